Background: an optimization exercise with open tools, aiming at small area. Do not read the settings as production practice.
Function was checked by simulation only, so behaviour that the tests miss may differ from the original.
Runs are listed by start time; runs that overlapped did not see each other's results, and the first one shown may already differ from the original design.
The series may have gaps, and a smaller design here may also do less where the tests do not look.
Power is estimated from default activity; no workload was simulated.

**design/flow/run.sh**
```bash
#!/bin/bash
# synth_recipe.tcl (not shown) runs the flow's synth.tcl, then flattens the netlist and writes it again
# the make line also repeats each setting of config.mk as NAME=value (left out here)
make -C /OpenROAD-flow-scripts/flow DESIGN_CONFIG=/design/flow/config.mk WORK_HOME=/design/flow/orfs CLKGATE_MAP_FILE= SYNTH_SCRIPT=/design/flow/synth_recipe.tcl finish
```
**design/flow/config.mk**
```make
export PLATFORM = sky130hd
export DESIGN_NAME = P_HV_image
export DESIGN_NICKNAME = P_HV_image
export VERILOG_FILES = /design/flow/design.v
export SDC_FILE = /design/flow/constraint.sdc
export NUM_CORES = 4
export LEC_CHECK = 0
export CAP_MARGIN = 20
export CORE_AREA = 5 5 555 555
export DIE_AREA = 0 0 560 560
export SLEW_MARGIN = 20
```
**design/flow/constraint.sdc**
```tcl
create_clock -name core_clock -period 6.0 [get_ports {clk}]
set_input_delay 1.2000 -clock core_clock [delete_from_list [all_inputs] [get_ports {clk}]]
set_output_delay 1.2000 -clock core_clock [all_outputs]
set_load 0.01 [all_outputs]
```
**design/flow/design.v**
```verilog
module vdc10bit(clk, reset, scalar, bs);
input clk,reset;
input [9:0] scalar;
output bs;
reg [9:0] outcount;
wire [9:0] vdcout;
always@(posedge clk)
begin
    if(reset)
        outcount <= 0;
    else
        outcount <= outcount + 1;
end
assign vdcout [9:0] = {outcount[0],outcount[1],outcount[2],outcount[3],outcount[4],outcount[5],outcount[6],outcount[7],outcount[8],outcount[9]};
assign bs = (scalar > vdcout) ? 1'b1:1'b0;
endmodule
module jk_ff ( input j, input k, input clk, input reset, output reg q);  
   always @ (posedge clk) begin  
      if (reset)
         q <= 1'b0;
      else
      case ({j,k})  
         2'b00 :  q <= q;  
         2'b01 :  q <= 0;  
         2'b10 :  q <= 1;  
         2'b11 :  q <= ~q;  
      endcase 
	end	  
endmodule
module P_HV_image (clk, reset, scalar, out_p);
input clk, reset;
input [1439:0] scalar;
output [143:0] out_p;
wire bs_vdc [0:143], Q_T [0:143];
genvar i;
generate
for (i=0; i<144; i = i+1)begin
	vdc10bit vdc(clk, reset, scalar[10*i+9:10*i],bs_vdc[i]);
	jk_ff TFF(bs_vdc[i], bs_vdc[i], clk, reset, Q_T[i]);
	assign out_p[i] = bs_vdc[i] ^ Q_T[i];
end
endgenerate
endmodule
```
==> results.json, run 1 <==
{
  "hpwlAfterDp_um": 259400,
  "post-place-ws_ns": 0.5729,
  "final_antenna_net_count": 0,
  "synth-seq-cells": 1584,
  "cts_buffers": 195,
  "whs_ns": 0.4410,
  "seq_area_frac_synth_pct": 31.10,
  "worst_ep_required_time_ns": 4.80,
  "io_pins": 1586,
  "start_kind": "primary input",
  "netlist-cell-type-count": 33,
  "cp-end-kind": "primary output",
  "worst-endpoint-arrival_ns": 4.09,
  "critical_path.max_fanout": 4,
  "largest_vdd_supply_drop_mv": 0.2190,
  "layout.cells.most_common": "sky130_fd_sc_hd__inv_1",
  "cts_setup_buffers": 0,
  "grt_start_max_net_pins": 151,
  "drt_pre_antenna_iters": 5,
  "instances_no_fill": 17780,
  "cell_area_after_placement_um2": 122400,
  "yosysWarnings": 3,
  "worstPathBufferInverterCount": 3,
  "grtUsageTotal_pct": 19.12,
  "max_clock_skew_ns": 0.04809,
  "synth_cells": 11880,
  "route.detailed.wl_per_inst_um": 17.58,
  "clkTransAtPathRegs_ns": 0.05,
  "clock_tree.root_cell": "sky130_fd_sc_hd__clkbuf_16",
  "holdBufCountCts": 0,
  "number_of_setup_violations_in_the_final_report": 0,
  "drive_above_1_share_pct": 5.536,
  "full_die_area_um2": 313600,
  "fin_crit_sh_pct": 88.12,
  "drc_errors": 0,
  "floorplan.die.width_um": 560,
  "tightest_slew_margin_relative_to_the_limit_pct": 41.07,
  "avg_vias_per_cell": 4.696,
  "setup.worst_path.class": "in2out",
  "post-route-cell-area_um2": 129200,
  "final_core_util_pct": 42.78,
  "placed_cells": 17290,
  "netlist.top_cell.by_area": "sky130_fd_sc_hd__dfxtp_1",
  "worstHoldPathType": "reg2reg",
  "htreeDepth": 4,
  "postSynthNetCount": 15050,
  "rsz0062_at_grt": "false",
  "floorplan.initialDensity_pct": 33.76,
  "setup_tns_ns": 0,
  "layout.nets": 16680,
  "setup_slack_of_the_critical_path_after_layout_ns": 0.7129,
  "fmaxAchievable_mhz": 189.1,
  "critical_path.slowest_cell": "sky130_fd_sc_hd__a221oi_2",
  "postSynthAreaPerCell_um2": 8.581,
  "antenna_found_initial": 257,
  "status": "finished clean",
  "globalplace.congestion": 0.9081,
  "vias_in_the_first_global_route": 82210,
  "worst-slew-pin-transition_ns": 0.8840,
  "final.fill_count": 29970,
  "synth_top_area_share_pct": 31.10,
  "post_synth_main_area_contributors": "sky130_fd_sc_hd__dfxtp_1 (31%), sky130_fd_sc_hd__ha_1 (21%), sky130_fd_sc_hd__xnor2_1 (9.6%), sky130_fd_sc_hd__inv_1 (6.9%), sky130_fd_sc_hd__nor2_1 (4.9%)",
  "final_period_minus_worst_setup_slack_ns": 5.287,
  "total_power_mw": 29.33,
  "die_height_um": 560,
  "power_density_nw_per_um2": 227.1,
  "vias": 83510,
  "critical_path.top_delay_family": "buffers and inverters",
  "critical_path_cell_sequence": "clkdlybuf4s50_1, ha_1, nand4_2, nor2_2, a211oi_2, a221oi_2, ha_1, inv_1, clkdlybuf4s50_1",
  "timing.critical_path.slowest_cell_delay_ns": 0.72,
  "portBuffers": 1585,
  "synthesis.area_um2": 102000,
  "coreArea_um2": 302000,
  "grt_overflow_total": 0,
  "drt-total-wl_um": 312600,
  "global_route_wire_length_before_repair_um": 471600,
  "clock_latency_reported_for_the_late_side_of_the_worst_skew_pair_ns": 0.87,
  "hold_viol_final": 0,
  "clock_sink_count": 1584,
  "ctsLongestPathBuffers": 4,
  "std_cell_rows": 202,
  "finalMaxSlewViolations": 0,
  "leakagePower_nw": 51.56,
  "detail_route.iter0.violations": 3906,
  "tritoncts_clock_tree": "built",
  "syn_to_final_growth_pct": 26.71,
  "most_frequent_cells_in_the_layout": "sky130_fd_sc_hd__inv_1 (1872), sky130_fd_sc_hd__ha_1 (1728), sky130_fd_sc_hd__dfxtp_1 (1584)",
  "cap_violations": 0,
  "cts-resized-gates": 0
}
-- cell usage after synthesis, drive strengths merged --
library cell	instances
inv	1872
ha	1728
dfxtp	1584
nor2	1362
xnor2	1118
nand3	685
and3	533
a21oi	424
a211oi	288
nand2b	288
nor2b	288
nand2	287
o21ai	280
nor3	259
nand4	187
a21o	144
mux2i	144
buf	134
a41oi	110
clkbuf	58
a211o	34
a221oi	34
or3	26
nor4	8
xor2	8
-- final timing paths --
| check | start | to | slack [ns] | cells past startpoint |
|---|---|---|---|---|
| max | scalar[959] | out_p[95] | 0.71 | 9 |
| min | genblk1[85].vdc.outcount[0] | genblk1[85].vdc.outcount[0] | 0.44 | 1 |
| min reg2reg | genblk1[85].vdc.outcount[0] | genblk1[85].vdc.outcount[0] | 0.44 | 1 |
| max reg2reg | genblk1[95].vdc.outcount[2] | genblk1[95].TFF.q | 3.45 | 9 |
-- cells by family (layout without fill, tap and decap cells) --
| family | after synthesis | in the layout | synth area share, % |
|---|---|---|---|
| XOR/XNOR | 1126 | 1126 | 9.672 |
| buffers and inverters | 2064 | 3837 | 7.757 |
| adder cells (fa/ha/maj) | 1728 | 1728 | 21.20 |
| AO/OA/AOI/OAI | 1314 | 1314 | 9.086 |
| multiplexers | 144 | 144 | 1.414 |
| AND/OR/NAND/NOR | 3923 | 3923 | 19.77 |
| other | 0 | 149 | 0 |
| flip-flops | 1584 | 1584 | 31.10 |
-- cell type report --
class                      count  area (µm²)  area share (%)
inverter                    1872        7027           5.439
multi-input combinational   8235       62340           48.26
tap                         3978        4977           3.853
sequential                  1584       31710           24.54
clock buffer                 279        5699           4.411
antenna                      149       372.9          0.2886
timing repair buffer        1621       16330           12.64
clock inverter                65       739.5          0.5724
-- worst reg2reg max path: cells and delay by family (launching register included) --
family          cells  cell delay [ns]
flops               1             0.41
simple gates        3             0.37
mux                 1             0.16
compound gates      2             0.80
fa+ha+maj           2             0.60
buf+inv             1             0.12
-- where the power goes --
part	internal, mW	leakage [nW]	switching (mW)
clock network	7.06	3.18	4.86
registers	10.9	12.9	0.300
logic	3.14	35.5	3.04
-- layer usage --
layer / vias up / wire [µm] / GRT usage (%)
met5: - / 1077 / 0
met4: 170 / 16280 / 9.705
met3: 692 / 24820 / 6.382
met2: 1841 / 147800 / 33.00
met1: 37600 / 122700 / 20.88
li1: 43220 / - / -
-- sequential cells by signal (all words and copies together), names as in the netlist --
register	cells
genblk1.vdc.outcount	1440
genblk1.TFF.q	144
==> run 2: changes to the inputs <==
==> design/flow/design.v (replaced) <==
module vdc_cmp (a, nv, gt);
input  [9:0] a;
input  [9:0] nv;
output gt;
wire [9:0] c;
assign c[0] = a[0] & nv[0];
genvar b;
generate
for (b = 1; b < 10; b = b + 1) begin : st
    vdc_maj m (.a(a[b]), .b(nv[b]), .c(c[b-1]), .y(c[b]));
end
endgenerate
assign gt = c[9];
endmodule
module vdc_maj (a, b, c, y);
input a, b, c;
output y;
assign y = (a & b) | (a & c) | (b & c);
endmodule
module P_HV_image (clk, reset, scalar, out_p);
input clk, reset;
input [1439:0] scalar;
output [143:0] out_p;
reg [9:0] n;
always @(posedge clk)
    if (reset) n <= 10'd0;
    else       n <= n + 10'd1;
wire [9:0] nv = ~{n[0],n[1],n[2],n[3],n[4],n[5],n[6],n[7],n[8],n[9]};
reg  [143:0] q;
wire [143:0] bs;
genvar i;
generate
for (i = 0; i < 144; i = i + 1) begin : ch
    vdc_cmp cmp (.a(scalar[10*i+9:10*i]), .nv(nv), .gt(bs[i]));
end
endgenerate
assign out_p = bs ^ q;
always @(posedge clk)
    if (reset) q <= 144'd0;
    else       q <= out_p;
endmodule
--- a/design/flow/config.mk
+++ b/design/flow/config.mk
@@ -8,4 +8,6 @@
 export CAP_MARGIN = 20
-export CORE_AREA = 5 5 555 555
-export DIE_AREA = 0 0 560 560
+export CORE_AREA = 5 5 295 295
+export DIE_AREA = 0 0 300 300
 export SLEW_MARGIN = 20
+export SYNTH_HIERARCHICAL = 1
+export SYNTH_MINIMUM_KEEP_SIZE = 0
==> results.json, run 2 <==
{
  "status": "stopped before the end",
  "stopped_at": "I/O pin placement",
  "first-error": "[ERROR PPL-0024] Number of IO pins (1586) exceeds maximum number of available positions (1082). Increase the die perimeter from 1200.00um to 2156.96um.",
  "share_of_synthesized_registers_carrying_an_async_set_or_reset_pct": 0,
  "synth_edf_count": 0,
  "netlist-cell-type-count": 22,
  "synth_top_area_share_pct": 69.33,
  "netlist.top_cell.by_area": "sky130_fd_sc_hd__maj3_2",
  "synthMostInstantiatedCell": "sky130_fd_sc_hd__maj3_2",
  "yosysWarnings": 7,
  "leading_register_cell_type_out_of_synthesis": "sky130_fd_sc_hd__dfxtp_1",
  "synth-seq-cells": 154,
  "floorplan.initialDensity_pct": 25.19,
  "postSynthAreaPerCell_um2": 10.85,
  "die_height_um": 300,
  "std_cell_rows": 106,
  "floorplan.die.width_um": 300,
  "postSynthNetCount": 3383,
  "post_synth_main_area_contributors": "sky130_fd_sc_hd__maj3_2 (69%), sky130_fd_sc_hd__dfxtp_1 (15%), sky130_fd_sc_hd__xor2_1 (6.0%), sky130_fd_sc_hd__nor2b_1 (4.3%), sky130_fd_sc_hd__and2_1 (4.3%)",
  "yosys-top-cells-count": "sky130_fd_sc_hd__maj3_2 (1296), sky130_fd_sc_hd__dfxtp_1 (154), sky130_fd_sc_hd__nor2b_1 (145)",
  "synth_cells": 1940,
  "seq_area_frac_synth_pct": 14.65,
  "synthesis.area_um2": 21050
}
[run 2: cell families after synthesis]
group | count (synthesis) | synth area share, %
compound gates | 10 | 0.2615
xor+xnor | 147 | 6.117
fa+ha+maj | 1297 | 69.39
buf+inv | 27 | 0.5587
flops | 154 | 14.65
simple gates | 305 | 9.023
[run 2: modules after synthesis, one instance, submodules excluded]
module      times used  flip-flops and latches
vdc_maj           1296                       0
vdc_cmp            144                       0
P_HV_image           1                     154
==> run 3: changes to the inputs <==
==> design/flow/flow/run.sh (new file) <==
#!/bin/bash
# Standard synthesis, then the standard layout with three changes:
# combinational cells start at their smallest drive strength (downsize.tcl,
# after floorplan), the port buffers are buf_1 cells, and repair_timing's power
# recovery downsizes cells on paths with positive slack after global routing.
set -euo pipefail
W=$(pwd)
bash standard.sh synth > "$W/synth.log" 2>&1
bash standard.sh \
  "POST_FLOORPLAN_TCL=$W/flow/downsize.tcl" \
  "BUFFER_PORTS_ARGS=-buffer_cell sky130_fd_sc_hd__buf_1" \
  "RECOVER_POWER=100" \
  finish > "$W/layout.log" 2>&1
==> design/flow/flow/downsize.tcl (new file) <==
# Swap every combinational cell that synthesis gave a drive strength above
# the smallest to the smallest cell of the same function; later repair steps
# size up again wherever timing, slew or capacitance needs it.
set n 0
foreach inst [get_cells *] {
  set m [get_property $inst ref_name]
  if {![regexp {^(sky130_fd_sc_hd__[a-z0-9]+)_([0-9]+)$} $m -> base drv]} { continue }
  if {[regexp {df|dl|sdf|edf|conb|tap|fill|decap} $base]} { continue }
  set cur [get_lib_cells */$m]
  set best ""
  set best_area [get_property $cur area]
  foreach d {0 1 2} {
    if {$d >= $drv} { break }
    set cand [get_lib_cells -quiet */${base}_$d]
    if {$cand eq ""} { continue }
    if {[get_property $cand dont_use]} { continue }
    set a [get_property $cand area]
    if {$a < $best_area} { set best $cand; set best_area $a }
  }
  if {$best ne ""} {
    replace_cell $inst $best
    incr n
  }
}
puts "downsize: swapped $n cells to a smaller drive strength"
==> design/flow/standard.sh (new file) <==
#!/bin/bash
# synth_recipe.tcl (not shown) runs the flow's synth.tcl, then flattens the netlist and writes it again
# the make line also repeats each setting of config.mk as NAME=value (left out here)
make -C /OpenROAD-flow-scripts/flow DESIGN_CONFIG=/design/flow/config.mk WORK_HOME=/design/flow/orfs CLKGATE_MAP_FILE= SYNTH_SCRIPT=/design/flow/synth_recipe.tcl "${@:-finish}"
removed: design/flow/run.sh
==> results.json, run 3 <==
{
  "synthMuxAreaShare_pct": 0,
  "synthesis.area_um2": 21050,
  "floorplan.initialDensity_pct": 25.19,
  "seq_area_frac_synth_pct": 14.65,
  "status": "stopped before the end",
  "synth_cells": 1940,
  "first-error": "[ERROR PPL-0024] Number of IO pins (1586) exceeds maximum number of available positions (1082). Increase the die perimeter from 1200.00um to 2156.96um.",
  "postSynthAreaPerCell_um2": 10.85,
  "stopped_at": "I/O pin placement",
  "largest_family_of_logic_cells_by_synthesized_area": "adder cells",
  "synth_edf_count": 0,
  "netlist.top_cell.by_area": "sky130_fd_sc_hd__maj3_2",
  "post_synth_xor_area_fraction_pct": 6.117,
  "die_height_um": 300,
  "yosys-top-cells-count": "sky130_fd_sc_hd__maj3_2 (1296), sky130_fd_sc_hd__dfxtp_1 (154), sky130_fd_sc_hd__nor2b_1 (145)",
  "synth-simple-area-share_pct": 9.023,
  "post_synth_main_area_contributors": "sky130_fd_sc_hd__maj3_2 (69%), sky130_fd_sc_hd__dfxtp_1 (15%), sky130_fd_sc_hd__xor2_1 (6.0%), sky130_fd_sc_hd__nor2b_1 (4.3%), sky130_fd_sc_hd__and2_1 (4.3%)",
  "yosysWarnings": 7,
  "synth-seq-cells": 154,
  "synth-adder-area-share_pct": 69.39,
  "leading_register_cell_type_out_of_synthesis": "sky130_fd_sc_hd__dfxtp_1",
  "floorplan.die.width_um": 300,
  "share_of_synthesized_registers_carrying_an_async_set_or_reset_pct": 0,
  "std_cell_rows": 106,
  "postSynthNetCount": 3383,
  "synth_compound_gate_area_share_pct": 0.2615,
  "synthMostInstantiatedCell": "sky130_fd_sc_hd__maj3_2",
  "netlist-cell-type-count": 22,
  "synth_top_area_share_pct": 69.33
}
## run 3: cell families after synthesis
logic type	Yosys count
xor gates and xnor gates	147
DFF	154
adders and majority gates	1297
AOI/OAI and AO/OA	10
and+or+nand+nor	305
buffers and inverters	27
## run 3: per-module statistics from Yosys (local to each module, per instance)
module      copies in the design  cell area (µm²)  flops+latches  cells inside
vdc_maj                     1296            11.26              0             1
P_HV_image                     1             5554            154           500
vdc_cmp                      144            6.256              0             1
==> run 4: changes to the inputs <==
==> design/flow/design.v (replaced) <==
module vdc_cmp (a, nv, gt);
input  [9:0] a;
input  [9:0] nv;
output gt;
wire [9:0] c;    
vdc_nand2 s0 (.a(a[0]), .b(nv[0]), .y(c[0]));    
vdc_stb  s1 (.a(a[1]), .b(nv[1]), .cn(c[0]), .y(c[1]));    
vdc_maj  s2 (.a(a[2]), .b(nv[2]), .c(c[1]), .y(c[2]));    
vdc_maj  s3 (.a(a[3]), .b(nv[3]), .c(c[2]), .y(c[3]));    
vdc_maj  s4 (.a(a[4]), .b(nv[4]), .c(c[3]), .y(c[4]));    
vdc_maj  s5 (.a(a[5]), .b(nv[5]), .c(c[4]), .y(c[5]));    
vdc_maj  s6 (.a(a[6]), .b(nv[6]), .c(c[5]), .y(c[6]));    
vdc_maj  s7 (.a(a[7]), .b(nv[7]), .c(c[6]), .y(c[7]));    
vdc_sta  s8 (.a(a[8]), .b(nv[8]), .c(c[7]), .y(c[8]));    
vdc_stb  s9 (.a(a[9]), .b(nv[9]), .cn(c[8]), .y(c[9]));    
assign gt = c[9];
endmodule
module vdc_stb (a, b, cn, y);
input a, b, cn;
output y;
wire np, ng;
vdc_nor2  u0 (.a(a), .b(b), .y(np));
vdc_nand2 u1 (.a(a), .b(b), .y(ng));
vdc_oai21 u2 (.a1(np), .a2(cn), .b1(ng), .y(y));
endmodule
module vdc_sta (a, b, c, y);
input a, b, c;
output y;
wire g, p;
vdc_and2  u0 (.a(a), .b(b), .y(g));
vdc_or2   u1 (.a(a), .b(b), .y(p));
vdc_oai21 u2 (.a1(c), .a2(g), .b1(p), .y(y));
endmodule
module vdc_and2 (a, b, y);
input a, b;
output y;
assign y = a & b;
endmodule
module vdc_or2 (a, b, y);
input a, b;
output y;
assign y = a | b;
endmodule
module vdc_maj (a, b, c, y);
input a, b, c;
output y;
assign y = (a & b) | (a & c) | (b & c);
endmodule
module vdc_nmaj (a, b, c, y);
input a, b, c;
output y;
vdc_aoi222 u0 (.a1(a), .a2(b), .b1(a), .b2(c), .c1(b), .c2(c), .y(y));
endmodule
module vdc_aoi222 (a1, a2, b1, b2, c1, c2, y);
input a1, a2, b1, b2, c1, c2;
output y;
assign y = ~((a1 & a2) | (b1 & b2) | (c1 & c2));
endmodule
module vdc_nand2 (a, b, y);
input a, b;
output y;
assign y = ~(a & b);
endmodule
module vdc_nor2 (a, b, y);
input a, b;
output y;
assign y = ~(a | b);
endmodule
module vdc_oai21 (a1, a2, b1, y);
input a1, a2, b1;
output y;
assign y = ~((a1 | a2) & b1);
endmodule
module P_HV_image (clk, reset, scalar, out_p);
input clk, reset;
input [1439:0] scalar;
output [143:0] out_p;
reg  [9:0] nv;
wire [9:0] n      = ~{nv[0],nv[1],nv[2],nv[3],nv[4],nv[5],nv[6],nv[7],nv[8],nv[9]};
wire [9:0] n_next = n + 10'd1;
always @(posedge clk)
    if (reset) nv <= 10'h3ff;
    else       nv <= ~{n_next[0],n_next[1],n_next[2],n_next[3],n_next[4],
                       n_next[5],n_next[6],n_next[7],n_next[8],n_next[9]};
reg  [143:0] q;
wire [143:0] bs;
genvar i;
generate
for (i = 0; i < 144; i = i + 1) begin : ch
    vdc_cmp cmp (.a(scalar[10*i+9:10*i]), .nv(nv), .gt(bs[i]));
end
endgenerate
assign out_p = bs ^ q;
always @(posedge clk)
    if (reset) q <= 144'd0;
    else       q <= out_p;
endmodule
--- a/design/flow/flow/run.sh
+++ b/design/flow/flow/run.sh
@@ -12,2 +12,3 @@
   "RECOVER_POWER=100" \
+  "PLACE_PINS_ARGS=-min_distance 1 -min_distance_in_tracks" \
   finish > "$W/layout.log" 2>&1
--- a/design/flow/config.mk
+++ b/design/flow/config.mk
@@ -8,4 +8,8 @@
 export CAP_MARGIN = 20
-export CORE_AREA = 5 5 295 295
-export DIE_AREA = 0 0 300 300
+export CELL_PAD_IN_SITES_DETAIL_PLACEMENT = 1
+export CELL_PAD_IN_SITES_GLOBAL_PLACEMENT = 1
+export CORE_AREA = 5 5 315 315
+export CTS_BUF_LIST = sky130_fd_sc_hd__clkbuf_4 sky130_fd_sc_hd__clkbuf_8
+export DIE_AREA = 0 0 320 320
+export PLACE_DENSITY = 0.35
 export SLEW_MARGIN = 20
==> results.json, run 4 <==
{
  "synth_cells": 2797,
  "largest_vdd_supply_drop_mv": 0.1317,
  "worst-endpoint-arrival_ns": 4.64,
  "drc_errors": 0,
  "final.fill_count": 12580,
  "hpwlAfterDp_um": 123100,
  "final_antenna_net_count": 0,
  "clock_tree.root_cell": "sky130_fd_sc_hd__clkbuf_8",
  "ctsLongestPathBuffers": 2,
  "seq_area_frac_synth_pct": 14.07,
  "yosysWarnings": 7,
  "drt_pre_antenna_iters": 5,
  "tightest_slew_margin_relative_to_the_limit_pct": -72.81,
  "leading_registers_by_flop_count": "q (144), nv (10)",
  "max_clock_skew_ns": 0.02418,
  "whs_ns": 0.5840,
  "floorplan.initialDensity_pct": 23.03,
  "critical_path_cell_sequence": "buf_12, nor2_1, o21ai_1, maj3_1, maj3_1, maj3_1, maj3_1, maj3_1, maj3_1, o21ai_0, o21ai_1, xor2_1, clkbuf_1",
  "grt.busiest_layer": "met2",
  "holdBufCountCts": 0,
  "layout.cells.most_common": "sky130_fd_sc_hd__buf_1",
  "so_faults": "max-capacitance violations, max-slew violations",
  "full_die_area_um2": 102400,
  "vias": 28080,
  "start_kind": "register",
  "number_of_setup_violations_in_the_final_report": 0,
  "grt.met3_usage_pct": 12.80,
  "synth-seq-cells": 154,
  "postSynthNetCount": 4240,
  "groute.layer.met1.usage_pct": 26.51,
  "cap_violations": 1,
  "hold_viol_final": 0,
  "layout.nets": 5867,
  "die_height_um": 320,
  "vias_in_the_first_global_route": 28460,
  "global_route_wire_length_before_repair_um": 203100,
  "tritoncts_clock_tree": "built",
  "largest_register_ffs": 144,
  "cts_buffers": 17,
  "final_period_minus_worst_setup_slack_ns": 5.845,
  "worst_ep_required_time_ns": 4.80,
  "yosys-top-cells-count": "sky130_fd_sc_hd__maj3_2 (864), sky130_fd_sc_hd__nand2_1 (436), sky130_fd_sc_hd__o21ai_1 (432)",
  "synth_edf_count": 0,
  "clock_latency_reported_for_the_late_side_of_the_worst_skew_pair_ns": 0.54,
  "leakagePower_nw": 8.402,
  "synth_top_area_share_pct": 44.39,
  "post_synth_main_area_contributors": "sky130_fd_sc_hd__maj3_2 (44%), sky130_fd_sc_hd__dfxtp_1 (14%), sky130_fd_sc_hd__o21ai_1 (9.9%), sky130_fd_sc_hd__and2_1 (8.2%), sky130_fd_sc_hd__nand2_1 (7.5%)",
  "antenna_found_initial": 190,
  "coreArea_um2": 95150,
  "syn_to_final_growth_pct": 35.30,
  "power_density_nw_per_um2": 137.5,
  "fmaxAchievable_mhz": 171.1,
  "synthesis.area_um2": 21920,
  "avg_vias_per_cell": 4.786,
  "worst-slew-pin-transition_ns": 2.589,
  "floorplan.die.width_um": 320,
  "timing.critical_path.slowest_cell_delay_ns": 0.49,
  "netlist.top_cell.by_area": "sky130_fd_sc_hd__maj3_2",
  "cp-end-kind": "primary output",
  "fin_crit_sh_pct": 97.41,
  "clkTransAtPathRegs_ns": 0.10,
  "post-route-cell-area_um2": 29650,
  "regMostFlops": "q",
  "route.detailed.wl_per_inst_um": 25.30,
  "share_of_synthesized_registers_carrying_an_async_set_or_reset_pct": 0,
  "clock_sink_count": 154,
  "status": "complete, but fails checks",
  "cell_mode_on_critical_path": "sky130_fd_sc_hd__maj3_1",
  "io_pins": 1586,
  "portBuffers": 1585,
  "leading_register_cell_type_out_of_synthesis": "sky130_fd_sc_hd__dfxtp_1",
  "final_core_util_pct": 31.16,
  "drt-total-wl_um": 148400,
  "critical_path.slowest_cell": "sky130_fd_sc_hd__dfxtp_4",
  "globalplace.congestion": 0.9429,
  "htreeDepth": 4,
  "grt_start_max_net_pins": 151,
  "drive_above_1_share_pct": 2.096,
  "detail_route.iter0.violations": 1286,
  "synthMostInstantiatedCell": "sky130_fd_sc_hd__maj3_2",
  "finalMaxSlewViolations": 66,
  "netlist-cell-type-count": 25,
  "grtUsageTotal_pct": 27.22,
  "postSynthAreaPerCell_um2": 7.836,
  "setup_tns_ns": 0,
  "grt.met2_usage_pct": 41.31,
  "std_cell_rows": 113,
  "critical_path.max_fanout": 82,
  "grt_overflow_total": 0,
  "most_frequent_cells_in_the_layout": "sky130_fd_sc_hd__buf_1 (1528), sky130_fd_sc_hd__maj3_1 (864), sky130_fd_sc_hd__nand2_1 (436)",
  "cell_area_after_placement_um2": 28740,
  "worstHoldPathType": "reg2reg",
  "setup.worst_path.class": "reg2out"
}
run 4: cell types whose count changed after synthesis, sizes merged, moves of 3 or more:
cell	change
nand2	+434
maj3	-432
o21ai	+432
nor2	+285
or2	+145
and2	+144
nor2b	-144
inv	-7
a21oi	-5
buf	-3
run 4: final timing paths:
check,start,slack (ns),depth (start not counted),end
worst min register to register,q[55],0.58,2,q[55]
worst min-delay path,q[55],0.58,2,q[55]
worst max register to register,nv[1],1.95,13,q[11]
worst max-delay path,nv[1],0.16,13,out_p[133]
run 4: layer usage:
| metal | wire length (µm) | vias to the layer above | part of all wire (%) |
|---|---|---|---|
| met4 | 17060 | 54 | 11 |
| met2 | 64890 | 1452 | 44 |
| li1 | - | 13220 | - |
| met1 | 51320 | 12790 | 35 |
| met5 | 372 | - | 0.25 |
| met3 | 14770 | 568 | 9.9 |
run 4: logic make-up (layout without fill, tap and decap cells):
family | after synthesis | after routing | synth area share, %
buffers and inverters | 20 | 1659 | 0.3425
other | 0 | 166 | 0
flip-flops | 154 | 154 | 14.07
multiplexers | 1 | 1 | 0.04567
adder cells (fa/ha/maj) | 865 | 865 | 44.45
XOR/XNOR | 146 | 146 | 5.835
AND/OR/NAND/NOR | 1174 | 1174 | 25.26
AO/OA/AOI/OAI | 437 | 437 | 10.00
run 4: timing repair:
item / in CTS / in global routing
setup endpoints to repair: 4 / 38
cloned: 0 / 0
resized for setup: 0 / 13
buffers inserted: 2 / 1
run 4: critical path: cells and delay by family, from the launching register on:
| family | cells | cell delay, ns |
|---|---|---|
| xor+xnor | 1 | 0.16 |
| flops | 1 | 0.49 |
| compound gates | 3 | 0.37 |
| fa+ha+maj | 6 | 2.28 |
| simple gates | 1 | 0.15 |
| buf+inv | 2 | 0.61 |
run 4: Yosys stat by module, one instance, submodules excluded, a selection:
module      flops+latches  cells inside  times used  area (µm²)
P_HV_image            154           493           1        5520
vdc_maj                 0             1         864       11.26
vdc_and2                0             1         144       6.256
vdc_or2                 0             1         144       6.256
vdc_oai21               0             1         432       5.005
vdc_nand2               0             1         432       3.754
vdc_nor2                0             1         288       3.754
run 4: layout make-up:
| class | instances | area (µm²) | area share (%) |
|---|---|---|---|
| clock buffers | 20 | 269.0 | 0.9072 |
| inverters | 4 | 20.02 | 0.06751 |
| diodes | 166 | 415.4 | 1.401 |
| flip-flops and latches | 154 | 3117 | 10.51 |
| repair buffers | 1624 | 6432 | 21.69 |
| multi-input cells | 2623 | 17670 | 59.59 |
| clock inverters | 11 | 145.1 | 0.4895 |
| well taps | 1265 | 1583 | 5.338 |
run 4: where the power goes:
group          internal, mW  leakage (nW)  switching (mW)  total, mW
logic                 0.762          6.91            1.14       1.90
registers              1.18          1.29           0.101       1.28
clock network         0.434         0.202           0.459      0.893
total                  2.38          8.40            1.70       4.08
run 4: per-stage QoR:
step | power, mW | std cells | worst slack [ns]
5_1_grt | 4.386 | 5844 | -0.009094
3_5_place_dp | 3.219 | 5667 | 0.2677
4_1_cts | 4.166 | 5700 | 0.04605
3_3_place_gp | 3.201 | 5667 | 0.2591
6_report | 4.076 | 5867 | 0.1553
2_1_floorplan | 2.265 | 2797 | 0.08910
==> run 5: changes to the inputs <==
--- a/design/flow/design.v
+++ b/design/flow/design.v
@@ -13,4 +13,4 @@
 vdc_maj  s7 (.a(a[7]), .b(nv[7]), .c(c[6]), .y(c[7]));    
-vdc_sta  s8 (.a(a[8]), .b(nv[8]), .c(c[7]), .y(c[8]));    
-vdc_stb  s9 (.a(a[9]), .b(nv[9]), .cn(c[8]), .y(c[9]));    
+vdc_maj  s8 (.a(a[8]), .b(nv[8]), .c(c[7]), .y(c[8]));    
+vdc_maj  s9 (.a(a[9]), .b(nv[9]), .c(c[8]), .y(c[9]));    
 assign gt = c[9];
==> design/flow/flow/run.sh (replaced) <==
#!/bin/bash
# Standard synthesis, then the standard layout with two changes:
# combinational cells start at their smallest drive strength (downsize.tcl,
# after floorplan; later repair steps size up where timing, slew or
# capacitance need it), and the port buffers are buf_1 cells.
set -euo pipefail
W=$(pwd)
bash standard.sh synth > "$W/synth.log" 2>&1
bash standard.sh \
  "POST_FLOORPLAN_TCL=$W/flow/downsize.tcl" \
  "BUFFER_PORTS_ARGS=-buffer_cell sky130_fd_sc_hd__buf_1" \
  "PLACE_PINS_ARGS=-min_distance 1 -min_distance_in_tracks" \
  finish > "$W/layout.log" 2>&1
--- a/design/flow/config.mk
+++ b/design/flow/config.mk
@@ -14,2 +14,3 @@
 export PLACE_DENSITY = 0.35
+export SETUP_SLACK_MARGIN = -0.6
 export SLEW_MARGIN = 20
==> results.json, run 5 <==
{
  "detail_route.iter0.violations": 1327,
  "full_die_area_um2": 102400,
  "largest_vdd_supply_drop_mv": 0.09059,
  "layout.cells.most_common": "sky130_fd_sc_hd__buf_1",
  "pwr-share-comb_pct": 47.8,
  "cap_violations": 0,
  "number_of_setup_violations_in_the_final_report": 141,
  "max_clock_skew_ns": 0.01778,
  "post-place-ws_ns": -0.2472,
  "holdBufCountCts": 0,
  "multi_input_comb_area_um2": 16230,
  "synthesis.area_um2": 20830,
  "clock_tree.root_cell": "sky130_fd_sc_hd__clkbuf_8",
  "worst_ep_required_time_ns": 4.80,
  "floorplan.initialDensity_pct": 21.90,
  "reg2regPathDepth": 14,
  "power.share.clock_pct": 21.3,
  "drive_above_1_share_pct": 4.422,
  "global_route_wire_length_before_repair_um": 216400,
  "layout.nets": 5297,
  "htreeDepth": 4,
  "drt_pre_antenna_iters": 6,
  "leakagePower_nw": 7.518,
  "postSynthNetCount": 3664,
  "io_pins": 1586,
  "clkTransAtPathRegs_ns": 0.10,
  "coreArea_um2": 95150,
  "tightest_slew_margin_relative_to_the_limit_pct": 26.96,
  "vias": 26290,
  "timing.hold.worst.start": "q[55]",
  "synth_cells": 2221,
  "grt_start_max_net_pins": 108,
  "status": "complete, but fails checks",
  "clock_latency_reported_for_the_late_side_of_the_worst_skew_pair_ns": 0.54,
  "hold_depth": 2,
  "holdPathEnd": "q[55]",
  "drc_errors": 0,
  "tritoncts_clock_tree": "built",
  "critical_path.reg2reg.startpoint": "nv[1]",
  "die_height_um": 320,
  "avg_vias_per_cell": 4.904,
  "endpoint_of_the_worst_slack_reg_to_reg_timing_path": "q[11]",
  "hold_viol_final": 0,
  "seq_area_frac_synth_pct": 14.80,
  "floorplan.die.width_um": 320,
  "std_cell_rows": 113,
  "critical_path.max_fanout": 86,
  "netlist-cell-type-count": 24,
  "setup.worst_path.class": "reg2out",
  "final.fill_count": 12140,
  "cts-resized-gates": 0,
  "register_cell_area_after_layout_um2": 3120,
  "clock_sink_count": 154,
  "power.net_switching_mw": 1.708,
  "start_kind": "register",
  "globalplace.congestion": 0.9708,
  "route.detailed.wl_per_inst_um": 30.17,
  "antenna_found_initial": 260,
  "final_period_minus_worst_setup_slack_ns": 6.304,
  "post_synth_main_area_contributors": "sky130_fd_sc_hd__maj3_2 (62%), sky130_fd_sc_hd__dfxtp_1 (15%), sky130_fd_sc_hd__xor2_1 (6.1%), sky130_fd_sc_hd__nand2_1 (5.3%), sky130_fd_sc_hd__and2_1 (4.3%)",
  "cp-end-kind": "primary output",
  "regMostFlops": "q",
  "postSynthAreaPerCell_um2": 9.381,
  "cts_setup_buffers": 0,
  "ctsLongestPathBuffers": 2,
  "syn_to_final_growth_pct": 37.64,
  "netSwitchingFraction_pct": 41.18,
  "worst-slew-pin-transition_ns": 1.096,
  "grtUsageTotal_pct": 29.78,
  "hpwlAfterDp_um": 129100,
  "cts_buffers": 17,
  "most_frequent_cells_in_the_layout": "sky130_fd_sc_hd__buf_1 (1503), sky130_fd_sc_hd__maj3_1 (1152), sky130_fd_sc_hd__nand2_1 (292)",
  "yosysWarnings": 7,
  "cell_internal_pwr_mw": 2.439,
  "yosys-top-cells-count": "sky130_fd_sc_hd__maj3_2 (1152), sky130_fd_sc_hd__nand2_1 (292), sky130_fd_sc_hd__dfxtp_1 (154)",
  "so_faults": "negative setup slack",
  "worstHoldPathType": "reg2reg",
  "netlist.top_cell.by_area": "sky130_fd_sc_hd__maj3_2",
  "drt-total-wl_um": 161700,
  "vias_in_the_first_global_route": 27810,
  "largest_register_ffs": 144,
  "final_antenna_net_count": 0,
  "portBuffers": 1585,
  "setup_slack_of_the_critical_path_after_layout_ns": -0.3044,
  "synth_top_area_share_pct": 62.26,
  "fin_crit_sh_pct": 105.1,
  "setup_tns_ns": -18.66,
  "leading_register_cell_type_out_of_synthesis": "sky130_fd_sc_hd__dfxtp_1",
  "synth-seq-cells": 154,
  "fmaxAchievable_mhz": 158.6,
  "synth_edf_count": 0,
  "grt_overflow_total": 0,
  "power_frac_seq_pct": 30.9,
  "reg2reg_slack_ns": 1.34,
  "share_of_synthesized_registers_carrying_an_async_set_or_reset_pct": 0,
  "leading_registers_by_flop_count": "q (144), nv (10)",
  "finalMaxSlewViolations": 0,
  "synthMostInstantiatedCell": "sky130_fd_sc_hd__maj3_2",
  "power_density_nw_per_um2": 144.6,
  "worst-endpoint-arrival_ns": 5.10
}
==> run 5: per-stage QoR <==
step	power, mW	hold slack, ns	cells	util (%)	cell area [µm²]
floorplan	2.217	0.6129	2221	-	20840
global placement	3.213	0.5702	5099	29.10	27690
detailed placement	3.241	0.5755	5100	29.12	27710
CTS	4.176	0.5897	5132	29.53	28100
global route	4.402	0.6089	5322	30.03	28580
finish	4.147	0.5872	5361	30.14	28680
==> run 5: power by group through the flow <==
stage	Combinational, mW	Clock (mW)	Sequential (mW)
floorplan	0.895	0	1.32
global placement	1.91	0	1.30
detailed placement	1.93	0	1.31
CTS	1.95	0.947	1.28
global route	2.14	0.967	1.30
finish	1.98	0.885	1.28
==> run 5: routing by layer <==
| metal | track usage (%) | share of wire [%] |
|---|---|---|
| met2 | 44.01 | 45 |
| met1 | 27.05 | 33 |
| met3 | 14.71 | 9.4 |
| met5 | 1.574 | 0.38 |
| met4 | 36.66 | 13 |
==> run 5: how the worst max path moves through the flow <==
stage,startpoint,cells past startpoint,end
4_1_cts,nv[1],13,out_p[108]
5_1_grt,nv[1],13,out_p[11]
3_3_place_gp,scalar[821],13,out_p[82]
6_report,nv[1],13,out_p[9]
3_5_place_dp,scalar[1081],13,out_p[108]
2_1_floorplan,nv[5],6,out_p[0]
==> run 5: area by class of cell <==
class | count | share of cell area [%]
Clock buffer | 22 | 0.9686
Sequential cell | 154 | 10.88
Clock inverter | 10 | 0.4101
Timing Repair Buffer | 1630 | 23.57
Inverter | 4 | 0.06108
Multi-Input combinational cell | 2047 | 56.59
Tap cell | 1265 | 5.519
Antenna cell | 229 | 1.998
==> run 5: kinds of logic (layout without fill, tap and decap cells) <==
logic type               count (synthesis)  in the layout  synth area share, %
multiplexers                             1              1              0.04804
flip-flops                             154            154                14.80
AND/OR/NAND/NOR                        598            598                12.73
buffers and inverters                   20           1666               0.3603
adder cells (fa/ha/maj)               1153           1153                62.32
other                                    0            229                    0
AO/OA/AOI/OAI                          149            149                3.603
XOR/XNOR                               146            146                6.137
==> run 5: Yosys stat by module, one instance, submodules excluded, excerpt <==
module / flops+latches / times used / cells inside / area (µm²)
vdc_oai21: 0 / 144 / 1 / 5.005
vdc_maj: 0 / 1152 / 1 / 11.26
P_HV_image: 154 / 1 / 493 / 5520
vdc_nand2: 0 / 288 / 1 / 3.754
vdc_nor2: 0 / 144 / 1 / 3.754
==> run 5: worst max-delay path: stages, from the launching register on <==
cell and delay (ns):
sky130_fd_sc_hd__dfxtp_4 0.49, sky130_fd_sc_hd__buf_12 0.27, sky130_fd_sc_hd__nor2_1 0.16, sky130_fd_sc_hd__o21ai_1 0.07, sky130_fd_sc_hd__maj3_1 0.35, sky130_fd_sc_hd__maj3_1 0.44
sky130_fd_sc_hd__maj3_1 0.39, sky130_fd_sc_hd__maj3_1 0.38, sky130_fd_sc_hd__maj3_1 0.37, sky130_fd_sc_hd__maj3_1 0.36, sky130_fd_sc_hd__maj3_1 0.36, sky130_fd_sc_hd__maj3_1 0.40
sky130_fd_sc_hd__xor2_1 0.19, sky130_fd_sc_hd__buf_1 0.25
==> run 6: changes to the inputs <==
--- a/design/flow/design.v
+++ b/design/flow/design.v
@@ -13,4 +13,4 @@
 vdc_maj  s7 (.a(a[7]), .b(nv[7]), .c(c[6]), .y(c[7]));    
-vdc_maj  s8 (.a(a[8]), .b(nv[8]), .c(c[7]), .y(c[8]));    
-vdc_maj  s9 (.a(a[9]), .b(nv[9]), .c(c[8]), .y(c[9]));    
+vdc_sta  s8 (.a(a[8]), .b(nv[8]), .c(c[7]), .y(c[8]));    
+vdc_stb  s9 (.a(a[9]), .b(nv[9]), .cn(c[8]), .y(c[9]));    
 assign gt = c[9];
--- a/design/flow/config.mk
+++ b/design/flow/config.mk
@@ -14,3 +14,2 @@
 export PLACE_DENSITY = 0.35
-export SETUP_SLACK_MARGIN = -0.6
 export SLEW_MARGIN = 20
==> results.json, run 6 <==
{
  "worstPathBufferInverterCount": 2,
  "worst-path-stages": 13,
  "ctsLongestPathBuffers": 2,
  "final_core_util_pct": 31.18,
  "holdBufCountCts": 0,
  "synth_compound_gate_area_share_pct": 10.00,
  "setup.worst_path.class": "reg2out",
  "fmaxAchievable_mhz": 172.0,
  "worst_setup_path_endpoint": "out_p[133]",
  "cp-startpoint": "nv[1]",
  "netlist.top_cell.by_area": "sky130_fd_sc_hd__maj3_2",
  "post-place-ws_ns": 0.2677,
  "final_antenna_net_count": 0,
  "synth-simple-area-share_pct": 25.26,
  "full_die_area_um2": 102400,
  "rsz0062_at_grt": "false",
  "std_cell_rows": 113,
  "postSynthNetCount": 4240,
  "avg_vias_per_cell": 4.786,
  "largest_vdd_supply_drop_mv": 0.1328,
  "drc_errors": 0,
  "grt_overflow_total": 0,
  "share_of_synthesized_registers_carrying_an_async_set_or_reset_pct": 0,
  "portBuffers": 1585,
  "layout.cells.most_common": "sky130_fd_sc_hd__buf_1",
  "antenna_found_initial": 190,
  "grtUsageTotal_pct": 27.22,
  "synthesis.area_um2": 21920,
  "critical_path.max_fanout": 82,
  "die_height_um": 320,
  "critical_path.top_delay_family": "adder cells",
  "reg2regPathDepth": 13,
  "cp-end-kind": "primary output",
  "regMostFlops": "q",
  "max_clock_skew_ns": 0.02622,
  "post_synth_main_area_contributors": "sky130_fd_sc_hd__maj3_2 (44%), sky130_fd_sc_hd__dfxtp_1 (14%), sky130_fd_sc_hd__o21ai_1 (9.9%), sky130_fd_sc_hd__and2_1 (8.2%), sky130_fd_sc_hd__nand2_1 (7.5%)",
  "detail_route.iter0.violations": 1277,
  "global_route_wire_length_before_repair_um": 203100,
  "clock_tree.root_cell": "sky130_fd_sc_hd__clkbuf_8",
  "post_synth_xor_area_fraction_pct": 5.835,
  "synth_top_area_share_pct": 44.39,
  "tritoncts_clock_tree": "built",
  "synthMostInstantiatedCell": "sky130_fd_sc_hd__maj3_2",
  "whs_ns": 0.5853,
  "setup_slack_of_the_critical_path_after_layout_ns": 0.1863,
  "seq_area_frac_synth_pct": 14.07,
  "synthMuxAreaShare_pct": 0.04567,
  "endpoint_of_the_worst_slack_reg_to_reg_timing_path": "q[11]",
  "leakagePower_nw": 8.416,
  "finalMaxSlewViolations": 0,
  "number_of_setup_violations_in_the_final_report": 0,
  "grt_start_max_net_pins": 151,
  "cell_mode_on_critical_path": "sky130_fd_sc_hd__maj3_1",
  "floorplan.initialDensity_pct": 23.03,
  "hold_viol_final": 0,
  "largest_register_ffs": 144,
  "synth-seq-cells": 154,
  "htreeDepth": 4,
  "syn_to_final_growth_pct": 35.39,
  "status": "finished clean",
  "critical_path.reg2reg.startpoint": "nv[1]",
  "netlist-cell-type-count": 25,
  "worstHoldPathType": "reg2reg",
  "hpwlAfterDp_um": 123100,
  "total_power_mw": 4.096,
  "cts_buffers": 17,
  "tightest_slew_margin_relative_to_the_limit_pct": 45.28,
  "vias": 28100,
  "synth-adder-area-share_pct": 44.45,
  "reg2reg_slack_ns": 1.93,
  "clock_sink_count": 154,
  "globalplace.congestion": 0.9429,
  "yosysWarnings": 7,
  "start_kind": "register",
  "timing.hold.worst.start": "q[73]",
  "drive_above_1_share_pct": 2.142,
  "leading_register_cell_type_out_of_synthesis": "sky130_fd_sc_hd__dfxtp_1",
  "timing.critical_path.slowest_cell_delay_ns": 0.48,
  "clock_latency_reported_for_the_late_side_of_the_worst_skew_pair_ns": 0.55,
  "synth_cells": 2797,
  "most_frequent_cells_in_the_layout": "sky130_fd_sc_hd__buf_1 (1572), sky130_fd_sc_hd__maj3_1 (864), sky130_fd_sc_hd__nand2_1 (436)",
  "setup_tns_ns": 0,
  "worst-endpoint-arrival_ns": 4.61,
  "io_pins": 1586,
  "coreArea_um2": 95150,
  "vias_in_the_first_global_route": 28460,
  "critical_path_cell_sequence": "buf_12, nor2_1, o21ai_1, maj3_1, maj3_1, maj3_1, maj3_1, maj3_1, maj3_1, o21ai_1, o21ai_1, xor2_1, buf_1",
  "power_density_nw_per_um2": 138.0,
  "yosys-top-cells-count": "sky130_fd_sc_hd__maj3_2 (864), sky130_fd_sc_hd__nand2_1 (436), sky130_fd_sc_hd__o21ai_1 (432)",
  "fin_crit_sh_pct": 96.90,
  "clkTransAtPathRegs_ns": 0.10,
  "floorplan.die.width_um": 320,
  "worst-slew-pin-transition_ns": 0.8208,
  "critical_path.slowest_cell": "sky130_fd_sc_hd__dfxtp_4",
  "largest_family_of_logic_cells_by_synthesized_area": "adder cells",
  "postSynthAreaPerCell_um2": 7.836,
  "cap_violations": 0,
  "drt-total-wl_um": 148400,
  "synth_edf_count": 0,
  "final_period_minus_worst_setup_slack_ns": 5.814,
  "worst_ep_required_time_ns": 4.80,
  "layout.nets": 5867,
  "drt_pre_antenna_iters": 5,
  "route.detailed.wl_per_inst_um": 25.27,
  "leading_registers_by_flop_count": "q (144), nv (10)"
}
[run 6: cell types whose count changed after synthesis, sizes merged]
cell,previous run,this run
maj3,1152,864
o21ai,147,435
or2,1,145
nand2,292,436
and2,144,288
nor2,145,289
[run 6: routing by layer]
metal | track usage [%] | up-vias | part of all wire (%)
li1 | - | 13240 | -
met1 | 26.51 | 12830 | 35
met2 | 41.31 | 1432 | 44
met3 | 12.80 | 555 | 9.9
met4 | 28.10 | 52 | 11
met5 | 0 | - | 0.24
[run 6: layout make-up]
type                    instances  area, µm²
fillers                     12570      65480
flip-flops and latches        154       3120
clock inverters                11      145.1
multi-input cells            2623      17670
inverters                       4      20.02
diodes                        171      427.9
repair buffers               1624       6436
clock buffers                  20      269.0
well taps                    1265       1583
[run 6: per-module statistics from Yosys (local to each module, per instance), a selection]
module	times used	area [µm²]	flops+latches	cells
vdc_oai21	432	5.005	0	1
vdc_maj	864	11.26	0	1
P_HV_image	1	5520	154	493
vdc_and2	144	6.256	0	1
vdc_nor2	288	3.754	0	1
vdc_or2	144	6.256	0	1
vdc_nand2	432	3.754	0	1
[run 6: tightest hold or removal path, stage by stage (launching register included)]
cell and delay, ns:
sky130_fd_sc_hd__dfxtp_1 0.33, sky130_fd_sc_hd__xor2_1 0.07, sky130_fd_sc_hd__and2_1 0.15
[run 6: cell families after synthesis]
logic type | Yosys count
buffers and inverters | 20
adders and majority gates | 865
and+or+nand+nor | 1174
AOI/OAI and AO/OA | 437
muxes | 1
xor gates and xnor gates | 146
DFF | 154
[run 6: how the worst min path moves through the flow]
stage	end	slack, ns	cells after the start
6_report	q[73]	0.59	2
5_1_grt	q[13]	0.61	2
4_1_cts	q[67]	0.59	2
3_5_place_dp	q[55]	0.57	2
3_3_place_gp	q[122]	0.57	2
2_1_floorplan	q[0]	0.61	2
[run 6: what timing repair did]
action                                  4_1_cts  5_1_grt
cloned                                        0        0
endpoints found under the setup margin        4       38
resized for setup                             0       13
setup buffers                                 2        1
[run 6: power by group]
| group | switching (mW) | internal [mW] | total (mW) | leakage [nW] |
|---|---|---|---|---|
| sequential | 0.101 | 1.18 | 1.28 | 1.29 |
| combinational | 1.15 | 0.771 | 1.92 | 6.93 |
| clock | 0.461 | 0.434 | 0.895 | 0.202 |
[run 6: stage by stage]
step | instance area, µm² | cells
after floorplan | 21920 | 2797
after global placement | 28740 | 5667
after detailed placement | 28740 | 5667
after CTS | 29210 | 5700
after global routing | 29600 | 5844
final | 29670 | 5872
==> run 7: changes to the inputs <==
--- a/design/flow/design.v
+++ b/design/flow/design.v
@@ -1,5 +1,6 @@
-module vdc_cmp (a, nv, gt);
+module vdc_cmp (a, nv, q, y);
 input  [9:0] a;
 input  [9:0] nv;
-output gt;
+input  q;
+output y;
 wire [9:0] c;    
@@ -13,5 +14,5 @@
 vdc_maj  s7 (.a(a[7]), .b(nv[7]), .c(c[6]), .y(c[7]));    
-vdc_sta  s8 (.a(a[8]), .b(nv[8]), .c(c[7]), .y(c[8]));    
+vdc_stc  s8 (.a(a[8]), .b(nv[8]), .c(c[7]), .y(c[8]));    
 vdc_stb  s9 (.a(a[9]), .b(nv[9]), .cn(c[8]), .y(c[9]));    
-assign gt = c[9];
+assign y = c[9] ^ q;
 endmodule
@@ -42,2 +43,14 @@
 assign y = a | b;
+endmodule
+module vdc_stc (a, b, c, y);
+input a, b, c;
+output y;
+wire g;
+vdc_and2  u0 (.a(a), .b(b), .y(g));
+vdc_oai22 u1 (.a1(c), .a2(g), .b1(a), .b2(b), .y(y));
+endmodule
+module vdc_oai22 (a1, a2, b1, b2, y);
+input a1, a2, b1, b2;
+output y;
+assign y = ~((a1 | a2) & (b1 | b2));
 endmodule
@@ -85,3 +98,2 @@
 reg  [143:0] q;
-wire [143:0] bs;
 genvar i;
@@ -89,6 +101,5 @@
 for (i = 0; i < 144; i = i + 1) begin : ch
-    vdc_cmp cmp (.a(scalar[10*i+9:10*i]), .nv(nv), .gt(bs[i]));
+    vdc_cmp cmp (.a(scalar[10*i+9:10*i]), .nv(nv), .q(q[i]), .y(out_p[i]));
 end
 endgenerate
-assign out_p = bs ^ q;
 always @(posedge clk)
==> results.json, run 7 <==
{
  "clock_latency_reported_for_the_late_side_of_the_worst_skew_pair_ns": 0.54,
  "synth_top_area_share_pct": 45.93,
  "clkTransAtPathRegs_ns": 0.09,
  "worst_ep_required_time_ns": 4.80,
  "cell_internal_pwr_mw": 2.369,
  "cp-startpoint": "nv[1]",
  "drive_above_1_share_pct": 2.282,
  "drc_errors": 0,
  "die_height_um": 320,
  "fmaxAchievable_mhz": 171.8,
  "grt_overflow_total": 0,
  "tritoncts_clock_tree": "built",
  "largest_vdd_supply_drop_mv": 0.1561,
  "floorplan.die.width_um": 320,
  "postSynthNetCount": 4094,
  "worst-slew-pin-transition_ns": 1.001,
  "global_route_wire_length_before_repair_um": 202900,
  "netlist-cell-type-count": 23,
  "seq_area_frac_synth_pct": 14.55,
  "number_of_setup_violations_in_the_final_report": 0,
  "hpwlAfterDp_um": 122500,
  "floorplan.initialDensity_pct": 22.26,
  "globalplace.congestion": 0.9516,
  "netlist.top_cell.by_area": "sky130_fd_sc_hd__maj3_2",
  "io_pins": 1586,
  "worst-endpoint-arrival_ns": 4.62,
  "power_density_nw_per_um2": 141.4,
  "start_kind": "register",
  "cts_buffers": 17,
  "power_frac_seq_pct": 31.0,
  "std_cell_rows": 113,
  "leading_register_cell_type_out_of_synthesis": "sky130_fd_sc_hd__dfxtp_1",
  "coreArea_um2": 95150,
  "hold_viol_final": 0,
  "power.share.clock_pct": 21.3,
  "drt-total-wl_um": 149800,
  "critical_path.max_fanout": 74,
  "postSynthAreaPerCell_um2": 7.991,
  "post-place-ws_ns": 0.1634,
  "synthMostInstantiatedCell": "sky130_fd_sc_hd__maj3_2",
  "final_antenna_net_count": 0,
  "total_power_mw": 4.104,
  "cp-end-kind": "primary output",
  "setup.worst_path.class": "reg2out",
  "share_of_synthesized_registers_carrying_an_async_set_or_reset_pct": 0,
  "route.detailed.wl_per_inst_um": 26.09,
  "htreeDepth": 4,
  "synth_edf_count": 0,
  "detail_route.iter0.violations": 1262,
  "leading_registers_by_flop_count": "q (144), nv (10)",
  "finalMaxSlewViolations": 0,
  "max_clock_skew_ns": 0.02453,
  "clock_sink_count": 154,
  "yosysWarnings": 7,
  "timing.hold.worst.start": "q[39]",
  "pwr-share-comb_pct": 47.7,
  "clock_tree.root_cell": "sky130_fd_sc_hd__clkbuf_8",
  "portBuffers": 1585,
  "vias_in_the_first_global_route": 28020,
  "full_die_area_um2": 102400,
  "regMostFlops": "q",
  "synth-seq-cells": 154,
  "worstHoldPathType": "reg2reg",
  "synth_cells": 2651,
  "final_period_minus_worst_setup_slack_ns": 5.821,
  "grt_start_max_net_pins": 127,
  "status": "finished clean",
  "tightest_slew_margin_relative_to_the_limit_pct": 33.24,
  "syn_to_final_growth_pct": 36.99,
  "synthesis.area_um2": 21180,
  "largest_register_ffs": 144,
  "grtUsageTotal_pct": 27.35,
  "antenna_found_initial": 203,
  "netSwitchingFraction_pct": 42.29,
  "holdBufCountCts": 0,
  "post_synth_main_area_contributors": "sky130_fd_sc_hd__maj3_2 (46%), sky130_fd_sc_hd__dfxtp_1 (15%), sky130_fd_sc_hd__nand2_1 (7.7%), sky130_fd_sc_hd__o21ai_1 (6.8%), sky130_fd_sc_hd__xor2_1 (6.0%)",
  "cap_violations": 0,
  "final.fill_count": 12600,
  "fin_crit_sh_pct": 97.01,
  "setup_slack_of_the_critical_path_after_layout_ns": 0.1793,
  "leakagePower_nw": 8.184,
  "critical_path.reg2reg.startpoint": "nv[1]",
  "most_frequent_cells_in_the_layout": "sky130_fd_sc_hd__buf_1 (1572), sky130_fd_sc_hd__maj3_1 (864), sky130_fd_sc_hd__nand2_1 (435)",
  "vias": 27630,
  "layout.cells.most_common": "sky130_fd_sc_hd__buf_1",
  "ctsLongestPathBuffers": 2,
  "drt_pre_antenna_iters": 5,
  "avg_vias_per_cell": 4.811,
  "layout.nets": 5725,
  "yosys-top-cells-count": "sky130_fd_sc_hd__maj3_2 (864), sky130_fd_sc_hd__nand2_1 (435), sky130_fd_sc_hd__nor2_1 (289)",
  "power.net_switching_mw": 1.735
}
==> run 7: cell families (layout without fill, tap and decap cells) <==
| family | after synthesis | after routing | share of synthesized area, % |
|---|---|---|---|
| other | 0 | 182 | 0 |
| buffers and inverters | 20 | 1664 | 0.3544 |
| AO/OA/AOI/OAI | 438 | 438 | 11.23 |
| AND/OR/NAND/NOR | 1028 | 1028 | 21.83 |
| adder cells (fa/ha/maj) | 865 | 865 | 45.99 |
| multiplexers | 1 | 1 | 0.04726 |
| flip-flops | 154 | 154 | 14.55 |
| XOR/XNOR | 145 | 145 | 5.995 |
==> run 7: per-module statistics from Yosys (local to each module, per instance), a selection <==
module	flip-flops and latches	times used	cells inside	area, µm²
P_HV_image	154	1	347	4247
vdc_and2	0	144	1	6.256
vdc_cmp	0	144	1	8.758
vdc_maj	0	864	1	11.26
vdc_nand2	0	432	1	3.754
vdc_nor2	0	288	1	3.754
vdc_oai21	0	288	1	5.005
vdc_oai22	0	144	1	6.256
==> run 7: worst max-delay path: stages, from the launching register on <==
cell                      delay, ns
sky130_fd_sc_hd__dfxtp_4       0.48
sky130_fd_sc_hd__buf_12        0.24
sky130_fd_sc_hd__nor2_1        0.15
sky130_fd_sc_hd__o21ai_1       0.08
sky130_fd_sc_hd__maj3_1        0.36
sky130_fd_sc_hd__maj3_1        0.39
sky130_fd_sc_hd__maj3_1        0.37
sky130_fd_sc_hd__maj3_1        0.36
sky130_fd_sc_hd__maj3_1        0.37
sky130_fd_sc_hd__maj3_1        0.37
sky130_fd_sc_hd__o22ai_1       0.17
sky130_fd_sc_hd__o21ai_1       0.10
sky130_fd_sc_hd__xor2_1        0.17
sky130_fd_sc_hd__buf_1         0.39
==> run 7: power groups by stage <==
| stage | registers [mW] | logic, mW | clock network [mW] |
|---|---|---|---|
| 5_1_grt | 1.29 | 2.14 | 0.976 |
| 3_5_place_dp | 1.31 | 1.91 | 0 |
| 4_1_cts | 1.29 | 1.92 | 0.947 |
| 3_3_place_gp | 1.31 | 1.89 | 0 |
| 2_1_floorplan | 1.34 | 0.930 | 0 |
| 6_report | 1.27 | 1.96 | 0.875 |
==> run 7: area by class of cell <==
cell class | count | area [µm²] | area share, %
Clock buffer | 22 | 284.0 | 0.9788
Clock inverter | 10 | 115.1 | 0.3967
Timing Repair Buffer | 1628 | 6505 | 22.42
Tap cell | 1265 | 1583 | 5.454
Antenna cell | 182 | 455.4 | 1.570
Inverter | 4 | 15.01 | 0.05174
Multi-Input combinational cell | 2477 | 16940 | 58.38
Sequential cell | 154 | 3120 | 10.75
==> run 7: final timing paths <==
kind | end | slack [ns] | depth (start not counted)
worst max-delay path | out_p[101] | 0.18 | 13
worst min register to register | q[39] | 0.56 | 2
worst max register to register | q[10] | 2.01 | 13
worst min-delay path | q[39] | 0.56 | 2
==> run 7: repair_timing <==
item,CTS,global route
resized for setup,2,12
endpoints found under the setup margin,13,44
buffers inserted,1,2
==> run 7: metrics by stage <==
stage	TNS [ns]	hold slack [ns]	instances	cell area [µm²]	util, %
after floorplan	0	0.5872	2651	21200	-
after global placement	0	0.5449	5524	28070	29.50
after detailed placement	0	0.5471	5524	28070	29.50
after CTS	0	0.5656	5557	28490	29.95
after global routing	-0.06413	0.5782	5720	28960	30.44
final	0	0.5607	5742	29020	30.50
==> run 7: metal layers <==
| layer | wire length, µm | share of wire (%) | global-route usage [%] |
|---|---|---|---|
| met5 | 322 | 0.21 | 0 |
| met4 | 17940 | 12 | 30.45 |
| met3 | 13870 | 9.3 | 11.44 |
| met2 | 64540 | 43 | 40.54 |
| met1 | 53140 | 35 | 27.40 |
==> run 8: changes to the inputs <==
--- a/design/flow/design.v
+++ b/design/flow/design.v
@@ -13,6 +13,6 @@
 vdc_maj  s6 (.a(a[6]), .b(nv[6]), .c(c[5]), .y(c[6]));    
-vdc_maj  s7 (.a(a[7]), .b(nv[7]), .c(c[6]), .y(c[7]));    
-vdc_stc  s8 (.a(a[8]), .b(nv[8]), .c(c[7]), .y(c[8]));    
-vdc_stb  s9 (.a(a[9]), .b(nv[9]), .cn(c[8]), .y(c[9]));    
-assign y = c[9] ^ q;
+vdc_stc  s7 (.a(a[7]), .b(nv[7]), .c(c[6]), .y(c[7]));    
+vdc_stb  s8 (.a(a[8]), .b(nv[8]), .cn(c[7]), .y(c[8]));    
+vdc_stc  s9 (.a(a[9]), .b(nv[9]), .c(c[8]), .y(c[9]));    
+assign y = ~(c[9] ^ q);    
 endmodule
==> results.json, run 8 <==
{
  "layout.cells.most_common": "sky130_fd_sc_hd__buf_1",
  "final_period_minus_worst_setup_slack_ns": 5.733,
  "vias_in_the_first_global_route": 29110,
  "portBuffers": 1585,
  "globalplace.congestion": 0.9429,
  "grtUsageTotal_pct": 27.48,
  "cell_mode_on_critical_path": "sky130_fd_sc_hd__maj3_1",
  "synth_top_area_share_pct": 37.95,
  "hpwlAfterDp_um": 122600,
  "finalMaxSlewViolations": 0,
  "tritoncts_clock_tree": "built",
  "most_frequent_cells_in_the_layout": "sky130_fd_sc_hd__buf_1 (1578), sky130_fd_sc_hd__maj3_1 (720), sky130_fd_sc_hd__nand2_1 (435)",
  "regMostFlops": "q",
  "seq_area_frac_synth_pct": 14.43,
  "final_antenna_net_count": 0,
  "postSynthAreaPerCell_um2": 7.643,
  "worstPathBufferInverterCount": 2,
  "critical_path.max_fanout": 46,
  "layout.nets": 5862,
  "route.detailed.wl_per_inst_um": 25.66,
  "vias": 28890,
  "synth-simple-area-share_pct": 25.86,
  "std_cell_rows": 113,
  "worst-endpoint-arrival_ns": 4.53,
  "synth_cells": 2795,
  "post_synth_main_area_contributors": "sky130_fd_sc_hd__maj3_2 (38%), sky130_fd_sc_hd__dfxtp_1 (14%), sky130_fd_sc_hd__and2_1 (8.4%), sky130_fd_sc_hd__o22ai_1 (8.4%), sky130_fd_sc_hd__nand2_1 (7.6%)",
  "post-route-cell-area_um2": 29210,
  "detail_route.iter0.violations": 1292,
  "worst-slew-pin-transition_ns": 1.066,
  "timing.critical_path.slowest_cell_delay_ns": 0.50,
  "largest_family_of_logic_cells_by_synthesized_area": "adder cells",
  "avg_vias_per_cell": 4.920,
  "setup_slack_of_the_critical_path_after_layout_ns": 0.2672,
  "post_synth_xor_area_fraction_pct": 5.945,
  "die_height_um": 320,
  "leading_registers_by_flop_count": "q (144), nv (10)",
  "synthMostInstantiatedCell": "sky130_fd_sc_hd__maj3_2",
  "reg2reg_slack_ns": 2.07,
  "clock_tree.root_cell": "sky130_fd_sc_hd__clkbuf_8",
  "ctsLongestPathBuffers": 2,
  "post-place-ws_ns": 0.4362,
  "cts_buffers": 17,
  "cap_violations": 0,
  "io_pins": 1586,
  "htreeDepth": 4,
  "final_core_util_pct": 30.70,
  "drc_errors": 0,
  "netlist.top_cell.by_area": "sky130_fd_sc_hd__maj3_2",
  "yosysWarnings": 7,
  "fin_crit_sh_pct": 95.55,
  "synthesis.area_um2": 21360,
  "final.fill_count": 12630,
  "hold_viol_final": 0,
  "critical_path.slowest_cell": "sky130_fd_sc_hd__dfxtp_4",
  "clock_sink_count": 154,
  "largest_register_ffs": 144,
  "syn_to_final_growth_pct": 36.74,
  "global_route_wire_length_before_repair_um": 205400,
  "clock_latency_reported_for_the_late_side_of_the_worst_skew_pair_ns": 0.55,
  "power_density_nw_per_um2": 141.7,
  "status": "finished clean",
  "fmaxAchievable_mhz": 174.4,
  "grt_overflow_total": 0,
  "cell_area_after_placement_um2": 28360,
  "share_of_synthesized_registers_carrying_an_async_set_or_reset_pct": 0,
  "full_die_area_um2": 102400,
  "tightest_slew_margin_relative_to_the_limit_pct": 28.93,
  "drt_pre_antenna_iters": 5,
  "floorplan.initialDensity_pct": 22.45,
  "critical_path_cell_sequence": "buf_4, nor2_1, o21ai_1, maj3_1, maj3_1, maj3_1, maj3_1, maj3_1, o22ai_1, o21ai_1, o22ai_1, xnor2_1, buf_1",
  "max_clock_skew_ns": 0.02944,
  "synth-adder-area-share_pct": 38.01,
  "synth_compound_gate_area_share_pct": 15.36,
  "synthMuxAreaShare_pct": 0.04685,
  "floorplan.die.width_um": 320,
  "number_of_setup_violations_in_the_final_report": 0,
  "antenna_found_initial": 209,
  "worst_ep_required_time_ns": 4.80,
  "clkTransAtPathRegs_ns": 0.10,
  "leakagePower_nw": 8.219,
  "postSynthNetCount": 4238,
  "worstHoldPathType": "reg2reg",
  "drt-total-wl_um": 150700,
  "yosys-top-cells-count": "sky130_fd_sc_hd__maj3_2 (720), sky130_fd_sc_hd__nand2_1 (435), sky130_fd_sc_hd__nor2_1 (289)",
  "start_kind": "register",
  "grt_start_max_net_pins": 181,
  "leading_register_cell_type_out_of_synthesis": "sky130_fd_sc_hd__dfxtp_1",
  "coreArea_um2": 95150,
  "synth-seq-cells": 154,
  "netlist-cell-type-count": 22,
  "synth_edf_count": 0,
  "cp-end-kind": "primary output",
  "largest_vdd_supply_drop_mv": 0.1325,
  "drive_above_1_share_pct": 1.918,
  "setup.worst_path.class": "reg2out",
  "critical_path.top_delay_family": "adder cells"
}
==> run 8: cells by family (layout without fill, tap and decap cells) <==
| logic type | count (synthesis) | in the layout |
|---|---|---|
| AND/OR/NAND/NOR | 1172 | 1172 |
| adder cells (fa/ha/maj) | 721 | 721 |
| AO/OA/AOI/OAI | 582 | 582 |
| flip-flops | 154 | 154 |
| XOR/XNOR | 145 | 145 |
| buffers and inverters | 20 | 1657 |
| multiplexers | 1 | 1 |
| other | 0 | 175 |
==> run 8: modules after synthesis, one instance, submodules excluded, excerpt <==
module,times used,flops+latches,cell area (µm²)
vdc_and2,288,0,6.256
vdc_nand2,432,0,3.754
P_HV_image,1,154,4247
vdc_oai21,288,0,5.005
vdc_oai22,288,0,6.256
vdc_maj,720,0,11.26
vdc_cmp,144,0,8.758
vdc_nor2,288,0,3.754
==> run 8: area by class of cell <==
type                    instances  area, µm²  share of cell area [%]
multi-input cells            2621      17300                   59.22
repair buffers               1621       6372                   21.81
flip-flops and latches        154       3120                   10.68
well taps                    1265       1583                   5.418
diodes                        175      437.9                   1.499
clock buffers                  18      247.7                  0.8481
clock inverters                14      135.1                  0.4626
inverters                       4      15.01                 0.05140
==> run 8: what timing repair did <==
action	CTS	global route
endpoints found under the setup margin	4	26
hold buffers	0	0
pin swaps	0	0
buffers inserted	0	1
cloned	0	0
gates resized for setup	1	6
==> run 8: path summary, 6_finish.rpt <==
kind | startpoint | to | depth (start not counted)
max | nv[1] | out_p[35] | 13
min | q[55] | q[55] | 2
max reg2reg | nv[1] | q[111] | 14
min reg2reg | q[55] | q[55] | 2
==> run 8: tightest hold or removal path: cells and delay by family (launching register included) <==
family / cells / cell delay [ns]
simple gates: 1 / 0.12
xor+xnor: 1 / 0.08
flops: 1 / 0.33
==> run 8: routing by layer <==
layer | part of all wire [%] | wire, µm | track usage (%) | vias to the layer above
met2 | 43 | 65500 | 41.52 | 1464
met5 | 0.32 | 489 | 0.3704 | -
met1 | 35 | 52810 | 27.13 | 13190
met4 | 11 | 16770 | 28.09 | 72
li1 | - | - | - | 13560
met3 | 10 | 15080 | 12.68 | 608
==> run 8: where the power goes <==
part	total (mW)	switching (mW)	internal [mW]
combinational	2.01	1.16	0.843
clock	0.856	0.508	0.348
sequential	1.28	0.102	1.17
total	4.14	1.77	2.37
==> run 8: through the flow <==
step,hold slack [ns],power [mW],setup TNS [ns],std cells
2_1_floorplan,0.6099,2.339,0,2795
3_3_place_gp,0.5543,3.255,0,5664
3_5_place_dp,0.5561,3.277,0,5664
4_1_cts,0.5774,4.188,0,5696
5_1_grt,0.5877,4.444,-0.002147,5850
6_report,0.5696,4.139,0,5872
==> run 9: changes to the inputs <==
--- a/design/flow/design.v
+++ b/design/flow/design.v
@@ -1,5 +1,5 @@
-module vdc_cmp (a, nv, q, y);
+module vdc_cmp (a, nv, qn, y);
 input  [9:0] a;
 input  [9:0] nv;
-input  q;
+input  qn;
 output y;
@@ -13,6 +13,6 @@
 vdc_maj  s6 (.a(a[6]), .b(nv[6]), .c(c[5]), .y(c[6]));    
-vdc_stc  s7 (.a(a[7]), .b(nv[7]), .c(c[6]), .y(c[7]));    
-vdc_stb  s8 (.a(a[8]), .b(nv[8]), .cn(c[7]), .y(c[8]));    
-vdc_stc  s9 (.a(a[9]), .b(nv[9]), .c(c[8]), .y(c[9]));    
-assign y = ~(c[9] ^ q);    
+vdc_maj  s7 (.a(a[7]), .b(nv[7]), .c(c[6]), .y(c[7]));    
+vdc_stc  s8 (.a(a[8]), .b(nv[8]), .c(c[7]), .y(c[8]));    
+vdc_stb  s9 (.a(a[9]), .b(nv[9]), .cn(c[8]), .y(c[9]));    
+assign y = ~(c[9] ^ qn);
 endmodule
@@ -97,3 +97,3 @@
                        n_next[5],n_next[6],n_next[7],n_next[8],n_next[9]};
-reg  [143:0] q;
+reg  [143:0] qn;
 genvar i;
@@ -101,3 +101,3 @@
 for (i = 0; i < 144; i = i + 1) begin : ch
-    vdc_cmp cmp (.a(scalar[10*i+9:10*i]), .nv(nv), .q(q[i]), .y(out_p[i]));
+    vdc_cmp   cmp (.a(scalar[10*i+9:10*i]), .nv(nv), .qn(qn[i]), .y(out_p[i]));
 end
@@ -105,4 +105,3 @@
 always @(posedge clk)
-    if (reset) q <= 144'd0;
-    else       q <= out_p;
+    qn <= ~(out_p & {144{~reset}});
 endmodule
--- a/design/flow/flow/run.sh
+++ b/design/flow/flow/run.sh
@@ -4,3 +4,4 @@
 # after floorplan; later repair steps size up where timing, slew or
-# capacitance need it), and the port buffers are buf_1 cells.
+# capacitance need it), the port buffers are buf_1 cells, and each channel's
+# pins are kept together (io.tcl).
 set -euo pipefail
@@ -12,2 +13,3 @@
   "PLACE_PINS_ARGS=-min_distance 1 -min_distance_in_tracks" \
+  "PRE_IO_PLACEMENT_TCL=$W/flow/io.tcl" \
   finish > "$W/layout.log" 2>&1
==> design/flow/flow/io.tcl (new file) <==
# Keep each channel's pins together, in the order its logic uses them:
# scalar[10*i] .. scalar[10*i+9], then out_p[i].
for {set i 0} {$i < 144} {incr i} {
  set pins {}
  for {set b 0} {$b < 10} {incr b} {
    lappend pins "scalar\[[expr {10 * $i + $b}]\]"
  }
  lappend pins "out_p\[$i\]"
  set_io_pin_constraint -group -order -pin_names $pins
}
==> results.json, run 9 <==
{
  "netlist-cell-type-count": 24,
  "holdBufCountCts": 0,
  "most_frequent_cells_in_the_layout": "sky130_fd_sc_hd__buf_1 (1557), sky130_fd_sc_hd__maj3_1 (864), sky130_fd_sc_hd__nand2_1 (580)",
  "seq_area_frac_synth_pct": 14.80,
  "start_kind": "primary input",
  "drt_pre_antenna_iters": 5,
  "avg_vias_per_cell": 4.834,
  "hpwlAfterDp_um": 116100,
  "leading_register_cell_type_out_of_synthesis": "sky130_fd_sc_hd__dfxtp_1",
  "largest_register_ffs": 144,
  "synth_cells": 2653,
  "yosysWarnings": 7,
  "final_period_minus_worst_setup_slack_ns": 5.810,
  "regMostFlops": "qn",
  "largest_vdd_supply_drop_mv": 0.1568,
  "floorplan.initialDensity_pct": 21.90,
  "met3RoutedLength_um": 14100,
  "antenna_found_initial": 218,
  "clock_tree.root_cell": "sky130_fd_sc_hd__clkbuf_8",
  "final_antenna_net_count": 0,
  "cell_mode_on_critical_path": "sky130_fd_sc_hd__maj3_1",
  "synth_top_area_share_pct": 46.70,
  "instances_no_fill": 5748,
  "fin_crit_sh_pct": 96.83,
  "htreeDepth": 4,
  "grtUsageTotal_pct": 26.35,
  "maxUsedRoutingLayer": "met5",
  "coreArea_um2": 95150,
  "grt_overflow_total": 0,
  "number_of_setup_violations_in_the_final_report": 0,
  "postSynthAreaPerCell_um2": 7.853,
  "vias": 27790,
  "layout.nets": 5728,
  "vias_in_the_first_global_route": 28300,
  "reg2reg_slack_ns": 1.87,
  "final_core_util_pct": 30.14,
  "status": "finished clean",
  "worst-slew-pin-transition_ns": 1.009,
  "synthesis.area_um2": 20830,
  "portBuffers": 1585,
  "full_die_area_um2": 102400,
  "clkTransAtPathRegs_ns": 0.10,
  "netlist.top_cell.by_area": "sky130_fd_sc_hd__maj3_2",
  "met2RoutedLength_um": 61540,
  "detail_route.iter0.violations": 1197,
  "power_density_nw_per_um2": 142.5,
  "placed_cells": 5522,
  "clock_sink_count": 154,
  "final.fill_count": 12530,
  "leading_registers_by_flop_count": "qn (144), nv (10)",
  "synth_edf_count": 0,
  "multi_input_comb_area_um2": 16590,
  "leakagePower_nw": 8.117,
  "critical_path_cell_sequence": "buf_1, nor2_1, o21ai_1, maj3_1, maj3_1, maj3_1, maj3_1, maj3_1, maj3_1, o22ai_1, o21ai_1, xnor2_1, buf_1",
  "std_cell_rows": 113,
  "yosys-top-cells-count": "sky130_fd_sc_hd__maj3_2 (864), sky130_fd_sc_hd__nand2_1 (580), sky130_fd_sc_hd__nor2_1 (289)",
  "drt-total-wl_um": 144000,
  "io_pins": 1586,
  "setup.worst_path.class": "in2out",
  "ctsLongestPathBuffers": 2,
  "cts_buffers": 17,
  "worst_ep_required_time_ns": 4.80,
  "drc_errors": 0,
  "hold_viol_final": 0,
  "register_cell_area_after_layout_um2": 3120,
  "tightest_slew_margin_relative_to_the_limit_pct": 32.72,
  "finalMaxSlewViolations": 0,
  "syn_to_final_growth_pct": 37.64,
  "route.detailed.wl_per_inst_um": 25.04,
  "fmaxAchievable_mhz": 172.1,
  "worst-endpoint-arrival_ns": 4.61,
  "share_of_synthesized_registers_carrying_an_async_set_or_reset_pct": 0,
  "floorplan.die.width_um": 320,
  "tritoncts_clock_tree": "built",
  "clock_latency_reported_for_the_late_side_of_the_worst_skew_pair_ns": 0.55,
  "globalplace.congestion": 0.9340,
  "synth-seq-cells": 154,
  "drive_above_1_share_pct": 2.699,
  "cp-end-kind": "primary output",
  "critical_path.max_fanout": 2,
  "synthMostInstantiatedCell": "sky130_fd_sc_hd__maj3_2",
  "postSynthNetCount": 4096,
  "cap_violations": 0,
  "critical_path.slowest_cell": "sky130_fd_sc_hd__maj3_1",
  "grt_start_max_net_pins": 112,
  "post_synth_main_area_contributors": "sky130_fd_sc_hd__maj3_2 (47%), sky130_fd_sc_hd__dfxtp_1 (15%), sky130_fd_sc_hd__nand2_1 (10%), sky130_fd_sc_hd__o21ai_1 (6.9%), sky130_fd_sc_hd__xnor2_1 (6.1%)",
  "timing.critical_path.slowest_cell_delay_ns": 0.38,
  "global_route_wire_length_before_repair_um": 197900,
  "die_height_um": 320,
  "worstHoldPathType": "reg2reg",
  "layout.cells.most_common": "sky130_fd_sc_hd__buf_1",
  "wirelength_met1_um": 50020,
  "max_clock_skew_ns": 0.02293
}
## run 9: path summary, 6_finish.rpt
| kind | start | to | depth (start not counted) |
|---|---|---|---|
| worst max-delay path | scalar[751] | out_p[75] | 13 |
| worst min-delay path | qn[53] | qn[53] | 2 |
| worst max register to register | nv[1] | qn[6] | 15 |
| worst min register to register | qn[53] | qn[53] | 2 |
## run 9: cell families after synthesis
| family | synth area share, % |
|---|---|
| and+or+nand+nor | 20.51 |
| muxes | 0.04804 |
| AOI/OAI and AO/OA | 11.39 |
| xor gates and xnor gates | 6.137 |
| adders and majority gates | 46.76 |
| buffers and inverters | 0.3603 |
| DFF | 14.80 |
## run 9: worst max-delay path: cells and delay by family
family	cells	cell delay, ns
fa+ha+maj	6	2.18
buf+inv	2	0.47
compound gates	3	0.41
xor+xnor	1	0.26
simple gates	1	0.09
## run 9: metal layers
metal / up-vias / track usage, %
li1: 13000 / -
met1: 12590 / 25.96
met2: 1490 / 38.81
met3: 655 / 11.65
met4: 54 / 29.92
met5: - / 0.3241
## run 9: per-module statistics from Yosys, one instance, submodules excluded, a selection
module / flip-flops and latches / cells
P_HV_image: 154 / 349
vdc_oai21: 0 / 1
vdc_cmp: 0 / 1
vdc_and2: 0 / 1
vdc_nor2: 0 / 1
vdc_nand2: 0 / 1
vdc_oai22: 0 / 1
vdc_maj: 0 / 1
## run 9: report_power, final
part           internal, mW  switching (mW)
clock                 0.386           0.482
combinational         0.788            1.14
sequential             1.18           0.110
total                  2.35            1.73
## run 9: per-stage QoR
step                hold slack [ns]  setup slack (ns)  setup TNS (ns)  power (mW)  cell area (µm²)
detailed placement           0.4758            0.1369               0       3.198            27680
global placement             0.4743            0.1546               0       3.189            27680
CTS                          0.5051           0.01999               0       4.119            28100
floorplan                    0.5307           0.03411               0       2.286            20850
global route                 0.5189          -0.01129        -0.02871       4.399            28630
finish                       0.4964            0.1901               0       4.086            28680
## run 9: what timing repair did
item | 4_1_cts | 5_1_grt
pin swaps | 0 | 3
endpoints found under the setup margin | 31 | 64
resized for setup | 4 | 32
buffers inserted | 2 | 7
## run 9: layout make-up
| class | count | area share [%] |
|---|---|---|
| Multi-Input combinational cell | 2479 | 57.85 |
| Timing Repair Buffer | 1629 | 22.71 |
| Sequential cell | 154 | 10.88 |
| Tap cell | 1265 | 5.519 |
| Antenna cell | 185 | 1.614 |
| Clock buffer | 20 | 0.9163 |
| Clock inverter | 12 | 0.4320 |
| Inverter | 4 | 0.06981 |
==> run 10: changes to the inputs <==
--- a/design/flow/config.mk
+++ b/design/flow/config.mk
@@ -12,2 +12,4 @@
 export CTS_BUF_LIST = sky130_fd_sc_hd__clkbuf_4 sky130_fd_sc_hd__clkbuf_8
+export CTS_CLUSTER_DIAMETER = 120
+export CTS_CLUSTER_SIZE = 30
 export DIE_AREA = 0 0 320 320
==> results.json, run 10 <==
{
  "number_of_setup_violations_in_the_final_report": 0,
  "seq_area_frac_synth_pct": 14.80,
  "leading_register_cell_type_out_of_synthesis": "sky130_fd_sc_hd__dfxtp_1",
  "clock_sink_count": 154,
  "drt_pre_antenna_iters": 5,
  "hold_depth": 2,
  "critical_path.max_fanout": 2,
  "worst-endpoint-arrival_ns": 4.61,
  "final_period_minus_worst_setup_slack_ns": 5.810,
  "avg_vias_per_cell": 4.834,
  "route.detailed.wl_per_inst_um": 25.04,
  "finalMaxSlewViolations": 0,
  "post-place-ws_ns": 0.1369,
  "post_synth_main_area_contributors": "sky130_fd_sc_hd__maj3_2 (47%), sky130_fd_sc_hd__dfxtp_1 (15%), sky130_fd_sc_hd__nand2_1 (10%), sky130_fd_sc_hd__o21ai_1 (6.9%), sky130_fd_sc_hd__xnor2_1 (6.1%)",
  "drc_errors": 0,
  "final_antenna_net_count": 0,
  "std_cell_rows": 113,
  "synthMostInstantiatedCell": "sky130_fd_sc_hd__maj3_2",
  "full_die_area_um2": 102400,
  "fmaxAchievable_mhz": 172.1,
  "worst_ep_required_time_ns": 4.80,
  "hpwlAfterDp_um": 116100,
  "timing.hold.worst.start": "qn[53]",
  "clkTransAtPathRegs_ns": 0.10,
  "power_frac_seq_pct": 31.6,
  "setup_slack_of_the_critical_path_after_layout_ns": 0.1901,
  "start_kind": "primary input",
  "holdBufCountCts": 0,
  "reg2reg_slack_ns": 1.87,
  "portBuffers": 1585,
  "post-route-cell-area_um2": 28680,
  "total_power_mw": 4.086,
  "coreArea_um2": 95150,
  "cell_area_after_placement_um2": 27680,
  "endpoint_of_the_worst_slack_reg_to_reg_timing_path": "qn[6]",
  "max_clock_skew_ns": 0.02293,
  "status": "finished clean",
  "regMostFlops": "qn",
  "critical_path_cell_sequence": "buf_1, nor2_1, o21ai_1, maj3_1, maj3_1, maj3_1, maj3_1, maj3_1, maj3_1, o22ai_1, o21ai_1, xnor2_1, buf_1",
  "tightest_slew_margin_relative_to_the_limit_pct": 32.72,
  "cp-end-kind": "primary output",
  "holdPathEnd": "qn[53]",
  "syn_to_final_growth_pct": 37.64,
  "fin_crit_sh_pct": 96.83,
  "layout.cells.most_common": "sky130_fd_sc_hd__buf_1",
  "power.share.clock_pct": 21.3,
  "grt_start_max_net_pins": 112,
  "reg2regPathDepth": 15,
  "pwr-share-comb_pct": 47.2,
  "final_core_util_pct": 30.14,
  "largest_vdd_supply_drop_mv": 0.1568,
  "most_frequent_cells_in_the_layout": "sky130_fd_sc_hd__buf_1 (1557), sky130_fd_sc_hd__maj3_1 (864), sky130_fd_sc_hd__nand2_1 (580)",
  "whs_ns": 0.4964,
  "drive_above_1_share_pct": 2.699,
  "netlist.top_cell.by_area": "sky130_fd_sc_hd__maj3_2",
  "die_height_um": 320,
  "io_pins": 1586,
  "share_of_synthesized_registers_carrying_an_async_set_or_reset_pct": 0,
  "yosysWarnings": 7,
  "grt_overflow_total": 0,
  "synth_edf_count": 0,
  "antenna_found_initial": 218,
  "leakagePower_nw": 8.117,
  "synth-seq-cells": 154,
  "floorplan.initialDensity_pct": 21.90,
  "detail_route.iter0.violations": 1197,
  "drt-total-wl_um": 144000,
  "critical_path.reg2reg.startpoint": "nv[1]",
  "leading_registers_by_flop_count": "qn (144), nv (10)",
  "clock_latency_reported_for_the_late_side_of_the_worst_skew_pair_ns": 0.55,
  "netSwitchingFraction_pct": 42.40,
  "cell_internal_pwr_mw": 2.354,
  "yosys-top-cells-count": "sky130_fd_sc_hd__maj3_2 (864), sky130_fd_sc_hd__nand2_1 (580), sky130_fd_sc_hd__nor2_1 (289)",
  "globalplace.congestion": 0.9340,
  "postSynthAreaPerCell_um2": 7.853,
  "global_route_wire_length_before_repair_um": 197900,
  "worstHoldPathType": "reg2reg",
  "floorplan.die.width_um": 320,
  "placed_cells": 5522,
  "setup.worst_path.class": "in2out",
  "setup_tns_ns": 0,
  "cap_violations": 0,
  "instances_no_fill": 5748,
  "synthesis.area_um2": 20830,
  "ctsLongestPathBuffers": 2,
  "cts_buffers": 17,
  "layout.nets": 5728,
  "vias": 27790,
  "grtUsageTotal_pct": 26.35,
  "vias_in_the_first_global_route": 28300,
  "postSynthNetCount": 4096,
  "netlist-cell-type-count": 24,
  "timing.critical_path.slowest_cell_delay_ns": 0.38,
  "hold_viol_final": 0,
  "critical_path.slowest_cell": "sky130_fd_sc_hd__maj3_1",
  "synth_cells": 2653,
  "power.net_switching_mw": 1.732,
  "clock_tree.root_cell": "sky130_fd_sc_hd__clkbuf_8",
  "worst-slew-pin-transition_ns": 1.009,
  "htreeDepth": 4,
  "cell_mode_on_critical_path": "sky130_fd_sc_hd__maj3_1",
  "power_density_nw_per_um2": 142.5,
  "largest_register_ffs": 144,
  "tritoncts_clock_tree": "built",
  "synth_top_area_share_pct": 46.70
}
-- run 10: cell counts after synthesis --
Identical to the previous run, type by type.
-- run 10: kinds of logic after synthesis --
family / share of synthesized area [%]
DFF: 14.80
muxes: 0.04804
AOI/OAI and AO/OA: 11.39
xor gates and xnor gates: 6.137
adders and majority gates: 46.76
buffers and inverters: 0.3603
and+or+nand+nor: 20.51
-- run 10: power groups by stage --
stage                     clock network (mW)  logic (mW)  registers, mW
after floorplan                            0       0.948           1.34
after global placement                     0        1.87           1.32
after detailed placement                   0        1.88           1.32
after CTS                              0.930        1.89           1.29
after global routing                   0.961        2.13           1.31
final                                  0.869        1.93           1.29
-- run 10: worst max-delay path: cells and delay by family --
family | cells | cell delay [ns]
adder cells (fa/ha/maj) | 6 | 2.18
buffers and inverters | 2 | 0.47
AO/OA/AOI/OAI | 3 | 0.41
XOR/XNOR | 1 | 0.26
AND/OR/NAND/NOR | 1 | 0.09
-- run 10: per-layer routing --
metal	wire length (µm)	part of all wire, %	GRT usage, %	up-vias
met5	340	0.24	0.3241	-
met4	17950	12	29.92	54
met3	14100	9.8	11.65	655
met2	61540	43	38.81	1490
met1	50020	35	25.96	12590
li1	-	-	-	13000
-- run 10: layout make-up --
type                    count  area (µm²)
fillers                 12530       66480
clock inverters            12       123.9
repair buffers           1629        6514
diodes                    185       462.9
inverters                   4       20.02
multi-input cells        2479       16590
clock buffers              20       262.8
well taps                1265        1583
flip-flops and latches    154        3120
-- run 10: how the worst max path moves through the flow --
| stage | from | end | slack, ns | cells after the start |
|---|---|---|---|---|
| finish | scalar[751] | out_p[75] | 0.19 | 13 |
| global route | nv[0] | out_p[70] | -0.01 | 13 |
| CTS | nv[1] | out_p[68] | 0.02 | 14 |
| detailed placement | scalar[751] | out_p[75] | 0.14 | 13 |
| global placement | scalar[751] | out_p[75] | 0.15 | 13 |
| floorplan | nv[7] | out_p[0] | 0.03 | 4 |
-- run 10: what timing repair did --
action / 4_1_cts / 5_1_grt
buffers inserted: 2 / 7
gates cloned: 0 / 0
resized for setup: 4 / 32
endpoints found under the setup margin: 31 / 64
pin swaps: 0 / 3
-- run 10: modules after synthesis (local to each module, per instance), excerpt --
module | area, µm² | cells inside | copies in the design
P_HV_image | 3899 | 349 | 1
vdc_maj | 11.26 | 1 | 864
vdc_cmp | 8.758 | 1 | 144
vdc_and2 | 6.256 | 1 | 144
vdc_oai22 | 6.256 | 1 | 144
vdc_oai21 | 5.005 | 1 | 288
vdc_nand2 | 3.754 | 1 | 432
vdc_nor2 | 3.754 | 1 | 288
==> run 11: changes to the inputs <==
--- a/design/flow/flow/run.sh
+++ b/design/flow/flow/run.sh
@@ -4,4 +4,5 @@
 # after floorplan; later repair steps size up where timing, slew or
-# capacitance need it), the port buffers are buf_1 cells, and each channel's
-# pins are kept together (io.tcl).
+# capacitance need it), the port buffers are buf_1 cells, each channel's
+# pins are kept together (io.tcl), and clock tree synthesis adds no dummy
+# loads.
 set -euo pipefail
@@ -14,2 +15,3 @@
   "PRE_IO_PLACEMENT_TCL=$W/flow/io.tcl" \
+  "CTS_ARGS=-sink_clustering_enable -repair_clock_nets -dont_use_dummy_load -buf_list {sky130_fd_sc_hd__clkbuf_4 sky130_fd_sc_hd__clkbuf_8}" \
   finish > "$W/layout.log" 2>&1
--- a/design/flow/config.mk
+++ b/design/flow/config.mk
@@ -12,4 +12,2 @@
 export CTS_BUF_LIST = sky130_fd_sc_hd__clkbuf_4 sky130_fd_sc_hd__clkbuf_8
-export CTS_CLUSTER_DIAMETER = 120
-export CTS_CLUSTER_SIZE = 30
 export DIE_AREA = 0 0 320 320
==> results.json, run 11 <==
{
  "status": "finished clean",
  "seq_area_frac_synth_pct": 14.80,
  "avg_vias_per_cell": 4.824,
  "clkTransAtPathRegs_ns": 0.06,
  "share_of_synthesized_registers_carrying_an_async_set_or_reset_pct": 0,
  "worst_ep_required_time_ns": 4.80,
  "global_route_wire_length_before_repair_um": 198100,
  "std_cell_rows": 113,
  "yosysWarnings": 7,
  "cap_violations": 0,
  "route.detailed.wl_per_inst_um": 25.14,
  "fin_crit_sh_pct": 96.55,
  "largest_register_ffs": 144,
  "worst-path-stages": 13,
  "floorplan.die.width_um": 320,
  "hpwlAfterDp_um": 116100,
  "placed_cells": 5522,
  "layout.cells.most_common": "sky130_fd_sc_hd__buf_1",
  "cell_mode_on_critical_path": "sky130_fd_sc_hd__maj3_1",
  "htreeDepth": 4,
  "post_synth_main_area_contributors": "sky130_fd_sc_hd__maj3_2 (47%), sky130_fd_sc_hd__dfxtp_1 (15%), sky130_fd_sc_hd__nand2_1 (10%), sky130_fd_sc_hd__o21ai_1 (6.9%), sky130_fd_sc_hd__xnor2_1 (6.1%)",
  "worst-slew-pin-transition_ns": 1.021,
  "netlist-cell-type-count": 24,
  "synth_top_area_share_pct": 46.70,
  "drive_above_1_share_pct": 2.242,
  "final_antenna_net_count": 0,
  "critical_path_cell_sequence": "buf_1, nor2_1, o21ai_1, maj3_1, maj3_1, maj3_1, maj3_1, maj3_1, maj3_1, o22ai_1, o21ai_1, xnor2_1, buf_1",
  "vias": 27670,
  "critical_path.top_delay_family": "adder cells",
  "finalMaxSlewViolations": 0,
  "cts_buffers": 17,
  "critical_path.max_fanout": 2,
  "grt_start_max_net_pins": 112,
  "most_frequent_cells_in_the_layout": "sky130_fd_sc_hd__buf_1 (1560), sky130_fd_sc_hd__maj3_1 (864), sky130_fd_sc_hd__nand2_1 (580)",
  "worst-endpoint-arrival_ns": 4.59,
  "reg2regPathDepth": 15,
  "grt_overflow_total": 0,
  "postSynthAreaPerCell_um2": 7.853,
  "worst_setup_path_endpoint": "out_p[75]",
  "power_frac_seq_pct": 33.1,
  "postSynthNetCount": 4096,
  "full_die_area_um2": 102400,
  "cell_internal_pwr_mw": 2.214,
  "instances_no_fill": 5736,
  "leading_registers_by_flop_count": "qn (144), nv (10)",
  "antenna_found_initial": 216,
  "worstPathBufferInverterCount": 2,
  "hold_viol_final": 0,
  "final.fill_count": 12530,
  "number_of_setup_violations_in_the_final_report": 0,
  "rsz0062_at_grt": "true",
  "clock_latency_reported_for_the_late_side_of_the_worst_skew_pair_ns": 0.55,
  "floorplan.initialDensity_pct": 21.90,
  "clock_sink_count": 154,
  "synth-seq-cells": 154,
  "largest_vdd_supply_drop_mv": 0.1604,
  "grtUsageTotal_pct": 26.39,
  "portBuffers": 1585,
  "final_period_minus_worst_setup_slack_ns": 5.793,
  "tightest_slew_margin_relative_to_the_limit_pct": 31.91,
  "synth_edf_count": 0,
  "drt-total-wl_um": 144200,
  "power_density_nw_per_um2": 136.6,
  "cp-startpoint": "scalar[751]",
  "layout.nets": 5726,
  "netSwitchingFraction_pct": 43.16,
  "leakagePower_nw": 8.022,
  "critical_path.slowest_cell": "sky130_fd_sc_hd__maj3_1",
  "synthMostInstantiatedCell": "sky130_fd_sc_hd__maj3_2",
  "coreArea_um2": 95150,
  "fmaxAchievable_mhz": 172.6,
  "cp-end-kind": "primary output",
  "syn_to_final_growth_pct": 36.88,
  "start_kind": "primary input",
  "clock_tree.root_cell": "sky130_fd_sc_hd__clkbuf_8",
  "leading_register_cell_type_out_of_synthesis": "sky130_fd_sc_hd__dfxtp_1",
  "power.net_switching_mw": 1.681,
  "pwr-share-comb_pct": 49.5,
  "synth_cells": 2653,
  "critical_path.reg2reg.startpoint": "nv[1]",
  "worstHoldPathType": "reg2reg",
  "tritoncts_clock_tree": "built",
  "ctsLongestPathBuffers": 2,
  "drc_errors": 0,
  "regMostFlops": "qn",
  "netlist.top_cell.by_area": "sky130_fd_sc_hd__maj3_2",
  "synthesis.area_um2": 20830,
  "globalplace.congestion": 0.9340,
  "whs_ns": 0.4941,
  "die_height_um": 320,
  "yosys-top-cells-count": "sky130_fd_sc_hd__maj3_2 (864), sky130_fd_sc_hd__nand2_1 (580), sky130_fd_sc_hd__nor2_1 (289)",
  "endpoint_of_the_worst_slack_reg_to_reg_timing_path": "qn[48]",
  "vias_in_the_first_global_route": 28290,
  "power.share.clock_pct": 17.4,
  "setup.worst_path.class": "in2out",
  "max_clock_skew_ns": 0.02626,
  "drt_pre_antenna_iters": 5,
  "timing.critical_path.slowest_cell_delay_ns": 0.38,
  "detail_route.iter0.violations": 1304,
  "reg2reg_slack_ns": 1.90,
  "io_pins": 1586
}
[run 11: metal layers]
metal	wire length [µm]	GRT usage [%]	up-vias	part of all wire, %
met2	61490	39.02	1455	43
met4	18090	29.57	52	13
met5	356	0.3241	-	0.25
li1	-	-	12980	-
met3	13930	11.62	633	9.7
met1	50330	26.06	12550	35
[run 11: Yosys stat by module, one instance, submodules excluded, a selection]
module	cells	area, µm²	times used
vdc_and2	1	6.256	144
vdc_nor2	1	3.754	288
P_HV_image	349	3899	1
vdc_nand2	1	3.754	432
vdc_oai22	1	6.256	144
vdc_oai21	1	5.005	288
vdc_maj	1	11.26	864
vdc_cmp	1	8.758	144
[run 11: layout make-up]
cell class | instances | area, µm² | share of cell area, %
Clock buffer | 17 | 234.0 | 0.8204
Timing Repair Buffer | 1627 | 6497 | 22.78
Sequential cell | 154 | 3120 | 10.94
Antenna cell | 190 | 475.5 | 1.667
Inverter | 4 | 20.02 | 0.07019
Multi-Input combinational cell | 2479 | 16590 | 58.17
Tap cell | 1265 | 1583 | 5.550
[run 11: worst min path at each step]
stage | startpoint | end | slack (ns) | depth (start not counted)
CTS | qn[9] | qn[9] | 0.50 | 2
floorplan | qn[0] | qn[0] | 0.53 | 2
finish | qn[9] | qn[9] | 0.49 | 2
detailed placement | qn[53] | qn[53] | 0.48 | 2
global route | qn[91] | qn[91] | 0.52 | 2
global placement | qn[116] | qn[116] | 0.47 | 2
[run 11: repair_timing]
| action | in CTS | in global routing |
|---|---|---|
| buffers inserted | 2 | 5 |
| hold buffers | 0 | 0 |
| resized for setup | 3 | 33 |
| pin swaps | 0 | 1 |
| endpoints found under the setup margin | 27 | 61 |
[run 11: kinds of logic after synthesis]
group,synth area share (%)
AO/OA/AOI/OAI,11.39
XOR/XNOR,6.137
adder cells (fa/ha/maj),46.76
buffers and inverters,0.3603
flip-flops,14.80
multiplexers,0.04804
AND/OR/NAND/NOR,20.51
[run 11: power groups by stage]
stage,clock network [mW],logic [mW],registers [mW]
after CTS,0.739,1.89,1.29
after detailed placement,0,1.88,1.32
final,0.678,1.93,1.29
after global placement,0,1.87,1.32
after floorplan,0,0.948,1.34
after global routing,0.764,2.13,1.31
[run 11: worst min-delay path: stages (launching register included)]
cell                      delay [ns]
sky130_fd_sc_hd__dfxtp_1        0.32
sky130_fd_sc_hd__xnor2_1        0.08
sky130_fd_sc_hd__nand2_1        0.06
[run 11: per-stage QoR]
| step | TNS, ns | total power, mW | area (µm²) | setup slack [ns] | util (%) |
|---|---|---|---|---|---|
| final | 0 | 3.895 | 28520 | 0.2069 | 29.97 |
| after floorplan | 0 | 2.286 | 20850 | 0.03411 | - |
| after global routing | -0.05583 | 4.208 | 28460 | -0.03614 | 29.91 |
| after detailed placement | 0 | 3.198 | 27680 | 0.1369 | 29.09 |
| after CTS | 0 | 3.927 | 27950 | 0.01611 | 29.37 |
| after global placement | 0 | 3.189 | 27680 | 0.1546 | 29.09 |
==> run 12: changes to the inputs <==
--- a/design/flow/design.v
+++ b/design/flow/design.v
@@ -14,5 +14,5 @@
 vdc_maj  s7 (.a(a[7]), .b(nv[7]), .c(c[6]), .y(c[7]));    
-vdc_stc  s8 (.a(a[8]), .b(nv[8]), .c(c[7]), .y(c[8]));    
-vdc_stb  s9 (.a(a[9]), .b(nv[9]), .cn(c[8]), .y(c[9]));    
-assign y = ~(c[9] ^ qn);
+vdc_maj  s8 (.a(a[8]), .b(nv[8]), .c(c[7]), .y(c[8]));    
+vdc_stc  s9 (.a(a[9]), .b(nv[9]), .c(c[8]), .y(c[9]));    
+assign y = c[9] ^ qn;    
 endmodule
--- a/design/flow/flow/run.sh
+++ b/design/flow/flow/run.sh
@@ -4,3 +4,4 @@
 # after floorplan; later repair steps size up where timing, slew or
-# capacitance need it), the port buffers are buf_1 cells, each channel's
+# capacitance need it), the input port buffers are buf_1 cells and the output
+# ones buf_2 (outbuf.tcl), each channel's
 # pins are kept together (io.tcl), and clock tree synthesis adds no dummy
@@ -12,3 +13,4 @@
   "POST_FLOORPLAN_TCL=$W/flow/downsize.tcl" \
-  "BUFFER_PORTS_ARGS=-buffer_cell sky130_fd_sc_hd__buf_1" \
+  "PRE_GLOBAL_PLACE_TCL=$W/flow/outbuf.tcl" \
+  "BUFFER_PORTS_ARGS=-inputs -buffer_cell sky130_fd_sc_hd__buf_1" \
   "PLACE_PINS_ARGS=-min_distance 1 -min_distance_in_tracks" \
==> design/flow/flow/outbuf.tcl (new file) <==
# Buffer the outputs with buf_2 cells; the inputs get buf_1 cells from the
# standard buffer_ports call that follows (BUFFER_PORTS_ARGS -inputs).
buffer_ports -outputs -buffer_cell sky130_fd_sc_hd__buf_2
--- a/design/flow/config.mk
+++ b/design/flow/config.mk
@@ -13,3 +13,3 @@
 export DIE_AREA = 0 0 320 320
-export PLACE_DENSITY = 0.35
+export PLACE_DENSITY = 0.5
 export SLEW_MARGIN = 20
==> results.json, run 12 <==
{
  "final_core_util_pct": 31.39,
  "hold_depth": 2,
  "grtUsageTotal_pct": 23.29,
  "synth-seq-cells": 154,
  "postSynthNetCount": 3808,
  "syn_to_final_growth_pct": 44.58,
  "holdBufCountCts": 0,
  "avg_vias_per_cell": 4.904,
  "clock_latency_reported_for_the_late_side_of_the_worst_skew_pair_ns": 0.59,
  "post_synth_main_area_contributors": "sky130_fd_sc_hd__maj3_2 (55%), sky130_fd_sc_hd__dfxtp_1 (15%), sky130_fd_sc_hd__nand2_1 (7.9%), sky130_fd_sc_hd__xor2_1 (6.1%), sky130_fd_sc_hd__and2_1 (4.4%)",
  "global_route_wire_length_before_repair_um": 176700,
  "netlist.top_cell.by_area": "sky130_fd_sc_hd__maj3_2",
  "clkTransAtPathRegs_ns": 0.08,
  "clock_tree.root_cell": "sky130_fd_sc_hd__clkbuf_8",
  "worst-endpoint-arrival_ns": 4.66,
  "detail_route.iter0.violations": 1019,
  "timing.hold.worst.start": "qn[41]",
  "critical_path.reg2reg.startpoint": "nv[1]",
  "grt_start_max_net_pins": 148,
  "fmaxAchievable_mhz": 170.7,
  "vias": 26670,
  "globalplace.congestion": 0.9165,
  "final_period_minus_worst_setup_slack_ns": 5.860,
  "io_pins": 1586,
  "drt-total-wl_um": 134300,
  "power_frac_seq_pct": 32.3,
  "tritoncts_clock_tree": "built",
  "ctsLongestPathBuffers": 2,
  "holdPathEnd": "qn[41]",
  "largest_register_ffs": 144,
  "antenna_found_initial": 199,
  "grt_overflow_total": 0,
  "full_die_area_um2": 102400,
  "yosys-top-cells-count": "sky130_fd_sc_hd__maj3_2 (1008), sky130_fd_sc_hd__nand2_1 (436), sky130_fd_sc_hd__dfxtp_1 (154)",
  "max_clock_skew_ns": 0.02603,
  "reg2reg_slack_ns": 1.71,
  "regMostFlops": "qn",
  "synth_top_area_share_pct": 54.96,
  "cp-end-kind": "primary output",
  "synthMostInstantiatedCell": "sky130_fd_sc_hd__maj3_2",
  "synthesis.area_um2": 20650,
  "power.net_switching_mw": 1.630,
  "number_of_setup_violations_in_the_final_report": 0,
  "status": "finished clean",
  "rsz0062_at_grt": "true",
  "postSynthAreaPerCell_um2": 8.734,
  "worst_ep_required_time_ns": 4.80,
  "layout.cells.most_common": "sky130_fd_sc_hd__buf_1",
  "leading_register_cell_type_out_of_synthesis": "sky130_fd_sc_hd__dfxtp_1",
  "largest_vdd_supply_drop_mv": 0.1782,
  "vias_in_the_first_global_route": 26580,
  "drt_pre_antenna_iters": 5,
  "critical_path.max_fanout": 13,
  "finalMaxSlewViolations": 0,
  "power_density_nw_per_um2": 133.0,
  "most_frequent_cells_in_the_layout": "sky130_fd_sc_hd__buf_1 (1441), sky130_fd_sc_hd__maj3_1 (985), sky130_fd_sc_hd__nand2_1 (436)",
  "endpoint_of_the_worst_slack_reg_to_reg_timing_path": "qn[6]",
  "cap_violations": 0,
  "cp-startpoint": "nv[1]",
  "route.detailed.wl_per_inst_um": 24.70,
  "worstHoldPathType": "reg2reg",
  "synth_cells": 2365,
  "coreArea_um2": 95150,
  "leakagePower_nw": 8.372,
  "setup.worst_path.class": "reg2out",
  "drive_above_1_share_pct": 9.338,
  "hpwlAfterDp_um": 98820,
  "hold_viol_final": 0,
  "worst-slew-pin-transition_ns": 1.059,
  "tightest_slew_margin_relative_to_the_limit_pct": 29.42,
  "cell_internal_pwr_mw": 2.341,
  "floorplan.die.width_um": 320,
  "netSwitchingFraction_pct": 41.04,
  "floorplan.initialDensity_pct": 21.71,
  "std_cell_rows": 113,
  "drc_errors": 0,
  "share_of_synthesized_registers_carrying_an_async_set_or_reset_pct": 0,
  "seq_area_frac_synth_pct": 14.93,
  "pwr-share-comb_pct": 50.1,
  "reg2regPathDepth": 14,
  "setup_tns_ns": 0,
  "yosysWarnings": 7,
  "htreeDepth": 4,
  "die_height_um": 320,
  "fin_crit_sh_pct": 97.66,
  "power.share.clock_pct": 17.6,
  "leading_registers_by_flop_count": "qn (144), nv (10)",
  "start_kind": "register",
  "whs_ns": 0.4815,
  "cts_buffers": 17,
  "layout.nets": 5418,
  "netlist-cell-type-count": 25,
  "synth_edf_count": 0,
  "clock_sink_count": 154,
  "final_antenna_net_count": 0,
  "portBuffers": 1585
}
run 12: changes by cell type in the layout (fill, tap and decap cells not counted), sizes merged:
cell	delta
o21ai	-144
xnor2	-144
nand2	-144
diode	+10
maj3	+144
buf	-8
xor2	+144
nor2	-144
clkbuf	-12
run 12: power by group through the flow:
| stage | Sequential (mW) | Combinational, mW | Clock, mW |
|---|---|---|---|
| finish | 1.28 | 1.99 | 0.699 |
| global placement | 1.30 | 1.80 | 0 |
| floorplan | 1.33 | 0.880 | 0 |
| CTS | 1.28 | 1.84 | 0.771 |
| global route | 1.30 | 2.16 | 0.802 |
| detailed placement | 1.30 | 1.83 | 0 |
run 12: cells by family after synthesis:
| family | synth area share (%) |
|---|---|
| AOI/OAI and AO/OA | 7.996 |
| xor gates and xnor gates | 6.191 |
| adders and majority gates | 55.02 |
| buffers and inverters | 0.3635 |
| DFF | 14.93 |
| muxes | 0.04846 |
| and+or+nand+nor | 15.46 |
run 12: layout make-up:
cell class | instances | area (µm²)
well taps | 1265 | 1583
repair buffers | 1607 | 7194
inverters | 4 | 20.02
diodes | 200 | 500.5
multi-input cells | 2191 | 17210
clock buffers | 17 | 234.0
fillers | 12200 | 65290
flip-flops and latches | 154 | 3120
run 12: per-module statistics from Yosys, one instance, submodules excluded, a selection:
module      cells inside  copies in the design
P_HV_image           349                     1
vdc_maj                1                  1008
vdc_and2               1                   144
vdc_oai22              1                   144
vdc_cmp                1                   144
vdc_nor2               1                   144
vdc_oai21              1                   144
vdc_nand2              1                   288
run 12: worst max-delay path by stage:
stage                       to  slack, ns  depth (start not counted)
floorplan             out_p[0]       0.14                         11
global placement     out_p[55]       0.22                         12
detailed placement   out_p[34]       0.17                         12
CTS                 out_p[112]      -0.04                         13
global route         out_p[48]      -0.09                         13
finish               out_p[36]       0.14                         14
run 12: timing repair:
action,4_1_cts,5_1_grt
setup endpoints to repair,123,123
setup buffers,5,17
gates cloned,0,12
gates resized for setup,7,185
pin swaps,0,65
hold endpoints to repair,0,0
run 12: through the flow:
step | instance area, µm² | instances | total power, mW | setup WS, ns
5_1_grt | 29840 | 5427 | 4.262 | -0.09151
2_1_floorplan | 20670 | 2365 | 2.211 | 0.1448
3_3_place_gp | 27560 | 5185 | 3.097 | 0.2182
4_1_cts | 27910 | 5207 | 3.894 | -0.03769
6_report | 29860 | 5438 | 3.971 | 0.1404
3_5_place_dp | 27560 | 5185 | 3.128 | 0.1724
run 12: per-layer routing:
layer  part of all wire, %  wire length [µm]  GRT usage [%]
met1                    34             46270          22.19
met2                    44             59200          35.20
met3                   9.2             12420          10.07
met4                    12             16310          26.92
met5                  0.11               143              0
run 12: worst max-delay path, cell delays in order, from the launching register on:
cell	delay (ns)
sky130_fd_sc_hd__dfxtp_4	0.39
sky130_fd_sc_hd__buf_12	0.17
sky130_fd_sc_hd__buf_16	0.18
sky130_fd_sc_hd__nor2_1	0.11
sky130_fd_sc_hd__o21ai_1	0.06
sky130_fd_sc_hd__maj3_1	0.36
sky130_fd_sc_hd__maj3_1	0.37
sky130_fd_sc_hd__maj3_1	0.36
sky130_fd_sc_hd__maj3_1	0.36
sky130_fd_sc_hd__maj3_1	0.36
sky130_fd_sc_hd__maj3_1	0.36
sky130_fd_sc_hd__maj3_1	0.40
sky130_fd_sc_hd__o22ai_2	0.17
sky130_fd_sc_hd__xor2_1	0.19
sky130_fd_sc_hd__buf_4	0.19
==> run 13: changes to the inputs <==
--- a/design/flow/design.v
+++ b/design/flow/design.v
@@ -8,11 +8,11 @@
 vdc_stb  s1 (.a(a[1]), .b(nv[1]), .cn(c[0]), .y(c[1]));    
-vdc_maj  s2 (.a(a[2]), .b(nv[2]), .c(c[1]), .y(c[2]));    
-vdc_maj  s3 (.a(a[3]), .b(nv[3]), .c(c[2]), .y(c[3]));    
-vdc_maj  s4 (.a(a[4]), .b(nv[4]), .c(c[3]), .y(c[4]));    
-vdc_maj  s5 (.a(a[5]), .b(nv[5]), .c(c[4]), .y(c[5]));    
-vdc_maj  s6 (.a(a[6]), .b(nv[6]), .c(c[5]), .y(c[6]));    
-vdc_maj  s7 (.a(a[7]), .b(nv[7]), .c(c[6]), .y(c[7]));    
-vdc_maj  s8 (.a(a[8]), .b(nv[8]), .c(c[7]), .y(c[8]));    
-vdc_stc  s9 (.a(a[9]), .b(nv[9]), .c(c[8]), .y(c[9]));    
-assign y = c[9] ^ qn;    
+vdc_maj  s2 (.a(c[1]), .b(a[2]), .c(nv[2]), .y(c[2]));    
+vdc_maj  s3 (.a(c[2]), .b(a[3]), .c(nv[3]), .y(c[3]));    
+vdc_maj  s4 (.a(c[3]), .b(a[4]), .c(nv[4]), .y(c[4]));    
+vdc_maj  s5 (.a(c[4]), .b(a[5]), .c(nv[5]), .y(c[5]));    
+vdc_maj  s6 (.a(c[5]), .b(a[6]), .c(nv[6]), .y(c[6]));    
+vdc_maj  s7 (.a(c[6]), .b(a[7]), .c(nv[7]), .y(c[7]));    
+vdc_stc  s8 (.a(a[8]), .b(nv[8]), .c(c[7]), .y(c[8]));    
+vdc_stb  s9 (.a(a[9]), .b(nv[9]), .cn(c[8]), .y(c[9]));    
+assign y = ~(c[9] ^ qn);
 endmodule
@@ -24,3 +24,3 @@
 vdc_nand2 u1 (.a(a), .b(b), .y(ng));
-vdc_oai21 u2 (.a1(np), .a2(cn), .b1(ng), .y(y));
+vdc_oai21 u2 (.a1(cn), .a2(np), .b1(ng), .y(y));
 endmodule
@@ -49,3 +49,3 @@
 vdc_and2  u0 (.a(a), .b(b), .y(g));
-vdc_oai22 u1 (.a1(c), .a2(g), .b1(a), .b2(b), .y(y));
+vdc_oai22 u1 (.a1(a), .a2(b), .b1(c), .b2(g), .y(y));
 endmodule
==> design/flow/flow/run.sh (replaced) <==
#!/bin/bash
# Standard synthesis, then the standard layout with these changes:
# combinational cells start at their smallest drive strength (downsize.tcl,
# after floorplan; later repair steps size up where timing, slew or
# capacitance need it), the port buffers are buf_1 cells, each channel's
# pins are kept together (io.tcl), and clock tree synthesis adds no dummy
# loads.
set -euo pipefail
W=$(pwd)
bash standard.sh synth > "$W/synth.log" 2>&1
bash standard.sh \
  "POST_FLOORPLAN_TCL=$W/flow/downsize.tcl" \
  "BUFFER_PORTS_ARGS=-buffer_cell sky130_fd_sc_hd__buf_1" \
  "PLACE_PINS_ARGS=-min_distance 1 -min_distance_in_tracks" \
  "PRE_IO_PLACEMENT_TCL=$W/flow/io.tcl" \
  "CTS_ARGS=-sink_clustering_enable -repair_clock_nets -dont_use_dummy_load -buf_list {sky130_fd_sc_hd__clkbuf_4 sky130_fd_sc_hd__clkbuf_8}" \
  finish > "$W/layout.log" 2>&1
--- a/design/flow/config.mk
+++ b/design/flow/config.mk
@@ -13,3 +13,3 @@
 export DIE_AREA = 0 0 320 320
-export PLACE_DENSITY = 0.5
+export PLACE_DENSITY = 0.35
 export SLEW_MARGIN = 20
removed: design/flow/flow/outbuf.tcl
==> results.json, run 13 <==
{
  "status": "finished clean",
  "std_cell_rows": 113,
  "postSynthAreaPerCell_um2": 7.853,
  "critical_path.slowest_cell": "sky130_fd_sc_hd__dfxtp_4",
  "die_height_um": 320,
  "floorplan.die.width_um": 320,
  "largest_vdd_supply_drop_mv": 0.1142,
  "drt_pre_antenna_iters": 5,
  "worstHoldPathType": "reg2reg",
  "post_synth_main_area_contributors": "sky130_fd_sc_hd__maj3_2 (47%), sky130_fd_sc_hd__dfxtp_1 (15%), sky130_fd_sc_hd__nand2_1 (10%), sky130_fd_sc_hd__o21ai_1 (6.9%), sky130_fd_sc_hd__xnor2_1 (6.1%)",
  "io_pins": 1586,
  "clkTransAtPathRegs_ns": 0.10,
  "fin_crit_sh_pct": 95.90,
  "fmaxAchievable_mhz": 173.8,
  "layout.nets": 5720,
  "final.fill_count": 12600,
  "number_of_setup_violations_in_the_final_report": 0,
  "detail_route.iter0.violations": 1148,
  "largest_register_ffs": 144,
  "final_period_minus_worst_setup_slack_ns": 5.754,
  "regMostFlops": "qn",
  "coreArea_um2": 95150,
  "final_antenna_net_count": 0,
  "setup_tns_ns": 0,
  "share_of_synthesized_registers_carrying_an_async_set_or_reset_pct": 0,
  "worst-path-stages": 13,
  "vias_in_the_first_global_route": 27800,
  "syn_to_final_growth_pct": 36.55,
  "cell_mode_on_critical_path": "sky130_fd_sc_hd__maj3_1",
  "globalplace.congestion": 0.9434,
  "netlist-cell-type-count": 24,
  "post-route-cell-area_um2": 28450,
  "finalMaxSlewViolations": 0,
  "layout.cells.most_common": "sky130_fd_sc_hd__buf_1",
  "total_power_mw": 3.884,
  "hpwlAfterDp_um": 119100,
  "worstPathBufferInverterCount": 2,
  "grt_start_max_net_pins": 149,
  "hold_depth": 2,
  "netlist.top_cell.by_area": "sky130_fd_sc_hd__maj3_2",
  "yosys-top-cells-count": "sky130_fd_sc_hd__maj3_2 (864), sky130_fd_sc_hd__nand2_1 (580), sky130_fd_sc_hd__nor2_1 (289)",
  "leading_registers_by_flop_count": "qn (144), nv (10)",
  "portBuffers": 1585,
  "cts_buffers": 17,
  "vias": 27530,
  "leading_register_cell_type_out_of_synthesis": "sky130_fd_sc_hd__dfxtp_1",
  "setup.worst_path.class": "reg2out",
  "worst-endpoint-arrival_ns": 4.55,
  "timing.critical_path.slowest_cell_delay_ns": 0.45,
  "max_clock_skew_ns": 0.03959,
  "synthMostInstantiatedCell": "sky130_fd_sc_hd__maj3_2",
  "most_frequent_cells_in_the_layout": "sky130_fd_sc_hd__buf_1 (1577), sky130_fd_sc_hd__maj3_1 (864), sky130_fd_sc_hd__nand2_1 (580)",
  "global_route_wire_length_before_repair_um": 199200,
  "start_kind": "register",
  "grt_overflow_total": 0,
  "reg2regPathDepth": 13,
  "drc_errors": 0,
  "clock_sink_count": 154,
  "route.detailed.wl_per_inst_um": 25.38,
  "yosysWarnings": 7,
  "critical_path_cell_sequence": "buf_12, nand2_1, o21ai_1, maj3_1, maj3_1, maj3_1, maj3_1, maj3_1, maj3_1, o22ai_1, o21ai_1, xnor2_1, buf_1",
  "ctsLongestPathBuffers": 2,
  "cp-end-kind": "primary output",
  "grtUsageTotal_pct": 26.63,
  "postSynthNetCount": 4096,
  "clock_latency_reported_for_the_late_side_of_the_worst_skew_pair_ns": 0.56,
  "htreeDepth": 4,
  "synth_edf_count": 0,
  "cap_violations": 0,
  "drive_above_1_share_pct": 1.708,
  "floorplan.initialDensity_pct": 21.90,
  "worst-slew-pin-transition_ns": 1.005,
  "cell_area_after_placement_um2": 27710,
  "power_density_nw_per_um2": 136.5,
  "seq_area_frac_synth_pct": 14.80,
  "tritoncts_clock_tree": "built",
  "drt-total-wl_um": 145700,
  "leakagePower_nw": 8.131,
  "worst_ep_required_time_ns": 4.80,
  "synth-seq-cells": 154,
  "clock_tree.root_cell": "sky130_fd_sc_hd__clkbuf_8",
  "rsz0062_at_grt": "false",
  "synthesis.area_um2": 20830,
  "tightest_slew_margin_relative_to_the_limit_pct": 32.98,
  "critical_path.max_fanout": 76,
  "avg_vias_per_cell": 4.798,
  "synth_top_area_share_pct": 46.70,
  "hold_viol_final": 0,
  "critical_path.top_delay_family": "adder cells",
  "synth_cells": 2653,
  "full_die_area_um2": 102400,
  "antenna_found_initial": 211
}
## run 13: changes by cell type after synthesis
cell and change:
sky130_fd_sc_hd__xnor2_1 +144, sky130_fd_sc_hd__xor2_1 -144, sky130_fd_sc_hd__nor2_1 +144, sky130_fd_sc_hd__nand2_1 +144
sky130_fd_sc_hd__o21ai_1 +144, sky130_fd_sc_hd__maj3_2 -144
## run 13: kinds of logic (layout without fill, tap and decap cells)
| logic type | after synthesis | count (layout) | synth area share, % |
|---|---|---|---|
| compound gates | 437 | 437 | 11.39 |
| xor+xnor | 146 | 146 | 6.137 |
| fa+ha+maj | 865 | 865 | 46.76 |
| buf+inv | 20 | 1642 | 0.3603 |
| flops | 154 | 154 | 14.80 |
| mux | 1 | 1 | 0.04804 |
| other cells | 0 | 199 | 0 |
| simple gates | 1030 | 1030 | 20.51 |
## run 13: through the flow
| step | hold WS, ns | utilization (%) | instances | setup slack, ns |
|---|---|---|---|---|
| after floorplan | 0.5307 | - | 2653 | 0.1946 |
| after global placement | 0.4740 | 29.12 | 5523 | 0.3488 |
| after detailed placement | 0.4796 | 29.12 | 5523 | 0.3854 |
| after CTS | 0.5023 | 29.37 | 5540 | 0.1418 |
| after global routing | 0.5110 | 29.84 | 5716 | 0.005934 |
| final | 0.4945 | 29.90 | 5739 | 0.2460 |
## run 13: Yosys stat by module, one instance, submodules excluded, excerpt
module      cells  copies in the design
vdc_nand2       1                   432
vdc_and2        1                   144
vdc_maj         1                   864
P_HV_image    349                     1
vdc_nor2        1                   288
vdc_oai21       1                   288
vdc_cmp         1                   144
vdc_oai22       1                   144
## run 13: routing by layer
layer	GRT usage [%]	vias to the layer above	wire length [µm]
met2	39.53	1452	62690
met5	0	-	244
met1	25.84	12520	50350
met4	30.45	36	18210
li1	-	12910	-
met3	11.94	614	14170
## run 13: worst min-delay path: cells and delay by family, from the launching register on
kind,cells,cell delay (ns)
xor gates and xnor gates,1,0.08
DFF,1,0.32
and+or+nand+nor,1,0.06
## run 13: area by class of cell
| class | count | area [µm²] | share of cell area, % |
|---|---|---|---|
| multi-input combinational | 2479 | 16590 | 58.31 |
| timing repair buffer | 1621 | 6405 | 22.51 |
| sequential | 154 | 3120 | 10.97 |
| tap | 1265 | 1583 | 5.563 |
| antenna | 199 | 498.0 | 1.750 |
| clock buffer | 17 | 234.0 | 0.8224 |
| inverter | 4 | 20.02 | 0.07037 |
## run 13: worst paths after layout
check	slack (ns)	from	to
max reg2reg	2.02	nv[0]	qn[9]
min	0.49	qn[27]	qn[27]
max	0.25	nv[0]	out_p[31]
min reg2reg	0.49	qn[27]	qn[27]
## run 13: power by group
group,switching [mW],leakage [nW],internal [mW]
registers,0.108,1.29,1.18
clock network,0.419,0.123,0.249
logic,1.16,6.72,0.766
total,1.69,8.13,2.20
## run 13: what timing repair did
item / in CTS / in global routing
endpoints found under the hold margin: 0 / 0
hold buffers: 0 / 0
endpoints found under the setup margin: 0 / 8
resized for setup: 0 / 8
buffers inserted: 0 / 0
==> run 14: changes to the inputs <==
--- a/design/flow/design.v
+++ b/design/flow/design.v
@@ -14,5 +14,5 @@
 vdc_maj  s7 (.a(c[6]), .b(a[7]), .c(nv[7]), .y(c[7]));    
-vdc_stc  s8 (.a(a[8]), .b(nv[8]), .c(c[7]), .y(c[8]));    
-vdc_stb  s9 (.a(a[9]), .b(nv[9]), .cn(c[8]), .y(c[9]));    
-assign y = ~(c[9] ^ qn);
+vdc_maj  s8 (.a(c[7]), .b(a[8]), .c(nv[8]), .y(c[8]));    
+vdc_stc  s9 (.a(a[9]), .b(nv[9]), .c(c[8]), .y(c[9]));    
+assign y = c[9] ^ qn;    
 endmodule
==> results.json, run 14 <==
{
  "grt_overflow_total": 0,
  "critical_path.slowest_cell": "sky130_fd_sc_hd__dfxtp_4",
  "global_route_wire_length_before_repair_um": 214900,
  "cell_area_after_placement_um2": 27290,
  "worstPathBufferInverterCount": 3,
  "postSynthNetCount": 3808,
  "largest_vdd_supply_drop_mv": 0.1470,
  "worst-slew-pin-transition_ns": 1.005,
  "holdBufCountCts": 0,
  "worst_ep_required_time_ns": 4.80,
  "layout.cells.most_common": "sky130_fd_sc_hd__buf_1",
  "leading_register_cell_type_out_of_synthesis": "sky130_fd_sc_hd__dfxtp_1",
  "critical_path.max_fanout": 33,
  "floorplan.initialDensity_pct": 21.71,
  "grtUsageTotal_pct": 29.12,
  "netlist.top_cell.by_area": "sky130_fd_sc_hd__maj3_2",
  "tritoncts_clock_tree": "built",
  "io_pins": 1586,
  "antenna_found_initial": 224,
  "seq_area_frac_synth_pct": 14.93,
  "leading_registers_by_flop_count": "qn (144), nv (10)",
  "drt_pre_antenna_iters": 15,
  "drive_above_1_share_pct": 4.485,
  "tightest_slew_margin_relative_to_the_limit_pct": 32.97,
  "std_cell_rows": 113,
  "hold_viol_final": 0,
  "total_power_mw": 3.937,
  "hpwlAfterDp_um": 122400,
  "regMostFlops": "qn",
  "netlist-cell-type-count": 25,
  "floorplan.die.width_um": 320,
  "synth_cells": 2365,
  "number_of_setup_violations_in_the_final_report": 0,
  "synth_top_area_share_pct": 54.96,
  "cap_violations": 0,
  "finalMaxSlewViolations": 0,
  "yosysWarnings": 7,
  "synthesis.area_um2": 20650,
  "layout.nets": 5458,
  "fmaxAchievable_mhz": 170.4,
  "clock_sink_count": 154,
  "cell_mode_on_critical_path": "sky130_fd_sc_hd__maj3_1",
  "status": "finished clean",
  "critical_path_cell_sequence": "buf_16, buf_6, nor2_1, o21ai_1, maj3_1, maj3_1, maj3_1, maj3_1, maj3_1, maj3_1, maj3_1, o22ai_1, xor2_1, buf_4",
  "route.detailed.wl_per_inst_um": 29.05,
  "avg_vias_per_cell": 4.988,
  "cp-end-kind": "primary output",
  "clock_tree.root_cell": "sky130_fd_sc_hd__clkbuf_8",
  "synthMostInstantiatedCell": "sky130_fd_sc_hd__maj3_2",
  "post_synth_main_area_contributors": "sky130_fd_sc_hd__maj3_2 (55%), sky130_fd_sc_hd__dfxtp_1 (15%), sky130_fd_sc_hd__nand2_1 (7.9%), sky130_fd_sc_hd__xor2_1 (6.1%), sky130_fd_sc_hd__and2_1 (4.4%)",
  "rsz0062_at_grt": "true",
  "post-route-cell-area_um2": 28560,
  "yosys-top-cells-count": "sky130_fd_sc_hd__maj3_2 (1008), sky130_fd_sc_hd__nand2_1 (436), sky130_fd_sc_hd__dfxtp_1 (154)",
  "final_period_minus_worst_setup_slack_ns": 5.868,
  "setup_tns_ns": 0,
  "grt_start_max_net_pins": 119,
  "htreeDepth": 4,
  "ctsLongestPathBuffers": 2,
  "synth_edf_count": 0,
  "power_density_nw_per_um2": 137.9,
  "fin_crit_sh_pct": 97.80,
  "largest_register_ffs": 144,
  "syn_to_final_growth_pct": 38.27,
  "vias": 27300,
  "final_antenna_net_count": 0,
  "setup.worst_path.class": "reg2out",
  "cts_buffers": 17,
  "timing.critical_path.slowest_cell_delay_ns": 0.44,
  "synth-seq-cells": 154,
  "portBuffers": 1585,
  "most_frequent_cells_in_the_layout": "sky130_fd_sc_hd__buf_1 (1508), sky130_fd_sc_hd__maj3_1 (1008), sky130_fd_sc_hd__nand2_1 (436)",
  "critical_path.top_delay_family": "adder cells",
  "start_kind": "register",
  "worstHoldPathType": "reg2reg",
  "share_of_synthesized_registers_carrying_an_async_set_or_reset_pct": 0,
  "drt-total-wl_um": 159000,
  "coreArea_um2": 95150,
  "full_die_area_um2": 102400,
  "max_clock_skew_ns": 0.03503,
  "drc_errors": 0,
  "final_core_util_pct": 30.01,
  "clock_latency_reported_for_the_late_side_of_the_worst_skew_pair_ns": 0.56,
  "postSynthAreaPerCell_um2": 8.734,
  "leakagePower_nw": 8.087,
  "detail_route.iter0.violations": 1402,
  "globalplace.congestion": 1.021,
  "die_height_um": 320,
  "vias_in_the_first_global_route": 28560,
  "clkTransAtPathRegs_ns": 0.10,
  "worst-endpoint-arrival_ns": 4.67
}
[run 14: cell types whose count changed after synthesis, sizes merged]
cell   change
maj3     +144
nand2    -144
nor2     -144
o21ai    -144
xnor2    -144
xor2     +144
[run 14: power by group]
part | switching [mW] | internal, mW
Sequential | 0.0993 | 1.18
Combinational | 1.19 | 0.782
Clock | 0.437 | 0.250
[run 14: worst reg2reg max path, cell delays in order (launching register included)]
cell                        delay (ns)
sky130_fd_sc_hd__dfxtp_4          0.44
sky130_fd_sc_hd__buf_12           0.16
sky130_fd_sc_hd__bufbuf_16        0.31
sky130_fd_sc_hd__nor2_1           0.13
sky130_fd_sc_hd__o21ai_1          0.08
sky130_fd_sc_hd__maj3_1           0.33
sky130_fd_sc_hd__maj3_1           0.34
sky130_fd_sc_hd__maj3_1           0.34
sky130_fd_sc_hd__maj3_1           0.35
sky130_fd_sc_hd__maj3_1           0.34
sky130_fd_sc_hd__maj3_1           0.34
sky130_fd_sc_hd__maj3_1           0.34
sky130_fd_sc_hd__o22ai_1          0.15
sky130_fd_sc_hd__xor2_1           0.21
sky130_fd_sc_hd__buf_4            0.14
sky130_fd_sc_hd__nand2_1          0.05
[run 14: per-module statistics from Yosys, one instance, submodules excluded, a selection]
module | cell area, µm² | cells inside | times used
P_HV_image | 3899 | 349 | 1
vdc_nand2 | 3.754 | 1 | 288
vdc_maj | 11.26 | 1 | 1008
vdc_and2 | 6.256 | 1 | 144
vdc_cmp | 8.758 | 1 | 144
vdc_oai21 | 5.005 | 1 | 144
vdc_oai22 | 6.256 | 1 | 144
vdc_nor2 | 3.754 | 1 | 144
[run 14: repair_timing]
action / in CTS / in global routing
endpoints found under the setup margin: 57 / 100
pin swaps: 0 / 18
setup buffers: 5 / 20
gates resized for setup: 20 / 119
cloned: 1 / 0
endpoints found under the hold margin: 0 / 0
[run 14: per-stage QoR]
| step | setup slack, ns | instances | hold slack (ns) |
|---|---|---|---|
| after floorplan | 0.09064 | 2365 | 0.5066 |
| after global placement | 0.1300 | 5235 | 0.4641 |
| after detailed placement | 0.09269 | 5235 | 0.4669 |
| after CTS | -0.002431 | 5258 | 0.4871 |
| after global routing | -0.04781 | 5443 | 0.5055 |
| final | 0.1323 | 5473 | 0.4802 |
[run 14: layout make-up]
cell class	count	area, µm²
sequential	154	3120
tap	1265	1583
clock buffer	17	234.0
timing repair buffer	1647	6812
fill	12230	66590
multi-input combinational	2191	16300
inverter	4	20.02
antenna	195	488.0
[run 14: final timing paths]
check / start / to / slack [ns] / cells after the start
worst max-delay path: nv[1] / out_p[86] / 0.13 / 14
worst min-delay path: qn[87] / qn[87] / 0.48 / 2
worst max register to register: nv[1] / qn[127] / 1.80 / 15
worst min register to register: qn[87] / qn[87] / 0.48 / 2
[run 14: per-layer routing]
| layer | track usage [%] | up-vias | wire [µm] |
|---|---|---|---|
| met5 | 0.7870 | - | 506 |
| met4 | 33.02 | 64 | 20090 |
| met3 | 13.70 | 772 | 15030 |
| met2 | 43.77 | 1664 | 70000 |
| met1 | 27.47 | 12700 | 53350 |
| li1 | - | 12100 | - |
[run 14: cell families after synthesis]
family / after synthesis / share of synthesized area (%)
xor+xnor: 146 / 6.191
flops: 154 / 14.93
simple gates: 742 / 15.46
fa+ha+maj: 1009 / 55.02
compound gates: 293 / 7.996
mux: 1 / 0.04846
buf+inv: 20 / 0.3635
==> run 15: changes to the inputs <==
--- a/design/flow/config.mk
+++ b/design/flow/config.mk
@@ -13,3 +13,3 @@
 export DIE_AREA = 0 0 320 320
-export PLACE_DENSITY = 0.35
+export PLACE_DENSITY = 0.55
 export SLEW_MARGIN = 20
==> results.json, run 15 <==
{
  "status": "finished clean",
  "largest_vdd_supply_drop_mv": 0.1388,
  "power_frac_seq_pct": 34.6,
  "wirelength_met1_um": 44530,
  "die_height_um": 320,
  "hold_depth": 2,
  "floorplan.die.width_um": 320,
  "number_of_setup_violations_in_the_final_report": 0,
  "worst_ep_required_time_ns": 4.80,
  "htreeDepth": 4,
  "floorplan.initialDensity_pct": 21.71,
  "drive_above_1_share_pct": 2.134,
  "hpwlAfterDp_um": 95630,
  "netSwitchingFraction_pct": 42.01,
  "regMostFlops": "qn",
  "full_die_area_um2": 102400,
  "fin_crit_sh_pct": 98.19,
  "drt-total-wl_um": 124400,
  "yosysWarnings": 7,
  "avg_vias_per_cell": 4.813,
  "worst-slew-pin-transition_ns": 1.116,
  "power.share.clock_pct": 18.2,
  "synth-simple-area-share_pct": 15.46,
  "ctsLongestPathBuffers": 2,
  "synth_cells": 2365,
  "met2RoutedLength_um": 53200,
  "vias_in_the_first_global_route": 26540,
  "holdBufCountCts": 0,
  "globalplace.congestion": 0.9574,
  "multi_input_comb_area_um2": 16230,
  "start_kind": "register",
  "seq_area_frac_synth_pct": 14.93,
  "post-route-cell-area_um2": 27970,
  "netlist.top_cell.by_area": "sky130_fd_sc_hd__maj3_2",
  "cp-end-kind": "primary output",
  "power.net_switching_mw": 1.552,
  "pwr-share-comb_pct": 47.2,
  "placed_cells": 5229,
  "drc_errors": 0,
  "synth_compound_gate_area_share_pct": 7.996,
  "final_core_util_pct": 29.39,
  "coreArea_um2": 95150,
  "met3RoutedLength_um": 11730,
  "synth_top_area_share_pct": 54.96,
  "maxUsedRoutingLayer": "met5",
  "synthMostInstantiatedCell": "sky130_fd_sc_hd__maj3_2",
  "grt_overflow_total": 0,
  "share_of_synthesized_registers_carrying_an_async_set_or_reset_pct": 0,
  "instances_no_fill": 5410,
  "reg2regPathDepth": 13,
  "synth-seq-cells": 154,
  "worst-endpoint-arrival_ns": 4.69,
  "post_synth_main_area_contributors": "sky130_fd_sc_hd__maj3_2 (55%), sky130_fd_sc_hd__dfxtp_1 (15%), sky130_fd_sc_hd__nand2_1 (7.9%), sky130_fd_sc_hd__xor2_1 (6.1%), sky130_fd_sc_hd__and2_1 (4.4%)",
  "setup.worst_path.class": "reg2out",
  "global_route_wire_length_before_repair_um": 172200,
  "total_power_mw": 3.695,
  "drt_pre_antenna_iters": 22,
  "max_clock_skew_ns": 0.05167,
  "postSynthNetCount": 3808,
  "post_synth_xor_area_fraction_pct": 6.191,
  "most_frequent_cells_in_the_layout": "sky130_fd_sc_hd__buf_1 (1563), sky130_fd_sc_hd__maj3_1 (1008), sky130_fd_sc_hd__nand2_1 (436)",
  "final_period_minus_worst_setup_slack_ns": 5.891,
  "fmaxAchievable_mhz": 169.7,
  "leading_register_cell_type_out_of_synthesis": "sky130_fd_sc_hd__dfxtp_1",
  "leading_registers_by_flop_count": "qn (144), nv (10)",
  "clock_sink_count": 154,
  "cell_area_after_placement_um2": 27230,
  "portBuffers": 1585,
  "layout.cells.most_common": "sky130_fd_sc_hd__buf_1",
  "yosys-top-cells-count": "sky130_fd_sc_hd__maj3_2 (1008), sky130_fd_sc_hd__nand2_1 (436), sky130_fd_sc_hd__dfxtp_1 (154)",
  "grt_start_max_net_pins": 153,
  "tritoncts_clock_tree": "built",
  "route.detailed.wl_per_inst_um": 22.99,
  "critical_path.max_fanout": 150,
  "clkTransAtPathRegs_ns": 0.07,
  "netlist-cell-type-count": 25,
  "std_cell_rows": 113,
  "io_pins": 1586,
  "synthesis.area_um2": 20650,
  "final_antenna_net_count": 0,
  "synth-adder-area-share_pct": 55.02,
  "cts_buffers": 17,
  "final.fill_count": 12450,
  "hold_viol_final": 0,
  "tightest_slew_margin_relative_to_the_limit_pct": 25.60,
  "clock_latency_reported_for_the_late_side_of_the_worst_skew_pair_ns": 0.55,
  "largest_register_ffs": 144,
  "clock_tree.root_cell": "sky130_fd_sc_hd__clkbuf_8",
  "layout.nets": 5429,
  "leakagePower_nw": 7.697,
  "rsz0062_at_grt": "true",
  "power_density_nw_per_um2": 132.1,
  "cap_violations": 0,
  "register_cell_area_after_layout_um2": 3120,
  "cell_internal_pwr_mw": 2.143,
  "vias": 26040,
  "synthMuxAreaShare_pct": 0.04846,
  "synth_edf_count": 0,
  "grtUsageTotal_pct": 22.38,
  "finalMaxSlewViolations": 0,
  "largest_family_of_logic_cells_by_synthesized_area": "adder cells",
  "worstHoldPathType": "reg2reg",
  "syn_to_final_growth_pct": 35.41,
  "antenna_found_initial": 156,
  "detail_route.iter0.violations": 1107,
  "postSynthAreaPerCell_um2": 8.734
}
[run 15: changes by cell type in the layout (fill, tap and decap cells not counted), moves of 2 or more]
cell | previous run | this run
sky130_fd_sc_hd__diode_2 | 195 | 161
sky130_fd_sc_hd__buf_2 | 13 | 1
sky130_fd_sc_hd__o22ai_1 | 134 | 144
sky130_fd_sc_hd__buf_12 | 13 | 11
sky130_fd_sc_hd__buf_1 | 1508 | 1563
sky130_fd_sc_hd__clkbuf_2 | 44 | 18
sky130_fd_sc_hd__buf_4 | 56 | 20
sky130_fd_sc_hd__o22ai_2 | 10 | 0
sky130_fd_sc_hd__buf_16 | 2 | 0
sky130_fd_sc_hd__buf_6 | 6 | 2
[run 15: layout make-up]
| class | instances | share of cell area [%] |
|---|---|---|
| Antenna cell | 161 | 1.440 |
| Timing Repair Buffer | 1618 | 22.80 |
| Clock buffer | 17 | 0.8365 |
| Inverter | 4 | 0.07158 |
| Multi-Input combinational cell | 2191 | 58.03 |
| Sequential cell | 154 | 11.16 |
| Tap cell | 1265 | 5.659 |
[run 15: path summary, 6_finish.rpt]
path,startpoint,endpoint,slack [ns]
min,qn[58],qn[58],0.48
max,nv[1],out_p[66],0.11
max reg2reg,nv[1],qn[66],1.88
min reg2reg,qn[58],qn[58],0.48
[run 15: timing repair]
action                     4_1_cts  5_1_grt
setup endpoints to repair        6       89
buffers inserted                 1        2
hold endpoints to repair         0        0
resized for setup                0       32
[run 15: logic make-up (layout without fill, tap and decap cells)]
| group | count (synthesis) | count (layout) |
|---|---|---|
| simple gates | 742 | 742 |
| fa+ha+maj | 1009 | 1009 |
| buf+inv | 20 | 1639 |
| mux | 1 | 1 |
| xor+xnor | 146 | 146 |
| flops | 154 | 154 |
| other cells | 0 | 161 |
| compound gates | 293 | 293 |
[run 15: Yosys stat by module, one instance, submodules excluded, a selection]
module,cells inside,flip-flops and latches,copies in the design
P_HV_image,349,154,1
vdc_oai21,1,0,144
vdc_and2,1,0,144
vdc_nand2,1,0,288
vdc_oai22,1,0,144
vdc_maj,1,0,1008
vdc_cmp,1,0,144
vdc_nor2,1,0,144
[run 15: per-layer routing]
metal  vias up  track usage [%]
met5         -           0.6019
met1     11870            22.62
met2      1538            32.94
met4         8            24.46
li1      11980                -
met3       636            9.561
[run 15: power groups by stage]
stage,registers [mW],clock network (mW),logic [mW]
final,1.28,0.671,1.74
after global routing,1.30,0.764,1.92
after CTS,1.29,0.745,1.70
after detailed placement,1.31,0,1.69
after global placement,1.31,0,1.66
after floorplan,1.34,0,0.850
[run 15: stage by stage]
step | hold slack (ns) | setup TNS [ns] | setup WS, ns
floorplan | 0.5066 | 0 | 0.09064
global placement | 0.4622 | 0 | 0.3254
detailed placement | 0.4663 | 0 | 0.2730
CTS | 0.4887 | 0 | 0.004698
global route | 0.5021 | -0.9506 | -0.1356
finish | 0.4817 | 0 | 0.1087
[run 15: critical path, cell delays in order (launching register included)]
cell	delay [ns]
sky130_fd_sc_hd__dfxtp_4	0.37
sky130_fd_sc_hd__buf_12	0.23
sky130_fd_sc_hd__nor2_1	0.23
sky130_fd_sc_hd__o21ai_1	0.09
sky130_fd_sc_hd__maj3_1	0.33
sky130_fd_sc_hd__maj3_1	0.33
sky130_fd_sc_hd__maj3_1	0.35
sky130_fd_sc_hd__maj3_1	0.34
sky130_fd_sc_hd__maj3_1	0.34
sky130_fd_sc_hd__maj3_1	0.35
sky130_fd_sc_hd__maj3_1	0.34
sky130_fd_sc_hd__o22ai_1	0.14
sky130_fd_sc_hd__xor2_1	0.23
sky130_fd_sc_hd__buf_1	0.30
==> run 16: changes to the inputs <==
--- a/design/flow/config.mk
+++ b/design/flow/config.mk
@@ -10,6 +10,6 @@
 export CELL_PAD_IN_SITES_GLOBAL_PLACEMENT = 1
-export CORE_AREA = 5 5 315 315
+export CORE_AREA = 5 5 295 295
 export CTS_BUF_LIST = sky130_fd_sc_hd__clkbuf_4 sky130_fd_sc_hd__clkbuf_8
-export DIE_AREA = 0 0 320 320
-export PLACE_DENSITY = 0.55
+export DIE_AREA = 0 0 300 300
+export PLACE_DENSITY = 0.6
 export SLEW_MARGIN = 20
==> results.json, run 16 <==
{
  "status": "finished clean",
  "clock_sink_count": 154,
  "yosysWarnings": 7,
  "cap_violations": 0,
  "postSynthNetCount": 3808,
  "start_kind": "register",
  "number_of_setup_violations_in_the_final_report": 0,
  "tritoncts_clock_tree": "built",
  "worst_ep_required_time_ns": 4.80,
  "avg_vias_per_cell": 4.986,
  "largest_vdd_supply_drop_mv": 0.1364,
  "netlist.top_cell.by_area": "sky130_fd_sc_hd__maj3_2",
  "drc_errors": 0,
  "route.detailed.wl_per_inst_um": 22.90,
  "die_height_um": 300,
  "leakagePower_nw": 7.744,
  "setup_slack_of_the_critical_path_after_layout_ns": 0.1198,
  "cts_buffers": 17,
  "final_core_util_pct": 33.16,
  "layout.nets": 5425,
  "post_synth_main_area_contributors": "sky130_fd_sc_hd__maj3_2 (55%), sky130_fd_sc_hd__dfxtp_1 (15%), sky130_fd_sc_hd__nand2_1 (7.9%), sky130_fd_sc_hd__xor2_1 (6.1%), sky130_fd_sc_hd__and2_1 (4.4%)",
  "clock_tree.root_cell": "sky130_fd_sc_hd__clkbuf_8",
  "io_pins": 1586,
  "clock_latency_reported_for_the_late_side_of_the_worst_skew_pair_ns": 0.54,
  "worst-endpoint-arrival_ns": 4.68,
  "setup.worst_path.class": "reg2out",
  "seq_area_frac_synth_pct": 14.93,
  "post-place-ws_ns": 0.2185,
  "leading_register_cell_type_out_of_synthesis": "sky130_fd_sc_hd__dfxtp_1",
  "portBuffers": 1585,
  "worstHoldPathType": "reg2reg",
  "final_period_minus_worst_setup_slack_ns": 5.880,
  "grt.busiest_layer": "met2",
  "groute.layer.met1.usage_pct": 26.92,
  "share_of_synthesized_registers_carrying_an_async_set_or_reset_pct": 0,
  "netlist-cell-type-count": 25,
  "synthesis.area_um2": 20650,
  "most_frequent_cells_in_the_layout": "sky130_fd_sc_hd__buf_1 (1555), sky130_fd_sc_hd__maj3_1 (1008), sky130_fd_sc_hd__nand2_1 (436)",
  "hold_viol_final": 0,
  "final_antenna_net_count": 0,
  "global_route_wire_length_before_repair_um": 165700,
  "holdBufCountCts": 0,
  "clkTransAtPathRegs_ns": 0.07,
  "grt.met2_usage_pct": 35.06,
  "yosys-top-cells-count": "sky130_fd_sc_hd__maj3_2 (1008), sky130_fd_sc_hd__nand2_1 (436), sky130_fd_sc_hd__dfxtp_1 (154)",
  "drt_pre_antenna_iters": 5,
  "floorplan.die.width_um": 300,
  "syn_to_final_growth_pct": 34.13,
  "hpwlAfterDp_um": 91030,
  "htreeDepth": 4,
  "critical_path.max_fanout": 71,
  "synth_top_area_share_pct": 54.96,
  "detail_route.iter0.violations": 1305,
  "ctsLongestPathBuffers": 2,
  "finalMaxSlewViolations": 0,
  "floorplan.initialDensity_pct": 24.72,
  "antenna_found_initial": 123,
  "std_cell_rows": 106,
  "grt_overflow_total": 0,
  "synth_cells": 2365,
  "power_density_nw_per_um2": 134.1,
  "max_clock_skew_ns": 0.05171,
  "full_die_area_um2": 90000,
  "grt.met3_usage_pct": 10.85,
  "grt_start_max_net_pins": 137,
  "regMostFlops": "qn",
  "drive_above_1_share_pct": 2.261,
  "synthMostInstantiatedCell": "sky130_fd_sc_hd__maj3_2",
  "vias_in_the_first_global_route": 26040,
  "leading_registers_by_flop_count": "qn (144), nv (10)",
  "globalplace.congestion": 0.9481,
  "cp-end-kind": "primary output",
  "grtUsageTotal_pct": 24.41,
  "vias": 25860,
  "layout.cells.most_common": "sky130_fd_sc_hd__buf_1",
  "drt-total-wl_um": 118800,
  "synth_edf_count": 0,
  "coreArea_um2": 83560,
  "largest_register_ffs": 144,
  "synth-seq-cells": 154,
  "postSynthAreaPerCell_um2": 8.734,
  "fmaxAchievable_mhz": 170.1,
  "worst-slew-pin-transition_ns": 0.9960,
  "fin_crit_sh_pct": 98.00,
  "tightest_slew_margin_relative_to_the_limit_pct": 33.60,
  "final.fill_count": 10960
}
[run 16: cell count changes in the layout (fill, tap and decap cells not counted), moves of 2 or more]
cell | previous run | this run
sky130_fd_sc_hd__clkbuf_2 | 18 | 26
sky130_fd_sc_hd__o22ai_2 | 0 | 2
sky130_fd_sc_hd__buf_6 | 2 | 0
sky130_fd_sc_hd__o22ai_1 | 144 | 142
sky130_fd_sc_hd__buf_1 | 1563 | 1555
sky130_fd_sc_hd__buf_4 | 20 | 12
sky130_fd_sc_hd__buf_12 | 11 | 17
sky130_fd_sc_hd__diode_2 | 161 | 126
[run 16: modules after synthesis (local to each module, per instance), excerpt]
module / area, µm² / cells / copies in the design
vdc_oai21: 5.005 / 1 / 144
vdc_nor2: 3.754 / 1 / 144
vdc_cmp: 8.758 / 1 / 144
vdc_nand2: 3.754 / 1 / 288
P_HV_image: 3899 / 349 / 1
vdc_and2: 6.256 / 1 / 144
vdc_maj: 11.26 / 1 / 1008
vdc_oai22: 6.256 / 1 / 144
[run 16: area by class of cell]
class	instances	area, µm²	share of cell area (%)
repair buffers	1614	6422	23.18
multi-input cells	2191	16240	58.62
inverters	4	20.02	0.07226
diodes	126	315.3	1.138
flip-flops and latches	154	3120	11.26
well taps	1080	1351	4.877
clock buffers	17	234.0	0.8445
[run 16: power by group]
group	switching (mW)	internal, mW
combinational	1.06	0.715
clock	0.407	0.249
sequential	0.0970	1.18
[run 16: path summary, 6_finish.rpt]
check                           startpoint    endpoint  slack [ns]  cells past startpoint
worst max-delay path                 nv[0]  out_p[135]        0.12                     13
worst min-delay path                qn[33]      qn[33]        0.48                      2
worst max register to register       nv[0]     qn[128]        1.78                     14
worst min register to register      qn[33]      qn[33]        0.48                      2
[run 16: timing repair]
action / CTS / global route
resized for setup: 0 / 38
hold endpoints to repair: 0 / 0
endpoints found under the setup margin: 0 / 31
buffers inserted: 0 / 1
[run 16: cell families after synthesis]
logic type               count (synthesis)  share of synthesized area [%]
AND/OR/NAND/NOR                        742                          15.46
multiplexers                             1                        0.04846
flip-flops                             154                          14.93
AO/OA/AOI/OAI                          293                          7.996
adder cells (fa/ha/maj)               1009                          55.02
XOR/XNOR                               146                          6.191
buffers and inverters                   20                         0.3635
[run 16: worst max-delay path, stage by stage, from the launching register on]
cell and delay, ns:
sky130_fd_sc_hd__dfxtp_4 0.45, sky130_fd_sc_hd__buf_12 0.21, sky130_fd_sc_hd__nand2_1 0.16, sky130_fd_sc_hd__o21ai_1 0.07, sky130_fd_sc_hd__maj3_1 0.32, sky130_fd_sc_hd__maj3_1 0.33, sky130_fd_sc_hd__maj3_1 0.34, sky130_fd_sc_hd__maj3_1 0.33
sky130_fd_sc_hd__maj3_1 0.33, sky130_fd_sc_hd__maj3_1 0.35, sky130_fd_sc_hd__maj3_1 0.34, sky130_fd_sc_hd__o22ai_1 0.18, sky130_fd_sc_hd__xor2_1 0.21, sky130_fd_sc_hd__buf_1 0.33
[run 16: metrics by stage]
step	hold WS, ns	area (µm²)	instances	TNS [ns]	power [mW]
2_1_floorplan	0.5066	20670	2365	0	2.188
3_3_place_gp	0.4618	27090	5042	0	2.963
3_5_place_dp	0.4681	27090	5042	0	2.995
4_1_cts	0.4883	27330	5059	0	3.717
5_1_grt	0.5054	27670	5172	-0.02577	3.991
6_report	0.4804	27710	5186	0	3.716
[run 16: metal layers]
layer	part of all wire (%)	wire length [µm]
met5	0.077	92
met4	10	12460
met3	11	12740
met2	41	48120
met1	38	45340

port drivers added, routing unchanged:
The results above use ideal ports. As a check the final layouts listed here were re-extracted and re-timed, cells and wires unchanged.
Step 1, drivers: a clkbuf_16 drives clk and a buf_2 each remaining input, both assumed.
Step 2 times the ports against the registers' clock, not the clock port: input delays grow and output delays shrink by t, the midpoint of the rising clock arrivals with the driver on.
a / b / c = no drivers / after step 1 / after step 2; a / b = the first two.
run | shift t [ns] | slack for setup (ns) | pins driven straight from the clock port
run 1 | 0.931 | 0.713 / 0.540 / 0.540 | 1
run 4 | 0.591 | 0.155 / 0.091 / 0.217 | 1
run 5 | 0.604 | -0.304 / -0.374 / -0.257 | 1
run 6 | 0.595 | 0.186 / 0.122 / 0.256 | 1
run 7 | 0.601 | 0.179 / 0.110 / 0.173 | 1
run 8 | 0.595 | 0.267 / 0.201 / 0.312 | 1
run 9 | 0.601 | 0.190 / 0.147 / 0.147 | 1
run 10 | 0.601 | 0.190 / 0.147 / 0.147 | 1
run 11 | 0.599 | 0.207 / 0.148 / 0.148 | 1
run 12 | 0.638 | 0.140 / 0.081 / 0.142 | 1
run 13 | 0.606 | 0.246 / 0.179 / 0.258 | 1
run 14 | 0.597 | 0.132 / 0.068 / 0.068 | 1
run 15 | 0.576 | 0.109 / 0.052 / 0.183 | 1
run 16 | 0.574 | 0.120 / 0.064 / 0.183 | 1
For run 1, which loses most, drivers alone change the setup slack by -0.173 ns; drivers and shift together by -0.173 ns.
